Context: an optimization exercise on an open-source flow, tuned for small area and a short achievable clock period. The choices shown serve that exercise and are no tape-out recipe. At most, simulation tests tie the RTL to the original design; equivalence was not proved. Runs are listed by start time; runs that overlapped did not see each other's results, and the first one shown may already differ from the original design. The series may have gaps, and a smaller design here may also do less where the tests do not look. For runs 2, 3, 6, 9 to 12, 16, 18, 19, 21, 22 and 27 to 30, only the layout was checked, not whether the RTL still works.

### design/flow/design.v
module fifo 
#(
parameter DATA_WIDTH = 8,						 
parameter ADDR_WIDTH = 6						 
)(
input                          rst_n,			 
input                          clk,				 
input                          push,			 
input                          pop,				 
input      [DATA_WIDTH -1 : 0] data_in,			 
output reg [DATA_WIDTH -1 : 0] data_out,		 
output reg                     empty,
output reg                     full,
output reg [DATA_WIDTH -1 : 0] fifo_counter		 
);
reg [ADDR_WIDTH -1 : 0] tail; 					 
reg [ADDR_WIDTH -1 : 0] head; 					 
reg [DATA_WIDTH -1 : 0] buf_mem[63:0]; 			 
always@(fifo_counter) 
begin
	empty = (fifo_counter == 0 );  				 
	full  = (fifo_counter == 64); 				 
end
always@(posedge clk or posedge rst_n) 
begin
	if (rst_n) 										 
		fifo_counter <= 0; 							 
	else if ((!full && push) && (!empty && pop))	 
		fifo_counter <= fifo_counter;				 
	else if (!full && push) 						 
		fifo_counter <= fifo_counter + 1;			 
	else if (!empty && pop) 						 
		fifo_counter <= fifo_counter - 1;			 
	else
		fifo_counter <= fifo_counter; 				 
end
always@(posedge clk or posedge rst_n) 				 
begin
	if (rst_n)										 
		data_out <= 0; 								 
	else begin
		if (pop && !empty) 							 
			data_out <= buf_mem[tail]; 				
		else
			data_out <= data_out; 					 
	end
end
always@(posedge clk) 
begin
	if (push && !full) 								 
		buf_mem[head] <= data_in; 
	else
		buf_mem[head] <= buf_mem[head]; 
end
always@(posedge clk or posedge rst_n)
begin
	if(rst_n)										 
		begin
			head <= 0; 								 
			tail <= 0; 
		end
	else
		begin
			if(!full && push) 						 
				head <= head + 1; 					 
			else
				head <= head;						 
			if(!empty && pop) 						 
				tail <= tail + 1; 					 
			else
				tail <= tail;						 
		end
end
endmodule
### design/flow/run.sh
#!/bin/bash
# synth_recipe.tcl (not shown) runs the flow's synth.tcl, then flattens the netlist and writes it again
# the make line also repeats each setting of config.mk as NAME=value (left out here)
make -C /OpenROAD-flow-scripts/flow DESIGN_CONFIG=/design/flow/config.mk WORK_HOME=/design/flow/orfs CLKGATE_MAP_FILE= SYNTH_SCRIPT=/design/flow/synth_recipe.tcl finish
### design/flow/config.mk
export PLATFORM = sky130hd
export DESIGN_NAME = fifo
export DESIGN_NICKNAME = fifo
export VERILOG_FILES = /design/flow/design.v
export SDC_FILE = /design/flow/constraint.sdc
export NUM_CORES = 4
export LEC_CHECK = 0
export CAP_MARGIN = 20
export CORE_MARGIN = 2
export CORE_UTILIZATION = 40
export SLEW_MARGIN = 20
### design/flow/constraint.sdc
create_clock -name core_clock -period 2.8 [get_ports {clk}]
set_input_delay 0.5600 -clock core_clock [delete_from_list [all_inputs] [get_ports {clk}]]
set_output_delay 0.5600 -clock core_clock [all_outputs]
set_load 0.01 [all_outputs]
==> impl_results.md, run 1 <==
- Pin count of the biggest net entering global routing: 65
- Die area: between 50000 and 60000 um^2
- Crit path from: tail[0]
- Layout Skew: 0.02210 ns
- Largest stage delay, worst path: between 0.6 and 0.7 ns
- Core area: 53710 um^2
- Grt ovf: 0
- CTS tree: done
- Wirelength, routed: ~47 mm
- Setup violations, final: 0
- Synth warn: 1
- Main synth FF type: edfxtp_1
- Clock root buffer: clkbuf_16
- Final ANT Viol Nets: 0
- Initial antenna violation count: 0
- CP Launch Type: flop
- Cell family with most CP delay: multiplexers
- Slew @ Worst Pin: 0.8106 ns
- Min Clock Period, post-route: 2.617 ns
- Yosys top cell area share: 71.00%
- Worst relative slew slack: a little under half
- Status: no timing/DRC/antenna violations
- Clk slew on worst S/H paths: 0.06 ns
- Mapped cell area: 21650 um^2
- CTS Hold Bufs: 0
- CTS sink count: 540
- Share of layout cells above drive strength 1: 24.94%
- Vias per Instance: 5.348
- Final hold violations: 0
- Slowest CP cell: dfrtp_4
- # fillers: 4431
- ANT cells: 0
- RSZ-0062 raised after global routing: false
- Synth area leader: edfxtp_1
- Synthesized Nets: 1152
- Initial DRC Count: 852
- Post-synth EDFFs: roughly 500
- Global-route wire length before repair: 70.55 mm
- Async S/R FF share, synth: under 10%
- Vert. Die Dim: 236.7 um
- Max Slew Vio Count: 0
- Final hold slack: approximately 0.42 ns
- Max-cap violations: 0
- Die X-Extent: 236.7 um
- WP buf/inv: 2
- Residual DRC: 0
- Post-Synthesis Cells: 1131
- Vias: 10820
- Unique masters post-synth: 51
- Crit path setup slack, layout: about 0.18 ns
- Synth top area cells: edfxtp_1 (71%), mux4_2 (8.4%), mux2i_1 (4.1%), dfrtp_1 (3.2%), mux4_1 (1.8%)
- Pre-CTS setup slack: -0.1124 ns
- Cell breakdown of the critical path: buf_4 > mux4_2 > mux2i_1 > a21oi_1 > a21oi_1 > buf_4 > o31ai_2
- Critical path arrival: 3.07 ns
- Commonest non-fill, non-tap cell in the layout: edfxtp_1
- Final period util: 93.47%
- Clk latency of the worst-skew pair: 0.61 ns
- Most frequent cells in the layout: edfxtp_1 (512), buf_4 (116), nor2_1 (99)
- Rows: 85
- Fmax: 382.1 MHz
- Port Buffers: 29
- First-pass DRT Iterations: 5
- Sequential-to-total area share from yosys stat: between 70% and 80%
- Fin nets: 1306
- Total CTS buffers: 54
- Max FO, Critical Path: 14
- GP Congestion: 0.8054
- Setup_tns: 0 ns
- Crit Path Class: flop to flop
- Final Core Density: 47.07%
- Crit. End Element: flop
- Flop and latch count out of synthesis: 540
- WP data required: ~3.3 ns
- CTS H-tree depth: 2
- Total GRT Usage: 16.98%
- Clock Path Buffers: 3
- Initial core utilization: 40.32%
- DP HPWL: a little under 30 mm
- Wire per inst: 23.17 um
- Area Growth Syn to Fin: 16.76%
- Io pins: 30
- Number of global-route vias before repair: 11180
- Avg Cell Area, Syn: about 19 um^2
- Hold crit path type: input pin to async pin
- FF-to-FF Start: tail[0]
path summary, 6_finish.rpt:
path / end / slack, ns / cells after the start
setup / recovery: data_out[3] / 0.18 / 7
hold / removal: fifo_counter[6] / 0.42 / 2
setup reg to reg: data_out[3] / 0.18 / 7
hold reg to reg: data_out[5] / 0.49 / 2
max in group asynchronous: head[2] / 1.70 / 3
min in group core_clock: buf_mem[48][4] / 0.49 / 2
synth_stat cells, types with 7 or more instances:
library cell,number
mux2i_1,89
o22ai_1,9
mux4_2,81
nor2b_1,13
o21ai_1,9
nand3_1,8
nor2_1,99
nand2_1,32
buf_1,8
inv_1,10
nor3_1,11
edfxtp_1,512
mux4_1,15
a22oi_1,24
dfrtp_1,28
o41ai_1,9
ha_1,8
o31ai_2,8
a21oi_1,36
clkbuf_1,12
buf_6,7
buf_2,21
xnor2_1,10
o221ai_1,8
cells by family (layout without fill, tap and decap cells):
kind of cell    Yosys count  count (layout)  synth area share, %
simple gates            185             185                3.843
mux                     186             186                14.41
xor+xnor                 15              15               0.6067
compound gates          122             122                4.016
buf+inv                  74             270                2.329
flops                   540             540                74.24
fa+ha+maj                 9               9               0.5547
metrics by stage:
stage | cell area [um^2] | cells
after CTS | 25270 | 2023
after detailed placement | 23520 | 1924
final | 25280 | 2023
after global placement | 23520 | 1924
after global routing | 25280 | 2023
after floorplan | 21650 | 1131
timing repair:
action,4_1_cts,5_1_grt
gates resized for setup,1,3
setup buffers,1,0
pin swaps,1,1
endpoints found under the setup margin,2,2
sequential cells by signal (all words and copies together) (netlist names):
name	cells
data_out	8
tail	6
fifo_counter	8
buf_mem	512
head	6
layer usage:
layer | GRT usage (%) | up-vias | share of wire [%]
li1 | - | 4869 | -
met1 | 23.75 | 5612 | 45
met2 | 27.11 | 252 | 47
met3 | 3.078 | 85 | 4.8
met4 | 5.485 | 0 | 2.9
met5 | 0 | - | 0
area by class of cell:
class / count / area [um^2] / area share (%)
sequential: 540 / 16090 / 63.62
multi-input combinational: 517 / 5082 / 20.10
timing repair buffer: 162 / 1463 / 5.785
clock buffer: 68 / 1435 / 5.677
tap: 696 / 870.8 / 3.445
clock inverter: 30 / 307.8 / 1.217
inverter: 10 / 37.54 / 0.1485
Power of run 1 is not shown: the default activity estimate is doubtful for this run.
==> inputs of run 2 (changes only) <==
==> design/flow/design.v (replaced) <==
module fifo
#(
parameter DATA_WIDTH = 8,
parameter ADDR_WIDTH = 6
)(
input                          rst_n,
input                          clk,
input                          push,
input                          pop,
input      [DATA_WIDTH -1 : 0] data_in,
output reg [DATA_WIDTH -1 : 0] data_out,
output reg                     empty,
output                         full,
output     [DATA_WIDTH -1 : 0] fifo_counter
);
reg [ADDR_WIDTH -1 : 0] tail;
reg [ADDR_WIDTH -1 : 0] head;
reg [ADDR_WIDTH : 0]    cnt;
reg [DATA_WIDTH -1 : 0] buf_mem[63:0];
assign full         = cnt[ADDR_WIDTH];
assign fifo_counter = {1'b0, cnt};
wire do_push = push & ~cnt[ADDR_WIDTH];
wire do_pop  = pop & ~empty;
always @(posedge clk or posedge rst_n)
	if (rst_n) begin
		cnt   <= 0;
		empty <= 1'b1;
	end else begin
		if (do_push & ~do_pop)
			cnt <= cnt + 1'b1;
		else if (do_pop & ~do_push)
			cnt <= cnt - 1'b1;
		empty <= (empty & ~push) | ((cnt == 1) & pop & ~push);
	end
always @(posedge clk or posedge rst_n)
	if (rst_n)
		data_out <= 0;
	else if (do_pop)
		data_out <= buf_mem[tail];
always @(posedge clk)
	if (do_push)
		buf_mem[head] <= data_in;
always @(posedge clk or posedge rst_n)
	if (rst_n) begin
		head <= 0;
		tail <= 0;
	end else begin
		if (do_push) head <= head + 1'b1;
		if (do_pop)  tail <= tail + 1'b1;
	end
endmodule
==> run 2 against run 1 <==
Compared with the run above: sequential cell count unchanged; synthesized cell count down 2.7%; via count up 1.1%; critical path depth down 1; sequential share of layout area up 0.62 points; routed wire length up 8.3%; core utilization up 0.58 points; clock-buffer cell count up 10; critical endpoint is now data_out[0].
==> impl_results.md, run 2 <==
- Largest register FFs: approximately 510
- Min Clock Period, post-route: 2.558 ns
- Avg Cell Area, Syn: 19.34 um^2
- Layout Skew: 0.01573 ns
- Share of layout cells above drive strength 1: 27.23%
- Final ANT Viol Nets: 0
- Wirelength, routed: ~50 mm
- WP data required: 3.29 ns
- Synth cell count leaders: edfxtp_1 (512), mux4_2 (96), nor2_1 (85)
- Flop and latch count out of synthesis: 540
- Critical path arrival: 3.05 ns
- Area Growth Syn to Fin: 17.64%
- Fmax: 390.9 MHz
- Global-route wire length before repair: 75.20 mm
- Count leader, synth: edfxtp_1
- Vias per Instance: between 5 and 6
- Max-cap violations: 0
- RSZ-0062 raised after global routing: false
- Residual DRC: 0
- Unique masters post-synth: a little over 50
- Initial core utilization: 40.51%
- Max Slew Vio Count: 0
- Max FO, Critical Path: 27
- Synth warn: 1
- Main synth FF type: edfxtp_1
- Pin count of the biggest net entering global routing: 65
- Fin area: 25040 um^2
- Clk slew on worst S/H paths: 0.06 ns
- Wire per inst: 25.52 um
- Final hold violations: 0
- Post-CTS Setup Inserts: 0
- Clk latency of the worst-skew pair: 0.60 ns
- Clock Path Buffers: 3
- Crit Path Class: flop to flop
- Mapped cell area: 21290 um^2
- Rows: 84
- Crit path setup slack, layout: 0.2418 ns
- Hold crit path type: input pin to async pin
- Synthesized Nets: roughly 1100
- Post-cts sizing count: 0
- Setup violations, final: 0
- Io pins: 30
- Crit. End Element: flop
- Fin nets: roughly 1300
- CTS tree: done
- Die area: 55080 um^2
- Total GRT Usage: 18.40%
- First-pass DRT Iterations: 5
- # fillers: 4384
- Most flops, register: buf_mem
- Most frequent cells in the layout: edfxtp_1 (512), buf_4 (123), mux4_2 (96)
- CTS Hold Bufs: 0
- Total CTS buffers: 55
- Worst relative slew slack: 47.76%
- Initial antenna violation count: 0
- Synth top area cells: edfxtp_1 (72%), mux4_2 (10%), dfrtp_1 (3.2%), mux2i_1 (2.7%), mux2_2 (1.7%)
- Vias: 10940
- Largest registers: buf_mem: 512 flops, data_out: 8 flops, cnt: 7 flops
- Vert. Die Dim: 234.7 um
- GP Congestion: between 0.8 and 0.9
- Dpl cell area: 23220 um^2
- Status: no timing/DRC/antenna violations
- Yosys top cell area share: slightly above 70%
- Commonest non-fill, non-tap cell in the layout: edfxtp_1
- CP Launch Type: flop
- Core area: around 53000 um^2
- CTS sink count: 540
- Post-Synthesis Cells: 1101
- Sequential-to-total area share from yosys stat: 75.52%
- Initial DRC Count: 1087
- Non-Filler Instances: 1988
- Synth area leader: edfxtp_1
- Final period util: 91.37%
- Die X-Extent: roughly 230 um
- Port Buffers: 28
- ANT cells: 0
- Pre-CTS setup slack: roughly 0.010 ns
- Post-synth EDFFs: 512
- Slew @ Worst Pin: approximately 0.78 ns
- Clock root buffer: clkbuf_16
- Placed cell count: approximately 1900
- DP HPWL: 32.80 mm
- CTS H-tree depth: 2
- Number of global-route vias before repair: roughly 11000
- Grt ovf: 0
- Async S/R FF share, synth: approximately 5.2%
[run 2: cell count changes in the layout (fill, tap and decap cells not counted), moves of 14 or more]
cell      delta
mux2i_1     -32
mux4_2      +15
a22oi_1     -16
mux4_1      -15
nor2_1      -14
a221oi_1    +16
nand2_1     +19
mux2_2      +32
[run 2: worst paths after layout]
kind	start	endpoint	slack, ns	cells past startpoint
worst min-delay path	rst_n	cnt[1]	0.34	3
worst min register to register	head[2]	head[2]	0.51	1
worst max-delay path	tail[1]	data_out[0]	0.24	6
max in group asynchronous	rst_n	tail[0]	2.13	3
min in group core_clock	data_in[5]	buf_mem[17][5]	0.38	1
worst max register to register	tail[1]	data_out[0]	0.24	6
[run 2: through the flow]
stage | hold slack [ns] | TNS, ns | util [%]
finish | 0.3448 | 0 | 47.65
global route | 0.3713 | 0 | 47.65
CTS | 0.3334 | 0 | 47.65
detailed placement | 0.4894 | 0 | 44.20
global placement | 0.4908 | -0.1404 | 44.20
floorplan | 0.4599 | 0 | -
[run 2: layer usage]
layer | GRT usage (%) | wire length (um) | vias up
met5 | 0 | 0 | -
met4 | 5.773 | 1329 | 0
met3 | 4.088 | 3719 | 90
met2 | 28.06 | 23260 | 365
met1 | 26.46 | 22430 | 5709
li1 | - | - | 4771
[run 2: cell families after synthesis]
group / Yosys count / share of synthesized area (%)
DFF: 540 / 75.52
muxes: 186 / 14.58
and+or+nand+nor: 182 / 3.838
AOI/OAI and AO/OA: 101 / 3.385
buffers and inverters: 68 / 1.605
xor gates and xnor gates: 17 / 0.6994
adders and majority gates: 6 / 0.3526
other: 1 / 0.01762
[run 2: area by class of cell]
type,count,area (um^2),area share (%)
inverter,6,22.52,0.08993
timing repair buffer,162,1384,5.526
sequential,540,16090,64.24
clock inverter,21,272.8,1.089
multi-input combinational,493,4870,19.45
tap,688,860.8,3.437
clock buffer,78,1545,6.170
[run 2: critical path: stages (launching register included)]
cell	delay [ns]
dfrtp_4	0.77
buf_4	0.42
buf_4	0.29
mux2i_1	0.32
o2111ai_1	0.14
a211o_1	0.31
a22o_1	0.18
Power of run 2 is not shown: the default activity estimate is doubtful for this run.
==> inputs of run 3 (changes only) <==
--- a/design/flow/config.mk
+++ b/design/flow/config.mk
@@ -9,3 +9,5 @@
 export CORE_MARGIN = 2
-export CORE_UTILIZATION = 40
+export CORE_UTILIZATION = 65
+export CTS_BUF_LIST = sky130_fd_sc_hd__clkbuf_4 sky130_fd_sc_hd__clkbuf_8
+export PLACE_DENSITY = 0.75
 export SLEW_MARGIN = 20
==> run 3 against run 2 <==
Compared with the run above: via count grew 2.6%; cell count shrank 11%; synthesized cell count is the same; register-to-register slack gained 0.09 ns; hold slack lost 0.0023 ns; clock skew grew 0.0082 ns; sequential cell count is the same; setup slack gained 0.087 ns; critical path type unchanged; highest routed layer unchanged.
==> impl_results.md, run 3 <==
- Status: no timing/DRC/antenna violations
- Core area: ~32000 um^2
- Unique masters post-synth: 51
- Initial antenna violation count: 0
- Port Buffers: 28
- Synth warn: 1
- Main synth FF type: edfxtp_1
- Hold crit path type: input pin to async pin
- Cell family with most CP delay: flip-flops
- Commonest non-fill, non-tap cell in the layout: edfxtp_1
- CTS H-tree depth: 3
- Yosys top cell area share: 72.22%
- Post-Synthesis Cells: 1101
- Final hold violations: 0
- DP HPWL: 29.48 mm
- CTS sink count: 540
- Most flops, register: buf_mem
- Number of global-route vias before repair: 11440
- Largest register FFs: 512
- R2R Setup Slk: ~0.33 ns
- CTS Hold Bufs: 0
- FF-to-FF Start: tail[1]
- Total GRT Usage: 28.78%
- CP Launch Type: flop
- Synth top area cells: edfxtp_1 (72%), mux4_2 (10%), dfrtp_1 (3.2%), mux2i_1 (2.7%), mux2_2 (1.7%)
- Clock root buffer: clkbuf_8
- Grt ovf: 0
- Final ANT Viol Nets: 0
- First-pass DRT Iterations: 5
- ANT cells: 0
- Largest stage delay, worst path: 0.79 ns
- Layout Skew: 0.02393 ns
- CP endpoint: data_out[1]
- Post-Synth Simple-Gate Area: 3.838%
- Max Slew Vio Count: 0
- Most frequent cells in the layout: edfxtp_1 (512), buf_4 (107), mux4_2 (96)
- Fin nets: 1288
- Cell breakdown of the critical path: buf_4 > mux4_2 > o21ai_0 > a32o_1 > o2bb2ai_1
- RSZ-0062 raised after global routing: false
- Post-CTS Setup Inserts: 0
- Crit path from: tail[1]
- Slew @ Worst Pin: about 0.78 ns
- Vias: 11220
- Synth cell count leaders: edfxtp_1 (512), mux4_2 (96), nor2_1 (85)
- Synthesized Nets: 1119
- Die X-Extent: 185.0 um
- Post-synth EDFFs: 512
- Post-cts sizing count: 0
- Final period util: 88.24%
- Critical path arrival: 2.96 ns
- Synth Area in Adders: 0.3527%
- Die area: between 30000 and 40000 um^2
- Max FO, Critical Path: 30
- Post-synthesis compound-gate area fraction: 3.385%
- Async S/R FF share, synth: under 10%
- Initial core utilization: approximately two thirds
- WP data required: 3.28 ns
- Min Clock Period, post-route: 2.471 ns
- Total CTS buffers: 81
- Flop and latch count out of synthesis: 540
- Worst r2r path cells: 5
- Vert. Die Dim: 185.0 um
- Post-Synth XOR/XNOR Area: less than 1%
- Largest family of logic cells by synthesized area: multiplexers
- Worst r2r dst: data_out[1]
- Clock Path Buffers: 3
- Crit Path Class: flop to flop
- Cell depth of the worst setup path: 5
- Sequential-to-total area share from yosys stat: 75.52%
- Worst relative slew slack: 47.87%
- Fmax: 404.7 MHz
- WP buf/inv: 1
- Max-cap violations: 0
- Rows: 66
- GP Congestion: approximately 0.9
- Io pins: 30
- Largest registers: buf_mem: 512 flops, data_out: 8 flops, cnt: 7 flops
- Global-route wire length before repair: approximately 70 mm
- Clk latency of the worst-skew pair: between 0.6 and 0.7 ns
- Area Growth Syn to Fin: 14.92%
- Final hold slack: 0.3426 ns
- Residual DRC: 0
- Clk slew on worst S/H paths: 0.06 ns
- Setup violations, final: 0
- Pin count of the biggest net entering global routing: 65
- Share of layout cells above drive strength 1: between 20% and 30%
- CTS tree: done
- Count leader, synth: edfxtp_1
- Setup_tns: 0 ns
- Vias per Instance: 6.316
- Mapped cell area: 21290 um^2
- Slowest CP cell: dfrtp_4
- Crit. End Element: flop
- Synth area leader: edfxtp_1
- Wirelength, routed: 47.02 mm
- Wire per inst: ~26 um
- Initial DRC Count: between 1500 and 2000
- Fin area: 24460 um^2
- Multiplexer share of the synthesized area: about 15%
- Avg Cell Area, Syn: between 15 and 20 um^2
- Dpl cell area: 22840 um^2
-- run 3: cell families after synthesis --
group,Yosys count
adder cells (fa/ha/maj),6
multiplexers,186
AND/OR/NAND/NOR,182
buffers and inverters,68
XOR/XNOR,17
other,1
AO/OA/AOI/OAI,101
flip-flops,540
-- run 3: per-stage QoR --
stage | cells | util, % | setup slack (ns)
after floorplan | 1101 | - | 0.2322
after global placement | 1629 | 70.55 | 0.2062
after detailed placement | 1629 | 70.55 | 0.1763
after CTS | 1776 | 75.58 | 0.3574
after global routing | 1776 | 75.58 | 0.2512
final | 1776 | 75.58 | 0.3292
-- run 3: worst reg2reg max path: cells and delay by family, from the launching register on --
kind,cells,cell delay [ns]
buffers and inverters,1,0.35
flip-flops,1,0.79
multiplexers,1,0.53
AO/OA/AOI/OAI,3,0.69
-- run 3: layer usage --
| layer | wire, um | track usage [%] | part of all wire [%] | vias to the layer above |
|---|---|---|---|---|
| li1 | - | - | - | 4813 |
| met1 | 18610 | 40.49 | 40 | 5675 |
| met2 | 22570 | 44.93 | 48 | 628 |
| met3 | 4314 | 6.842 | 9.2 | 101 |
| met4 | 1527 | 10.57 | 3.2 | 0 |
| met5 | 0 | 0 | 0 | - |
-- run 3: how the worst min path moves through the flow --
stage,cells past startpoint,end,slack [ns]
after CTS,2,cnt[4],0.32
final,2,head[0],0.34
after floorplan,1,head[2],0.46
after global placement,1,tail[5],0.48
after global routing,2,cnt[0],0.37
after detailed placement,1,head[2],0.50
-- run 3: layout make-up --
type / count / area (um^2)
clock inverters: 37 / 264.0
multi-input cells: 493 / 4870
well taps: 442 / 553.0
fillers: 1851 / 7906
inverters: 6 / 22.52
clock buffers: 110 / 1364
flip-flops and latches: 540 / 16090
repair buffers: 148 / 1304
Power of run 3 is not shown: the default activity estimate is doubtful for this run.
==> inputs of run 4 (changes only) <==
==> design/flow/design.v (replaced) <==
module fifo
#(
parameter DATA_WIDTH = 8,
parameter ADDR_WIDTH = 6
)(
input                          rst_n,
input                          clk,
input                          push,
input                          pop,
input      [DATA_WIDTH -1 : 0] data_in,
output reg [DATA_WIDTH -1 : 0] data_out,
output reg                     empty,
output                         full,
output     [DATA_WIDTH -1 : 0] fifo_counter
);
reg [ADDR_WIDTH : 0]    cnt;
reg [7:0]               sel_lo;		 
reg [7:0]               sel_hi;		 
reg [DATA_WIDTH -1 : 0] buf_mem[63:0];
assign full         = cnt[ADDR_WIDTH];
assign fifo_counter = {1'b0, cnt};
wire do_push = push & ~cnt[ADDR_WIDTH];
wire do_pop  = pop & ~empty;
wire inc     = do_push & ~do_pop;
wire dec     = do_pop & ~do_push;
always @(posedge clk or posedge rst_n)
	if (rst_n) begin
		cnt    <= 0;
		empty  <= 1'b1;
		sel_lo <= 8'd1;
		sel_hi <= 8'd1;
	end else begin
		if (inc) begin
			cnt    <= cnt + 1'b1;
			sel_lo <= {sel_lo[6:0], sel_lo[7]};
			if (sel_lo[7]) sel_hi <= {sel_hi[6:0], sel_hi[7]};
		end else if (dec) begin
			cnt    <= cnt - 1'b1;
			sel_lo <= {sel_lo[0], sel_lo[7:1]};
			if (sel_lo[0]) sel_hi <= {sel_hi[0], sel_hi[7:1]};
		end
		empty <= (empty & ~push) | ((cnt == 1) & pop & ~push);
	end
reg [DATA_WIDTH -1 : 0] grp[7:0];
reg [DATA_WIDTH -1 : 0] rd;
integer a, b;
always @* begin
	for (a = 0; a < 8; a = a + 1) begin
		grp[a] = 0;
		for (b = 0; b < 8; b = b + 1)
			grp[a] = grp[a] | ({DATA_WIDTH{sel_lo[b]}} & buf_mem[(8*a + b + 63) % 64]);
	end
	rd = 0;
	for (a = 0; a < 8; a = a + 1)
		rd = rd | ({DATA_WIDTH{sel_hi[a]}} & grp[a]);
end
always @(posedge clk or posedge rst_n)
	if (rst_n)
		data_out <= 0;
	else if (do_pop)
		data_out <= rd;
integer i;
always @(posedge clk)
	if (do_push) begin
		buf_mem[0] <= data_in;
		for (i = 1; i < 64; i = i + 1)
			buf_mem[i] <= buf_mem[i-1];
	end
endmodule
--- a/design/flow/config.mk
+++ b/design/flow/config.mk
@@ -11,3 +11,6 @@
 export CTS_BUF_LIST = sky130_fd_sc_hd__clkbuf_4 sky130_fd_sc_hd__clkbuf_8
+export CTS_CLUSTER_DIAMETER = 60
+export CTS_CLUSTER_SIZE = 15
 export PLACE_DENSITY = 0.75
+export SETUP_SLACK_MARGIN = 1.2
 export SLEW_MARGIN = 20
==> run 4 against run 3 <==
Compared with the run above: hold slack gained 0.046 ns; synthesized area shrank 6.4%; sequential share of layout area grew 2.1 points; non-clock buffer count grew 19; setup slack gained 0.52 ns; clock-buffer cell count shrank 38; core utilization grew 2.9 points; global-route usage grew 1.0 points; via count grew 3.8%; fmax grew 27%; highest routed layer unchanged; synthesized cell count shrank 2.5%.
==> impl_results.md, run 4 <==
- Post-Synthesis Cells: 1073
- Pin count of the biggest net entering global routing: 95
- Fin area: 23890 um^2
- Pre-CTS setup slack: ~0.39 ns
- WP data required: 3.31 ns
- Layout Skew: 0.03516 ns
- Unique masters post-synth: 32
- Slew @ Worst Pin: 1.074 ns
- Largest family of logic cells by synthesized area: compound AO/OA/AOI/OAI gates
- Share of layout cells above drive strength 1: around 28%
- Min Clock Period, post-route: 1.947 ns
- Clock root buffer: clkbuf_8
- Io pins: 30
- Synth area leader: edfxtp_1
- Multiplexer share of the synthesized area: 0.9040%
- CTS tree: done
- Most flops, register: buf_mem
- Post-synthesis compound-gate area fraction: 13.12%
- Main synth FF type: edfxtp_1
- Die X-Extent: 179.1 um
- Mapped cell area: 19930 um^2
- Number of global-route vias before repair: 11380
- Final period util: a little over two thirds
- Flop and latch count out of synthesis: 544
- Global-route wire length before repair: 69.77 mm
- Initial DRC Count: 1533
- Commonest non-fill, non-tap cell in the layout: edfxtp_1
- # fillers: roughly 1500
- Total CTS buffers: 43
- Initial core utilization: ~65%
- ANT cells: 0
- Clk latency of the worst-skew pair: 0.61 ns
- Final hold violations: 0
- Post-Synth XOR/XNOR Area: 0.3076%
- Largest register FFs: ~510
- Synth warn: 3
- CTS H-tree depth: 2
- Status: no timing/DRC/antenna violations
- Fin nets: 1229
- Area Growth Syn to Fin: 19.88%
- Core area: 30430 um^2
- First-pass DRT Iterations: 5
- Max-cap violations: 0
- Slowest CP cell: dfstp_2
- Critical path arrival: 2.46 ns
- Setup_tns: 0 ns
- Crit Path Class: flop to flop
- Async S/R FF share, synth: 5.882%
- Synth Area in Adders: 0.2511%
- Port Buffers: 28
- Fmax: 513.6 MHz
- Cell mode on critical path: a41oi_2
- Yosys top cell area share: 77.14%
- CP Launch Type: flop
- Sequential-to-total area share from yosys stat: 81.18%
- Worst relative slew slack: 28.40%
- Most frequent cells in the layout: edfxtp_1 (512), a22oi_1 (224), buf_4 (59)
- Post-synth EDFFs: 512
- Count leader, synth: edfxtp_1
- Rows: 64
- Final ANT Viol Nets: 0
- Grt ovf: 0
- Largest stage delay, worst path: 0.72 ns
- Wirelength, routed: 48.90 mm
- Cell breakdown of the critical path: buf_8 > a22oi_1 > a41oi_2 > a2111oi_4 > a41oi_2
- Post-Synth Simple-Gate Area: 1.952%
- Vias per Instance: 7.083
- RSZ-0062 raised after global routing: true
- Crit. End Element: flop
- Synthesized Nets: 1089
- Initial antenna violation count: 0
- Synth top area cells: edfxtp_1 (77%), a22oi_1 (9.9%), dfrtp_1 (3.6%), a41oi_1 (1.8%), buf_2 (1.3%)
- Clock Path Buffers: 3
- Setup violations, final: 0
- Total GRT Usage: 29.79%
- Crit path setup slack, layout: around 0.85 ns
- Vert. Die Dim: 179.1 um
- Vias: approximately 12000
- Hold crit path type: input pin to async pin
- GP Congestion: 0.7737
- Synth cell count leaders: edfxtp_1 (512), a22oi_1 (263), buf_2 (52)
- Max Slew Vio Count: 0
- Avg Cell Area, Syn: 18.57 um^2
- Max FO, Critical Path: 29
- Wire per inst: 29.76 um
- DP HPWL: 23.35 mm
- Residual DRC: 0
- CTS sink count: 544
- Die area: 32080 um^2
- Clk slew on worst S/H paths: ~0.10 ns
- Dpl cell area: 20880 um^2
[run 4: cell types whose count changed after synthesis, moves of 9 or more]
cell	change
a41oi_1	+40
buf_2	+32
clkbuf_1	-12
nand4_1	+31
nor2_1	-63
nand2_1	-39
mux2_2	-33
mux4_2	-96
a22oi_1	+255
mux2i_1	-39
o22ai_1	-9
a221oi_1	-16
buf_1	-9
[run 4: critical path: cells and delay by family (launching register included)]
family	cells	cell delay (ns)
AO/OA/AOI/OAI	4	0.85
flip-flops	1	0.72
buffers and inverters	1	0.30
[run 4: metal layers]
metal / GRT usage (%) / up-vias / part of all wire, %
met5: 0 / - / 0
li1: - / 4803 / -
met4: 11.09 / 0 / 3.5
met3: 6.425 / 125 / 9.8
met2: 46.20 / 808 / 48
met1: 42.44 / 5902 / 39
[run 4: repair_timing]
item,CTS,global route
setup endpoints to repair,284,338
hold buffers,0,0
cloned,13,11
pin swaps,36,26
setup buffers,54,14
resized for setup,187,75
[run 4: metrics by stage]
step / util, % / cells / hold WS, ns
global route: 78.52 / 1643 / 0.4168
CTS: 76.29 / 1618 / 0.3837
global placement: 68.62 / 1472 / 0.4278
finish: 78.52 / 1643 / 0.3887
detailed placement: 68.62 / 1472 / 0.4338
floorplan: - / 1073 / 0.4272
[run 4: cells by family (layout without fill, tap and decap cells)]
group / count (synthesis) / count (layout)
xor gates and xnor gates: 7 / 7
adders and majority gates: 4 / 4
other: 1 / 1
buffers and inverters: 81 / 255
DFF: 544 / 544
muxes: 18 / 18
AOI/OAI and AO/OA: 342 / 342
and+or+nand+nor: 76 / 76
[run 4: worst paths after layout]
check                               from            end  slack [ns]  cells after the start
min reg2reg                buf_mem[3][4]  buf_mem[4][4]        0.45                      0
min in group core_clock              pop          empty        0.44                      5
min                                rst_n    data_out[6]        0.39                      3
max reg2reg                    sel_lo[0]    data_out[3]        0.85                      5
max                            sel_lo[0]    data_out[3]        0.85                      5
max in group asynchronous          rst_n      sel_lo[3]        2.01                      3
[run 4: layout make-up]
type                            count  area, um^2  area share (%)
Tap cell                          396       495.5           2.074
Inverter                            9       37.54          0.1571
Sequential cell                   544       16210           67.84
Multi-Input combinational cell    448        3902           16.33
Timing Repair Buffer              167        2355           9.855
Clock buffer                       72       815.8           3.414
Clock inverter                      7       78.83          0.3299
Power of run 4 is not shown: the default activity estimate is doubtful for this run.
==> inputs of run 5 (changes only) <==
--- a/design/flow/config.mk
+++ b/design/flow/config.mk
@@ -14,3 +14,3 @@
 export PLACE_DENSITY = 0.75
-export SETUP_SLACK_MARGIN = 1.2
+export SETUP_SLACK_MARGIN = 0.9
 export SLEW_MARGIN = 20
==> run 5 against run 4 <==
Compared with the run above: still clean; global-route usage down 2.3 points; via count shrank 4.8%; core utilization fell by 3.8 points; routed wire length is 9.9% lower; register-to-register slack gained 0.03 ns; sequential share of layout area rose by 3.5 points; die area stayed put; fmax rose by 1.7%; synthesized area stayed put; final area fell by 4.9%; synthesized cell count is the same; clock skew down 0.0023 ns; critical endpoint unchanged; largest cell class unchanged.
==> impl_results.md, run 5 <==
- Status: no timing/DRC/antenna violations
- CP Launch Type: flop
- Clock root buffer: clkbuf_8
- Global-route wire length before repair: ~65 mm
- Io pins: 30
- Max FO, Critical Path: 8
- Avg Cell Area, Syn: 18.57 um^2
- R2R Setup Slk: just under 0.9 ns
- Mapped cell area: 19930 um^2
- Unique masters post-synth: 32
- Placed cell count: between 1000 and 1500
- Yosys top cell area share: 77.14%
- Max Slew Vio Count: 0
- Fin nets: about 1200
- Share of layout cells above drive strength 1: a little over a fifth
- Final period util: 68.40%
- Final hold slack: 0.4141 ns
- GP Congestion: 0.7737
- Fin area: between 20000 and 25000 um^2
- Area Growth Syn to Fin: 14.02%
- Pin count of the biggest net entering global routing: 95
- Residual DRC: 0
- Most flops, register: buf_mem
- Register area: 16210 um^2
- Min Clock Period, post-route: 1.915 ns
- Vert. Die Dim: 179.1 um
- First-pass DRT Iterations: 5
- Wire per inst: 27.63 um
- Crit Path Class: flop to flop
- Largest register FFs: slightly above 500
- Total CTS buffers: between 40 and 50
- Sequential-to-total area share from yosys stat: 81.18%
- Rows: 64
- CTS sink count: approximately 540
- Count leader, synth: edfxtp_1
- Footprint of the multi-input gates: ~3700 um^2
- Clock Path Buffers: 3
- Non-Filler Instances: 1595
- Synth area leader: edfxtp_1
- Initial DRC Count: 1497
- Worst r2r dst: data_out[3]
- Synth top area cells: edfxtp_1 (77%), a22oi_1 (9.9%), dfrtp_1 (3.6%), a41oi_1 (1.8%), buf_2 (1.3%)
- Synthesized Nets: 1089
- Initial core utilization: 65.50%
- Worst r2r path cells: 4
- Post-synth EDFFs: 512
- Initial antenna violation count: 0
- Critical path arrival: 2.35 ns
- Slew @ Worst Pin: between 1 and 1.5 ns
- Vias: around 11000
- Wirelength, routed: 44.06 mm
- Die X-Extent: 179.1 um
- Port Buffers: 28
- CTS tree: done
- Total GRT Usage: 27.53%
- Core area: 30430 um^2
- Synth warn: 3
- Final ANT Viol Nets: 0
- Dpl cell area: approximately 21000 um^2
- Most frequent cells in the layout: edfxtp_1 (512), a22oi_1 (231), buf_4 (46)
- Main synth FF type: edfxtp_1
- Flop and latch count out of synthesis: 544
- Vias per Instance: about 6.9
- Clk slew on worst S/H paths: approximately 0.10 ns
- WP data required: 3.24 ns
- Crit. End Element: flop
- Fmax: 522.1 MHz
- Layout Skew: 0.03281 ns
- Die area: 32080 um^2
- Max-cap violations: 0
- Hold crit path type: input pin to async pin
- # fillers: ~1700
- RSZ-0062 raised after global routing: true
- Clk latency of the worst-skew pair: 0.59 ns
- Post-Synthesis Cells: between 1000 and 1500
- Synth cell count leaders: edfxtp_1 (512), a22oi_1 (263), buf_2 (52)
- Number of global-route vias before repair: 10840
- Commonest non-fill, non-tap cell in the layout: edfxtp_1
- Async S/R FF share, synth: 5.882%
- Grt ovf: 0
- FF-to-FF Start: sel_hi[4]
- DP HPWL: approximately 23 mm
- ANT cells: 0
- Final hold violations: 0
- Worst relative slew slack: 29.06%
- CTS H-tree depth: 2
- Setup violations, final: 0
## run 5: cell count changes in the layout (fill, tap and decap cells not counted), sizes merged, moves of 3 or more
cell           change
dlygate4sd2       +12
buf               -55
clkdlybuf4s15      +3
bufbuf             -4
clkbuf             -5
## run 5: worst max path at each step
stage	start	to	slack, ns
after floorplan	push	sel_hi[0]	-6.93
after global placement	push	buf_mem[54][3]	0.42
after detailed placement	pop	sel_hi[2]	0.39
after CTS	cnt[0]	fifo_counter[0]	0.74
after global routing	sel_lo[2]	data_out[1]	0.81
final	sel_hi[4]	data_out[3]	0.88
## run 5: cells by family after synthesis
logic type	count (synthesis)	share of synthesized area, %
buffers and inverters	81	2.266
DFF	544	81.18
adders and majority gates	4	0.2511
muxes	18	0.9040
xor gates and xnor gates	7	0.3076
and+or+nand+nor	76	1.952
AOI/OAI and AO/OA	342	13.12
other	1	0.01882
## run 5: repair_timing
action	in CTS	in global routing
setup endpoints to repair	25	41
hold buffers	0	0
cloned	1	3
resized for setup	65	53
pin swaps	15	24
setup buffers	29	11
## run 5: routing by layer
metal  share of wire [%]  GRT usage (%)
met3                 8.5          4.962
met5                   0              0
met1                  41          40.59
met4                 2.5          8.434
met2                  48          42.87
## run 5: stage by stage
step                utilization (%)  TNS (ns)  setup WS (ns)
floorplan                         -  -3154.40         -6.934
finish                        74.68         0         0.8848
global placement              68.62         0         0.4190
global route                  74.68         0         0.8140
detailed placement            68.62         0         0.3878
CTS                           73.22         0         0.7359
## run 5: cell type report
type	count	share of cell area, %
flip-flops and latches	544	71.32
multi-input cells	448	16.30
repair buffers	119	6.117
clock buffers	72	3.590
well taps	396	2.180
clock inverters	7	0.3469
inverters	9	0.1487
## run 5: worst max-delay path, cell delays in order, from the launching register on
cell	delay (ns)
dfrtp_1	0.42
inv_1	0.59
a41oi_2	0.14
a2111oi_4	0.46
a41oi_1	0.16
Power of run 5 is not shown: the default activity estimate is doubtful for this run.
==> inputs of run 6 (changes only) <==
--- a/design/flow/design.v
+++ b/design/flow/design.v
@@ -17,3 +17,2 @@
 reg [7:0]               sel_lo;		 
-reg [7:0]               sel_hi;		 
 reg [DATA_WIDTH -1 : 0] buf_mem[63:0];
@@ -21,6 +20,13 @@
 assign fifo_counter = {1'b0, cnt};
-wire do_push = push & ~cnt[ADDR_WIDTH];
-wire do_pop  = pop & ~empty;
-wire inc     = do_push & ~do_pop;
-wire dec     = do_pop & ~do_push;
+wire [ADDR_WIDTH : 0] cnt_inc = cnt + 1'b1;
+wire [ADDR_WIDTH : 0] cnt_dec = cnt - 1'b1;
+wire [7:0] lo_inc = {sel_lo[6:0], sel_lo[7]};
+wire [7:0] lo_dec = {sel_lo[0], sel_lo[7:1]};
+wire [ADDR_WIDTH : 0] cnt_10 = full  ? cnt : cnt_inc;
+wire [ADDR_WIDTH : 0] cnt_01 = empty ? cnt : cnt_dec;
+wire [ADDR_WIDTH : 0] cnt_11 = empty ? cnt_inc : (full ? cnt_dec : cnt);
+wire [7:0] lo_10 = full  ? sel_lo : lo_inc;
+wire [7:0] lo_01 = empty ? sel_lo : lo_dec;
+wire [7:0] lo_11 = empty ? lo_inc : (full ? lo_dec : sel_lo);
+wire one = (cnt == 1);
 always @(posedge clk or posedge rst_n)
@@ -30,15 +36,8 @@
 		sel_lo <= 8'd1;
-		sel_hi <= 8'd1;
 	end else begin
-		if (inc) begin
-			cnt    <= cnt + 1'b1;
-			sel_lo <= {sel_lo[6:0], sel_lo[7]};
-			if (sel_lo[7]) sel_hi <= {sel_hi[6:0], sel_hi[7]};
-		end else if (dec) begin
-			cnt    <= cnt - 1'b1;
-			sel_lo <= {sel_lo[0], sel_lo[7:1]};
-			if (sel_lo[0]) sel_hi <= {sel_hi[0], sel_hi[7:1]};
-		end
-		empty <= (empty & ~push) | ((cnt == 1) & pop & ~push);
+		cnt    <= push ? (pop ? cnt_11 : cnt_10) : (pop ? cnt_01 : cnt);
+		sel_lo <= push ? (pop ? lo_11 : lo_10) : (pop ? lo_01 : sel_lo);
+		empty  <= ~push & (empty | (pop & one));
 	end
+wire [7:0] sel_hi = 8'd1 << cnt[5:3];
 reg [DATA_WIDTH -1 : 0] grp[7:0];
@@ -59,4 +58,5 @@
 		data_out <= 0;
-	else if (do_pop)
+	else if (pop & ~empty)
 		data_out <= rd;
+wire do_push = push & ~full;
 integer i;
==> run 6 against run 5 <==
Compared with the run above: final area up 1.2%; clock-buffer cell count up 4; via count up 5.2%; first-iteration DRC count up 20%; sequential cell count down 8; non-clock buffer count up 43; synthesized cell count up 0.19%; routed wire length up 6.8%; critical path depth up 2; fmax down 6.2%; highest routed layer is now met5.
==> impl_results.md, run 6 <==
- Synth warn: 3
- GP Congestion: 0.8013
- Area Growth Syn to Fin: 16.33%
- Flop and latch count out of synthesis: 536
- Async S/R FF share, synth: about 4.5%
- Worst r2r dst: data_out[5]
- Initial DRC Count: 1789
- Fin nets: 1228
- CP Launch Type: flop
- Initial core utilization: 66.34%
- Layout Skew: 0.03651 ns
- Io pins: 30
- Main synth FF type: edfxtp_1
- Synthesized Nets: 1092
- Clock Path Buffers: 3
- Critical path arrival: 2.49 ns
- Final period util: approximately 73%
- Total CTS buffers: 42
- Global-route wire length before repair: 67.74 mm
- Count leader, synth: edfxtp_1
- Post-synthesis compound-gate area fraction: 13.55%
- CP endpoint: data_out[5]
- Wirelength, routed: ~47 mm
- RSZ-0062 raised after global routing: true
- Commonest non-fill, non-tap cell in the layout: edfxtp_1
- Largest family of logic cells by synthesized area: compound AO/OA/AOI/OAI gates
- Post-synth EDFFs: 512
- Clk latency of the worst-skew pair: 0.60 ns
- Die X-Extent: 178.4 um
- Setup violations, final: 0
- CTS tree: done
- Residual DRC: 0
- Synth top area cells: edfxtp_1 (78%), a22oi_1 (9.0%), dfrtp_1 (2.8%), buf_2 (1.1%), a41oi_1 (1.1%)
- Final hold slack: 0.3452 ns
- Mapped cell area: 19770 um^2
- Wire per inst: ~29 um
- Clock root buffer: clkbuf_8
- Unique masters post-synth: between 50 and 60
- Share of layout cells above drive strength 1: 23.13%
- Slew @ Worst Pin: 0.5403 ns
- R2R Setup Slk: 0.76 ns
- Most flops, register: buf_mem
- Max FO, Critical Path: 10
- Synth Area in Adders: 0.3165%
- Vias: about 12000
- Largest stage delay, worst path: approximately 0.60 ns
- Min Clock Period, post-route: 2.042 ns
- Post-Synthesis Cells: 1075
- WP buf/inv: 1
- Crit path from: sel_lo[2]
- Vias per Instance: slightly above 7
- Largest register FFs: 512
- Multiplexer share of the synthesized area: 0.5064%
- Final hold violations: 0
- Synth area leader: edfxtp_1
- Initial antenna violation count: 1
- Final ANT Viol Nets: 0
- Pin count of the biggest net entering global routing: 88
- Die area: 31820 um^2
- Worst relative slew slack: 63.74%
- Clk slew on worst S/H paths: 0.11 ns
- WP data required: 3.25 ns
- Port Buffers: 28
- Core area: 29800 um^2
- Cell breakdown of the critical path: buf_12 > a22o_1 > a221oi_1 > a311oi_1 > o31ai_2 > a31oi_1
- Hold crit path type: input pin to async pin
- Crit. End Element: flop
- Sequential-to-total area share from yosys stat: 80.83%
- Largest registers: buf_mem: 512 flops, data_out: 8 flops, sel_lo: 8 flops
- Post-Synth Simple-Gate Area: 2.494%
- Avg Cell Area, Syn: between 15 and 20 um^2
- Crit Path Class: flop to flop
- CTS Hold Bufs: 0
- Cell family with most CP delay: compound AO/OA/AOI/OAI gates
- Synth cell count leaders: edfxtp_1 (512), a22oi_1 (236), buf_2 (43)
- # fillers: 1591
- Post-Synth XOR/XNOR Area: less than 1%
- Max-cap violations: 0
- ANT cells: 0
- CTS H-tree depth: 2
- First-pass DRT Iterations: 6
- Most frequent cells in the layout: edfxtp_1 (512), a22oi_1 (211), buf_4 (80)
- CTS sink count: 536
- Status: no timing/DRC/antenna violations
- Vert. Die Dim: 178.4 um
- Max Slew Vio Count: 0
- Rows: between 60 and 70
- Worst r2r path cells: 6
- Yosys top cell area share: 77.78%
- DP HPWL: 24.46 mm
- FF-to-FF Start: sel_lo[2]
- Footprint of the multi-input gates: 3670 um^2
- Cell depth of the worst setup path: 6
- Number of global-route vias before repair: 11270
- Register area: 16020 um^2
- Grt ovf: 0
- Final Core Density: 77.18%
- Total GRT Usage: 28.91%
- Fmax: 489.6 MHz
- Slowest CP cell: dfrtp_4
## run 6: kinds of logic (layout without fill, tap and decap cells)
kind of cell,count (synthesis),count (layout)
xor gates and xnor gates,4,4
AOI/OAI and AO/OA,355,356
buffers and inverters,79,248
DFF,536,536
muxes,10,10
adders and majority gates,5,5
other,1,1
and+or+nand+nor,85,85
## run 6: how the worst min path moves through the flow
| stage | start | end | slack, ns | cells past startpoint |
|---|---|---|---|---|
| global route | rst_n | sel_lo[2] | 0.39 | 3 |
| CTS | rst_n | sel_lo[4] | 0.34 | 3 |
| finish | rst_n | sel_lo[4] | 0.35 | 3 |
| detailed placement | buf_mem[39][2] | buf_mem[40][2] | 0.43 | 0 |
| floorplan | buf_mem[23][0] | buf_mem[24][0] | 0.43 | 0 |
| global placement | buf_mem[13][6] | buf_mem[14][6] | 0.43 | 0 |
## run 6: final cells by class
| type | count | share of cell area, % |
|---|---|---|
| flip-flops and latches | 536 | 69.65 |
| multi-input cells | 461 | 15.96 |
| repair buffers | 162 | 8.308 |
| clock buffers | 76 | 3.705 |
| well taps | 390 | 2.122 |
| inverters | 8 | 0.1469 |
| clock inverters | 2 | 0.1088 |
## run 6: worst register-to-register path: stages (launching register included)
cell	delay, ns
dfrtp_4	0.60
buf_12	0.19
a22o_1	0.24
a221oi_1	0.31
a311oi_1	0.19
o31ai_2	0.24
a31oi_1	0.12
## run 6: timing repair
| item | in CTS | in global routing |
|---|---|---|
| setup endpoints to repair | 26 | 367 |
| buffers inserted | 46 | 20 |
| gates cloned | 2 | 10 |
| resized for setup | 74 | 74 |
| pin swaps | 16 | 25 |
## run 6: stage by stage
stage,cells,area [um^2],setup TNS (ns),worst slack [ns]
after detailed placement,1479,20810,0,0.3628
after CTS,1605,22290,0,0.7138
final,1635,23000,0,0.7577
after global routing,1635,23000,0,0.7215
after global placement,1479,20810,0,0.4040
after floorplan,1075,19780,-1249.33,-2.839
## run 6: layer usage
metal  global-route usage, %  vias up  wire (um)
li1                        -     4823          -
met1                   44.09     5918      18920
met2                   41.84      799      21570
met3                   7.396      112       5366
met4                   8.943        2       1201
met5                       0        -         13
Power of run 6 is not shown: the default activity estimate is doubtful for this run.
==> inputs of run 7 (changes only) <==
--- a/design/flow/design.v
+++ b/design/flow/design.v
@@ -17,2 +17,3 @@
 reg [7:0]               sel_lo;		 
+reg [7:0]               sel_hi;		 
 reg [DATA_WIDTH -1 : 0] buf_mem[63:0];
@@ -20,13 +21,6 @@
 assign fifo_counter = {1'b0, cnt};
-wire [ADDR_WIDTH : 0] cnt_inc = cnt + 1'b1;
-wire [ADDR_WIDTH : 0] cnt_dec = cnt - 1'b1;
-wire [7:0] lo_inc = {sel_lo[6:0], sel_lo[7]};
-wire [7:0] lo_dec = {sel_lo[0], sel_lo[7:1]};
-wire [ADDR_WIDTH : 0] cnt_10 = full  ? cnt : cnt_inc;
-wire [ADDR_WIDTH : 0] cnt_01 = empty ? cnt : cnt_dec;
-wire [ADDR_WIDTH : 0] cnt_11 = empty ? cnt_inc : (full ? cnt_dec : cnt);
-wire [7:0] lo_10 = full  ? sel_lo : lo_inc;
-wire [7:0] lo_01 = empty ? sel_lo : lo_dec;
-wire [7:0] lo_11 = empty ? lo_inc : (full ? lo_dec : sel_lo);
-wire one = (cnt == 1);
+wire do_push = push & ~cnt[ADDR_WIDTH];
+wire do_pop  = pop & ~empty;
+wire inc     = do_push & ~do_pop;
+wire dec     = do_pop & ~do_push;
 always @(posedge clk or posedge rst_n)
@@ -36,8 +30,15 @@
 		sel_lo <= 8'd1;
+		sel_hi <= 8'd1;
 	end else begin
-		cnt    <= push ? (pop ? cnt_11 : cnt_10) : (pop ? cnt_01 : cnt);
-		sel_lo <= push ? (pop ? lo_11 : lo_10) : (pop ? lo_01 : sel_lo);
-		empty  <= ~push & (empty | (pop & one));
+		if (inc) begin
+			cnt    <= cnt + 1'b1;
+			sel_lo <= {sel_lo[6:0], sel_lo[7]};
+			if (sel_lo[7]) sel_hi <= {sel_hi[6:0], sel_hi[7]};
+		end else if (dec) begin
+			cnt    <= cnt - 1'b1;
+			sel_lo <= {sel_lo[0], sel_lo[7:1]};
+			if (sel_lo[0]) sel_hi <= {sel_hi[0], sel_hi[7:1]};
+		end
+		empty <= (empty & ~push) | ((cnt == 1) & pop & ~push);
 	end
-wire [7:0] sel_hi = 8'd1 << cnt[5:3];
 reg [DATA_WIDTH -1 : 0] grp[7:0];
@@ -58,5 +59,4 @@
 		data_out <= 0;
-	else if (pop & ~empty)
+	else if (do_pop)
 		data_out <= rd;
-wire do_push = push & ~full;
 integer i;
==> design/flow/flow/run.sh (new file) <==
#!/bin/bash
# Standard ORFS layout, but let the resizer swap cells across footprints so
# the port buffers (which start as delay cells) can be resized to fast ones.
set -euo pipefail
bash standard.sh MATCH_CELL_FOOTPRINT=0 finish > standard.log 2>&1
==> design/flow/standard.sh (new file) <==
#!/bin/bash
# synth_recipe.tcl (not shown) runs the flow's synth.tcl, then flattens the netlist and writes it again
# the make line also repeats each setting of config.mk as NAME=value (left out here)
make -C /OpenROAD-flow-scripts/flow DESIGN_CONFIG=/design/flow/config.mk WORK_HOME=/design/flow/orfs CLKGATE_MAP_FILE= SYNTH_SCRIPT=/design/flow/synth_recipe.tcl "${@:-finish}"
removed: design/flow/run.sh
==> run 7 against run 6 <==
Compared with the run above: sequential cell count increased by 8; final area shrank 1.5%; register-to-register slack gained 0.05 ns; via count shrank 6.5%; setup slack improved by 0.045 ns; clock-buffer cell count down 3; hold slack improved by 0.046 ns; non-clock buffer count fell by 55; synthesized area grew 0.82%; first-iteration DRC count is 11% lower; still clean; highest routed layer is now met4.
==> impl_results.md, run 7 <==
- Status: no timing/DRC/antenna violations
- Die area: 32080 um^2
- Largest register FFs: approximately 500
- GP Congestion: 0.7869
- CTS tree: done
- Clk latency of the worst-skew pair: just under 0.6 ns
- Core area: 30430 um^2
- Fin area: 22660 um^2
- Unique masters post-synth: 32
- CP Launch Type: flop
- Cell breakdown of the critical path: buf_4 > a22oi_2 > a41oi_2 > a2111oi_2 > a41oi_1
- Avg Cell Area, Syn: between 15 and 20 um^2
- Grt ovf: 0
- Dpl cell area: 20850 um^2
- Max Slew Vio Count: 0
- Most frequent cells in the layout: edfxtp_1 (512), a22oi_1 (232), clkbuf_8 (43)
- WP data required: about 3.2 ns
- Post-synthesis compound-gate area fraction: roughly an eighth
- Pre-CTS setup slack: roughly 0.35 ns
- ANT cells: 0
- Post-Synth XOR/XNOR Area: less than 1%
- Post-synth EDFFs: 512
- Largest stage delay, worst path: 0.58 ns
- Residual DRC: 0
- DR WL met2: 19.68 mm
- Crit path setup slack, layout: 0.8030 ns
- Yosys top cell area share: 77.14%
- Wirelength, routed: 42.52 mm
- Clock Path Buffers: 3
- DR top layer: met4
- Wire length on met3: 3.909 mm
- CTS sink count: 544
- Met1 WL: 17.75 mm
- Port Buffers: 28
- Min Clock Period, post-route: between 1.5 and 2 ns
- R2R Setup Slk: between 0.8 and 0.9 ns
- Wire per inst: 26.91 um
- DP HPWL: 22.62 mm
- Count leader, synth: edfxtp_1
- Synth warn: 3
- Post-Synthesis Cells: around 1100
- First-pass DRT Iterations: 5
- Io pins: 30
- Fin nets: roughly 1200
- Synth area leader: edfxtp_1
- Pin count of the biggest net entering global routing: 99
- Setup violations, final: 0
- Synth Area in Adders: less than 1%
- Slew @ Worst Pin: 1.158 ns
- Sequential-to-total area share from yosys stat: 81.18%
- CTS H-tree depth: 2
- Layout Skew: 0.02288 ns
- Final period util: a little under three quarters
- Synthesized Nets: 1089
- Number of global-route vias before repair: approximately 11000
- Vias per Instance: a little under 7
- Final hold violations: 0
- Main synth FF type: edfxtp_1
- RSZ-0062 raised after global routing: true
- Largest family of logic cells by synthesized area: compound AO/OA/AOI/OAI gates
- Hold crit path type: input pin to async pin
- Clock root buffer: clkbuf_8
- Flop and latch count out of synthesis: 544
- Final ANT Viol Nets: 0
- Max-cap violations: 0
- Initial DRC Count: 1600
- Fmax: 500.8 MHz
- # fillers: 1718
- Final Core Density: 74.45%
- Post-Synth Simple-Gate Area: 1.952%
- Rows: 64
- Total GRT Usage: 26.86%
- Critical path arrival: 2.44 ns
- Initial antenna violation count: 0
- Most flops, register: buf_mem
- Area Growth Syn to Fin: 13.67%
- Global-route wire length before repair: roughly 64 mm
- Synth cell count leaders: edfxtp_1 (512), a22oi_1 (263), buf_2 (52)
- Initial core utilization: between 60% and 70%
- Clk slew on worst S/H paths: around 0.10 ns
- Synth top area cells: edfxtp_1 (77%), a22oi_1 (9.9%), dfrtp_1 (3.6%), a41oi_1 (1.8%), buf_2 (1.3%)
- Total CTS buffers: 42
- Worst r2r path cells: 5
- Vias: about 11000
- Die X-Extent: 179.1 um
- Share of layout cells above drive strength 1: slightly above 20%
- Crit Path Class: flop to flop
- Commonest non-fill, non-tap cell in the layout: edfxtp_1
- Final hold slack: 0.3915 ns
- Slowest CP cell: dfrtp_4
- Mapped cell area: 19930 um^2
- Crit. End Element: flop
- Worst r2r dst: data_out[3]
- Worst relative slew slack: a little under a quarter
- Vert. Die Dim: 179.1 um
- Max FO, Critical Path: 14
- Async S/R FF share, synth: under 10%
- FF-to-FF Start: sel_lo[5]
- Multiplexer share of the synthesized area: less than 1%
## run 7: cell types whose count changed after synthesis, sizes merged, moves of 5 or more
cell	delta
a22oi	+26
o21ai	-11
buf	+6
dfrtp	+7
a41oi	+16
a22o	-11
a31oi	-11
nor2	+10
a21oi	+9
mux2i	+8
nand3b	-5
clkbuf	-5
a221oi	-14
## run 7: routing by layer
metal  vias to the layer above  track usage, %
met5                         -               0
met4                         0           9.543
met3                        82           5.577
met2                       645           39.20
met1                      5512           41.06
li1                       4661               -
## run 7: kinds of logic (layout without fill, tap and decap cells)
kind of cell             after synthesis  in the layout
AND/OR/NAND/NOR                       76             76
flip-flops                           544            544
AO/OA/AOI/OAI                        342            342
other                                  1              1
multiplexers                          18             18
adder cells (fa/ha/maj)                4              4
buffers and inverters                 81            192
XOR/XNOR                               7              7
## run 7: worst max-delay path: cells and delay by family, from the launching register on
kind                   cells  cell delay (ns)
AOI/OAI and AO/OA          4             1.02
DFF                        1             0.58
buffers and inverters      1             0.25
## run 7: how the worst max path moves through the flow
stage               slack [ns]              to      start
detailed placement        0.35  buf_mem[19][0]       push
floorplan                -6.96       sel_hi[1]       push
finish                    0.80     data_out[3]  sel_lo[5]
global placement          0.39          cnt[6]       push
global route              0.81     data_out[3]  sel_lo[3]
CTS                       0.84     data_out[6]  sel_lo[7]
## run 7: cell type report
cell class / count / area, um^2 / share of cell area, %
timing repair buffer: 107 / 1325 / 5.849
clock inverter: 3 / 45.04 / 0.1988
tap: 396 / 495.5 / 2.187
clock buffer: 73 / 817.0 / 3.606
multi-input combinational: 448 / 3725 / 16.44
sequential: 544 / 16210 / 71.54
inverter: 9 / 41.29 / 0.1822
## run 7: through the flow
step,std cells,TNS [ns]
CTS,1574,0
global placement,1467,0
detailed placement,1467,0
global route,1580,0
floorplan,1073,-3154.86
finish,1580,0
## run 7: repair_timing
item | 4_1_cts | 5_1_grt
resized for setup | 62 | 45
setup buffers | 28 | 5
hold buffers | 0 | 0
setup endpoints to repair | 25 | 121
cloned | 3 | 1
pin swaps | 22 | 22
Power of run 7 is not shown: the default activity estimate is doubtful for this run.
==> inputs of run 8 (changes only) <==
==> design/flow/flow/run.sh (replaced) <==
#!/bin/bash
# Standard ORFS layout with fast port buffers (buf_4) instead of the
# default choice.
set -euo pipefail
bash standard.sh "BUFFER_PORTS_ARGS=-buffer_cell sky130_fd_sc_hd__buf_4" finish > standard.log 2>&1
--- a/design/flow/config.mk
+++ b/design/flow/config.mk
@@ -14,3 +14,3 @@
 export PLACE_DENSITY = 0.75
-export SETUP_SLACK_MARGIN = 0.9
+export SETUP_SLACK_MARGIN = 1.1
 export SLEW_MARGIN = 20
==> run 8 against run 7 <==
Compared with the run above: fmax grew 4.8%; sequential cell count is the same; sequential share of layout area is 0.88 points lower; clock skew is 0.0014 ns lower; die area unchanged; still clean; hold slack worse by 0.28 ns; clock-buffer cell count up 1.
==> impl_results.md, run 8 <==
- Status: no timing/DRC/antenna violations
- Post-synth EDFFs: around 500
- Share of layout cells above drive strength 1: 25.46%
- Port Buffers: 28
- Grt ovf: 0
- Unique masters post-synth: 32
- Count leader, synth: edfxtp_1
- Total GRT Usage: 28.62%
- Synth warn: 3
- Crit Path Class: flop to flop
- R2R Setup Slk: 0.89 ns
- Critical path arrival: 2.34 ns
- Area Growth Syn to Fin: 15.05%
- Main synth FF type: edfxtp_1
- Residual DRC: 0
- Max Slew Vio Count: 0
- Fmax: ~520 MHz
- Clk latency of the worst-skew pair: 0.59 ns
- Total CTS buffers: 43
- Met2 Track Usage GR: 44.33%
- Initial core utilization: about 65%
- Io pins: 30
- Final ANT Viol Nets: 0
- Most frequent cells in the layout: edfxtp_1 (512), a22oi_1 (212), a22oi_2 (52)
- Layout Skew: ~0.021 ns
- Clock root buffer: clkbuf_8
- RSZ-0062 raised after global routing: true
- Yosys top cell area share: 77.14%
- Pin count of the biggest net entering global routing: 75
- CTS Hold Bufs: 0
- Synth cell count leaders: edfxtp_1 (512), a22oi_1 (263), buf_2 (52)
- Met1 usage: 42.05%
- CTS tree: done
- CP Launch Type: flop
- Fin nets: 1172
- Core area: ~30000 um^2
- Synthesized Nets: 1089
- Die area: roughly 32000 um^2
- Crit. End Element: flop
- Clock Path Buffers: 3
- Most flops, register: buf_mem
- Placed cell count: 1460
- DP HPWL: 22.76 mm
- Max FO, Critical Path: 24
- Min Clock Period, post-route: 1.906 ns
- Hold crit path type: input pin to async pin
- WP data required: 3.23 ns
- Global-route wire length before repair: 67.09 mm
- First-pass DRT Iterations: 5
- Mapped cell area: roughly 20000 um^2
- Non-Filler Instances: 1586
- Vias: 11150
- ANT cells: 0
- Synth top area cells: edfxtp_1 (77%), a22oi_1 (9.9%), dfrtp_1 (3.6%), a41oi_1 (1.8%), buf_2 (1.3%)
- Initial antenna violation count: 0
- Largest register FFs: a little over 500
- CTS sink count: about 540
- Post-Synthesis Cells: 1073
- Die X-Extent: 179.1 um
- Clk slew on worst S/H paths: 0.10 ns
- Vias per Instance: roughly 7
- Synth area leader: edfxtp_1
- Initial DRC Count: approximately 1600
- Sequential-to-total area share from yosys stat: about four fifths
- Worst relative slew slack: 20.45%
- Number of global-route vias before repair: 10850
- Final hold violations: 0
- Max-cap violations: 0
- Avg Cell Area, Syn: 18.57 um^2
- Rows: between 60 and 70
- Flop and latch count out of synthesis: 544
- Vert. Die Dim: roughly 180 um
- Commonest non-fill, non-tap cell in the layout: edfxtp_1
- Final period util: 68.08%
- Setup violations, final: 0
- GRT Max-Usage Layer: met2
- Wire per inst: 28.72 um
- Slew @ Worst Pin: approximately 1.2 ns
- GP Congestion: approximately 0.8
- GR Util met3: 4.750%
- Wirelength, routed: between 40 and 50 mm
- CTS H-tree depth: 2
- Async S/R FF share, synth: under 10%
==> run 8: cell count changes in the layout (fill, tap and decap cells not counted), sizes merged <==
cell / previous run / this run
buf: 74 / 103
bufbuf: 0 / 4
dlymetal6s2s: 16 / 0
bufinv: 1 / 0
inv: 7 / 9
clkdlybuf4s50: 11 / 0
clkinv: 0 / 1
clkbuf: 79 / 77
==> run 8: cell families after synthesis <==
family	count (synthesis)	share of synthesized area (%)
AOI/OAI and AO/OA	342	13.12
xor gates and xnor gates	7	0.3076
adders and majority gates	4	0.2511
buffers and inverters	81	2.266
DFF	544	81.18
muxes	18	0.9040
other	1	0.01882
and+or+nand+nor	76	1.952
==> run 8: path summary, 6_finish.rpt <==
path / start / to / cells past startpoint
worst max-delay path: sel_lo[7] / data_out[7] / 5
worst min-delay path: rst_n / data_out[0] / 3
worst max register to register: sel_lo[7] / data_out[7] / 5
worst min register to register: buf_mem[8][7] / buf_mem[9][7] / 0
max in group asynchronous: rst_n / sel_lo[3] / 3
min in group core_clock: push / empty / 2
==> run 8: worst max-delay path: stages, from the launching register on <==
cell and delay, ns:
dfrtp_4 0.54, buf_8 0.19, a22oi_1 0.22, nand4_1 0.20
a2111oi_4 0.42, a41oi_2 0.17
==> run 8: metal layers <==
| layer | up-vias | share of wire [%] |
|---|---|---|
| li1 | 4676 | - |
| met1 | 5655 | 40 |
| met2 | 708 | 48 |
| met3 | 107 | 9.7 |
| met4 | 0 | 3.1 |
| met5 | - | 0 |
==> run 8: layout make-up <==
type / instances / area, um^2
Clock buffer: 74 / 837.1
Clock inverter: 5 / 46.29
Fill cell: 1652 / 7498
Inverter: 9 / 33.78
Multi-Input combinational cell: 448 / 3849
Sequential cell: 544 / 16200
Tap cell: 396 / 495.5
Timing Repair Buffer: 110 / 1466
==> run 8: stage by stage <==
stage                     util (%)  hold WS, ns  TNS (ns)  cell area, um^2  setup WS (ns)
after CTS                    74.12      0.08067         0            22550         0.9713
after global placement       67.93       0.4283         0            20670         0.5911
after detailed placement     67.93       0.4336         0            20670         0.5434
after floorplan                  -       0.4272  -3154.40            19970         -6.934
after global routing         75.36       0.1006         0            22930         0.8677
final                        75.36       0.1080         0            22930         0.8937
==> run 8: timing repair <==
action | in CTS | in global routing
resized for setup | 90 | 58
endpoints found under the setup margin | 455 | 192
cloned | 7 | 3
pin swaps | 37 | 30
setup buffers | 32 | 5
hold endpoints to repair | 0 | 0
Power of run 8 is not shown: the default activity estimate is doubtful for this run.
==> inputs of run 9 (changes only) <==
--- a/design/flow/design.v
+++ b/design/flow/design.v
@@ -21,6 +21,18 @@
 assign fifo_counter = {1'b0, cnt};
-wire do_push = push & ~cnt[ADDR_WIDTH];
-wire do_pop  = pop & ~empty;
-wire inc     = do_push & ~do_pop;
-wire dec     = do_pop & ~do_push;
+wire [ADDR_WIDTH : 0] cnt_inc = cnt + 1'b1;
+wire [ADDR_WIDTH : 0] cnt_dec = cnt - 1'b1;
+wire [7:0] lo_inc = {sel_lo[6:0], sel_lo[7]};
+wire [7:0] lo_dec = {sel_lo[0], sel_lo[7:1]};
+wire [7:0] hi_inc = sel_lo[7] ? {sel_hi[6:0], sel_hi[7]} : sel_hi;
+wire [7:0] hi_dec = sel_lo[0] ? {sel_hi[0], sel_hi[7:1]} : sel_hi;
+wire [ADDR_WIDTH : 0] cnt_10 = full  ? cnt : cnt_inc;
+wire [ADDR_WIDTH : 0] cnt_01 = empty ? cnt : cnt_dec;
+wire [ADDR_WIDTH : 0] cnt_11 = empty ? cnt_inc : (full ? cnt_dec : cnt);
+wire [7:0] lo_10 = full  ? sel_lo : lo_inc;
+wire [7:0] lo_01 = empty ? sel_lo : lo_dec;
+wire [7:0] lo_11 = empty ? lo_inc : (full ? lo_dec : sel_lo);
+wire [7:0] hi_10 = full  ? sel_hi : hi_inc;
+wire [7:0] hi_01 = empty ? sel_hi : hi_dec;
+wire [7:0] hi_11 = empty ? hi_inc : (full ? hi_dec : sel_hi);
+wire one = (cnt == 1);
 always @(posedge clk or posedge rst_n)
@@ -32,13 +44,9 @@
 	end else begin
-		if (inc) begin
-			cnt    <= cnt + 1'b1;
-			sel_lo <= {sel_lo[6:0], sel_lo[7]};
-			if (sel_lo[7]) sel_hi <= {sel_hi[6:0], sel_hi[7]};
-		end else if (dec) begin
-			cnt    <= cnt - 1'b1;
-			sel_lo <= {sel_lo[0], sel_lo[7:1]};
-			if (sel_lo[0]) sel_hi <= {sel_hi[0], sel_hi[7:1]};
-		end
-		empty <= (empty & ~push) | ((cnt == 1) & pop & ~push);
+		cnt    <= push ? (pop ? cnt_11 : cnt_10) : (pop ? cnt_01 : cnt);
+		sel_lo <= push ? (pop ? lo_11 : lo_10) : (pop ? lo_01 : sel_lo);
+		sel_hi <= push ? (pop ? hi_11 : hi_10) : (pop ? hi_01 : sel_hi);
+		empty  <= ~push & (empty | (pop & one));
 	end
+wire do_push = push & ~full;
+wire do_pop  = pop & ~empty;
 reg [DATA_WIDTH -1 : 0] grp[7:0];
--- a/design/flow/config.mk
+++ b/design/flow/config.mk
@@ -14,3 +14,3 @@
 export PLACE_DENSITY = 0.75
-export SETUP_SLACK_MARGIN = 1.1
+export SETUP_SLACK_MARGIN = 0.9
 export SLEW_MARGIN = 20
==> run 9 against run 8 <==
Compared with the run above: sequential cell count stayed put; register-to-register slack gained 0.02 ns; sequential share of layout area is 3.2 points higher; hold slack better by 0.025 ns; core utilization shrank 3.4 points; setup slack gained 0.022 ns; via count rose by 0.35%; still clean; critical endpoint is now data_out[3]; clock-buffer cell count unchanged.
==> impl_results.md, run 9 <==
- Status: no timing/DRC/antenna violations
- Slew @ Worst Pin: 0.8119 ns
- Clock root buffer: clkbuf_8
- Count leader, synth: edfxtp_1
- Total GRT Usage: 26.24%
- Initial DRC Count: 1833
- Die X-Extent: 179.9 um
- Number of global-route vias before repair: ~11000
- Die area: 32370 um^2
- GP Congestion: slightly above 0.8
- Share of layout cells above drive strength 1: 16.60%
- Sequential-to-total area share from yosys stat: between 80% and 90%
- Met2 Track Usage GR: a little under two fifths
- Final ANT Viol Nets: 0
- Initial core utilization: 65.93%
- Wire per inst: 27.63 um
- Final Core Density: 71.96%
- RSZ-0062 raised after global routing: false
- ANT cells: 0
- Main synth FF type: edfxtp_1
- CTS Hold Bufs: 0
- Crit. End Element: flop
- First-pass DRT Iterations: 6
- DP HPWL: 23.11 mm
- Worst relative slew slack: a little under half
- Worst r2r path cells: 4
- R2R Setup Slk: 0.92 ns
- WP data required: 3.30 ns
- Grt ovf: 0
- FF-to-FF Start: sel_hi[4]
- Synth cell count leaders: edfxtp_1 (512), a22oi_1 (256), a41oi_1 (65)
- Global-route wire length before repair: about 65 mm
- GR Util met3: 5.045%
- Max Slew Vio Count: 0
- Met1 usage: 41.48%
- CP Launch Type: flop
- Avg Cell Area, Syn: 18.51 um^2
- Layout Skew: 0.01305 ns
- CTS sink count: 544
- Residual DRC: 0
- Synth warn: 3
- Clk slew on worst S/H paths: around 0.1 ns
- Dpl cell area: roughly 21000 um^2
- Synthesized Nets: about 1100
- Vias per Instance: around 7
- Most frequent cells in the layout: edfxtp_1 (512), a22oi_1 (255), a41oi_1 (64)
- Initial antenna violation count: 0
- Mapped cell area: 20120 um^2
- Min Clock Period, post-route: 1.885 ns
- Fin nets: roughly 1200
- Unique masters post-synth: 42
- Flop and latch count out of synthesis: 544
- Post-synth EDFFs: 512
- Setup violations, final: 0
- Fin area: between 20000 and 25000 um^2
- Most flops, register: buf_mem
- Crit Path Class: flop to flop
- Io pins: 30
- Post-Synthesis Cells: about 1100
- Worst r2r dst: data_out[3]
- Largest register FFs: 512
- CTS tree: done
- Hold crit path type: input pin to async pin
- Area Growth Syn to Fin: 9.143%
- Total CTS buffers: 42
- Commonest non-fill, non-tap cell in the layout: edfxtp_1
- Yosys top cell area share: 76.43%
- Clock Path Buffers: 3
- GRT Max-Usage Layer: met1
- Clk latency of the worst-skew pair: between 0.5 and 0.6 ns
- Synth top area cells: edfxtp_1 (76%), a22oi_1 (9.6%), dfrtp_1 (3.6%), a41oi_1 (2.8%), buf_2 (0.97%)
- Wirelength, routed: 43.41 mm
- Fmax: 530.6 MHz
- Final period util: 67.31%
- Rows: 64
- Final hold slack: approximately 0.13 ns
- Max FO, Critical Path: 9
- Synth area leader: edfxtp_1
- Vert. Die Dim: 179.9 um
- Port Buffers: 28
- CTS H-tree depth: 2
- Max-cap violations: 0
- Critical path arrival: 2.38 ns
- Async S/R FF share, synth: 5.882%
- # fillers: 1810
- Core area: between 30000 and 40000 um^2
- Pin count of the biggest net entering global routing: between 100 and 150
- Vias: 11190
- Final hold violations: 0
==> run 9: cell types whose count changed in the layout (fill, tap and decap cells not counted), sizes merged, moves of 6 or more <==
cell	delta
mux2i	-10
a22oi	-8
buf	-25
a2111oi	-8
nand4	-34
o22ai	+9
nor4	+16
a41oi	+25
a21oi	-6
a31oi	+9
a2bb2oi	+8
==> run 9: cells by family (layout without fill, tap and decap cells) <==
logic type | after synthesis | count (layout) | synth area share, %
other | 1 | 1 | 0.01864
XOR/XNOR | 5 | 5 | 0.2177
AO/OA/AOI/OAI | 378 | 378 | 14.37
multiplexers | 8 | 8 | 0.3981
buffers and inverters | 82 | 170 | 2.594
AND/OR/NAND/NOR | 64 | 64 | 1.655
flip-flops | 544 | 544 | 80.43
adder cells (fa/ha/maj) | 5 | 5 | 0.3110
==> run 9: layout make-up <==
| type | instances | area (um^2) | share of cell area, % |
|---|---|---|---|
| Sequential cell | 544 | 16210 | 73.81 |
| Multi-Input combinational cell | 461 | 3510 | 15.99 |
| Clock buffer | 74 | 837.1 | 3.813 |
| Timing Repair Buffer | 80 | 799.5 | 3.642 |
| Tap cell | 396 | 495.5 | 2.257 |
| Inverter | 14 | 68.82 | 0.3134 |
| Clock inverter | 2 | 38.79 | 0.1767 |
==> run 9: per-layer routing <==
layer	vias to the layer above	part of all wire, %
met3	103	10
met4	0	2.9
met5	-	0
met2	726	45
met1	5648	42
li1	4708	-
==> run 9: per-stage QoR <==
| stage | setup TNS, ns | instances | worst slack, ns |
|---|---|---|---|
| after floorplan | -3018.94 | 1087 | -6.132 |
| after global placement | 0 | 1473 | 0.7297 |
| after detailed placement | 0 | 1473 | 0.7065 |
| after CTS | 0 | 1556 | 0.8996 |
| after global routing | 0 | 1571 | 0.8639 |
| final | 0 | 1571 | 0.9154 |
==> run 9: worst max-delay path by stage <==
stage	startpoint	end	slack (ns)	cells after the start
final	sel_hi[4]	data_out[3]	0.92	4
after global routing	sel_lo[2]	data_out[6]	0.86	5
after CTS	sel_lo[4]	data_out[6]	0.90	5
after detailed placement	push	buf_mem[39][4]	0.71	4
after global placement	pop	cnt[3]	0.73	5
after floorplan	push	cnt[5]	-6.13	4
==> run 9: worst max-delay path, stage by stage, from the launching register on <==
cell and delay [ns]:
dfrtp_1 0.43, clkinv_1 0.56, a41oi_1 0.52, nor4_2 0.11, a31oi_1 0.17
==> run 9: repair_timing <==
item	in CTS	in global routing
resized for setup	16	14
pin swaps	0	3
endpoints found under the setup margin	18	18
setup buffers	7	15
Power of run 9 is not shown: the default activity estimate is doubtful for this run.
==> inputs of run 10 (changes only) <==
--- a/design/flow/config.mk
+++ b/design/flow/config.mk
@@ -15,2 +15,2 @@
 export SETUP_SLACK_MARGIN = 0.9
-export SLEW_MARGIN = 20
+export SLEW_MARGIN = 70
==> run 10 against run 9 <==
Compared with the run above: via count grew 0.33%; clock-buffer cell count grew 2; global-route usage is 0.46 points higher; critical endpoint is now data_out[0]; non-clock buffer count increased by 8; hold slack improved by 0.019 ns; routed wire length rose by 1.1%; sequential cell count stayed put; register-to-register slack about the same.
==> impl_results.md, run 10 <==
- Wire per inst: 27.77 um
- Synth cell count leaders: edfxtp_1 (512), a22oi_1 (256), a41oi_1 (65)
- Initial DRC Count: 1698
- Synth top area cells: edfxtp_1 (76%), a22oi_1 (9.6%), dfrtp_1 (3.6%), a41oi_1 (2.8%), buf_2 (0.97%)
- Layout Skew: between 0.02 and 0.03 ns
- Max-cap violations: 0
- Sequential-to-total area share from yosys stat: 80.43%
- ANT cells: 0
- CTS tree: done
- Global-route wire length before repair: 66.36 mm
- Async S/R FF share, synth: 5.882%
- Clock root buffer: clkbuf_8
- Core area: between 30000 and 40000 um^2
- Number of global-route vias before repair: 11050
- Clk slew on worst S/H paths: 0.10 ns
- Total CTS buffers: between 40 and 50
- Fmax: 532.7 MHz
- Commonest non-fill, non-tap cell in the layout: edfxtp_1
- Main synth FF type: edfxtp_1
- Post-Synth Simple-Gate Area: under 10%
- Final period util: 67.04%
- Total GRT Usage: 26.71%
- Max Slew Vio Count: 0
- CTS H-tree depth: 2
- Cell breakdown of the critical path: buf_4 > a22oi_1 > a41oi_1 > nor4_2 > a31oi_1
- Clk latency of the worst-skew pair: 0.59 ns
- Unique masters post-synth: 42
- Grt ovf: 0
- WP data required: roughly 3.3 ns
- Most flops, register: buf_mem
- Clock Path Buffers: 3
- Status: no timing/DRC/antenna violations
- Pin count of the biggest net entering global routing: 75
- Vert. Die Dim: 179.9 um
- GP Congestion: slightly above 0.8
- # fillers: between 1500 and 2000
- Largest stage delay, worst path: 0.56 ns
- Initial antenna violation count: 0
- Residual DRC: 0
- RSZ-0062 raised after global routing: true
- DP HPWL: 23.46 mm
- Die area: 32370 um^2
- Initial core utilization: around 66%
- Post-synthesis compound-gate area fraction: 14.37%
- Post-Synthesis Cells: 1087
- Slowest CP cell: dfrtp_4
- Pre-CTS setup slack: between 0.5 and 0.6 ns
- Wirelength, routed: 43.90 mm
- Vias per Instance: 7.098
- Crit. End Element: flop
- Mapped cell area: 20120 um^2
- Port Buffers: 28
- CP Launch Type: flop
- Cell family with most CP delay: compound AO/OA/AOI/OAI gates
- Fin nets: ~1200
- Fin area: 22180 um^2
- Crit path setup slack, layout: 0.9228 ns
- Die X-Extent: 179.9 um
- Post-synth EDFFs: about 510
- Count leader, synth: edfxtp_1
- Area Growth Syn to Fin: 10.27%
- Critical path arrival: 2.33 ns
- Final hold violations: 0
- Vias: 11220
- Rows: between 60 and 70
- Final ANT Viol Nets: 0
- Synth warn: 3
- Largest register FFs: 512
- Avg Cell Area, Syn: ~19 um^2
- Synthesized Nets: between 1000 and 1500
- Post-Synth XOR/XNOR Area: 0.2177%
- First-pass DRT Iterations: 5
- Setup violations, final: 0
- Most frequent cells in the layout: edfxtp_1 (512), a22oi_1 (254), a41oi_1 (64)
- Max FO, Critical Path: 20
- Largest family of logic cells by synthesized area: compound AO/OA/AOI/OAI gates
- Yosys top cell area share: 76.43%
- WP buf/inv: 1
- Synth area leader: edfxtp_1
- Hold crit path type: input pin to flop
- CTS sink count: roughly 540
- Share of layout cells above drive strength 1: 17.13%
- Flop and latch count out of synthesis: roughly 540
- Min Clock Period, post-route: 1.877 ns
- Synth Area in Adders: less than 1%
- Multiplexer share of the synthesized area: 0.3981%
- Io pins: 30
- Final Core Density: 72.70%
- Crit Path Class: flop to flop
- Dpl cell area: between 20000 and 25000 um^2
[run 10: cell families after synthesis]
logic type               count (synthesis)
AO/OA/AOI/OAI                          378
multiplexers                             8
XOR/XNOR                                 5
flip-flops                             544
buffers and inverters                   82
adder cells (fa/ha/maj)                  5
AND/OR/NAND/NOR                         64
other                                    1
[run 10: per-stage QoR]
stage          hold slack (ns)   TNS, ns  std cells
2_1_floorplan           0.4268  -3018.94       1087
3_3_place_gp            0.4287         0       1473
3_5_place_dp            0.4345         0       1477
4_1_cts                 0.1294         0       1567
5_1_grt                 0.1247         0       1581
6_report                0.1521         0       1581
[run 10: layout make-up]
type                    count  area [um^2]  share of cell area (%)
multi-input cells         461         3500                   15.78
clock buffers              76        852.1                   3.841
well taps                 396        495.5                   2.234
inverters                  14        62.56                  0.2820
clock inverters             2        15.01                 0.06769
flip-flops and latches    544        16200                   73.05
repair buffers             88         1052                   4.744
[run 10: timing repair]
action / in CTS / in global routing
endpoints found under the setup margin: 104 / 80
endpoints found under the hold margin: 15 / 0
buffers inserted: 8 / 12
cloned: 3 / 1
pin swaps: 0 / 1
hold buffers: 1 / 0
gates resized for setup: 5 / 11
[run 10: routing by layer]
metal	wire [um]	GRT usage (%)	vias to the layer above	share of wire [%]
li1	-	-	4733	-
met1	18240	41.18	5722	42
met2	19970	39.00	678	45
met3	4703	6.524	89	11
met4	994	7.220	0	2.3
met5	0	0	-	0
[run 10: path summary, 6_finish.rpt]
path	start	endpoint	slack [ns]	depth (start not counted)
setup / recovery	sel_lo[6]	data_out[0]	0.92	5
hold / removal	data_in[2]	buf_mem[0][2]	0.15	1
setup reg to reg	sel_lo[6]	data_out[0]	0.92	5
hold reg to reg	buf_mem[6][5]	buf_mem[7][5]	0.45	0
max in group asynchronous	rst_n	sel_hi[0]	1.79	4
min in group asynchronous	rst_n	sel_lo[3]	0.48	3
Power of run 10 is not shown: the default activity estimate is doubtful for this run.
==> inputs of run 11 (changes only) <==
--- a/design/flow/design.v
+++ b/design/flow/design.v
@@ -16,4 +16,4 @@
 reg [ADDR_WIDTH : 0]    cnt;
-reg [7:0]               sel_lo;		 
-reg [7:0]               sel_hi;		 
+reg [15:0]              sel_lo;		 
+reg [3:0]               sel_hi;		 
 reg [DATA_WIDTH -1 : 0] buf_mem[63:0];
@@ -23,6 +23,6 @@
 wire [ADDR_WIDTH : 0] cnt_dec = cnt - 1'b1;
-wire [7:0] lo_inc = {sel_lo[6:0], sel_lo[7]};
-wire [7:0] lo_dec = {sel_lo[0], sel_lo[7:1]};
-wire [7:0] hi_inc = sel_lo[7] ? {sel_hi[6:0], sel_hi[7]} : sel_hi;
-wire [7:0] hi_dec = sel_lo[0] ? {sel_hi[0], sel_hi[7:1]} : sel_hi;
+wire [15:0] lo_inc = {sel_lo[14:0], sel_lo[15]};
+wire [15:0] lo_dec = {sel_lo[0], sel_lo[15:1]};
+wire [3:0]  hi_inc = sel_lo[15] ? {sel_hi[2:0], sel_hi[3]} : sel_hi;
+wire [3:0]  hi_dec = sel_lo[0]  ? {sel_hi[0], sel_hi[3:1]} : sel_hi;
 wire [ADDR_WIDTH : 0] cnt_10 = full  ? cnt : cnt_inc;
@@ -30,8 +30,8 @@
 wire [ADDR_WIDTH : 0] cnt_11 = empty ? cnt_inc : (full ? cnt_dec : cnt);
-wire [7:0] lo_10 = full  ? sel_lo : lo_inc;
-wire [7:0] lo_01 = empty ? sel_lo : lo_dec;
-wire [7:0] lo_11 = empty ? lo_inc : (full ? lo_dec : sel_lo);
-wire [7:0] hi_10 = full  ? sel_hi : hi_inc;
-wire [7:0] hi_01 = empty ? sel_hi : hi_dec;
-wire [7:0] hi_11 = empty ? hi_inc : (full ? hi_dec : sel_hi);
+wire [15:0] lo_10 = full  ? sel_lo : lo_inc;
+wire [15:0] lo_01 = empty ? sel_lo : lo_dec;
+wire [15:0] lo_11 = empty ? lo_inc : (full ? lo_dec : sel_lo);
+wire [3:0]  hi_10 = full  ? sel_hi : hi_inc;
+wire [3:0]  hi_01 = empty ? sel_hi : hi_dec;
+wire [3:0]  hi_11 = empty ? hi_inc : (full ? hi_dec : sel_hi);
 wire one = (cnt == 1);
@@ -41,4 +41,4 @@
 		empty  <= 1'b1;
-		sel_lo <= 8'd1;
-		sel_hi <= 8'd1;
+		sel_lo <= 16'd1;
+		sel_hi <= 4'd1;
 	end else begin
@@ -51,3 +51,3 @@
 wire do_pop  = pop & ~empty;
-reg [DATA_WIDTH -1 : 0] grp[7:0];
+reg [DATA_WIDTH -1 : 0] grp[3:0];
 reg [DATA_WIDTH -1 : 0] rd;
@@ -55,9 +55,9 @@
 always @* begin
-	for (a = 0; a < 8; a = a + 1) begin
+	for (a = 0; a < 4; a = a + 1) begin
 		grp[a] = 0;
-		for (b = 0; b < 8; b = b + 1)
-			grp[a] = grp[a] | ({DATA_WIDTH{sel_lo[b]}} & buf_mem[(8*a + b + 63) % 64]);
+		for (b = 0; b < 16; b = b + 1)
+			grp[a] = grp[a] | ({DATA_WIDTH{sel_lo[b]}} & buf_mem[(16*a + b + 63) % 64]);
 	end
 	rd = 0;
-	for (a = 0; a < 8; a = a + 1)
+	for (a = 0; a < 4; a = a + 1)
 		rd = rd | ({DATA_WIDTH{sel_hi[a]}} & grp[a]);
==> design/flow/flow/run.sh (replaced) <==
#!/bin/bash
# Standard ORFS layout with fast port buffers (buf_4) instead of the
# default choice, and a clock tree without dummy loads.
set -euo pipefail
bash standard.sh "BUFFER_PORTS_ARGS=-buffer_cell sky130_fd_sc_hd__buf_4" \
  "CTS_ARGS=-sink_clustering_enable -repair_clock_nets -sink_clustering_size 15 -sink_clustering_max_diameter 60 -buf_list {sky130_fd_sc_hd__clkbuf_4 sky130_fd_sc_hd__clkbuf_8} -dont_use_dummy_load" \
  finish > standard.log 2>&1
--- a/design/flow/config.mk
+++ b/design/flow/config.mk
@@ -15,2 +15,2 @@
 export SETUP_SLACK_MARGIN = 0.9
-export SLEW_MARGIN = 70
+export SLEW_MARGIN = 20
==> run 11 against run 10 <==
Compared with the run above: highest routed layer unchanged; setup slack got worse by 0.078 ns; via count increased by 3.2%; critical endpoint is now data_out[2]; final area increased by 0.80%.
==> impl_results.md, run 11 <==
- Status: no timing/DRC/antenna violations
- Cell depth of the worst setup path: 6
- Main synth FF type: edfxtp_1
- Max Slew Vio Count: 0
- First-pass DRT Iterations: 5
- Yosys top cell area share: between 70 and 80%
- Hold crit path type: input pin to flop
- Initial DRC Count: 1634
- Port Buffers: 28
- Clock Path Buffers: 3
- Most flops, register: buf_mem
- Wire per inst: 32.98 um
- Min Clock Period, post-route: 1.955 ns
- Flop and latch count out of synthesis: between 500 and 600
- Fin nets: about 1200
- Cell breakdown of the critical path: buf_12 > a22o_1 > a221oi_1 > nand4_1 > a22oi_2 > a31oi_1
- Max-cap violations: 0
- Largest registers: buf_mem: 512 flops, sel_lo: 16 flops, data_out: 8 flops
- Core area: 30510 um^2
- Crit. End Element: flop
- Clock root buffer: clkbuf_8
- DP HPWL: 22.59 mm
- Sequential-to-total area share from yosys stat: approximately 81%
- Async S/R FF share, synth: 6.569%
- Final hold violations: 0
- Slew @ Worst Pin: between 1 and 1.5 ns
- Clk slew on worst S/H paths: 0.10 ns
- WP data required: 3.26 ns
- Layout Skew: roughly 0.04 ns
- Min-Delay Startpoint: data_in[7]
- GP Congestion: around 0.8
- R2R Setup Slk: 0.85 ns
- Total CTS buffers: 42
- FF-to-FF Start: sel_lo[1]
- GR Util met3: around 8.5%
- Share of layout cells above drive strength 1: 18.12%
- CTS H-tree depth: 2
- Avg Cell Area, Syn: 18.85 um^2
- Worst r2r path cells: 6
- Largest register FFs: 512
- Initial antenna violation count: 1
- Mapped cell area: slightly above 20000 um^2
- Worst r2r dst: data_out[2]
- Vert. Die Dim: between 150 and 200 um
- Unique masters post-synth: 45
- Setup_tns: 0 ns
- Final period util: 69.82%
- Fin area: around 22000 um^2
- Commonest non-fill, non-tap cell in the layout: edfxtp_1
- CP Launch Type: flop
- Synth top area cells: edfxtp_1 (76%), a221oi_1 (5.6%), a22o_1 (5.6%), dfrtp_1 (4.1%), nand4_1 (0.99%)
- Largest stage delay, worst path: between 0.5 and 0.6 ns
- Dpl cell area: 20660 um^2
- Io pins: 30
- Worst relative slew slack: 30.62%
- Count leader, synth: edfxtp_1
- Slowest CP cell: dfrtp_4
- Wirelength, routed: 50.59 mm
- Final Core Density: 73.28%
- Synth area leader: edfxtp_1
- CTS sink count: approximately 550
- Critical path arrival: 2.41 ns
- Post-synth EDFFs: 512
- Worst Hold End: buf_mem[0][7]
- Die area: 32400 um^2
- Vias: 11590
- Area Growth Syn to Fin: 11.04%
- Number of global-route vias before repair: 11180
- Synth warn: 3
- Total GRT Usage: 30.05%
- Global-route wire length before repair: slightly above 70 mm
- Initial core utilization: 65.99%
- WP buf/inv: 1
- Post-Synthesis Cells: 1068
- Clk latency of the worst-skew pair: 0.59 ns
- Final ANT Viol Nets: 0
- Synthesized Nets: 1085
- Met1 usage: 43.96%
- CTS tree: done
- Rows: 64
- Met2 Track Usage GR: a little over two fifths
- Residual DRC: 0
- Crit Path Class: flop to flop
- Synth cell count leaders: edfxtp_1 (512), a221oi_1 (129), a22o_1 (128)
- Hold path cells: 1
- Grt ovf: 0
- Max FO, Critical Path: 5
- GRT Max-Usage Layer: met1
- Fmax: 511.5 MHz
- Setup violations, final: 0
- Cell family with most CP delay: compound AO/OA/AOI/OAI gates
- Most frequent cells in the layout: edfxtp_1 (512), a22o_1 (128), a221oi_1 (112)
- RSZ-0062 raised after global routing: true
- Die X-Extent: between 150 and 200 um
- Pin count of the biggest net entering global routing: 192
- Vias per Instance: between 7 and 8
-- run 11: changes by cell type in the layout (fill, tap and decap cells not counted), moves of 10 or more --
cell	change
a41oi_1	-63
nand4_1	+32
buf_12	+17
a221oi_2	+17
clkbuf_4	-31
a22oi_1	-242
a221oi_1	+111
o21ai_0	+14
a22o_1	+128
buf_4	+10
-- run 11: timing repair --
item,CTS,global route
pin swaps,0,6
setup endpoints to repair,12,189
hold buffers,1,0
gates resized for setup,16,30
buffers inserted,35,27
endpoints found under the hold margin,3,0
gates cloned,0,0
-- run 11: kinds of logic after synthesis --
kind of cell | count (synthesis) | synth area share [%]
flip-flops | 548 | 80.85
AO/OA/AOI/OAI | 319 | 13.25
buffers and inverters | 85 | 2.057
AND/OR/NAND/NOR | 84 | 2.225
multiplexers | 21 | 1.069
adder cells (fa/ha/maj) | 5 | 0.3107
XOR/XNOR | 5 | 0.2175
other | 1 | 0.01862
-- run 11: final cells by class --
class	instances	area, um^2
diodes	1	2.502
clock buffers	42	578.1
fillers	1705	8152
inverters	4	15.01
multi-input cells	435	3593
flip-flops and latches	548	16340
well taps	396	495.5
repair buffers	108	1331
-- run 11: stage by stage --
step | instances | worst slack, ns | hold slack (ns)
CTS | 1506 | 0.8612 | 0.1236
global route | 1533 | 0.8540 | 0.1273
global placement | 1428 | 0.7315 | 0.4282
finish | 1534 | 0.8450 | 0.1529
floorplan | 1068 | -6.883 | 0.4267
detailed placement | 1428 | 0.6520 | 0.4344
-- run 11: worst max-delay path by stage --
stage	start	end	slack, ns
after floorplan	push	sel_lo[12]	-6.88
after global placement	sel_lo[0]	data_out[7]	0.73
after detailed placement	sel_lo[0]	data_out[3]	0.65
after CTS	sel_lo[9]	data_out[3]	0.86
after global routing	sel_lo[4]	data_out[4]	0.85
final	sel_lo[1]	data_out[2]	0.85
-- run 11: routing by layer --
metal / share of wire, % / wire, um
met2: 44 / 22280
met4: 4.6 / 2341
met1: 36 / 18410
met5: 0 / 0
met3: 15 / 7559
Power of run 11 is not shown: the default activity estimate is doubtful for this run.
==> inputs of run 12 (changes only) <==
--- a/design/flow/design.v
+++ b/design/flow/design.v
@@ -16,4 +16,4 @@
 reg [ADDR_WIDTH : 0]    cnt;
-reg [15:0]              sel_lo;		 
-reg [3:0]               sel_hi;		 
+reg [7:0]               sel_lo;		 
+reg [7:0]               sel_hi;		 
 reg [DATA_WIDTH -1 : 0] buf_mem[63:0];
@@ -23,6 +23,6 @@
 wire [ADDR_WIDTH : 0] cnt_dec = cnt - 1'b1;
-wire [15:0] lo_inc = {sel_lo[14:0], sel_lo[15]};
-wire [15:0] lo_dec = {sel_lo[0], sel_lo[15:1]};
-wire [3:0]  hi_inc = sel_lo[15] ? {sel_hi[2:0], sel_hi[3]} : sel_hi;
-wire [3:0]  hi_dec = sel_lo[0]  ? {sel_hi[0], sel_hi[3:1]} : sel_hi;
+wire [7:0] lo_inc = {sel_lo[6:0], sel_lo[7]};
+wire [7:0] lo_dec = {sel_lo[0], sel_lo[7:1]};
+wire [7:0] hi_inc = sel_lo[7] ? {sel_hi[6:0], sel_hi[7]} : sel_hi;
+wire [7:0] hi_dec = sel_lo[0] ? {sel_hi[0], sel_hi[7:1]} : sel_hi;
 wire [ADDR_WIDTH : 0] cnt_10 = full  ? cnt : cnt_inc;
@@ -30,8 +30,8 @@
 wire [ADDR_WIDTH : 0] cnt_11 = empty ? cnt_inc : (full ? cnt_dec : cnt);
-wire [15:0] lo_10 = full  ? sel_lo : lo_inc;
-wire [15:0] lo_01 = empty ? sel_lo : lo_dec;
-wire [15:0] lo_11 = empty ? lo_inc : (full ? lo_dec : sel_lo);
-wire [3:0]  hi_10 = full  ? sel_hi : hi_inc;
-wire [3:0]  hi_01 = empty ? sel_hi : hi_dec;
-wire [3:0]  hi_11 = empty ? hi_inc : (full ? hi_dec : sel_hi);
+wire [7:0] lo_10 = full  ? sel_lo : lo_inc;
+wire [7:0] lo_01 = empty ? sel_lo : lo_dec;
+wire [7:0] lo_11 = empty ? lo_inc : (full ? lo_dec : sel_lo);
+wire [7:0] hi_10 = full  ? sel_hi : hi_inc;
+wire [7:0] hi_01 = empty ? sel_hi : hi_dec;
+wire [7:0] hi_11 = empty ? hi_inc : (full ? hi_dec : sel_hi);
 wire one = (cnt == 1);
@@ -41,4 +41,4 @@
 		empty  <= 1'b1;
-		sel_lo <= 16'd1;
-		sel_hi <= 4'd1;
+		sel_lo <= 8'd1;
+		sel_hi <= 8'd1;
 	end else begin
@@ -51,3 +51,3 @@
 wire do_pop  = pop & ~empty;
-reg [DATA_WIDTH -1 : 0] grp[3:0];
+reg [DATA_WIDTH -1 : 0] grp[7:0];
 reg [DATA_WIDTH -1 : 0] rd;
@@ -55,9 +55,9 @@
 always @* begin
-	for (a = 0; a < 4; a = a + 1) begin
+	for (a = 0; a < 8; a = a + 1) begin
 		grp[a] = 0;
-		for (b = 0; b < 16; b = b + 1)
-			grp[a] = grp[a] | ({DATA_WIDTH{sel_lo[b]}} & buf_mem[(16*a + b + 63) % 64]);
+		for (b = 0; b < 8; b = b + 1)
+			grp[a] = grp[a] | ({DATA_WIDTH{sel_lo[b]}} & buf_mem[(8*a + b + 63) % 64]);
 	end
 	rd = 0;
-	for (a = 0; a < 4; a = a + 1)
+	for (a = 0; a < 8; a = a + 1)
 		rd = rd | ({DATA_WIDTH{sel_hi[a]}} & grp[a]);
--- a/design/flow/config.mk
+++ b/design/flow/config.mk
@@ -7,2 +7,3 @@
 export LEC_CHECK = 0
+export ABC_AREA = 1
 export CAP_MARGIN = 20
==> run 12 against run 11 <==
Compared with the run above: final area up 4.2%; global-route usage shrank 3.0 points; still clean; register-to-register slack gained 0.12 ns; via count is 16% higher; hold slack lost 0.067 ns; non-clock buffer count down 24; critical path depth is 4 lower; cell count up 54%; first-iteration DRC count fell by 8.4%; synthesized cell count is 76% higher.
==> impl_results.md, run 12 <==
- R2R Setup Slk: 0.97 ns
- Final ANT Viol Nets: 0
- Flop and latch count out of synthesis: approximately 540
- Fmax: 540.2 MHz
- Initial DRC Count: 1496
- Most frequent cells in the layout: nand2_1 (934), edfxtp_1 (512), nor2_1 (151)
- Worst r2r dst: data_out[6]
- Total CTS buffers: 42
- Post-synth EDFFs: around 510
- Vias per Instance: 5.685
- Share of layout cells above drive strength 1: 7.936%
- Pre-CTS setup slack: roughly 0.66 ns
- Yosys top cell area share: slightly above 70%
- Number of global-route vias before repair: between 10000 and 15000
- Clk slew on worst S/H paths: 0.10 ns
- Unique masters post-synth: 31
- Port Buffers: 28
- Most flops, register: buf_mem
- FF-to-FF Start: sel_lo[0]
- Post-Synthesis Cells: 1879
- Crit path setup slack, layout: approximately 0.95 ns
- Synthesized Nets: 1896
- Vias: 13470
- Crit Path Class: flop to primary output
- Synth area leader: edfxtp_1
- CTS tree: done
- Worst relative slew slack: around 43%
- Non-Filler Instances: about 2400
- Worst r2r path cells: 11
- # fillers: about 2200
- Residual DRC: 0
- Clock root buffer: clkbuf_8
- Final Core Density: 71.40%
- Pin count of the biggest net entering global routing: 95
- Mapped cell area: around 22000 um^2
- Initial antenna violation count: 0
- CP Launch Type: flop
- Initial core utilization: roughly two thirds
- Hold crit path type: input pin to async pin
- Count leader, synth: nand2_1
- RSZ-0062 raised after global routing: true
- Avg Cell Area, Syn: 11.49 um^2
- Max-cap violations: 0
- Dpl cell area: 22470 um^2
- Wire per inst: between 15 and 20 um
- Async S/R FF share, synth: roughly 6%
- Final period util: 66.11%
- Main synth FF type: edfxtp_1
- Largest register FFs: 512
- Fin area: ~23000 um^2
- Wirelength, routed: 45.55 mm
- Core area: 32620 um^2
- WP data required: 2.24 ns
- Clk latency of the worst-skew pair: 0.60 ns
- First-pass DRT Iterations: 5
- Layout Skew: 0.05660 ns
- GP Congestion: slightly below 0.8
- Setup violations, final: 0
- Global-route wire length before repair: 70.56 mm
- Commonest non-fill, non-tap cell in the layout: nand2_1
- CTS Hold Bufs: 0
- Clock Path Buffers: 3
- Crit. End Element: primary output
- Sequential-to-total area share from yosys stat: 74.97%
- Max FO, Critical Path: 4
- Vert. Die Dim: 186.2 um
- CTS H-tree depth: 2
- Max Slew Vio Count: 0
- Area Growth Syn to Fin: 7.913%
- ANT cells: 0
- Final hold violations: 0
- Synth top area cells: edfxtp_1 (71%), nand2_1 (16%), dfrtp_1 (3.4%), nor2_1 (2.7%), buf_2 (1.1%)
- Die area: approximately 35000 um^2
- DP HPWL: between 20 and 30 mm
- Io pins: 30
- Fin nets: around 1900
- Status: no timing/DRC/antenna violations
- Synth cell count leaders: nand2_1 (934), edfxtp_1 (512), nor2_1 (154)
- Synth warn: 3
- Die X-Extent: 186.2 um
- Grt ovf: 0
- CTS sink count: 544
- Rows: 66
- Critical path arrival: 1.29 ns
- Min Clock Period, post-route: approximately 1.9 ns
- Total GRT Usage: between 20% and 30%
- Slew @ Worst Pin: 0.8547 ns
- Placed cell count: 2310
run 12: cell type report:
class / instances / area [um^2] / area share (%)
Sequential cell: 544 / 16210 / 69.59
Tap cell: 442 / 553.0 / 2.375
Inverter: 41 / 160.2 / 0.6877
Clock buffer: 42 / 578.1 / 2.482
Timing Repair Buffer: 84 / 894.6 / 3.841
Multi-Input combinational cell: 1217 / 4896 / 21.02
run 12: cell families after synthesis:
| kind of cell | Yosys count | synth area share, % |
|---|---|---|
| buffers and inverters | 119 | 2.522 |
| adders and majority gates | 5 | 0.2899 |
| other | 1 | 0.01738 |
| and+or+nand+nor | 1125 | 19.86 |
| DFF | 544 | 74.97 |
| AOI/OAI and AO/OA | 80 | 2.145 |
| xor gates and xnor gates | 5 | 0.2029 |
run 12: per-layer routing:
metal	up-vias	part of all wire, %	track usage (%)
li1	6287	-	-
met1	6522	42	40.54
met2	568	47	41.83
met3	97	8.3	4.128
met4	0	2.8	8.126
met5	-	0	0
run 12: worst max path at each step:
stage,from,end,slack [ns],cells past startpoint
2_1_floorplan,push,buf_mem[0][0],-5.85,2
6_report,cnt[0],fifo_counter[0],0.95,2
3_3_place_gp,push,cnt[2],0.71,7
5_1_grt,sel_lo[0],data_out[6],0.86,11
4_1_cts,cnt[0],cnt[6],0.88,6
3_5_place_dp,pop,cnt[2],0.66,7
run 12: worst max-delay path: stages (launching register included):
cell and delay, ns:
dfrtp_2 0.45, buf_4 0.15, buf_4 0.14
run 12: stage by stage:
step	setup TNS, ns	hold WS [ns]
final	0	0.08580
after global routing	0	0.09004
after CTS	0	0.07896
after detailed placement	0	0.4323
after global placement	0	0.4284
after floorplan	-2996.60	0.4262
run 12: timing repair:
item	in CTS	in global routing
endpoints found under the setup margin	26	28
setup buffers	1	16
gates resized for setup	7	10
gates cloned	1	0
pin swaps	1	0
Power of run 12 is not shown: the default activity estimate is doubtful for this run.
==> inputs of run 13 (changes only) <==
--- a/design/flow/design.v
+++ b/design/flow/design.v
@@ -21,18 +21,6 @@
 assign fifo_counter = {1'b0, cnt};
-wire [ADDR_WIDTH : 0] cnt_inc = cnt + 1'b1;
-wire [ADDR_WIDTH : 0] cnt_dec = cnt - 1'b1;
-wire [7:0] lo_inc = {sel_lo[6:0], sel_lo[7]};
-wire [7:0] lo_dec = {sel_lo[0], sel_lo[7:1]};
-wire [7:0] hi_inc = sel_lo[7] ? {sel_hi[6:0], sel_hi[7]} : sel_hi;
-wire [7:0] hi_dec = sel_lo[0] ? {sel_hi[0], sel_hi[7:1]} : sel_hi;
-wire [ADDR_WIDTH : 0] cnt_10 = full  ? cnt : cnt_inc;
-wire [ADDR_WIDTH : 0] cnt_01 = empty ? cnt : cnt_dec;
-wire [ADDR_WIDTH : 0] cnt_11 = empty ? cnt_inc : (full ? cnt_dec : cnt);
-wire [7:0] lo_10 = full  ? sel_lo : lo_inc;
-wire [7:0] lo_01 = empty ? sel_lo : lo_dec;
-wire [7:0] lo_11 = empty ? lo_inc : (full ? lo_dec : sel_lo);
-wire [7:0] hi_10 = full  ? sel_hi : hi_inc;
-wire [7:0] hi_01 = empty ? sel_hi : hi_dec;
-wire [7:0] hi_11 = empty ? hi_inc : (full ? hi_dec : sel_hi);
-wire one = (cnt == 1);
+wire do_push = push & ~cnt[ADDR_WIDTH];
+wire do_pop  = pop & ~empty;
+wire inc     = do_push & ~do_pop;
+wire dec     = do_pop & ~do_push;
 always @(posedge clk or posedge rst_n)
@@ -44,9 +32,13 @@
 	end else begin
-		cnt    <= push ? (pop ? cnt_11 : cnt_10) : (pop ? cnt_01 : cnt);
-		sel_lo <= push ? (pop ? lo_11 : lo_10) : (pop ? lo_01 : sel_lo);
-		sel_hi <= push ? (pop ? hi_11 : hi_10) : (pop ? hi_01 : sel_hi);
-		empty  <= ~push & (empty | (pop & one));
+		if (inc) begin
+			cnt    <= cnt + 1'b1;
+			sel_lo <= {sel_lo[6:0], sel_lo[7]};
+			if (sel_lo[7]) sel_hi <= {sel_hi[6:0], sel_hi[7]};
+		end else if (dec) begin
+			cnt    <= cnt - 1'b1;
+			sel_lo <= {sel_lo[0], sel_lo[7:1]};
+			if (sel_lo[0]) sel_hi <= {sel_hi[0], sel_hi[7:1]};
+		end
+		empty <= (empty & ~push) | ((cnt == 1) & pop & ~push);
 	end
-wire do_push = push & ~full;
-wire do_pop  = pop & ~empty;
 reg [DATA_WIDTH -1 : 0] grp[7:0];
--- a/design/flow/config.mk
+++ b/design/flow/config.mk
@@ -7,3 +7,2 @@
 export LEC_CHECK = 0
-export ABC_AREA = 1
 export CAP_MARGIN = 20
==> run 13 against run 12 <==
Compared with the run above: still clean on timing, DRC and antenna; die area shrank 7.5%; fmax shrank 2.7%; routed wire length shrank 5.8%; critical path depth grew 3; non-clock buffer count shrank 5; critical path type is now flop to flop; largest cell class unchanged.
==> impl_results.md, run 13 <==
- Status: no timing/DRC/antenna violations
- Io pins: 30
- Vias per Instance: 7.150
- Clk latency of the worst-skew pair: 0.58 ns
- Final period util: 67.94%
- Async S/R FF share, synth: 5.882%
- Die X-Extent: 179.1 um
- Crit Path Class: flop to flop
- # fillers: 1849
- CTS sink count: 544
- Most frequent cells in the layout: edfxtp_1 (512), a22oi_1 (259), buf_4 (51)
- Rows: 64
- Synth warn: 3
- Max Slew Vio Count: 0
- Setup violations, final: 0
- Slew @ Worst Pin: 1.102 ns
- Area Growth Syn to Fin: 8.576%
- Wire per inst: 28.24 um
- Max-cap violations: 0
- Total GRT Usage: 27.15%
- CP Launch Type: flop
- Synth area leader: edfxtp_1
- Final hold violations: 0
- GRT Max-Usage Layer: met2
- Met2 Track Usage GR: 41.46%
- WP data required: ~3.2 ns
- Wirelength, routed: 42.90 mm
- Synthesized Nets: 1089
- Final hold slack: 0.1155 ns
- Mapped cell area: 19930 um^2
- FF-to-FF Start: sel_lo[5]
- Sequential-to-total area share from yosys stat: between 80% and 90%
- Grt ovf: 0
- Main synth FF type: edfxtp_1
- Commonest non-fill, non-tap cell in the layout: edfxtp_1
- Total CTS buffers: 43
- Yosys top cell area share: ~77%
- DP HPWL: 22.76 mm
- Register area: 16200 um^2
- First-pass DRT Iterations: 5
- Largest register FFs: 512
- Most flops, register: buf_mem
- Die area: 32080 um^2
- Clock root buffer: clkbuf_8
- Non-Filler Instances: 1519
- Clk slew on worst S/H paths: 0.10 ns
- Final ANT Viol Nets: 0
- Avg Cell Area, Syn: 18.57 um^2
- Post-synth EDFFs: 512
- Pin count of the biggest net entering global routing: 80
- Fmax: 525.7 MHz
- Synth top area cells: edfxtp_1 (77%), a22oi_1 (9.9%), dfrtp_1 (3.6%), a41oi_1 (1.8%), buf_2 (1.3%)
- Min Clock Period, post-route: 1.902 ns
- Worst relative slew slack: a little over a quarter
- Worst r2r dst: data_out[7]
- Max FO, Critical Path: 14
- Share of layout cells above drive strength 1: 13.62%
- Count leader, synth: edfxtp_1
- Initial DRC Count: between 1500 and 2000
- Initial core utilization: about two thirds
- R2R Setup Slk: 0.90 ns
- Setup_tns: 0 ns
- Hold crit path type: input pin to async pin
- Global-route wire length before repair: 63.95 mm
- Residual DRC: 0
- Met1 usage: between 40% and 50%
- RSZ-0062 raised after global routing: true
- Unique masters post-synth: 32
- Port Buffers: 28
- Placed cell count: 1460
- Layout Skew: roughly 0.054 ns
- Core area: 30430 um^2
- CTS H-tree depth: 2
- Vert. Die Dim: 179.1 um
- Fin nets: 1141
- Synth cell count leaders: edfxtp_1 (512), a22oi_1 (263), buf_2 (52)
- Post-Synthesis Cells: 1073
- Clock Path Buffers: 3
- Number of global-route vias before repair: 10440
- Critical path arrival: around 2.3 ns
- Crit path from: sel_lo[5]
- Worst r2r path cells: 5
- Crit. End Element: flop
- ANT cells: 0
- GP Congestion: 0.7799
- CTS tree: done
- GR Util met3: roughly 5.3%
- Footprint of the multi-input gates: 3386 um^2
- Vias: 10860
- CP endpoint: data_out[7]
- Flop and latch count out of synthesis: 544
- CTS Hold Bufs: 0
- Initial antenna violation count: 0
## run 13: cell count changes in the layout (fill, tap and decap cells not counted), sizes merged, moves of 6 or more
cell     delta
o211ai     -16
buf         -6
nand3      -27
a22oi     +264
mux2i      +18
nand4      +31
inv        -31
nand2     -923
o21ai      -33
a2111oi     +8
a41oi      +40
nor2      -131
## run 13: cells by family (layout without fill, tap and decap cells)
kind of cell / count (synthesis) / count (layout) / synth area share, %
other: 1 / 1 / 0.01882
xor gates and xnor gates: 7 / 7 / 0.3076
adders and majority gates: 4 / 4 / 0.2511
buffers and inverters: 81 / 131 / 2.266
DFF: 544 / 544 / 81.18
muxes: 18 / 18 / 0.9040
AOI/OAI and AO/OA: 342 / 342 / 13.12
and+or+nand+nor: 76 / 76 / 1.952
## run 13: what timing repair did
action                                  4_1_cts  5_1_grt
resized for setup                             8       17
pin swaps                                     1        8
setup buffers                                 8        6
cloned                                        2        0
endpoints found under the setup margin      375      142
endpoints found under the hold margin         0        0
## run 13: stage by stage
stage	area (um^2)	setup slack [ns]	utilization, %
floorplan	19970	-6.934	-
global placement	20670	0.5911	67.93
detailed placement	20670	0.5434	67.93
CTS	21470	0.7591	70.57
global route	21640	0.8583	71.11
finish	21640	0.8977	71.11
## run 13: worst min path at each step
stage / endpoint / slack (ns) / depth (start not counted)
3_5_place_dp: buf_mem[16][7] / 0.43 / 0
6_report: data_out[5] / 0.12 / 3
3_3_place_gp: buf_mem[41][0] / 0.43 / 0
5_1_grt: empty / 0.12 / 2
2_1_floorplan: buf_mem[10][0] / 0.43 / 0
4_1_cts: data_out[5] / 0.1 / 3
## run 13: area by class of cell
cell class                      count  area share (%)
Sequential cell                   544           74.85
Multi-Input combinational cell    448           15.65
Clock buffer                       43           2.735
Inverter                            9          0.1561
Tap cell                          396           2.290
Timing Repair Buffer               79           4.319
## run 13: worst max-delay path: stages, from the launching register on
cell	delay, ns
dfrtp_4	0.57
buf_4	0.23
a22oi_1	0.20
nand4_1	0.18
a2111oi_4	0.39
a41oi_1	0.17
## run 13: per-layer routing
layer | part of all wire, % | vias to the layer above | wire length (um)
met3 | 9.5 | 106 | 4068
met1 | 41 | 5530 | 17380
met4 | 2.9 | 0 | 1260
met2 | 47 | 649 | 20190
li1 | - | 4576 | -
met5 | 0 | - | 0
Power of run 13 is not shown: the default activity estimate is doubtful for this run.
==> inputs of run 14 (changes only) <==
--- a/design/flow/config.mk
+++ b/design/flow/config.mk
@@ -9,3 +9,3 @@
 export CORE_MARGIN = 2
-export CORE_UTILIZATION = 65
+export CORE_UTILIZATION = 75
 export CTS_BUF_LIST = sky130_fd_sc_hd__clkbuf_4 sky130_fd_sc_hd__clkbuf_8
@@ -13,3 +13,3 @@
 export CTS_CLUSTER_SIZE = 15
-export PLACE_DENSITY = 0.75
+export PLACE_DENSITY = 0.85
 export SETUP_SLACK_MARGIN = 0.9
==> run 14 against run 13 <==
Compared with the run above: critical path depth is 3 higher; register-to-register slack lost 0.17 ns; via count increased by 4.9%; fmax fell by 8.0%; synthesized area unchanged; sequential cell count unchanged; die area is 13% lower; global-route usage grew 4.1 points.
==> impl_results.md, run 14 <==
- CP Launch Type: flop
- First-pass DRT Iterations: 6
- Initial DRC Count: 2037
- Initial antenna violation count: 1
- Post-Synth XOR/XNOR Area: 0.3076%
- Clock Path Buffers: 3
- CP endpoint: cnt[6]
- Count leader, synth: edfxtp_1
- Initial core utilization: 76.48%
- Post-Synth Simple-Gate Area: 1.952%
- Commonest non-fill, non-tap cell in the layout: edfxtp_1
- Vert. Die Dim: 167.0 um
- Vias per Instance: 7.774
- Worst r2r path cells: 8
- Residual DRC: 0
- Synth Area in Adders: 0.2511%
- Max FO, Critical Path: 15
- Largest register FFs: 512
- Slowest CP cell: dfstp_2
- Clk slew on worst S/H paths: 0.10 ns
- Post-synth EDFFs: 512
- CTS H-tree depth: 2
- Final period util: between 70% and 80%
- Setup_tns: 0 ns
- Clock root buffer: clkbuf_8
- Synth cell count leaders: edfxtp_1 (512), a22oi_1 (263), buf_2 (52)
- Crit path from: empty
- Global-route wire length before repair: approximately 65 mm
- Max-cap violations: 0
- Fmax: 483.4 MHz
- Critical path arrival: 2.54 ns
- CTS sink count: ~540
- Final hold violations: 0
- Setup violations, final: 0
- Worst relative slew slack: between 20% and 30%
- Post-Synthesis Cells: 1073
- Most frequent cells in the layout: edfxtp_1 (512), a22oi_1 (239), buf_4 (57)
- CTS Hold Bufs: 0
- Wire per inst: 31.50 um
- Layout Skew: 0.03946 ns
- Vias: 11390
- Main synth FF type: edfxtp_1
- Rows: 59
- Final ANT Viol Nets: 0
- Clk latency of the worst-skew pair: 0.59 ns
- Port Buffers: 28
- Pre-CTS setup slack: 0.6014 ns
- Mapped cell area: 19930 um^2
- Share of layout cells above drive strength 1: 17.09%
- RSZ-0062 raised after global routing: true
- Avg Cell Area, Syn: 18.57 um^2
- Cell family with most CP delay: flip-flops
- FF-to-FF Start: empty
- Synthesized Nets: 1089
- Cell depth of the worst setup path: 8
- DP HPWL: 24.19 mm
- Crit. End Element: flop
- Crit Path Class: flop to flop
- Final hold slack: 0.06918 ns
- Final Core Density: 83.63%
- Synth warn: 3
- Flop and latch count out of synthesis: 544
- CTS tree: done
- Grt ovf: 0
- Fin nets: 1147
- Sequential-to-total area share from yosys stat: 81.18%
- Post-synthesis compound-gate area fraction: approximately an eighth
- Total CTS buffers: 42
- Io pins: 30
- Yosys top cell area share: between 70 and 80%
- WP data required: 3.28 ns
- Min Clock Period, post-route: between 2 and 2.5 ns
- Most flops, register: buf_mem
- Core area: 26060 um^2
- Pin count of the biggest net entering global routing: 154
- Area Growth Syn to Fin: 9.342%
- Slew @ Worst Pin: between 1 and 1.5 ns
- GP Congestion: 0.7917
- Status: no timing/DRC/antenna violations
- Wirelength, routed: 46.15 mm
- WP buf/inv: 2
- Largest stage delay, worst path: 0.57 ns
- R2R Setup Slk: 0.73 ns
- Die X-Extent: roughly 170 um
- Cell breakdown of the critical path: nor2b_2 > inv_1 > ha_2 > buf_6 > nand4_1 > o2bb2ai_1 > nand2_1 > xnor2_1
- Die area: 27890 um^2
- Synth area leader: edfxtp_1
- Multiplexer share of the synthesized area: 0.9040%
- Async S/R FF share, synth: 5.882%
- Synth top area cells: edfxtp_1 (77%), a22oi_1 (9.9%), dfrtp_1 (3.6%), a41oi_1 (1.8%), buf_2 (1.3%)
- Worst r2r dst: cnt[6]
- Hold crit path type: input pin to async pin
- Unique masters post-synth: 32
- Largest family of logic cells by synthesized area: compound AO/OA/AOI/OAI gates
- Max Slew Vio Count: 0
- Total GRT Usage: 31.20%
- Crit path setup slack, layout: 0.7313 ns
- Number of global-route vias before repair: 10990
==> run 14: changes by cell type in the layout (fill, tap and decap cells not counted), sizes merged <==
cell	previous run	this run
buf	78	83
clkbuf	43	45
diode	0	1
bufbuf	1	0
==> run 14: how the worst min path moves through the flow <==
stage,cells after the start,startpoint,slack (ns),to
after floorplan,0,buf_mem[9][0],0.43,buf_mem[10][0]
after global placement,0,buf_mem[27][1],0.43,buf_mem[28][1]
after detailed placement,0,buf_mem[26][7],0.43,buf_mem[27][7]
after CTS,2,rst_n,0.05,data_out[0]
after global routing,2,rst_n,0.07,data_out[3]
final,2,rst_n,0.07,data_out[0]
==> run 14: stage by stage <==
| step | area (um^2) | cells |
|---|---|---|
| after floorplan | 19970 | 1073 |
| after detailed placement | 20580 | 1394 |
| after global placement | 20580 | 1394 |
| after global routing | 21790 | 1464 |
| after CTS | 21400 | 1455 |
| final | 21790 | 1465 |
==> run 14: routing by layer <==
metal / share of wire, % / track usage [%] / vias to the layer above
met5: 0 / 0 / -
met3: 14 / 6.868 / 159
met1: 35 / 47.17 / 5510
met2: 47 / 46.68 / 1133
met4: 4.1 / 10.72 / 0
li1: - / - / 4587
==> run 14: final cells by class <==
type                    count  area (um^2)
clock buffers              42        578.1
diodes                      1        2.502
fillers                  1029         4267
well taps                 335        419.2
flip-flops and latches    544        16210
multi-input cells         448         3600
inverters                   9        33.78
repair buffers             86        950.9
==> run 14: cell families (layout without fill, tap and decap cells) <==
| kind of cell | count (synthesis) | after routing |
|---|---|---|
| DFF | 544 | 544 |
| AOI/OAI and AO/OA | 342 | 342 |
| buffers and inverters | 81 | 137 |
| and+or+nand+nor | 76 | 76 |
| muxes | 18 | 18 |
| xor gates and xnor gates | 7 | 7 |
| adders and majority gates | 4 | 4 |
| other | 1 | 2 |
==> run 14: what timing repair did <==
item / CTS / global route
endpoints found under the hold margin: 0 / 0
pin swaps: 5 / 17
resized for setup: 15 / 45
gates cloned: 0 / 2
buffers inserted: 19 / 7
endpoints found under the setup margin: 8 / 217
==> run 14: worst reg2reg max path, cell delays in order (launching register included) <==
cell and delay, ns:
dfstp_2 0.57, nor2b_2 0.06, inv_1 0.06, ha_2 0.25, buf_6 0.21, nand4_1 0.21, o2bb2ai_1 0.34, nand2_1 0.11
xnor2_1 0.14
Power of run 14 is not shown: the default activity estimate is doubtful for this run.
==> inputs of run 15 (changes only) <==
==> design/flow/flow/run.sh (replaced) <==
#!/bin/bash
# Standard ORFS layout with fast port buffers (buf_4) instead of the
# default choice, and a clock tree without dummy loads.
set -euo pipefail
bash standard.sh "BUFFER_PORTS_ARGS=-buffer_cell sky130_fd_sc_hd__buf_4" \
  "CTS_ARGS=-sink_clustering_enable -repair_clock_nets -sink_clustering_size 22 -sink_clustering_max_diameter 80 -buf_list {sky130_fd_sc_hd__clkbuf_8 sky130_fd_sc_hd__clkbuf_16} -dont_use_dummy_load" \
  finish > standard.log 2>&1
--- a/design/flow/config.mk
+++ b/design/flow/config.mk
@@ -9,3 +9,3 @@
 export CORE_MARGIN = 2
-export CORE_UTILIZATION = 75
+export CORE_UTILIZATION = 65
 export CTS_BUF_LIST = sky130_fd_sc_hd__clkbuf_4 sky130_fd_sc_hd__clkbuf_8
@@ -13,3 +13,3 @@
 export CTS_CLUSTER_SIZE = 15
-export PLACE_DENSITY = 0.85
+export PLACE_DENSITY = 0.75
 export SETUP_SLACK_MARGIN = 0.9
==> run 15 against run 14 <==
Compared with the run above: still clean; sequential cell count unchanged; die area rose by 15%; synthesized area unchanged; first-iteration DRC count shrank 28%.
==> impl_results.md, run 15 <==
- Die area: 32080 um^2
- Post-synth EDFFs: 512
- DP HPWL: 22.76 mm
- Initial core utilization: roughly two thirds
- Pin count of the biggest net entering global routing: 99
- Largest stage delay, worst path: approximately 0.47 ns
- Core area: 30430 um^2
- Synth area leader: edfxtp_1
- Initial DRC Count: about 1500
- Commonest non-fill, non-tap cell in the layout: edfxtp_1
- Layout Skew: 0.02521 ns
- Max FO, Critical Path: 22
- Fin nets: 1133
- Critical path arrival: 2.34 ns
- RSZ-0062 raised after global routing: true
- Synth top area cells: edfxtp_1 (77%), a22oi_1 (9.9%), dfrtp_1 (3.6%), a41oi_1 (1.8%), buf_2 (1.3%)
- Slew @ Worst Pin: around 1.1 ns
- # fillers: 1810
- Final period util: 67.92%
- CTS sink count: 544
- Main synth FF type: edfxtp_1
- CP Launch Type: flop
- Final ANT Viol Nets: 0
- Count leader, synth: edfxtp_1
- CTS tree: done
- Max-cap violations: 0
- Yosys top cell area share: 77.14%
- Wire per inst: 28.60 um
- Worst r2r path cells: 5
- Setup violations, final: 0
- Share of layout cells above drive strength 1: approximately 16%
- Min Clock Period, post-route: 1.902 ns
- Fmax: 525.8 MHz
- Worst relative slew slack: between 20% and 30%
- Grt ovf: 0
- Post-Synthesis Cells: about 1100
- Residual DRC: 0
- Async S/R FF share, synth: 5.882%
- Rows: 64
- Number of global-route vias before repair: 10320
- Worst r2r dst: data_out[7]
- Io pins: 30
- Most frequent cells in the layout: edfxtp_1 (512), a22oi_1 (242), buf_4 (57)
- Cell mode on critical path: a41oi_2
- Final hold violations: 0
- Vias: 10710
- Synthesized Nets: 1089
- Clk slew on worst S/H paths: 0.09 ns
- Crit Path Class: flop to flop
- Vias per Instance: 7.085
- Port Buffers: 28
- Status: no timing/DRC/antenna violations
- Slowest CP cell: dfrtp_2
- Sequential-to-total area share from yosys stat: approximately 81%
- Total GRT Usage: 26.92%
- Initial antenna violation count: 0
- FF-to-FF Start: sel_lo[2]
- Flop and latch count out of synthesis: 544
- Area Growth Syn to Fin: 10.36%
- Avg Cell Area, Syn: 18.57 um^2
- Most flops, register: buf_mem
- Clk latency of the worst-skew pair: 0.58 ns
- GP Congestion: 0.7799
- Total CTS buffers: 28
- Hold crit path type: input pin to async pin
- Max Slew Vio Count: 0
- Synth warn: 3
- First-pass DRT Iterations: 5
- Mapped cell area: 19930 um^2
- Die X-Extent: 179.1 um
- Wirelength, routed: 43.21 mm
- Final Core Density: slightly above 70%
- Unique masters post-synth: 32
- Clock root buffer: clkbuf_16
- CTS H-tree depth: 1
- Cell breakdown of the critical path: buf_4 > a22oi_1 > a41oi_2 > a2111oi_4 > a41oi_2
- WP data required: about 3.2 ns
- Vert. Die Dim: ~180 um
- Crit. End Element: flop
- Synth cell count leaders: edfxtp_1 (512), a22oi_1 (263), buf_2 (52)
- Largest register FFs: roughly 500
- R2R Setup Slk: 0.90 ns
- Global-route wire length before repair: 63.63 mm
- Clock Path Buffers: 3
- ANT cells: 0
## run 15: stage by stage
stage	hold slack (ns)	TNS (ns)	setup slack (ns)	cells	instance area [um^2]
floorplan	0.4272	-3154.40	-6.934	1073	19970
global placement	0.4283	0	0.5911	1460	20670
detailed placement	0.4336	0	0.5434	1460	20670
CTS	0.09453	0	0.8877	1501	21610
global route	0.1059	0	0.8445	1511	21990
finish	0.1108	0	0.8982	1511	21990
## run 15: critical path: cells and delay by family, from the launching register on
| family | cells | cell delay, ns |
|---|---|---|
| buffers and inverters | 1 | 0.27 |
| DFF | 1 | 0.47 |
| AOI/OAI and AO/OA | 4 | 1.00 |
## run 15: what timing repair did
item / CTS / global route
setup buffers: 12 / 8
endpoints found under the hold margin: 0 / 0
endpoints found under the setup margin: 393 / 297
resized for setup: 12 / 45
pin swaps: 2 / 18
gates cloned: 1 / 2
hold buffers: 0 / 0
## run 15: area by class of cell
class,instances,area [um^2],area share (%)
repair buffers,86,982.2,4.466
inverters,9,33.78,0.1536
clock buffers,28,700.7,3.186
well taps,396,495.5,2.253
multi-input cells,448,3583,16.29
flip-flops and latches,544,16200,73.65
## run 15: cell families (layout without fill, tap and decap cells)
logic type	count (synthesis)	after routing	share of synthesized area [%]
AOI/OAI and AO/OA	342	342	13.12
xor gates and xnor gates	7	7	0.3076
muxes	18	18	0.9040
buffers and inverters	81	123	2.266
adders and majority gates	4	4	0.2511
other	1	1	0.01882
and+or+nand+nor	76	76	1.952
DFF	544	544	81.18
## run 15: per-layer routing
| metal | up-vias | part of all wire (%) | GRT usage [%] |
|---|---|---|---|
| li1 | 4559 | - | - |
| met1 | 5469 | 40 | 40.18 |
| met2 | 588 | 48 | 41.88 |
| met3 | 89 | 9.1 | 4.686 |
| met4 | 0 | 3.1 | 7.594 |
| met5 | - | 0 | 0 |
## run 15: how the worst max path moves through the flow
| stage | start | end | cells past startpoint |
|---|---|---|---|
| 2_1_floorplan | push | sel_hi[0] | 6 |
| 3_5_place_dp | sel_lo[5] | data_out[7] | 5 |
| 6_report | sel_lo[2] | data_out[7] | 5 |
| 3_3_place_gp | push | buf_mem[40][1] | 4 |
| 5_1_grt | sel_lo[3] | data_out[4] | 7 |
| 4_1_cts | sel_lo[5] | data_out[7] | 5 |
Power of run 15 is not shown: the default activity estimate is doubtful for this run.
==> inputs of run 16 (changes only) <==
--- a/design/flow/design.v
+++ b/design/flow/design.v
@@ -17,3 +17,2 @@
 reg [7:0]               sel_lo;		 
-reg [7:0]               sel_hi;		 
 reg [DATA_WIDTH -1 : 0] buf_mem[63:0];
@@ -21,6 +20,13 @@
 assign fifo_counter = {1'b0, cnt};
-wire do_push = push & ~cnt[ADDR_WIDTH];
-wire do_pop  = pop & ~empty;
-wire inc     = do_push & ~do_pop;
-wire dec     = do_pop & ~do_push;
+wire [ADDR_WIDTH : 0] cnt_inc = cnt + 1'b1;
+wire [ADDR_WIDTH : 0] cnt_dec = cnt - 1'b1;
+wire [7:0] lo_inc = {sel_lo[6:0], sel_lo[7]};
+wire [7:0] lo_dec = {sel_lo[0], sel_lo[7:1]};
+wire [ADDR_WIDTH : 0] cnt_10 = full  ? cnt : cnt_inc;
+wire [ADDR_WIDTH : 0] cnt_01 = empty ? cnt : cnt_dec;
+wire [ADDR_WIDTH : 0] cnt_11 = empty ? cnt_inc : (full ? cnt_dec : cnt);
+wire [7:0] lo_10 = full  ? sel_lo : lo_inc;
+wire [7:0] lo_01 = empty ? sel_lo : lo_dec;
+wire [7:0] lo_11 = empty ? lo_inc : (full ? lo_dec : sel_lo);
+wire one = (cnt == 1);
 always @(posedge clk or posedge rst_n)
@@ -30,15 +36,8 @@
 		sel_lo <= 8'd1;
-		sel_hi <= 8'd1;
 	end else begin
-		if (inc) begin
-			cnt    <= cnt + 1'b1;
-			sel_lo <= {sel_lo[6:0], sel_lo[7]};
-			if (sel_lo[7]) sel_hi <= {sel_hi[6:0], sel_hi[7]};
-		end else if (dec) begin
-			cnt    <= cnt - 1'b1;
-			sel_lo <= {sel_lo[0], sel_lo[7:1]};
-			if (sel_lo[0]) sel_hi <= {sel_hi[0], sel_hi[7:1]};
-		end
-		empty <= (empty & ~push) | ((cnt == 1) & pop & ~push);
+		cnt    <= push ? (pop ? cnt_11 : cnt_10) : (pop ? cnt_01 : cnt);
+		sel_lo <= push ? (pop ? lo_11 : lo_10) : (pop ? lo_01 : sel_lo);
+		empty  <= ~push & (empty | (pop & one));
 	end
+wire [7:0] sel_hi = 8'd1 << cnt[5:3];
 reg [DATA_WIDTH -1 : 0] grp[7:0];
@@ -59,4 +58,5 @@
 		data_out <= 0;
-	else if (do_pop)
+	else if (pop & ~empty)
 		data_out <= rd;
+wire do_push = push & ~full;
 integer i;
==> design/flow/flow/run.sh (replaced) <==
#!/bin/bash
# Standard ORFS layout with fast port buffers (buf_4) instead of the
# default choice, and a clock tree without dummy loads.
set -euo pipefail
bash standard.sh "BUFFER_PORTS_ARGS=-buffer_cell sky130_fd_sc_hd__buf_4" \
  "CTS_ARGS=-sink_clustering_enable -repair_clock_nets -sink_clustering_size 15 -sink_clustering_max_diameter 60 -buf_list {sky130_fd_sc_hd__clkbuf_4 sky130_fd_sc_hd__clkbuf_8} -dont_use_dummy_load" \
  finish > standard.log 2>&1
==> run 16 against run 15 <==
Compared with the run above: cell count up 4.7%; routed wire length up 9.4%; synthesized cell count up 0.19%; die area down 0.80%; final area up 2.0%; non-clock buffer count up 60; highest routed layer unchanged.
==> impl_results.md, run 16 <==
- Synthesized Nets: approximately 1100
- CTS tree: done
- Synth area leader: edfxtp_1
- Pre-CTS setup slack: 0.4733 ns
- Yosys top cell area share: about 80%
- Clk latency of the worst-skew pair: 0.60 ns
- Wire per inst: between 20 and 30 um
- Die X-Extent: 178.4 um
- GP Congestion: 0.8324
- Grt ovf: 0
- Vias: approximately 12000
- Fin area: 22450 um^2
- Vert. Die Dim: 178.4 um
- Pin count of the biggest net entering global routing: 117
- Area Growth Syn to Fin: 13.55%
- Wirelength, routed: ~47 mm
- Cell mode on critical path: buf_6
- Most frequent cells in the layout: edfxtp_1 (512), a22oi_1 (197), buf_4 (98)
- Global-route wire length before repair: ~67 mm
- Initial DRC Count: 1946
- WP data required: between 2 and 2.5 ns
- Io pins: 30
- Initial antenna violation count: 1
- Clock Path Buffers: 3
- Final ANT Viol Nets: 0
- Total CTS buffers: 41
- Final Core Density: 75.33%
- # fillers: 1659
- Fmax: 512.9 MHz
- Final period util: a little under 70%
- Die area: between 30000 and 40000 um^2
- Worst relative slew slack: 43.60%
- Synth cell count leaders: edfxtp_1 (512), a22oi_1 (236), buf_2 (43)
- Port Buffers: 28
- Clock root buffer: clkbuf_8
- Initial core utilization: 66.34%
- Post-synth EDFFs: 512
- DP HPWL: around 25 mm
- Max Slew Vio Count: 0
- Rows: 63
- Avg Cell Area, Syn: around 18 um^2
- CP Launch Type: flop
- Crit path setup slack, layout: ~0.85 ns
- Commonest non-fill, non-tap cell in the layout: edfxtp_1
- Slowest CP cell: dfrtp_2
- Fin nets: 1210
- Vias per Instance: 7.272
- Min Clock Period, post-route: 1.950 ns
- Most flops, register: buf_mem
- Count leader, synth: edfxtp_1
- Clk slew on worst S/H paths: about 0.09 ns
- Layout Skew: 0.04198 ns
- Largest register FFs: a little over 500
- Slew @ Worst Pin: 0.8451 ns
- Unique masters post-synth: 55
- Largest registers: buf_mem: 512 flops, data_out: 8 flops, sel_lo: 8 flops
- Number of global-route vias before repair: 10850
- Register area: approximately 16000 um^2
- Flop and latch count out of synthesis: around 540
- CTS sink count: around 540
- Cell breakdown of the critical path: buf_6 > buf_6 > buf_6
- Hold crit path type: input pin to flop
- Async S/R FF share, synth: 4.478%
- RSZ-0062 raised after global routing: true
- Footprint of the multi-input gates: 3782 um^2
- Sequential-to-total area share from yosys stat: around four fifths
- Post-Synthesis Cells: ~1100
- Core area: approximately 30000 um^2
- Synth warn: 3
- Residual DRC: 0
- Share of layout cells above drive strength 1: 23.17%
- Main synth FF type: edfxtp_1
- Final hold violations: 0
- Setup violations, final: 0
- Status: no timing/DRC/antenna violations
- Total GRT Usage: 28.72%
- Synth top area cells: edfxtp_1 (78%), a22oi_1 (9.0%), dfrtp_1 (2.8%), buf_2 (1.1%), a41oi_1 (1.1%)
- CTS H-tree depth: 2
- Mapped cell area: 19770 um^2
- Max FO, Critical Path: 4
- Dpl cell area: 20660 um^2
- Max-cap violations: 0
- Crit. End Element: primary output
- Critical path arrival: about 1.4 ns
- Crit Path Class: flop to primary output
- First-pass DRT Iterations: 7
- Largest stage delay, worst path: 0.45 ns
[run 16: critical path: cells and delay by family (launching register included)]
family,cells,cell delay (ns)
buffers and inverters,3,0.35
DFF,1,0.45
[run 16: area by class of cell]
class,instances,share of cell area [%]
clock buffer,41,2.514
sequential,536,71.33
inverter,8,0.1505
timing repair buffer,146,6.968
multi-input combinational,460,16.85
antenna,1,0.01115
tap,390,2.174
[run 16: path summary, 6_finish.rpt]
check	start	to	slack (ns)	cells past startpoint
max	cnt[0]	fifo_counter[0]	0.85	3
min	data_in[2]	buf_mem[0][2]	0.14	1
max reg2reg	sel_lo[1]	data_out[7]	0.85	6
min reg2reg	buf_mem[11][3]	buf_mem[12][3]	0.45	0
max in group asynchronous	rst_n	data_out[1]	1.93	3
min in group asynchronous	rst_n	cnt[0]	0.15	2
[run 16: logic make-up after synthesis]
logic type                 share of synthesized area [%]
AOI/OAI and AO/OA                                  13.55
xor gates and xnor gates                          0.1773
adders and majority gates                         0.3165
buffers and inverters                              2.114
DFF                                                80.83
muxes                                             0.5064
other                                            0.01897
and+or+nand+nor                                    2.494
[run 16: routing by layer]
| metal | share of wire (%) | track usage (%) | up-vias |
|---|---|---|---|
| met1 | 39 | 43.66 | 5750 |
| met3 | 12 | 7.182 | 126 |
| met2 | 46 | 41.09 | 883 |
| met5 | 0 | 0 | - |
| met4 | 3.4 | 10.70 | 0 |
| li1 | - | - | 4746 |
[run 16: stage by stage]
| step | cells | hold slack, ns | TNS [ns] |
|---|---|---|---|
| after global routing | 1581 | 0.1232 | 0 |
| final | 1582 | 0.1427 | 0 |
| after CTS | 1561 | 0.1167 | 0 |
| after floorplan | 1075 | 0.4267 | -1249.33 |
| after global placement | 1476 | 0.4286 | 0 |
| after detailed placement | 1476 | 0.4344 | 0 |
[run 16: timing repair]
item	CTS	global route
resized for setup	48	75
setup buffers	43	14
hold buffers	0	0
cloned	1	6
pin swaps	18	42
setup endpoints to repair	118	243
Power of run 16 is not shown: the default activity estimate is doubtful for this run.
==> inputs of run 17 (changes only) <==
--- a/design/flow/design.v
+++ b/design/flow/design.v
@@ -17,2 +17,3 @@
 reg [7:0]               sel_lo;		 
+reg [7:0]               sel_hi;		 
 reg [DATA_WIDTH -1 : 0] buf_mem[63:0];
@@ -20,13 +21,6 @@
 assign fifo_counter = {1'b0, cnt};
-wire [ADDR_WIDTH : 0] cnt_inc = cnt + 1'b1;
-wire [ADDR_WIDTH : 0] cnt_dec = cnt - 1'b1;
-wire [7:0] lo_inc = {sel_lo[6:0], sel_lo[7]};
-wire [7:0] lo_dec = {sel_lo[0], sel_lo[7:1]};
-wire [ADDR_WIDTH : 0] cnt_10 = full  ? cnt : cnt_inc;
-wire [ADDR_WIDTH : 0] cnt_01 = empty ? cnt : cnt_dec;
-wire [ADDR_WIDTH : 0] cnt_11 = empty ? cnt_inc : (full ? cnt_dec : cnt);
-wire [7:0] lo_10 = full  ? sel_lo : lo_inc;
-wire [7:0] lo_01 = empty ? sel_lo : lo_dec;
-wire [7:0] lo_11 = empty ? lo_inc : (full ? lo_dec : sel_lo);
-wire one = (cnt == 1);
+wire do_push = push & ~cnt[ADDR_WIDTH];
+wire do_pop  = pop & ~empty;
+wire inc     = do_push & ~do_pop;
+wire dec     = do_pop & ~do_push;
 always @(posedge clk or posedge rst_n)
@@ -36,8 +30,15 @@
 		sel_lo <= 8'd1;
+		sel_hi <= 8'd1;
 	end else begin
-		cnt    <= push ? (pop ? cnt_11 : cnt_10) : (pop ? cnt_01 : cnt);
-		sel_lo <= push ? (pop ? lo_11 : lo_10) : (pop ? lo_01 : sel_lo);
-		empty  <= ~push & (empty | (pop & one));
+		if (inc) begin
+			cnt    <= cnt + 1'b1;
+			sel_lo <= {sel_lo[6:0], sel_lo[7]};
+			if (sel_lo[7]) sel_hi <= {sel_hi[6:0], sel_hi[7]};
+		end else if (dec) begin
+			cnt    <= cnt - 1'b1;
+			sel_lo <= {sel_lo[0], sel_lo[7:1]};
+			if (sel_lo[0]) sel_hi <= {sel_hi[0], sel_hi[7:1]};
+		end
+		empty <= (empty & ~push) | ((cnt == 1) & pop & ~push);
 	end
-wire [7:0] sel_hi = 8'd1 << cnt[5:3];
 reg [DATA_WIDTH -1 : 0] grp[7:0];
@@ -58,5 +59,4 @@
 		data_out <= 0;
-	else if (pop & ~empty)
+	else if (do_pop)
 		data_out <= rd;
-wire do_push = push & ~full;
 integer i;
--- a/design/flow/config.mk
+++ b/design/flow/config.mk
@@ -9,3 +9,3 @@
 export CORE_MARGIN = 2
-export CORE_UTILIZATION = 65
+export CORE_UTILIZATION = 55
 export CTS_BUF_LIST = sky130_fd_sc_hd__clkbuf_4 sky130_fd_sc_hd__clkbuf_8
@@ -13,3 +13,3 @@
 export CTS_CLUSTER_SIZE = 15
-export PLACE_DENSITY = 0.75
+export PLACE_DENSITY = 0.7
 export SETUP_SLACK_MARGIN = 0.9
==> run 17 against run 16 <==
Compared with the run above: core utilization down 13 points; sequential cell count up 8; cell count up 0.95%; setup slack worse by 0.0058 ns; sequential share of layout area up 2.1 points.
==> impl_results.md, run 17 <==
- CTS tree: done
- Core area: between 30000 and 40000 um^2
- Synthesized Nets: 1089
- Min Clock Period, post-route: 1.955 ns
- Main synth FF type: edfxtp_1
- Crit Path Class: flop to flop
- Crit path setup slack, layout: 0.8446 ns
- Die X-Extent: between 150 and 200 um
- Yosys top cell area share: a little under 80%
- Share of layout cells above drive strength 1: 16.81%
- Final hold violations: 0
- RSZ-0062 raised after global routing: true
- Rows: 69
- Residual DRC: 0
- Count leader, synth: edfxtp_1
- Final period util: 69.84%
- Commonest non-fill, non-tap cell in the layout: edfxtp_1
- First-pass DRT Iterations: 5
- Clock root buffer: clkbuf_8
- Pin count of the biggest net entering global routing: about 180
- Fmax: 511.4 MHz
- Layout Skew: ~0.033 ns
- DP HPWL: 22.07 mm
- Total GRT Usage: 22.26%
- Vert. Die Dim: 194.4 um
- Async S/R FF share, synth: 5.882%
- Clk slew on worst S/H paths: around 0.1 ns
- Max-cap violations: 0
- Synth warn: 3
- Io pins: 30
- Most frequent cells in the layout: edfxtp_1 (512), a22oi_1 (241), buf_4 (57)
- Sequential-to-total area share from yosys stat: roughly four fifths
- Synth cell count leaders: edfxtp_1 (512), a22oi_1 (263), buf_2 (52)
- Status: no timing/DRC/antenna violations
- Vias: 10750
- Critical path arrival: 2.40 ns
- Fin nets: roughly 1200
- Wirelength, routed: 43.49 mm
- Hold crit path type: input pin to async pin
- Post-synth EDFFs: between 500 and 600
- Initial antenna violation count: 0
- Area Growth Syn to Fin: 10.74%
- Port Buffers: 28
- Crit. End Element: flop
- Unique masters post-synth: 32
- Largest register FFs: 512
- Max FO, Critical Path: 18
- CTS sink count: 544
- Post-Synthesis Cells: 1073
- Max Slew Vio Count: 0
- ANT cells: 0
- Total CTS buffers: 42
- Avg Cell Area, Syn: ~19 um^2
- Worst relative slew slack: about 30%
- Pre-CTS setup slack: 0.5839 ns
- Vias per Instance: 6.730
- Clk latency of the worst-skew pair: 0.59 ns
- Wire per inst: 27.23 um
- Flop and latch count out of synthesis: 544
- Clock Path Buffers: 3
- Synth top area cells: edfxtp_1 (77%), a22oi_1 (9.9%), dfrtp_1 (3.6%), a41oi_1 (1.8%), buf_2 (1.3%)
- Final ANT Viol Nets: 0
- Synth area leader: edfxtp_1
- Setup violations, final: 0
- Die area: 37780 um^2
- Number of global-route vias before repair: 10540
- CTS H-tree depth: 2
- WP data required: 3.25 ns
- GP Congestion: ~0.79
- Grt ovf: 0
- Most flops, register: buf_mem
- Slew @ Worst Pin: 1.057 ns
- Mapped cell area: 19930 um^2
- Initial DRC Count: 1531
- Initial core utilization: 55.90%
- Global-route wire length before repair: 64.20 mm
- CP Launch Type: flop
==> run 17: logic make-up after synthesis <==
family	Yosys count	share of synthesized area, %
adders and majority gates	4	0.2511
DFF	544	81.18
and+or+nand+nor	76	1.952
buffers and inverters	81	2.266
other	1	0.01882
muxes	18	0.9040
xor gates and xnor gates	7	0.3076
AOI/OAI and AO/OA	342	13.12
==> run 17: stage by stage <==
stage | instance area, um^2 | hold WS [ns] | utilization [%] | setup TNS (ns) | cells
after floorplan | 19970 | 0.4272 | - | -3154.40 | 1073
after global placement | 20750 | 0.4283 | 58.19 | 0 | 1521
after detailed placement | 20750 | 0.4334 | 58.19 | 0 | 1521
after CTS | 21570 | 0.1075 | 60.50 | 0 | 1581
after global routing | 22070 | 0.1317 | 61.90 | 0 | 1597
final | 22070 | 0.1152 | 61.90 | 0 | 1597
==> run 17: routing by layer <==
metal / GRT usage [%] / wire length [um]
met2: 34.19 / 20680
met4: 7.379 / 1111
met1: 33.53 / 18400
met3: 3.002 / 3303
met5: 0 / 0
==> run 17: worst paths after layout <==
check                      slack (ns)  cells after the start      startpoint        endpoint
hold / removal                   0.12                      3           rst_n          cnt[5]
min in group core_clock          0.13                      2            push           empty
setup reg to reg                 0.84                      6       sel_lo[3]     data_out[0]
hold reg to reg                  0.44                      0  buf_mem[59][0]  buf_mem[60][0]
max in group asynchronous        2.26                      3           rst_n       sel_lo[4]
setup / recovery                 0.84                      6       sel_lo[3]     data_out[0]
==> run 17: what timing repair did <==
action | CTS | global route
setup buffers | 16 | 10
hold buffers | 0 | 0
pin swaps | 3 | 19
setup endpoints to repair | 160 | 353
gates cloned | 2 | 6
gates resized for setup | 10 | 50
==> run 17: worst max-delay path, stage by stage (launching register included) <==
cell	delay, ns
dfrtp_4	0.51
buf_6	0.17
buf_16	0.18
a22oi_1	0.20
a41oi_1	0.21
a2111oi_4	0.39
a41oi_1	0.15
==> run 17: layout make-up <==
type,instances,area [um^2]
Sequential cell,544,16200
Fill cell,2409,13580
Multi-Input combinational cell,448,3566
Timing Repair Buffer,93,1114
Clock buffer,42,578.1
Tap cell,461,576.8
Inverter,9,33.78
Power of run 17 is not shown: the default activity estimate is doubtful for this run.
==> inputs of run 18 (changes only) <==
--- a/design/flow/design.v
+++ b/design/flow/design.v
@@ -18,2 +18,4 @@
 reg [7:0]               sel_hi;		 
+reg [7:0]               sel_lo_n;	 
+reg                     not_full;	 
 reg [DATA_WIDTH -1 : 0] buf_mem[63:0];
@@ -21,6 +23,24 @@
 assign fifo_counter = {1'b0, cnt};
-wire do_push = push & ~cnt[ADDR_WIDTH];
-wire do_pop  = pop & ~empty;
-wire inc     = do_push & ~do_pop;
-wire dec     = do_pop & ~do_push;
+wire [ADDR_WIDTH : 0] cnt_inc = cnt + 1'b1;
+wire [ADDR_WIDTH : 0] cnt_dec = cnt - 1'b1;
+wire [7:0] lo_inc = {sel_lo[6:0], sel_lo[7]};
+wire [7:0] lo_dec = {sel_lo[0], sel_lo[7:1]};
+wire [7:0] ln_inc = {sel_lo_n[6:0], sel_lo_n[7]};
+wire [7:0] ln_dec = {sel_lo_n[0], sel_lo_n[7:1]};
+wire [7:0] hi_inc = sel_lo[7] ? {sel_hi[6:0], sel_hi[7]} : sel_hi;
+wire [7:0] hi_dec = sel_lo[0] ? {sel_hi[0], sel_hi[7:1]} : sel_hi;
+wire [ADDR_WIDTH : 0] cnt_10 = full  ? cnt : cnt_inc;
+wire [ADDR_WIDTH : 0] cnt_01 = empty ? cnt : cnt_dec;
+wire [ADDR_WIDTH : 0] cnt_11 = empty ? cnt_inc : (full ? cnt_dec : cnt);
+wire [7:0] lo_10 = full  ? sel_lo : lo_inc;
+wire [7:0] lo_01 = empty ? sel_lo : lo_dec;
+wire [7:0] lo_11 = empty ? lo_inc : (full ? lo_dec : sel_lo);
+wire [7:0] ln_10 = full  ? sel_lo_n : ln_inc;
+wire [7:0] ln_01 = empty ? sel_lo_n : ln_dec;
+wire [7:0] ln_11 = empty ? ln_inc : (full ? ln_dec : sel_lo_n);
+wire [7:0] hi_10 = full  ? sel_hi : hi_inc;
+wire [7:0] hi_01 = empty ? sel_hi : hi_dec;
+wire [7:0] hi_11 = empty ? hi_inc : (full ? hi_dec : sel_hi);
+wire one = (cnt == 1);
+wire s63 = (cnt == 63);
 always @(posedge clk or posedge rst_n)
@@ -31,14 +51,14 @@
 		sel_hi <= 8'd1;
+		sel_lo_n <= 8'hfe;
+		not_full <= 1'b1;
 	end else begin
-		if (inc) begin
-			cnt    <= cnt + 1'b1;
-			sel_lo <= {sel_lo[6:0], sel_lo[7]};
-			if (sel_lo[7]) sel_hi <= {sel_hi[6:0], sel_hi[7]};
-		end else if (dec) begin
-			cnt    <= cnt - 1'b1;
-			sel_lo <= {sel_lo[0], sel_lo[7:1]};
-			if (sel_lo[0]) sel_hi <= {sel_hi[0], sel_hi[7:1]};
-		end
-		empty <= (empty & ~push) | ((cnt == 1) & pop & ~push);
+		cnt    <= push ? (pop ? cnt_11 : cnt_10) : (pop ? cnt_01 : cnt);
+		sel_lo <= push ? (pop ? lo_11 : lo_10) : (pop ? lo_01 : sel_lo);
+		sel_hi <= push ? (pop ? hi_11 : hi_10) : (pop ? hi_01 : sel_hi);
+		sel_lo_n <= push ? (pop ? ln_11 : ln_10) : (pop ? ln_01 : sel_lo_n);
+		empty  <= ~push & (empty | (pop & one));
+		not_full <= ~((full & ~pop) | (s63 & push & ~pop));
 	end
+wire do_push = push & not_full;
+wire do_pop  = pop & ~empty;
 reg [DATA_WIDTH -1 : 0] grp[7:0];
@@ -50,3 +70,3 @@
 		for (b = 0; b < 8; b = b + 1)
-			grp[a] = grp[a] | ({DATA_WIDTH{sel_lo[b]}} & buf_mem[(8*a + b + 63) % 64]);
+			grp[a] = grp[a] | ({{(DATA_WIDTH/2){~sel_lo_n[b]}}, {(DATA_WIDTH/2){sel_lo[b]}}} & buf_mem[(8*a + b + 63) % 64]);
 	end
--- a/design/flow/config.mk
+++ b/design/flow/config.mk
@@ -9,3 +9,3 @@
 export CORE_MARGIN = 2
-export CORE_UTILIZATION = 55
+export CORE_UTILIZATION = 65
 export CTS_BUF_LIST = sky130_fd_sc_hd__clkbuf_4 sky130_fd_sc_hd__clkbuf_8
@@ -13,4 +13,4 @@
 export CTS_CLUSTER_SIZE = 15
-export PLACE_DENSITY = 0.7
-export SETUP_SLACK_MARGIN = 0.9
+export PLACE_DENSITY = 0.75
+export SETUP_SLACK_MARGIN = 1.0
 export SLEW_MARGIN = 20
==> run 18 against run 17 <==
Compared with the run above: largest cell class unchanged; via count increased by 14%; setup slack improved by 0.018 ns; first-iteration DRC count decreased by 2.4%.
==> impl_results.md, run 18 <==
- Wirelength, routed: between 40 and 50 mm
- Synth warn: 3
- Slew @ Worst Pin: 1.039 ns
- Clock Path Buffers: 3
- Clock root buffer: clkbuf_8
- ANT cells: 0
- Port Buffers: 28
- Final period util: 69.20%
- Post-Synthesis Cells: ~1400
- CP Launch Type: flop
- Area Growth Syn to Fin: 10.35%
- Clk slew on worst S/H paths: 0.10 ns
- Grt ovf: 0
- Avg Cell Area, Syn: 15.39 um^2
- R2R Setup Slk: 0.86 ns
- Vert. Die Dim: 185.9 um
- Share of layout cells above drive strength 1: 17.49%
- Largest register FFs: 512
- Total GRT Usage: 26.26%
- Max Slew Vio Count: 0
- Final hold slack: 0.02779 ns
- Flop and latch count out of synthesis: ~550
- Hold crit path type: input pin to async pin
- CTS H-tree depth: 2
- Unique masters post-synth: 48
- Vias: roughly 12000
- Io pins: 30
- Clk latency of the worst-skew pair: 0.59 ns
- Rows: 66
- Slowest CP cell: dfstp_4
- Setup violations, final: 0
- Die X-Extent: around 190 um
- Synth area leader: edfxtp_1
- Post-synth EDFFs: roughly 510
- Core area: 32540 um^2
- CTS Hold Bufs: 0
- Final hold violations: 0
- CTS tree: done
- Number of global-route vias before repair: 11990
- GP Congestion: 0.8285
- Synth top area cells: edfxtp_1 (71%), a22oi_1 (5.0%), inv_1 (4.5%), o22ai_1 (4.0%), dfrtp_1 (3.5%)
- WP data required: between 3 and 4 ns
- DP HPWL: 24.24 mm
- Worst relative slew slack: 30.73%
- Die area: 34570 um^2
- Min Clock Period, post-route: 1.938 ns
- Fmax: 516.1 MHz
- Sequential-to-total area share from yosys stat: between 70% and 80%
- CTS sink count: ~550
- Initial core utilization: approximately two thirds
- Cell breakdown of the critical path: buf_4 > o22ai_1 > o41ai_2 > nand4_1 > o31a_1
- Vias per Instance: about 6.4
- Mapped cell area: 21520 um^2
- Max FO, Critical Path: 11
- WP buf/inv: 1
- Yosys top cell area share: 71.46%
- Global-route wire length before repair: 68.50 mm
- Layout Skew: about 0.058 ns
- Pin count of the biggest net entering global routing: 90
- Crit Path Class: flop to flop
- Main synth FF type: edfxtp_1
- Most frequent cells in the layout: edfxtp_1 (512), inv_1 (259), a22oi_1 (135), o22ai_1 (135), buf_4 (73)
- Wire per inst: 23.55 um
- Largest stage delay, worst path: 0.68 ns
- Async S/R FF share, synth: 7.414%
- Count leader, synth: edfxtp_1
- Initial DRC Count: 1494
- Max-cap violations: 0
- Final ANT Viol Nets: 0
- Status: no timing/DRC/antenna violations
- Synth cell count leaders: edfxtp_1 (512), inv_1 (260), a22oi_1 (144)
- RSZ-0062 raised after global routing: true
- Most flops, register: buf_mem
- Residual DRC: 0
- Critical path arrival: 2.37 ns
- Commonest non-fill, non-tap cell in the layout: edfxtp_1
- First-pass DRT Iterations: 5
- Initial antenna violation count: 0
- Synthesized Nets: 1415
- Crit. End Element: flop
- Total CTS buffers: 43
- Fin nets: ~1500
- Cell family with most CP delay: compound AO/OA/AOI/OAI gates
[run 18: cell types whose count changed after synthesis, moves of 14 or more]
cell / before / now
buf_4: 2 / 19
o22ai_1: 0 / 137
o21ai_2: 0 / 14
nor2_1: 22 / 8
o41ai_1: 0 / 32
inv_1: 9 / 260
a22oi_1: 263 / 144
a41oi_1: 40 / 5
[run 18: cell type report]
type / instances / area (um^2)
multi-input combinational: 498 / 3851
inverter: 260 / 975.9
clock buffer: 43 / 591.8
fill: 2004 / 8793
timing repair buffer: 115 / 1310
sequential: 553 / 16460
tap: 442 / 553.0
[run 18: metrics by stage]
step                util (%)  instance area [um^2]  setup TNS [ns]  setup WS (ns)  std cells
detailed placement     68.19                 22190               0         0.5207       1818
CTS                    71.82                 23370               0         0.9169       1892
floorplan                  -                 21530         -948.61         -1.853       1398
global placement       68.19                 22190               0         0.5808       1818
global route           72.97                 23740               0         0.8138       1911
finish                 72.97                 23740               0         0.8625       1911
[run 18: layer usage]
layer / vias up / share of wire [%] / GRT usage (%)
met2: 704 / 45 / 38.75
li1: 5404 / - / -
met3: 102 / 11 / 3.894
met4: 0 / 2.7 / 7.024
met1: 6059 / 42 / 41.61
met5: - / 0 / 0
[run 18: logic make-up (layout without fill, tap and decap cells)]
group	after synthesis	count (layout)	share of synthesized area (%)
XOR/XNOR	4	4	0.1629
AO/OA/AOI/OAI	368	368	12.34
buffers and inverters	348	418	7.240
multiplexers	25	25	1.210
adder cells (fa/ha/maj)	5	5	0.2908
AND/OR/NAND/NOR	94	95	2.448
flip-flops	553	553	76.29
other	1	1	0.01743
[run 18: worst reg2reg max path, cell delays in order (launching register included)]
cell and delay, ns:
dfstp_4 0.68, buf_4 0.22, o22ai_1 0.11, o41ai_2 0.35, nand4_1 0.17, o31a_1 0.30
[run 18: worst paths after layout]
kind,from,end,cells after the start
worst max-delay path,sel_lo_n[6],data_out[7],5
worst min-delay path,rst_n,data_out[2],2
worst max register to register,sel_lo_n[6],data_out[7],5
worst min register to register,buf_mem[31][1],buf_mem[32][1],0
max in group asynchronous,rst_n,sel_lo_n[1],3
min in group core_clock,data_in[3],buf_mem[0][3],1
[run 18: timing repair]
| action | in CTS | in global routing |
|---|---|---|
| endpoints found under the hold margin | 0 | 0 |
| setup buffers | 28 | 16 |
| endpoints found under the setup margin | 33 | 16 |
| pin swaps | 17 | 13 |
| cloned | 3 | 3 |
| resized for setup | 48 | 35 |
Power of run 18 is not shown: the default activity estimate is doubtful for this run.
==> inputs of run 19 (changes only) <==
--- a/design/flow/config.mk
+++ b/design/flow/config.mk
@@ -14,3 +14,3 @@
 export PLACE_DENSITY = 0.75
-export SETUP_SLACK_MARGIN = 1.0
+export SETUP_SLACK_MARGIN = 0.9
 export SLEW_MARGIN = 20
==> run 19 against run 18 <==
Compared with the run above: still clean on timing, DRC and antenna; synthesized area unchanged; synthesized cell count unchanged; sequential cell count unchanged; clock skew increased by 0.00088 ns; fmax decreased by 0.43%; die area unchanged; critical path type unchanged; critical endpoint unchanged; largest cell class unchanged.
==> impl_results.md, run 19 <==
- Total GRT Usage: 25.65%
- Core area: 32540 um^2
- RSZ-0062 raised after global routing: true
- Initial core utilization: between 60% and 70%
- Post-synth EDFFs: roughly 510
- Min Clock Period, post-route: 1.946 ns
- Clock Path Buffers: 3
- Final Core Density: 72.00%
- Synth warn: 3
- Global-route wire length before repair: 67.10 mm
- Post-Synthesis Cells: 1398
- CTS Hold Bufs: 0
- Clock root buffer: clkbuf_8
- Vert. Die Dim: 185.9 um
- Worst relative slew slack: ~30%
- Io pins: 30
- Layout Skew: 0.05934 ns
- GP Congestion: 0.8285
- Crit path setup slack, layout: 0.8542 ns
- Grt ovf: 0
- Crit Path Class: flop to flop
- Clk latency of the worst-skew pair: 0.59 ns
- Share of layout cells above drive strength 1: 15.08%
- Vias: 12120
- Main synth FF type: edfxtp_1
- Residual DRC: 0
- Initial antenna violation count: 0
- Wire per inst: 23.26 um
- Fin nets: between 1000 and 1500
- Sequential-to-total area share from yosys stat: 76.29%
- Synthesized Nets: approximately 1400
- Most flops, register: buf_mem
- Total CTS buffers: 43
- Number of global-route vias before repair: 11840
- Setup violations, final: 0
- Synth cell count leaders: edfxtp_1 (512), inv_1 (260), a22oi_1 (144)
- Count leader, synth: edfxtp_1
- Max Slew Vio Count: 0
- Yosys top cell area share: 71.46%
- Non-Filler Instances: approximately 1900
- Unique masters post-synth: 48
- Largest register FFs: between 500 and 600
- Synth top area cells: edfxtp_1 (71%), a22oi_1 (5.0%), inv_1 (4.5%), o22ai_1 (4.0%), dfrtp_1 (3.5%)
- Pre-CTS setup slack: 0.5207 ns
- Dpl cell area: 22190 um^2
- Status: no timing/DRC/antenna violations
- Max-cap violations: 0
- CTS sink count: ~550
- Max FO, Critical Path: 6
- Crit. End Element: flop
- Initial DRC Count: around 1400
- Area Growth Syn to Fin: 8.880%
- Vias per Instance: roughly 6.4
- Final period util: a little over two thirds
- ANT cells: 0
- Avg Cell Area, Syn: between 15 and 20 um^2
- Wirelength, routed: 43.91 mm
- Commonest non-fill, non-tap cell in the layout: edfxtp_1
- Port Buffers: 28
- DP HPWL: around 24 mm
- Clk slew on worst S/H paths: 0.10 ns
- Rows: 66
- Fmax: 513.9 MHz
- WP data required: 3.23 ns
- Most frequent cells in the layout: edfxtp_1 (512), inv_1 (259), a22oi_1 (144)
- First-pass DRT Iterations: 5
- Die X-Extent: 185.9 um
- Pin count of the biggest net entering global routing: 90
- Hold crit path type: input pin to async pin
- Placed cell count: 1818
- Mapped cell area: 21520 um^2
- Die area: 34570 um^2
- Final hold violations: 0
- Final ANT Viol Nets: 0
- Critical path arrival: 2.38 ns
- Flop and latch count out of synthesis: 553
- Async S/R FF share, synth: 7.414%
- Synth area leader: edfxtp_1
- CP Launch Type: flop
- Fin area: 23430 um^2
- CTS tree: done
- CTS H-tree depth: 2
- Slew @ Worst Pin: 1.048 ns
run 19: cell families (layout without fill, tap and decap cells):
group | Yosys count | count (layout) | share of synthesized area, %
flip-flops | 553 | 553 | 76.29
AO/OA/AOI/OAI | 368 | 368 | 12.34
XOR/XNOR | 4 | 4 | 0.1629
AND/OR/NAND/NOR | 94 | 95 | 2.448
multiplexers | 25 | 25 | 1.210
buffers and inverters | 348 | 395 | 7.240
adder cells (fa/ha/maj) | 5 | 5 | 0.2908
other | 1 | 1 | 0.01743
run 19: layout make-up:
type | count | area, um^2
Sequential cell | 553 | 16450
Fill cell | 2063 | 9110
Multi-Input combinational cell | 498 | 3795
Timing Repair Buffer | 92 | 1057
Inverter | 260 | 975.9
Clock buffer | 43 | 591.8
Tap cell | 442 | 553.0
run 19: what timing repair did:
action | CTS | global route
gates resized for setup | 27 | 26
setup endpoints to repair | 22 | 19
pin swaps | 2 | 10
setup buffers | 12 | 10
cloned | 2 | 3
run 19: metal layers:
metal	share of wire, %	track usage (%)	vias up	wire (um)
met5	0	0	-	0
met4	2.7	7.055	0	1191
met3	9.3	4.167	92	4068
met2	45	37.59	589	19680
met1	43	40.53	6084	18980
li1	-	-	5350	-
run 19: worst max-delay path: stages, from the launching register on:
cell	delay (ns)
dfstp_4	0.73
buf_12	0.16
o22ai_1	0.11
o41ai_2	0.37
nand4_1	0.17
o31a_1	0.30
run 19: worst paths after layout:
kind,from,slack [ns],end,depth (start not counted)
min reg2reg,buf_mem[24][1],0.40,buf_mem[25][1],0
max,sel_lo_n[2],0.85,data_out[7],5
max in group asynchronous,rst_n,2.12,sel_lo_n[1],3
min,rst_n,0.03,data_out[3],2
max reg2reg,sel_lo_n[2],0.85,data_out[7],5
min in group core_clock,data_in[3],0.14,buf_mem[0][3],1
run 19: metrics by stage:
stage,hold slack [ns],TNS (ns)
final,0.02649,0
after global routing,0.04145,0
after CTS,0.01997,0
after detailed placement,0.4318,0
after floorplan,0.4264,-948.61
after global placement,0.4290,0
Power of run 19 is not shown: the default activity estimate is doubtful for this run.
==> inputs of run 20 (changes only) <==
==> design/flow/design.v (replaced) <==
module fifo
#(
parameter DATA_WIDTH = 8,
parameter ADDR_WIDTH = 6
)(
input                          rst_n,
input                          clk,
input                          push,
input                          pop,
input      [DATA_WIDTH -1 : 0] data_in,
output reg [DATA_WIDTH -1 : 0] data_out,
output reg                     empty,
output                         full,
output     [DATA_WIDTH -1 : 0] fifo_counter
);
reg [ADDR_WIDTH : 0]    cnt;
reg [7:0]               sel_lo;		 
reg [7:0]               sel_hi;		 
reg [DATA_WIDTH -1 : 0] buf_mem[63:0];
assign full         = cnt[ADDR_WIDTH];
assign fifo_counter = {1'b0, cnt};
wire do_push = push & ~cnt[ADDR_WIDTH];
wire do_pop  = pop & ~empty;
wire inc     = do_push & ~do_pop;
wire dec     = do_pop & ~do_push;
always @(posedge clk or posedge rst_n)
	if (rst_n) begin
		cnt    <= 0;
		empty  <= 1'b1;
		sel_lo <= 8'd1;
		sel_hi <= 8'd1;
	end else begin
		if (inc) begin
			cnt    <= cnt + 1'b1;
			sel_lo <= {sel_lo[6:0], sel_lo[7]};
			if (sel_lo[7]) sel_hi <= {sel_hi[6:0], sel_hi[7]};
		end else if (dec) begin
			cnt    <= cnt - 1'b1;
			sel_lo <= {sel_lo[0], sel_lo[7:1]};
			if (sel_lo[0]) sel_hi <= {sel_hi[0], sel_hi[7:1]};
		end
		empty <= (empty & ~push) | ((cnt == 1) & pop & ~push);
	end
reg [DATA_WIDTH -1 : 0] grp[7:0];
reg [DATA_WIDTH -1 : 0] rd;
integer a, b;
always @* begin
	for (a = 0; a < 8; a = a + 1) begin
		grp[a] = 0;
		for (b = 0; b < 8; b = b + 1)
			grp[a] = grp[a] | ({DATA_WIDTH{sel_lo[b]}} & buf_mem[(8*a + b + 63) % 64]);
	end
	rd = 0;
	for (a = 0; a < 8; a = a + 1)
		rd = rd | ({DATA_WIDTH{sel_hi[a]}} & grp[a]);
end
always @(posedge clk or posedge rst_n)
	if (rst_n)
		data_out <= 0;
	else if (do_pop)
		data_out <= rd;
integer i;
always @(posedge clk)
	if (do_push) begin
		buf_mem[0] <= data_in;
		for (i = 1; i < 64; i = i + 1)
			buf_mem[i] <= buf_mem[i-1];
	end
endmodule
--- a/design/flow/config.mk
+++ b/design/flow/config.mk
@@ -13,2 +13,3 @@
 export CTS_CLUSTER_SIZE = 15
+export GPL_TIMING_DRIVEN = 0
 export PLACE_DENSITY = 0.75
==> run 20 against run 19 <==
Compared with the run above: fmax decreased by 6.2%; synthesized area is 7.4% lower; clock-buffer cell count decreased by 1; critical path depth up 5; routed wire length up 24%; non-clock buffer count is 105 higher; cell count decreased by 13%; global-route usage grew 7.9 points; sequential share of layout area is 2.2 points lower; clock skew is 0.0043 ns lower; die area down 7.2%; critical path type unchanged.
==> impl_results.md, run 20 <==
- Status: no timing/DRC/antenna violations
- Async S/R FF share, synth: 5.882%
- Synth warn: 3
- Initial DRC Count: 2090
- Count leader, synth: edfxtp_1
- Initial core utilization: 65.50%
- Fin area: 23790 um^2
- Slew @ Worst Pin: 0.9849 ns
- Vias per Instance: 7.446
- Setup violations, final: 0
- Final ANT Viol Nets: 0
- Min Clock Period, post-route: 2.073 ns
- Flop and latch count out of synthesis: 544
- Die area: 32080 um^2
- Hold crit path type: input pin to flop
- Clock root buffer: clkbuf_8
- Fin nets: 1258
- CTS H-tree depth: 2
- Vias: 12180
- Clk slew on worst S/H paths: about 0.090 ns
- Dpl cell area: roughly 21000 um^2
- CTS tree: done
- Most flops, register: buf_mem
- Area Growth Syn to Fin: 19.37%
- Clock Path Buffers: 3
- Core area: 30430 um^2
- Final period util: roughly three quarters
- Max Slew Vio Count: 0
- Total GRT Usage: roughly a third
- Setup_tns: 0 ns
- Post-Synthesis Cells: 1073
- Largest register FFs: ~510
- GP Congestion: between 0.8 and 0.9
- Wire per inst: ~33 um
- Port Buffers: 28
- DP HPWL: 30.97 mm
- Sequential-to-total area share from yosys stat: 81.18%
- Final Core Density: 78.19%
- Pin count of the biggest net entering global routing: 33
- Layout Skew: around 0.055 ns
- WP data required: between 3 and 4 ns
- Commonest non-fill, non-tap cell in the layout: edfxtp_1
- Critical path arrival: 2.38 ns
- Total CTS buffers: 42
- Avg Cell Area, Syn: 18.57 um^2
- Mapped cell area: 19930 um^2
- Crit. End Element: flop
- Final hold violations: 0
- Grt ovf: 0
- Initial antenna violation count: 0
- ANT cells: 0
- Residual DRC: 0
- Yosys top cell area share: 77.14%
- RSZ-0062 raised after global routing: true
- Share of layout cells above drive strength 1: roughly a quarter
- Max-cap violations: 0
- # fillers: 1544
- Crit Path Class: flop to flop
- First-pass DRT Iterations: 6
- Wirelength, routed: 54.38 mm
- Synth area leader: edfxtp_1
- Clk latency of the worst-skew pair: a little under 0.6 ns
- Global-route wire length before repair: 76.09 mm
- Synthesized Nets: 1089
- Fmax: 482.3 MHz
- Unique masters post-synth: 32
- Die X-Extent: 179.1 um
- Most frequent cells in the layout: edfxtp_1 (512), a22oi_1 (242), buf_4 (83)
- Post-synth EDFFs: 512
- Main synth FF type: edfxtp_1
- Vert. Die Dim: 179.1 um
- Io pins: 30
- Synth cell count leaders: edfxtp_1 (512), a22oi_1 (263), buf_2 (52)
- Worst relative slew slack: 34.34%
- CTS sink count: 544
- CP Launch Type: flop
- Number of global-route vias before repair: roughly 12000
- Rows: 64
- Max FO, Critical Path: 6
- Synth top area cells: edfxtp_1 (77%), a22oi_1 (9.9%), dfrtp_1 (3.6%), a41oi_1 (1.8%), buf_2 (1.3%)
-- run 20: cell count changes after synthesis, moves of 14 or more --
cell / delta
o22ai_1: -137
nor2_1: +14
o21ai_2: -14
a22oi_1: +119
inv_1: -251
a41oi_1: +35
o41ai_1: -32
buf_4: -17
-- run 20: per-layer routing --
| layer | wire (um) | vias to the layer above | track usage [%] |
|---|---|---|---|
| li1 | - | 4824 | - |
| met1 | 20130 | 6163 | 48.32 |
| met2 | 25100 | 1030 | 50.38 |
| met3 | 6773 | 162 | 7.676 |
| met4 | 2341 | 2 | 13.91 |
| met5 | 40 | - | 0 |
-- run 20: final cells by class --
cell class                      count  area [um^2]  area share [%]
Sequential cell                   544        16180           68.01
Clock buffer                       42        578.1           2.430
Timing Repair Buffer              125         2102           8.835
Buffer                             72        645.6           2.714
Inverter                            9        38.79          0.1630
Multi-Input combinational cell    448         3750           15.76
Tap cell                          396        495.5           2.083
-- run 20: path summary, 6_finish.rpt --
check                                 endpoint      startpoint  depth (start not counted)  slack (ns)
worst max register to register  buf_mem[13][2]          cnt[6]                         10        0.73
worst min-delay path                     empty            push                          2        0.09
min in group asynchronous               cnt[3]           rst_n                          2        0.10
worst max-delay path            buf_mem[13][2]          cnt[6]                         10        0.73
max in group asynchronous               cnt[6]           rst_n                          2        2.11
worst min register to register  buf_mem[38][5]  buf_mem[37][5]                          0        0.42
-- run 20: kinds of logic after synthesis --
logic type	share of synthesized area, %
DFF	81.18
AOI/OAI and AO/OA	13.12
buffers and inverters	2.266
and+or+nand+nor	1.952
muxes	0.9040
xor gates and xnor gates	0.3076
adders and majority gates	0.2511
other	0.01882
-- run 20: through the flow --
stage | instances | hold WS (ns) | setup WS, ns
after floorplan | 1073 | 0.4272 | -6.934
after detailed placement | 1518 | 0.4343 | -0.4158
after CTS | 1614 | 0.08920 | 0.7782
after global placement | 1497 | 0.4298 | -9.683
final | 1636 | 0.08963 | 0.7265
after global routing | 1636 | 0.09281 | 0.7040
-- run 20: critical path, stage by stage (launching register included) --
cell and delay [ns]:
dfrtp_2 0.44, nor2b_4 0.16, buf_4 0.13, buf_6 0.09, buf_12 0.10, buf_16 0.10
buf_16 0.11, buf_16 0.11, buf_16 0.12, buf_16 0.14, bufbuf_16 0.27
-- run 20: what timing repair did --
item,CTS,global route
endpoints found under the setup margin,409,185
buffers inserted,35,12
gates resized for setup,70,146
hold buffers,0,0
pin swaps,8,21
cloned,19,10
Power of run 20 is not shown: the default activity estimate is doubtful for this run.
==> inputs of run 21 (changes only) <==
--- a/design/flow/design.v
+++ b/design/flow/design.v
@@ -18,2 +18,4 @@
 reg [7:0]               sel_hi;		 
+reg [7:0]               sel_lo2;	 
+reg                     not_full;	 
 reg [DATA_WIDTH -1 : 0] buf_mem[63:0];
@@ -21,6 +23,24 @@
 assign fifo_counter = {1'b0, cnt};
-wire do_push = push & ~cnt[ADDR_WIDTH];
-wire do_pop  = pop & ~empty;
-wire inc     = do_push & ~do_pop;
-wire dec     = do_pop & ~do_push;
+wire [ADDR_WIDTH : 0] cnt_inc = cnt + 1'b1;
+wire [ADDR_WIDTH : 0] cnt_dec = cnt - 1'b1;
+wire [7:0] lo_inc = {sel_lo[6:0], sel_lo[7]};
+wire [7:0] lo_dec = {sel_lo[0], sel_lo[7:1]};
+wire [7:0] l2_inc = {sel_lo2[6:0], sel_lo2[7]};
+wire [7:0] l2_dec = {sel_lo2[0], sel_lo2[7:1]};
+wire [7:0] hi_inc = sel_lo[7] ? {sel_hi[6:0], sel_hi[7]} : sel_hi;
+wire [7:0] hi_dec = sel_lo[0] ? {sel_hi[0], sel_hi[7:1]} : sel_hi;
+wire [ADDR_WIDTH : 0] cnt_10 = full  ? cnt : cnt_inc;
+wire [ADDR_WIDTH : 0] cnt_01 = empty ? cnt : cnt_dec;
+wire [ADDR_WIDTH : 0] cnt_11 = empty ? cnt_inc : (full ? cnt_dec : cnt);
+wire [7:0] lo_10 = full  ? sel_lo : lo_inc;
+wire [7:0] lo_01 = empty ? sel_lo : lo_dec;
+wire [7:0] lo_11 = empty ? lo_inc : (full ? lo_dec : sel_lo);
+wire [7:0] l2_10 = full  ? sel_lo2 : l2_inc;
+wire [7:0] l2_01 = empty ? sel_lo2 : l2_dec;
+wire [7:0] l2_11 = empty ? l2_inc : (full ? l2_dec : sel_lo2);
+wire [7:0] hi_10 = full  ? sel_hi : hi_inc;
+wire [7:0] hi_01 = empty ? sel_hi : hi_dec;
+wire [7:0] hi_11 = empty ? hi_inc : (full ? hi_dec : sel_hi);
+wire one = (cnt == 1);
+wire s63 = (cnt == 63);
 always @(posedge clk or posedge rst_n)
@@ -31,14 +51,14 @@
 		sel_hi <= 8'd1;
+		sel_lo2 <= 8'd1;
+		not_full <= 1'b1;
 	end else begin
-		if (inc) begin
-			cnt    <= cnt + 1'b1;
-			sel_lo <= {sel_lo[6:0], sel_lo[7]};
-			if (sel_lo[7]) sel_hi <= {sel_hi[6:0], sel_hi[7]};
-		end else if (dec) begin
-			cnt    <= cnt - 1'b1;
-			sel_lo <= {sel_lo[0], sel_lo[7:1]};
-			if (sel_lo[0]) sel_hi <= {sel_hi[0], sel_hi[7:1]};
-		end
-		empty <= (empty & ~push) | ((cnt == 1) & pop & ~push);
+		cnt    <= push ? (pop ? cnt_11 : cnt_10) : (pop ? cnt_01 : cnt);
+		sel_lo <= push ? (pop ? lo_11 : lo_10) : (pop ? lo_01 : sel_lo);
+		sel_hi <= push ? (pop ? hi_11 : hi_10) : (pop ? hi_01 : sel_hi);
+		sel_lo2 <= push ? (pop ? l2_11 : l2_10) : (pop ? l2_01 : sel_lo2);
+		empty  <= ~push & (empty | (pop & one));
+		not_full <= ~((full & ~pop) | (s63 & push & ~pop));
 	end
+wire do_push = push & not_full;
+wire do_pop  = pop & ~empty;
 reg [DATA_WIDTH -1 : 0] grp[7:0];
@@ -50,3 +70,3 @@
 		for (b = 0; b < 8; b = b + 1)
-			grp[a] = grp[a] | ({DATA_WIDTH{sel_lo[b]}} & buf_mem[(8*a + b + 63) % 64]);
+			grp[a] = grp[a] | ({{(DATA_WIDTH/2){sel_lo2[b]}}, {(DATA_WIDTH/2){sel_lo[b]}}} & buf_mem[(8*a + b + 63) % 64]);
 	end
==> design/flow/flow/run.sh (replaced) <==
#!/bin/bash
# Standard ORFS layout with fast port buffers (buf_4) instead of the
# default choice, and a clock tree without dummy loads.
set -euo pipefail
bash standard.sh "BUFFER_PORTS_ARGS=-buffer_cell sky130_fd_sc_hd__buf_4" \
  "CTS_ARGS=-sink_clustering_enable -repair_clock_nets -sink_clustering_size 20 -sink_clustering_max_diameter 50 -buf_list {sky130_fd_sc_hd__clkbuf_4 sky130_fd_sc_hd__clkbuf_8} -dont_use_dummy_load" \
  finish > standard.log 2>&1
--- a/design/flow/config.mk
+++ b/design/flow/config.mk
@@ -13,3 +13,2 @@
 export CTS_CLUSTER_SIZE = 15
-export GPL_TIMING_DRIVEN = 0
 export PLACE_DENSITY = 0.75
==> run 21 against run 20 <==
Compared with the run above: global-route usage shrank 7.6 points; hold slack better by 0.058 ns; clock-buffer cell count fell by 1; highest routed layer is now met4.
==> impl_results.md, run 21 <==
- Status: no timing/DRC/antenna violations
- Post-Synthesis Cells: 1145
- Non-Filler Instances: between 1500 and 2000
- Vias per Instance: 7.111
- Residual DRC: 0
- Synth top area cells: edfxtp_1 (75%), a22oi_1 (9.7%), dfrtp_1 (4.4%), a41oi_1 (1.8%), buf_2 (1.2%)
- Final hold violations: 0
- RSZ-0062 raised after global routing: true
- First-pass DRT Iterations: 5
- Initial antenna violation count: 0
- Total GRT Usage: 25.95%
- Crit path from: sel_lo[1]
- Vert. Die Dim: 181.3 um
- Unique masters post-synth: 49
- Grt ovf: 0
- Hold crit path type: input pin to flop
- Crit. End Element: flop
- CP Launch Type: flop
- Core area: about 30000 um^2
- Worst r2r dst: data_out[0]
- Slew @ Worst Pin: between 0.8 and 0.9 ns
- Wire per inst: 26.83 um
- Count leader, synth: edfxtp_1
- Io pins: 30
- Worst relative slew slack: around two fifths
- R2R Setup Slk: 0.91 ns
- Final ANT Viol Nets: 0
- CTS tree: done
- Wirelength, routed: 43.39 mm
- Synthesized Nets: 1162
- Clk slew on worst S/H paths: about 0.11 ns
- Critical path arrival: 2.32 ns
- Share of layout cells above drive strength 1: 18.43%
- Max-cap violations: 0
- Synth area leader: edfxtp_1
- Initial DRC Count: about 1800
- Final period util: 67.46%
- Area Growth Syn to Fin: 10.78%
- Rows: between 60 and 70
- Most flops, register: buf_mem
- Flop and latch count out of synthesis: about 550
- Port Buffers: 28
- Die X-Extent: 181.3 um
- Hold path cells: 1
- Max FO, Critical Path: 8
- Avg Cell Area, Syn: 17.85 um^2
- Dpl cell area: 21300 um^2
- # fillers: around 1800
- Fin nets: 1240
- Min Clock Period, post-route: 1.889 ns
- Synth warn: 3
- Yosys top cell area share: approximately three quarters
- Min-Delay Startpoint: data_in[4]
- Crit Path Class: flop to flop
- Global-route wire length before repair: about 65 mm
- Die area: about 33000 um^2
- FF-to-FF Start: sel_lo[1]
- Post-synth EDFFs: 512
- CTS H-tree depth: 2
- Placed cell count: 1534
- Commonest non-fill, non-tap cell in the layout: edfxtp_1
- Layout Skew: 0.04976 ns
- Clock Path Buffers: 3
- Setup violations, final: 0
- Initial core utilization: 66.46%
- Clock root buffer: clkbuf_8
- GP Congestion: 0.8018
- Vias: 11500
- Max Slew Vio Count: 0
- Number of global-route vias before repair: 11180
- Total CTS buffers: between 40 and 50
- CTS sink count: ~550
- Clk latency of the worst-skew pair: 0.58 ns
- Worst r2r path cells: 5
- ANT cells: 0
- Sequential-to-total area share from yosys stat: 80.29%
- CTS Hold Bufs: 0
- Synth cell count leaders: edfxtp_1 (512), a22oi_1 (264), buf_2 (51)
- Main synth FF type: edfxtp_1
- Fmax: between 500 and 600 MHz
- Worst Hold End: buf_mem[0][4]
- Most frequent cells in the layout: edfxtp_1 (512), a22oi_1 (255), buf_4 (85)
- Async S/R FF share, synth: roughly 7.4%
- Fin area: 22640 um^2
- Pin count of the biggest net entering global routing: 108
- DP HPWL: 24.17 mm
- Largest register FFs: roughly 510
- WP data required: 3.23 ns
- Mapped cell area: 20430 um^2
run 21: changes by cell type after synthesis, sizes merged, moves of 3 or more:
cell / delta
clkinv: +4
o22ai: +9
a221oi: +4
buf: -7
clkbuf: +17
o21ai: +12
or2: +3
dfrtp: +7
nor2: -6
a2bb2oi: +8
nand2: +12
run 21: worst max-delay path: stages, from the launching register on:
cell and delay (ns):
dfrtp_4 0.52, buf_4 0.20, a22oi_1 0.19, nand4_1 0.21
a2111oi_4 0.46, a41oi_1 0.17
run 21: routing by layer:
| layer | share of wire, % | up-vias | wire length (um) | GRT usage [%] |
|---|---|---|---|---|
| li1 | - | 4906 | - | - |
| met1 | 41 | 5755 | 17930 | 40.54 |
| met2 | 46 | 761 | 19860 | 38.22 |
| met3 | 11 | 76 | 4822 | 5.442 |
| met4 | 1.8 | 0 | 779 | 6.537 |
| met5 | 0 | - | 0 | 0 |
run 21: worst max path at each step:
stage               slack [ns]  depth (start not counted)       endpoint
detailed placement        0.15                          5    data_out[2]
global route              0.86                          5    data_out[0]
CTS                       0.90                          4    data_out[5]
global placement          0.19                          4    data_out[2]
floorplan                -1.86                          2  buf_mem[0][0]
finish                    0.91                          5    data_out[0]
run 21: cell type report:
class / instances / area [um^2] / share of cell area (%)
inverter: 12 / 57.56 / 0.2542
timing repair buffer: 117 / 1209 / 5.339
sequential: 553 / 16460 / 72.70
clock buffer: 41 / 564.3 / 2.493
tap: 396 / 495.5 / 2.189
multi-input combinational: 498 / 3854 / 17.02
run 21: repair_timing:
action	4_1_cts	5_1_grt
pin swaps	4	12
endpoints found under the setup margin	25	22
cloned	0	1
resized for setup	46	34
setup buffers	20	21
run 21: kinds of logic (layout without fill, tap and decap cells):
logic type	count (synthesis)	after routing	share of synthesized area (%)
simple gates	91	91	2.345
other cells	1	1	0.01835
mux	17	17	0.8388
fa+ha+maj	5	5	0.3061
buf+inv	94	170	2.131
xor+xnor	5	5	0.2143
compound gates	379	379	13.86
flops	553	553	80.29
run 21: through the flow:
stage	worst slack [ns]	util, %	hold slack, ns	setup TNS, ns
6_report	0.9111	73.62	0.1478	0
5_1_grt	0.8562	73.62	0.1228	0
4_1_cts	0.9015	72.23	0.1236	0
3_5_place_dp	0.1465	69.26	0.4334	0
3_3_place_gp	0.1896	69.26	0.4294	0
2_1_floorplan	-1.858	-	0.4268	-951.45
Power of run 21 is not shown: the default activity estimate is doubtful for this run.
==> inputs of run 22 (changes only) <==
--- a/design/flow/design.v
+++ b/design/flow/design.v
@@ -18,3 +18,2 @@
 reg [7:0]               sel_hi;		 
-reg [7:0]               sel_lo2;	 
 reg                     not_full;	 
@@ -27,4 +26,2 @@
 wire [7:0] lo_dec = {sel_lo[0], sel_lo[7:1]};
-wire [7:0] l2_inc = {sel_lo2[6:0], sel_lo2[7]};
-wire [7:0] l2_dec = {sel_lo2[0], sel_lo2[7:1]};
 wire [7:0] hi_inc = sel_lo[7] ? {sel_hi[6:0], sel_hi[7]} : sel_hi;
@@ -37,5 +34,2 @@
 wire [7:0] lo_11 = empty ? lo_inc : (full ? lo_dec : sel_lo);
-wire [7:0] l2_10 = full  ? sel_lo2 : l2_inc;
-wire [7:0] l2_01 = empty ? sel_lo2 : l2_dec;
-wire [7:0] l2_11 = empty ? l2_inc : (full ? l2_dec : sel_lo2);
 wire [7:0] hi_10 = full  ? sel_hi : hi_inc;
@@ -51,3 +45,2 @@
 		sel_hi <= 8'd1;
-		sel_lo2 <= 8'd1;
 		not_full <= 1'b1;
@@ -57,3 +50,2 @@
 		sel_hi <= push ? (pop ? hi_11 : hi_10) : (pop ? hi_01 : sel_hi);
-		sel_lo2 <= push ? (pop ? l2_11 : l2_10) : (pop ? l2_01 : sel_lo2);
 		empty  <= ~push & (empty | (pop & one));
@@ -70,3 +62,3 @@
 		for (b = 0; b < 8; b = b + 1)
-			grp[a] = grp[a] | ({{(DATA_WIDTH/2){sel_lo2[b]}}, {(DATA_WIDTH/2){sel_lo[b]}}} & buf_mem[(8*a + b + 63) % 64]);
+			grp[a] = grp[a] | ({DATA_WIDTH{sel_lo[b]}} & buf_mem[(8*a + b + 63) % 64]);
 	end
==> run 22 against run 21 <==
Compared with the run above: still clean; core utilization decreased by 0.93 points; sequential cell count decreased by 8; critical path depth unchanged; register-to-register slack about the same; final area decreased by 2.0%; routed wire length increased by 0.82%; die area decreased by 1.9%; via count decreased by 3.5%; synthesized area decreased by 1.9%; setup slack got worse by 0.0031 ns; first-iteration DRC count decreased by 2.7%; clock-buffer cell count decreased by 1; critical path type unchanged; largest cell class unchanged.
==> impl_results.md, run 22 <==
- Port Buffers: 28
- RSZ-0062 raised after global routing: true
- Synth warn: 3
- Fin area: around 22000 um^2
- Clock Path Buffers: 3
- Hold crit path type: input pin to async pin
- Commonest non-fill, non-tap cell in the layout: edfxtp_1
- Wire per inst: between 20 and 30 um
- Clk slew on worst S/H paths: around 0.12 ns
- Clock root buffer: clkbuf_8
- Grt ovf: 0
- Synthesized Nets: 1120
- Setup violations, final: 0
- CP Launch Type: flop
- Clk latency of the worst-skew pair: 0.60 ns
- Largest register FFs: 512
- Mapped cell area: 20050 um^2
- Max FO, Critical Path: 19
- Avg Cell Area, Syn: 18.18 um^2
- Most flops, register: buf_mem
- Fin nets: 1191
- Fmax: roughly 530 MHz
- Final Core Density: 72.69%
- Pin count of the biggest net entering global routing: slightly below 80
- Residual DRC: 0
- Synth top area cells: edfxtp_1 (77%), a22oi_1 (9.9%), dfrtp_1 (3.6%), a41oi_1 (1.8%), buf_2 (1.1%)
- Core area: 30510 um^2
- CTS H-tree depth: 2
- Synth area leader: edfxtp_1
- Global-route wire length before repair: 66.45 mm
- Min Clock Period, post-route: 1.892 ns
- Status: no timing/DRC/antenna violations
- ANT cells: 0
- Initial DRC Count: between 1500 and 2000
- Yosys top cell area share: 76.69%
- Worst relative slew slack: a little over a fifth
- Critical path arrival: 2.33 ns
- Area Growth Syn to Fin: 10.62%
- Wirelength, routed: 43.75 mm
- Unique masters post-synth: 48
- Dpl cell area: 20910 um^2
- First-pass DRT Iterations: 5
- Total GRT Usage: 27.05%
- GP Congestion: 0.8029
- Main synth FF type: edfxtp_1
- Slew @ Worst Pin: ~1.2 ns
- Final hold violations: 0
- Vias: 11090
- Layout Skew: 0.08141 ns
- Post-synth EDFFs: 512
- Final period util: between 60% and 70%
- Die X-Extent: 179.6 um
- Max Slew Vio Count: 0
- WP data required: 3.23 ns
- Max-cap violations: 0
- Crit Path Class: flop to flop
- Initial antenna violation count: 0
- Final ANT Viol Nets: 0
- Number of global-route vias before repair: 10870
- Vias per Instance: 7.075
- Post-Synthesis Cells: 1103
- CTS tree: done
- Vert. Die Dim: 179.6 um
- Most frequent cells in the layout: edfxtp_1 (512), a22oi_1 (246), buf_4 (69)
- Total CTS buffers: 40
- CTS Hold Bufs: 0
- Count leader, synth: edfxtp_1
- Flop and latch count out of synthesis: about 550
- Share of layout cells above drive strength 1: between 10% and 20%
- DP HPWL: roughly 25 mm
- Die area: 32260 um^2
- CTS sink count: about 550
- Sequential-to-total area share from yosys stat: 80.83%
- Synth cell count leaders: edfxtp_1 (512), a22oi_1 (264), buf_2 (43)
- Rows: 64
- Final hold slack: 0.02684 ns
- Async S/R FF share, synth: 6.055%
- Io pins: 30
- Crit. End Element: flop
- Initial core utilization: around two thirds
==> run 22: changes by cell type in the layout (fill, tap and decap cells not counted), moves of 7 or more <==
cell     delta
a22oi_1     -9
a22oi_2     +9
buf_4      -16
mux2i_1     -7
nand2_1     -9
o21ai_0    -10
==> run 22: area by class of cell <==
type	count	area, um^2
Timing Repair Buffer	103	1075
Tap cell	396	495.5
Sequential cell	545	16240
Inverter	11	46.29
Clock buffer	40	550.5
Fill cell	1796	8332
Multi-Input combinational cell	473	3772
==> run 22: critical path, stage by stage (launching register included) <==
cell and delay, ns:
dfrtp_4 0.60, buf_8 0.20, a22oi_1 0.22, nand4_1 0.18
a2111oi_4 0.39, a41oi_2 0.16
==> run 22: worst paths after layout <==
path | start | end | slack [ns] | cells after the start
max in group asynchronous | rst_n | sel_lo[6] | 2.42 | 3
min in group core_clock | data_in[0] | buf_mem[0][0] | 0.15 | 1
setup reg to reg | sel_lo[3] | data_out[7] | 0.91 | 5
hold reg to reg | buf_mem[57][4] | buf_mem[58][4] | 0.41 | 0
setup / recovery | sel_lo[3] | data_out[7] | 0.91 | 5
hold / removal | rst_n | data_out[1] | 0.03 | 3
==> run 22: metal layers <==
| metal | vias to the layer above | wire, um | global-route usage, % |
|---|---|---|---|
| li1 | 4750 | - | - |
| met1 | 5646 | 18160 | 41.84 |
| met3 | 88 | 4297 | 5.551 |
| met4 | 0 | 1200 | 7.935 |
| met5 | - | 0 | 0 |
| met2 | 610 | 20090 | 39.89 |
==> run 22: logic make-up after synthesis <==
logic type	share of synthesized area, %
buffers and inverters	1.941
and+or+nand+nor	2.228
xor gates and xnor gates	0.2184
AOI/OAI and AO/OA	13.94
adders and majority gates	0.3121
muxes	0.5055
DFF	80.83
other	0.01871
==> run 22: repair_timing <==
action | CTS | global route
endpoints found under the setup margin | 11 | 19
setup buffers | 19 | 12
pin swaps | 2 | 15
gates resized for setup | 25 | 53
==> run 22: through the flow <==
step / TNS, ns / std cells / worst slack, ns
after CTS: 0 / 1556 / 0.8469
after floorplan: -1017.48 / 1103 / -1.987
final: 0 / 1568 / 0.9080
after global placement: 0 / 1497 / 0.6360
after global routing: 0 / 1568 / 0.8277
after detailed placement: 0 / 1497 / 0.6003
Power of run 22 is not shown: the default activity estimate is doubtful for this run.
==> inputs of run 23 (changes only) <==
==> design/flow/design.v (replaced) <==
module fifo
#(
parameter DATA_WIDTH = 8,
parameter ADDR_WIDTH = 6
)(
input                          rst_n,
input                          clk,
input                          push,
input                          pop,
input      [DATA_WIDTH -1 : 0] data_in,
output reg [DATA_WIDTH -1 : 0] data_out,
output reg                     empty,
output                         full,
output     [DATA_WIDTH -1 : 0] fifo_counter
);
reg [ADDR_WIDTH : 0]    cnt;
reg [7:0]               sel_lo;		 
reg [7:0]               sel_hi;		 
reg [DATA_WIDTH -1 : 0] buf_mem[63:0];
assign full         = cnt[ADDR_WIDTH];
assign fifo_counter = {1'b0, cnt};
wire do_push = push & ~cnt[ADDR_WIDTH];
wire do_pop  = pop & ~empty;
wire inc     = do_push & ~do_pop;
wire dec     = do_pop & ~do_push;
always @(posedge clk or posedge rst_n)
	if (rst_n) begin
		cnt    <= 0;
		empty  <= 1'b1;
		sel_lo <= 8'd1;
		sel_hi <= 8'd1;
	end else begin
		if (inc) begin
			cnt    <= cnt + 1'b1;
			sel_lo <= {sel_lo[6:0], sel_lo[7]};
			if (sel_lo[7]) sel_hi <= {sel_hi[6:0], sel_hi[7]};
		end else if (dec) begin
			cnt    <= cnt - 1'b1;
			sel_lo <= {sel_lo[0], sel_lo[7:1]};
			if (sel_lo[0]) sel_hi <= {sel_hi[0], sel_hi[7:1]};
		end
		empty <= (empty & ~push) | ((cnt == 1) & pop & ~push);
	end
reg [DATA_WIDTH -1 : 0] grp[7:0];
reg [DATA_WIDTH -1 : 0] rd;
integer a, b;
always @* begin
	for (a = 0; a < 8; a = a + 1) begin
		grp[a] = 0;
		for (b = 0; b < 8; b = b + 1)
			grp[a] = grp[a] | ({DATA_WIDTH{sel_lo[b]}} & buf_mem[(8*a + b + 63) % 64]);
	end
	rd = 0;
	for (a = 0; a < 8; a = a + 1)
		rd = rd | ({DATA_WIDTH{sel_hi[a]}} & grp[a]);
end
always @(posedge clk or posedge rst_n)
	if (rst_n)
		data_out <= 0;
	else if (do_pop)
		data_out <= rd;
integer i;
always @(posedge clk)
	if (do_push) begin
		buf_mem[0] <= data_in;
		for (i = 1; i < 64; i = i + 1)
			buf_mem[i] <= buf_mem[i-1];
	end
endmodule
==> run 23 against run 22 <==
Compared with the run above: still clean; non-clock buffer count fell by 28; register-to-register slack barely moved; hold slack improved by 0.072 ns; routed wire length shrank 3.5%; final area decreased by 3.1%; fmax increased by 0.72%; die area decreased by 0.57%; first-iteration DRC count fell by 21%; critical endpoint unchanged.
==> impl_results.md, run 23 <==
- Cell breakdown of the critical path: buf_4 > a22oi_1 > nand4_1 > a2111oi_4 > a41oi_1
- RSZ-0062 raised after global routing: true
- Pin count of the biggest net entering global routing: 99
- Setup_tns: 0 ns
- Cell family with most CP delay: compound AO/OA/AOI/OAI gates
- Yosys top cell area share: a little under 80%
- Vert. Die Dim: 179.1 um
- Min Clock Period, post-route: 1.879 ns
- Synth top area cells: edfxtp_1 (77%), a22oi_1 (9.9%), dfrtp_1 (3.6%), a41oi_1 (1.8%), buf_2 (1.3%)
- Residual DRC: 0
- Hold crit path type: input pin to async pin
- Final ANT Viol Nets: 0
- Post-Synth XOR/XNOR Area: less than 1%
- Largest family of logic cells by synthesized area: compound AO/OA/AOI/OAI gates
- CP Launch Type: flop
- Max-cap violations: 0
- Post-synthesis compound-gate area fraction: 13.12%
- Share of layout cells above drive strength 1: 12.90%
- Clk latency of the worst-skew pair: 0.58 ns
- Flop and latch count out of synthesis: 544
- DP HPWL: 22.76 mm
- CTS sink count: 544
- Core area: 30430 um^2
- Status: no timing/DRC/antenna violations
- Rows: 64
- Total CTS buffers: 40
- Initial core utilization: 65.50%
- Post-Synthesis Cells: 1073
- Wire per inst: 27.93 um
- Total GRT Usage: 26.86%
- Port Buffers: 28
- First-pass DRT Iterations: 5
- Layout Skew: 0.04962 ns
- Area Growth Syn to Fin: 7.816%
- Initial antenna violation count: 0
- Slew @ Worst Pin: 0.9728 ns
- Crit. End Element: flop
- Unique masters post-synth: 32
- GP Congestion: 0.7799
- Post-synth EDFFs: 512
- CTS Hold Bufs: 0
- Final Core Density: between 70% and 80%
- Critical path arrival: between 2 and 2.5 ns
- Crit Path Class: flop to flop
- Clock root buffer: clkbuf_8
- Post-Synth Simple-Gate Area: 1.952%
- Synth warn: 3
- Vias per Instance: 7.077
- Commonest non-fill, non-tap cell in the layout: edfxtp_1
- Sequential-to-total area share from yosys stat: 81.18%
- Vias: roughly 11000
- Number of global-route vias before repair: 10310
- Count leader, synth: edfxtp_1
- Grt ovf: 0
- Clk slew on worst S/H paths: 0.12 ns
- Async S/R FF share, synth: 5.882%
- Avg Cell Area, Syn: roughly 19 um^2
- Max FO, Critical Path: 14
- WP data required: 3.23 ns
- Die area: ~32000 um^2
- Max Slew Vio Count: 0
- Clock Path Buffers: 3
- Slowest CP cell: dfrtp_4
- Fmax: 532.3 MHz
- Wirelength, routed: 42.23 mm
- Initial DRC Count: 1357
- Most frequent cells in the layout: edfxtp_1 (512), a22oi_1 (261), buf_4 (50)
- Synth area leader: edfxtp_1
- Final hold violations: 0
- ANT cells: 0
- Global-route wire length before repair: 63.26 mm
- Largest stage delay, worst path: approximately 0.57 ns
- Die X-Extent: 179.1 um
- CTS tree: done
- Io pins: 30
- Largest register FFs: 512
- Setup violations, final: 0
- Final period util: roughly 67%
- Multiplexer share of the synthesized area: less than 1%
- Synthesized Nets: between 1000 and 1500
- Main synth FF type: edfxtp_1
- Synth Area in Adders: 0.2511%
- Most flops, register: buf_mem
- Mapped cell area: about 20000 um^2
- CTS H-tree depth: 2
- Fin nets: 1134
- Worst relative slew slack: 35.15%
- WP buf/inv: 1
- Synth cell count leaders: edfxtp_1 (512), a22oi_1 (263), buf_2 (52)
==> run 23: cell types whose count changed after synthesis, moves of 4 or more <==
| cell | previous run | this run |
|---|---|---|
| a2bb2oi_1 | 8 | 0 |
| mux2i_1 | 9 | 18 |
| a2111oi_0 | 8 | 0 |
| clkinv_1 | 4 | 0 |
| o22ai_1 | 9 | 0 |
| a2111oi_2 | 0 | 8 |
| buf_1 | 10 | 0 |
| buf_2 | 43 | 52 |
| buf_6 | 0 | 10 |
| clkbuf_1 | 16 | 8 |
==> run 23: metal layers <==
| layer | track usage, % | wire length, um | vias up | part of all wire (%) |
|---|---|---|---|---|
| li1 | - | - | 4561 | - |
| met1 | 39.49 | 17240 | 5439 | 41 |
| met2 | 41.35 | 19930 | 602 | 47 |
| met3 | 5.916 | 3886 | 98 | 9.2 |
| met4 | 7.897 | 1168 | 0 | 2.8 |
| met5 | 0 | 0 | - | 0 |
==> run 23: kinds of logic (layout without fill, tap and decap cells) <==
kind of cell,Yosys count,after routing
AO/OA/AOI/OAI,342,342
XOR/XNOR,7,7
adder cells (fa/ha/maj),4,4
buffers and inverters,81,124
flip-flops,544,544
multiplexers,18,18
other,1,1
AND/OR/NAND/NOR,76,76
==> run 23: path summary, 6_finish.rpt <==
check,depth (start not counted),start,endpoint,slack [ns]
max,5,sel_lo[5],data_out[7],0.92
min,3,rst_n,data_out[1],0.1
max reg2reg,5,sel_lo[5],data_out[7],0.92
min reg2reg,0,buf_mem[54][6],buf_mem[55][6],0.40
max in group asynchronous,3,rst_n,sel_lo[7],2.26
min in group core_clock,2,push,empty,0.15
==> run 23: final cells by class <==
cell class                 count  area (um^2)
clock buffer                  40        550.5
fill                        1855         8941
multi-input combinational    448         3356
timing repair buffer          75        853.3
sequential                   544        16200
tap                          396        495.5
inverter                       9        33.78
==> run 23: through the flow <==
stage | worst slack (ns) | hold WS, ns | instances | area [um^2]
4_1_cts | 0.8075 | 0.08781 | 1510 | 21420
2_1_floorplan | -6.934 | 0.4272 | 1073 | 19970
6_report | 0.9214 | 0.09841 | 1512 | 21490
3_5_place_dp | 0.5434 | 0.4336 | 1460 | 20670
5_1_grt | 0.8611 | 0.1200 | 1512 | 21490
3_3_place_gp | 0.5911 | 0.4283 | 1460 | 20670
==> run 23: what timing repair did <==
action / 4_1_cts / 5_1_grt
hold endpoints to repair: 0 / 0
setup endpoints to repair: 300 / 98
setup buffers: 9 / 2
gates resized for setup: 7 / 11
gates cloned: 1 / 0
pin swaps: 2 / 6
==> run 23: worst reg2reg max path, stage by stage (launching register included) <==
cell and delay (ns):
dfrtp_4 0.57, buf_4 0.23, a22oi_1 0.21, nand4_1 0.18, a2111oi_4 0.39, a41oi_1 0.17
Power of run 23 is not shown: the default activity estimate is doubtful for this run.
==> inputs of run 24 (changes only) <==
--- a/design/flow/config.mk
+++ b/design/flow/config.mk
@@ -7,2 +7,3 @@
 export LEC_CHECK = 0
+export ABC_CLOCK_PERIOD_IN_PS = 1500
 export CAP_MARGIN = 20
==> run 24 against run 23 <==
Compared with the run above: die area did not move; synthesized cell count unchanged; core utilization did not move; non-clock buffer count did not move.
==> impl_results.md, run 24 <==
- Unique masters post-synth: 32
- First-pass DRT Iterations: 5
- CP endpoint: data_out[7]
- Final ANT Viol Nets: 0
- Number of global-route vias before repair: 10310
- RSZ-0062 raised after global routing: true
- Max FO, Critical Path: 14
- Min Clock Period, post-route: 1.879 ns
- Initial DRC Count: 1357
- Clock root buffer: clkbuf_8
- Mapped cell area: 19930 um^2
- CP Launch Type: flop
- Most frequent cells in the layout: edfxtp_1 (512), a22oi_1 (261), buf_4 (50)
- Initial core utilization: between 60 and 70%
- Slew @ Worst Pin: a little under 1 ns
- Placed cell count: 1460
- R2R Setup Slk: 0.92 ns
- Synth top area cells: edfxtp_1 (77%), a22oi_1 (9.9%), dfrtp_1 (3.6%), a41oi_1 (1.8%), buf_2 (1.3%)
- Critical path arrival: roughly 2.3 ns
- Non-Filler Instances: 1512
- Max-cap violations: 0
- Main synth FF type: edfxtp_1
- Status: no timing/DRC/antenna violations
- Die X-Extent: 179.1 um
- Fin nets: ~1100
- Synthesized Nets: 1089
- Async S/R FF share, synth: 5.882%
- Max Slew Vio Count: 0
- Avg Cell Area, Syn: 18.57 um^2
- Flop and latch count out of synthesis: approximately 540
- Residual DRC: 0
- Final hold violations: 0
- Count leader, synth: edfxtp_1
- Commonest non-fill, non-tap cell in the layout: edfxtp_1
- GP Congestion: 0.7799
- Vias per Instance: slightly above 7
- Total CTS buffers: 40
- ANT cells: 0
- Worst r2r dst: data_out[7]
- Clk slew on worst S/H paths: 0.12 ns
- Worst relative slew slack: 35.15%
- Crit Path Class: flop to flop
- Fmax: 532.3 MHz
- Post-synth EDFFs: slightly above 500
- Dpl cell area: 20670 um^2
- Crit. End Element: flop
- Post-Synthesis Cells: 1073
- Wirelength, routed: 42.23 mm
- Io pins: 30
- Vias: 10700
- Yosys top cell area share: 77.14%
- Layout Skew: around 0.050 ns
- CTS tree: done
- Global-route wire length before repair: between 60 and 70 mm
- WP data required: around 3.2 ns
- Footprint of the multi-input gates: 3356 um^2
- Share of layout cells above drive strength 1: 12.90%
- Most flops, register: buf_mem
- # fillers: 1855
- Final period util: 67.09%
- Rows: 64
- Pin count of the biggest net entering global routing: 99
- Synth area leader: edfxtp_1
- Setup violations, final: 0
- DP HPWL: 22.76 mm
- Grt ovf: 0
- Port Buffers: 28
- Largest register FFs: 512
- Synth warn: 3
- Final hold slack: 0.09841 ns
- Initial antenna violation count: 0
- CTS H-tree depth: 2
- Die area: ~32000 um^2
- Hold crit path type: input pin to async pin
- Clk latency of the worst-skew pair: 0.58 ns
- Clock Path Buffers: 3
- Sequential-to-total area share from yosys stat: 81.18%
- Total GRT Usage: 26.86%
- Vert. Die Dim: 179.1 um
- Synth cell count leaders: edfxtp_1 (512), a22oi_1 (263), buf_2 (52)
- FF-to-FF Start: sel_lo[5]
- Fin area: ~21000 um^2
- Wire per inst: around 28 um
- Register area: ~16000 um^2
- Setup_tns: 0 ns
- Crit path from: sel_lo[5]
- Area Growth Syn to Fin: 7.816%
- CTS sink count: 544
- Core area: 30430 um^2
- Worst r2r path cells: 5
[run 24: cell counts in the layout (fill, tap and decap cells not counted)]
Identical to the previous run, type by type.
[run 24: worst min path at each step]
| stage | from | slack [ns] | cells past startpoint | to |
|---|---|---|---|---|
| final | rst_n | 0.1 | 3 | data_out[1] |
| after global routing | rst_n | 0.12 | 3 | data_out[1] |
| after CTS | rst_n | 0.09 | 3 | data_out[1] |
| after detailed placement | buf_mem[15][7] | 0.43 | 0 | buf_mem[16][7] |
| after global placement | buf_mem[40][0] | 0.43 | 0 | buf_mem[41][0] |
| after floorplan | buf_mem[9][0] | 0.43 | 0 | buf_mem[10][0] |
[run 24: per-stage QoR]
stage          utilization, %  setup WS, ns
6_report                70.62        0.9214
5_1_grt                 70.62        0.8611
4_1_cts                 70.38        0.8075
3_5_place_dp            67.93        0.5434
3_3_place_gp            67.93        0.5911
2_1_floorplan               -        -6.934
[run 24: logic make-up (layout without fill, tap and decap cells)]
group / after synthesis / count (layout) / share of synthesized area, %
DFF: 544 / 544 / 81.18
AOI/OAI and AO/OA: 342 / 342 / 13.12
and+or+nand+nor: 76 / 76 / 1.952
other: 1 / 1 / 0.01882
buffers and inverters: 81 / 124 / 2.266
xor gates and xnor gates: 7 / 7 / 0.3076
adders and majority gates: 4 / 4 / 0.2511
muxes: 18 / 18 / 0.9040
[run 24: per-layer routing]
metal / share of wire (%) / vias up / global-route usage [%]
li1: - / 4561 / -
met2: 47 / 602 / 41.35
met3: 9.2 / 98 / 5.916
met5: 0 / - / 0
met1: 41 / 5439 / 39.49
met4: 2.8 / 0 / 7.897
[run 24: final cells by class]
cell class	count	share of cell area [%]
repair buffers	75	3.971
flip-flops and latches	544	75.39
inverters	9	0.1572
multi-input cells	448	15.62
well taps	396	2.306
clock buffers	40	2.562
[run 24: repair_timing]
item / CTS / global route
pin swaps: 2 / 6
gates cloned: 1 / 0
buffers inserted: 9 / 2
hold buffers: 0 / 0
resized for setup: 7 / 11
setup endpoints to repair: 300 / 98
[run 24: critical path: stages, from the launching register on]
cell       delay [ns]
dfrtp_4          0.57
buf_4            0.23
a22oi_1          0.20
nand4_1          0.18
a2111oi_4        0.39
a41oi_1          0.17
Power of run 24 is not shown: the default activity estimate is doubtful for this run.
==> inputs of run 25 (changes only) <==
--- a/design/flow/config.mk
+++ b/design/flow/config.mk
@@ -7,3 +7,3 @@
 export LEC_CHECK = 0
-export ABC_CLOCK_PERIOD_IN_PS = 1500
+export ABC_CLOCK_PERIOD_IN_PS = 3500
 export CAP_MARGIN = 20
==> run 25 against run 24 <==
Compared with the run above: fmax unchanged; die area unchanged; hold slack unchanged; via count unchanged; sequential share of layout area unchanged.
==> impl_results.md, run 25 <==
- Status: no timing/DRC/antenna violations
- CTS H-tree depth: 2
- Global-route wire length before repair: 63.26 mm
- GP Congestion: 0.7799
- Synth top area cells: edfxtp_1 (77%), a22oi_1 (9.9%), dfrtp_1 (3.6%), a41oi_1 (1.8%), buf_2 (1.3%)
- Initial DRC Count: 1357
- Slew @ Worst Pin: 0.9728 ns
- DP HPWL: around 23 mm
- Number of global-route vias before repair: around 10000
- Clock Path Buffers: 3
- Wirelength, routed: about 42 mm
- Max FO, Critical Path: 14
- CTS sink count: 544
- Clk slew on worst S/H paths: 0.12 ns
- Grt ovf: 0
- Fmax: 532.3 MHz
- Most flops, register: buf_mem
- Core area: between 30000 and 40000 um^2
- R2R Setup Slk: 0.92 ns
- Worst r2r path cells: 5
- Final hold violations: 0
- Setup violations, final: 0
- Post-synth EDFFs: 512
- Synth area leader: edfxtp_1
- Async S/R FF share, synth: 5.882%
- Hold crit path type: input pin to async pin
- Area Growth Syn to Fin: 7.816%
- Clock root buffer: clkbuf_8
- Total CTS buffers: 40
- Synth warn: 3
- Worst relative slew slack: between 30% and 40%
- Die area: 32080 um^2
- Sequential-to-total area share from yosys stat: around 80%
- Largest family of logic cells by synthesized area: compound AO/OA/AOI/OAI gates
- Crit. End Element: flop
- Dpl cell area: a little over 20000 um^2
- Vias: about 11000
- First-pass DRT Iterations: 5
- Post-Synth Simple-Gate Area: 1.952%
- Final ANT Viol Nets: 0
- Total GRT Usage: 26.86%
- Share of layout cells above drive strength 1: 12.90%
- CP Launch Type: flop
- Critical path arrival: 2.31 ns
- Max-cap violations: 0
- Mapped cell area: roughly 20000 um^2
- Post-Synthesis Cells: 1073
- Residual DRC: 0
- Crit Path Class: flop to flop
- Pin count of the biggest net entering global routing: 99
- Vias per Instance: 7.077
- Most frequent cells in the layout: edfxtp_1 (512), a22oi_1 (261), buf_4 (50)
- Rows: 64
- Port Buffers: 28
- Min Clock Period, post-route: between 1.5 and 2 ns
- Post-synthesis compound-gate area fraction: 13.12%
- Synth cell count leaders: edfxtp_1 (512), a22oi_1 (263), buf_2 (52)
- Largest register FFs: a little over 500
- Wire per inst: between 20 and 30 um
- Final period util: 67.09%
- Die X-Extent: 179.1 um
- Setup_tns: 0 ns
- Synth Area in Adders: 0.2511%
- CTS Hold Bufs: 0
- Vert. Die Dim: 179.1 um
- Initial antenna violation count: 0
- Io pins: 30
- Count leader, synth: edfxtp_1
- Unique masters post-synth: 32
- Multiplexer share of the synthesized area: 0.9040%
- Clk latency of the worst-skew pair: 0.58 ns
- ANT cells: 0
- Main synth FF type: edfxtp_1
- Synthesized Nets: 1089
- CTS tree: done
- Layout Skew: 0.04962 ns
- Yosys top cell area share: 77.14%
- Post-Synth XOR/XNOR Area: 0.3076%
- WP data required: 3.23 ns
- Final Core Density: 70.62%
- Fin nets: 1134
- RSZ-0062 raised after global routing: true
- Max Slew Vio Count: 0
- Fin area: 21490 um^2
- Initial core utilization: approximately two thirds
- Avg Cell Area, Syn: roughly 19 um^2
- Commonest non-fill, non-tap cell in the layout: edfxtp_1
- Flop and latch count out of synthesis: approximately 540
- # fillers: 1855
## run 25: cell counts after synthesis
Identical to the previous run, type by type.
## run 25: cells by family after synthesis
logic type,after synthesis
AO/OA/AOI/OAI,342
buffers and inverters,81
multiplexers,18
adder cells (fa/ha/maj),4
XOR/XNOR,7
other,1
flip-flops,544
AND/OR/NAND/NOR,76
## run 25: layout make-up
class                      instances  area, um^2  area share [%]
timing repair buffer              75       853.3           3.971
tap                              396       495.5           2.306
inverter                           9       33.78          0.1572
multi-input combinational        448        3356           15.62
clock buffer                      40       550.5           2.562
sequential                       544       16200           75.39
## run 25: path summary, 6_finish.rpt
path | from | end
worst max-delay path | sel_lo[5] | data_out[7]
worst max register to register | sel_lo[5] | data_out[7]
max in group asynchronous | rst_n | sel_lo[7]
worst min register to register | buf_mem[54][6] | buf_mem[55][6]
min in group core_clock | push | empty
worst min-delay path | rst_n | data_out[1]
## run 25: worst max-delay path, stage by stage (launching register included)
cell,delay (ns)
dfrtp_4,0.57
buf_4,0.23
a22oi_1,0.20
nand4_1,0.18
a2111oi_4,0.39
a41oi_1,0.17
## run 25: repair_timing
item,in CTS,in global routing
setup buffers,9,2
endpoints found under the setup margin,300,98
gates cloned,1,0
resized for setup,7,11
pin swaps,2,6
endpoints found under the hold margin,0,0
## run 25: routing by layer
| metal | wire length [um] | track usage (%) |
|---|---|---|
| met5 | 0 | 0 |
| met3 | 3886 | 5.916 |
| met4 | 1168 | 7.897 |
| met1 | 17240 | 39.49 |
| met2 | 19930 | 41.35 |
## run 25: per-stage QoR
| step | worst slack [ns] | hold WS [ns] | cells |
|---|---|---|---|
| 3_5_place_dp | 0.5434 | 0.4336 | 1460 |
| 3_3_place_gp | 0.5911 | 0.4283 | 1460 |
| 2_1_floorplan | -6.934 | 0.4272 | 1073 |
| 5_1_grt | 0.8611 | 0.1200 | 1512 |
| 4_1_cts | 0.8075 | 0.08781 | 1510 |
| 6_report | 0.9214 | 0.09841 | 1512 |
Power of run 25 is not shown: the default activity estimate is doubtful for this run.
==> inputs of run 26 (changes only) <==
--- a/design/flow/config.mk
+++ b/design/flow/config.mk
@@ -7,3 +7,3 @@
 export LEC_CHECK = 0
-export ABC_CLOCK_PERIOD_IN_PS = 3500
+export ABC_CLOCK_PERIOD_IN_PS = 2800
 export CAP_MARGIN = 20
==> run 26 against run 25 <==
Compared with the run above: clock-buffer cell count is the same; final area is the same; fmax is the same; core utilization is the same; via count is the same; sequential cell count is the same; synthesized area is the same; routed wire length is the same; first-iteration DRC count is the same; cell count is the same; global-route usage is the same; synthesized cell count is the same; highest routed layer unchanged.
==> impl_results.md, run 26 <==
- Clock Path Buffers: 3
- RSZ-0062 raised after global routing: true
- Worst r2r dst: data_out[7]
- Slowest CP cell: dfrtp_4
- # fillers: between 1500 and 2000
- Fin nets: 1134
- Most frequent cells in the layout: edfxtp_1 (512), a22oi_1 (261), buf_4 (50)
- Slew @ Worst Pin: 0.9728 ns
- Vias: 10700
- Cell family with most CP delay: compound AO/OA/AOI/OAI gates
- First-pass DRT Iterations: 5
- Final hold violations: 0
- Initial core utilization: 65.50%
- Synth top area cells: edfxtp_1 (77%), a22oi_1 (9.9%), dfrtp_1 (3.6%), a41oi_1 (1.8%), buf_2 (1.3%)
- Async S/R FF share, synth: 5.882%
- Clock root buffer: clkbuf_8
- Total CTS buffers: 40
- CTS Hold Bufs: 0
- Global-route wire length before repair: 63.26 mm
- Rows: 64
- Residual DRC: 0
- Min Clock Period, post-route: 1.879 ns
- Initial antenna violation count: 0
- R2R Setup Slk: approximately 0.92 ns
- Die area: 32080 um^2
- Unique masters post-synth: 32
- Yosys top cell area share: 77.14%
- Post-Synth XOR/XNOR Area: 0.3076%
- WP buf/inv: 1
- Largest stage delay, worst path: 0.57 ns
- Critical path arrival: 2.31 ns
- CTS sink count: 544
- Sequential-to-total area share from yosys stat: 81.18%
- Mapped cell area: 19930 um^2
- CP Launch Type: flop
- Area Growth Syn to Fin: 7.816%
- Wirelength, routed: 42.23 mm
- Io pins: 30
- Synth cell count leaders: edfxtp_1 (512), a22oi_1 (263), buf_2 (52)
- Post-Synthesis Cells: 1073
- FF-to-FF Start: sel_lo[5]
- Clk latency of the worst-skew pair: between 0.5 and 0.6 ns
- WP data required: 3.23 ns
- Crit path from: sel_lo[5]
- CTS H-tree depth: 2
- Count leader, synth: edfxtp_1
- Placed cell count: 1460
- Fmax: about 530 MHz
- Main synth FF type: edfxtp_1
- GP Congestion: 0.7799
- Max FO, Critical Path: 14
- Flop and latch count out of synthesis: 544
- Port Buffers: 28
- Die X-Extent: 179.1 um
- Hold crit path type: input pin to async pin
- DP HPWL: approximately 23 mm
- Final period util: approximately two thirds
- Multiplexer share of the synthesized area: less than 1%
- Vias per Instance: about 7.1
- ANT cells: 0
- Clk slew on worst S/H paths: 0.12 ns
- Number of global-route vias before repair: 10310
- CTS tree: done
- Post-Synth Simple-Gate Area: 1.952%
- Worst r2r path cells: 5
- Register area: 16200 um^2
- Post-synthesis compound-gate area fraction: between 10% and 20%
- Vert. Die Dim: between 150 and 200 um
- Synthesized Nets: 1089
- Share of layout cells above drive strength 1: 12.90%
- Grt ovf: 0
- Crit. End Element: flop
- Final ANT Viol Nets: 0
- Synth warn: 3
- Status: no timing/DRC/antenna violations
- Max-cap violations: 0
- Post-synth EDFFs: 512
- Commonest non-fill, non-tap cell in the layout: edfxtp_1
- Wire per inst: 27.93 um
- Largest family of logic cells by synthesized area: compound AO/OA/AOI/OAI gates
- Worst relative slew slack: between 30% and 40%
- Core area: just over 30000 um^2
- Footprint of the multi-input gates: around 3400 um^2
- Layout Skew: about 0.050 ns
- Non-Filler Instances: 1512
- Initial DRC Count: 1357
- Crit Path Class: flop to flop
- Most flops, register: buf_mem
- Max Slew Vio Count: 0
- Largest register FFs: a little over 500
- Cell breakdown of the critical path: buf_4 > a22oi_1 > nand4_1 > a2111oi_4 > a41oi_1
- Synth Area in Adders: 0.2511%
- Total GRT Usage: 26.86%
- Avg Cell Area, Syn: 18.57 um^2
- Setup violations, final: 0
- Pin count of the biggest net entering global routing: 99
- Synth area leader: edfxtp_1
[run 26: routing by layer]
layer	part of all wire (%)	GRT usage [%]
met1	41	39.49
met2	47	41.35
met3	9.2	5.916
met4	2.8	7.897
met5	0	0
[run 26: through the flow]
step	hold WS (ns)	utilization [%]	TNS (ns)	setup WS (ns)	cell area (um^2)
floorplan	0.4272	-	-3154.40	-6.934	19970
global placement	0.4283	67.93	0	0.5911	20670
detailed placement	0.4336	67.93	0	0.5434	20670
CTS	0.08781	70.38	0	0.8075	21420
global route	0.1200	70.62	0	0.8611	21490
finish	0.09841	70.62	0	0.9214	21490
[run 26: cell type report]
| cell class | count | share of cell area, % |
|---|---|---|
| clock buffer | 40 | 2.562 |
| inverter | 9 | 0.1572 |
| tap | 396 | 2.306 |
| timing repair buffer | 75 | 3.971 |
| sequential | 544 | 75.39 |
| multi-input combinational | 448 | 15.62 |
[run 26: kinds of logic (layout without fill, tap and decap cells)]
| logic type | Yosys count | in the layout |
|---|---|---|
| flip-flops | 544 | 544 |
| AO/OA/AOI/OAI | 342 | 342 |
| buffers and inverters | 81 | 124 |
| AND/OR/NAND/NOR | 76 | 76 |
| multiplexers | 18 | 18 |
| XOR/XNOR | 7 | 7 |
| adder cells (fa/ha/maj) | 4 | 4 |
| other | 1 | 1 |
[run 26: timing repair]
action | CTS | global route
pin swaps | 2 | 6
gates resized for setup | 7 | 11
hold endpoints to repair | 0 | 0
gates cloned | 1 | 0
setup buffers | 9 | 2
setup endpoints to repair | 300 | 98
[run 26: worst min-delay path, stage by stage]
cell,delay [ns]
buf_4,0.10
inv_1,0.04
buf_4,0.43
[run 26: worst max-delay path by stage]
stage,endpoint,slack (ns),depth (start not counted)
2_1_floorplan,sel_hi[0],-6.93,6
6_report,data_out[7],0.92,5
3_5_place_dp,data_out[7],0.54,5
5_1_grt,data_out[7],0.86,5
3_3_place_gp,buf_mem[40][1],0.59,4
4_1_cts,data_out[7],0.81,5
Power of run 26 is not shown: the default activity estimate is doubtful for this run.
==> inputs of run 27 (changes only) <==
--- a/design/flow/design.v
+++ b/design/flow/design.v
@@ -25,20 +25,15 @@
 wire dec     = do_pop & ~do_push;
+wire [ADDR_WIDTH : 0] cnt_nxt = inc ? cnt + 1'b1 : dec ? cnt - 1'b1 : cnt;
 always @(posedge clk or posedge rst_n)
 	if (rst_n) begin
-		cnt    <= 0;
-		empty  <= 1'b1;
-		sel_lo <= 8'd1;
-		sel_hi <= 8'd1;
+		cnt   <= 0;
+		empty <= 1'b1;
 	end else begin
-		if (inc) begin
-			cnt    <= cnt + 1'b1;
-			sel_lo <= {sel_lo[6:0], sel_lo[7]};
-			if (sel_lo[7]) sel_hi <= {sel_hi[6:0], sel_hi[7]};
-		end else if (dec) begin
-			cnt    <= cnt - 1'b1;
-			sel_lo <= {sel_lo[0], sel_lo[7:1]};
-			if (sel_lo[0]) sel_hi <= {sel_hi[0], sel_hi[7:1]};
-		end
+		cnt   <= cnt_nxt;
 		empty <= (empty & ~push) | ((cnt == 1) & pop & ~push);
 	end
+always @(posedge clk) begin
+	sel_lo <= 8'd1 << cnt_nxt[2:0];
+	sel_hi <= 8'd1 << cnt_nxt[5:3];
+end
 reg [DATA_WIDTH -1 : 0] grp[7:0];
--- a/design/flow/config.mk
+++ b/design/flow/config.mk
@@ -7,3 +7,2 @@
 export LEC_CHECK = 0
-export ABC_CLOCK_PERIOD_IN_PS = 2800
 export CAP_MARGIN = 20
==> run 27 against run 26 <==
Compared with the run above: sequential cell count stayed put; routed wire length shrank 1.1%; fmax down 13%; core utilization rose by 2.2 points; first-iteration DRC count rose by 12%; die area decreased by 1.9%; global-route usage down 0.28 points; clock skew grew 0.018 ns; synthesized cell count down 2.3%; largest cell class unchanged.
==> impl_results.md, run 27 <==
- Rows: 63
- Worst relative slew slack: 35.79%
- Pin count of the biggest net entering global routing: roughly 170
- Initial DRC Count: 1525
- Max Slew Vio Count: 0
- Async S/R FF share, synth: 2.941%
- Largest register FFs: 512
- Flop and latch count out of synthesis: 544
- Clock root buffer: clkbuf_8
- Max-cap violations: 0
- CP Launch Type: flop
- Final period util: 76.81%
- Clock Path Buffers: 3
- Fin nets: 1135
- Synthesized Nets: 1065
- Area Growth Syn to Fin: 10.48%
- Largest stage delay, worst path: 0.37 ns
- Initial core utilization: 65.94%
- Main synth FF type: edfxtp_1
- Post-synth EDFFs: 512
- Setup violations, final: 0
- Die area: 31470 um^2
- Vert. Die Dim: 177.4 um
- Cell mode on critical path: buf_6
- Clk latency of the worst-skew pair: 0.61 ns
- Die X-Extent: roughly 180 um
- Avg Cell Area, Syn: 18.65 um^2
- Most flops, register: buf_mem
- Initial antenna violation count: 0
- Slowest CP cell: dfrtp_1
- Crit. End Element: flop
- Crit Path Class: flop to flop
- Critical path arrival: 2.63 ns
- Commonest non-fill, non-tap cell in the layout: edfxtp_1
- ANT cells: 0
- Most frequent cells in the layout: edfxtp_1 (512), a22oi_1 (262), buf_4 (75)
- CTS sink count: roughly 540
- CTS tree: done
- Mapped cell area: 19540 um^2
- Total CTS buffers: 38
- Vias: between 10000 and 15000
- Share of layout cells above drive strength 1: 17.11%
- Slew @ Worst Pin: 0.9618 ns
- Sequential-to-total area share from yosys stat: 82.36%
- Final hold violations: 0
- Vias per Instance: 7.062
- Global-route wire length before repair: 62.35 mm
- Number of global-route vias before repair: roughly 10000
- Wirelength, routed: 41.76 mm
- Non-Filler Instances: 1506
- Synth area leader: edfxtp_1
- Layout Skew: about 0.068 ns
- Total GRT Usage: a little over a quarter
- WP data required: about 3.3 ns
- Grt ovf: 0
- Min Clock Period, post-route: 2.151 ns
- First-pass DRT Iterations: 5
- Setup_tns: 0 ns
- CTS Hold Bufs: 0
- Synth warn: 3
- Fmax: 465.0 MHz
- Synth top area cells: edfxtp_1 (79%), a22oi_1 (10%), dfrtp_1 (1.9%), a41oi_1 (1.8%), dfxtp_1 (1.6%)
- Clk slew on worst S/H paths: 0.11 ns
- Synth cell count leaders: edfxtp_1 (512), a22oi_1 (264), a41oi_1 (40)
- # fillers: 1773
- Unique masters post-synth: between 40 and 50
- Residual DRC: 0
- Placed cell count: 1439
- Count leader, synth: edfxtp_1
- Port Buffers: 28
- GP Congestion: 0.8237
- Max FO, Critical Path: 3
- Io pins: 30
- Final ANT Viol Nets: 0
- DP HPWL: 23.07 mm
- Hold crit path type: input pin to flop
- Yosys top cell area share: 78.67%
- Wire per inst: roughly 28 um
- Status: no timing/DRC/antenna violations
- Cell breakdown of the critical path: nand2b_4 > clkinvlp_4 > ha_4 > buf_6 > nand3b_1 > o32ai_4 > xnor2_2 > buf_4 > buf_6 > a211oi_2
- CTS H-tree depth: 2
- Core area: 29640 um^2
- RSZ-0062 raised after global routing: true
- Post-Synthesis Cells: 1048
-- run 27: cell types whose count changed after synthesis, moves of 8 or more --
cell       previous run  this run
a2111oi_0             0         8
o21ai_0               9         0
buf_6                10         0
mux2i_1              18         0
a2111oi_2             8         0
dfxtp_1               0        16
buf_2                52        20
a21oi_1              18        10
clkbuf_1              8        19
buf_1                 0        22
dfrtp_1              29        15
-- run 27: final timing paths --
| check | depth (start not counted) | from | endpoint | slack (ns) |
|---|---|---|---|---|
| hold / removal | 1 | data_in[3] | buf_mem[0][3] | 0.14 |
| hold reg to reg | 0 | buf_mem[22][4] | buf_mem[23][4] | 0.42 |
| min in group asynchronous | 2 | rst_n | data_out[4] | 0.16 |
| max in group asynchronous | 2 | rst_n | cnt[3] | 1.95 |
| setup reg to reg | 10 | cnt[6] | sel_hi[2] | 0.65 |
| setup / recovery | 10 | cnt[6] | sel_hi[2] | 0.65 |
-- run 27: metal layers --
layer | global-route usage, % | share of wire (%)
met1 | 40.88 | 42
met2 | 40.07 | 47
met3 | 3.942 | 8.1
met4 | 8.743 | 3.0
met5 | 0 | 0
-- run 27: area by class of cell --
cell class / count / area [um^2] / area share, %
Sequential cell: 544 / 16130 / 74.69
Tap cell: 390 / 488.0 / 2.260
Clock buffer: 38 / 523.0 / 2.422
Inverter: 13 / 58.81 / 0.2724
Timing Repair Buffer: 95 / 969.7 / 4.491
Multi-Input combinational cell: 426 / 3426 / 15.87
-- run 27: stage by stage --
step                hold WS [ns]  area, um^2  util [%]  setup slack, ns
floorplan                 0.4268       19630         -           -7.179
global placement          0.4282       20490     69.14           0.3762
detailed placement        0.4335       20490     69.14           0.2734
CTS                       0.1208       21340     71.99           0.7437
global route              0.1162       21590     72.85           0.5419
finish                    0.1393       21590     72.85           0.6494
-- run 27: what timing repair did --
action	4_1_cts	5_1_grt
cloned	1	1
setup buffers	16	11
resized for setup	38	21
pin swaps	10	10
endpoints found under the setup margin	360	169
-- run 27: worst max-delay path, delay by kind of cell, from the launching register on --
family | cells | cell delay, ns
AO/OA/AOI/OAI | 2 | 0.54
XOR/XNOR | 1 | 0.15
AND/OR/NAND/NOR | 2 | 0.36
adder cells (fa/ha/maj) | 1 | 0.17
buffers and inverters | 4 | 0.49
flip-flops | 1 | 0.37
-- run 27: cell families (layout without fill, tap and decap cells) --
| group | after synthesis | count (layout) | synth area share (%) |
|---|---|---|---|
| other | 1 | 1 | 0.01919 |
| and+or+nand+nor | 80 | 80 | 2.292 |
| buffers and inverters | 78 | 146 | 1.722 |
| AOI/OAI and AO/OA | 336 | 336 | 13.11 |
| xor gates and xnor gates | 4 | 4 | 0.1792 |
| adders and majority gates | 5 | 5 | 0.3201 |
| DFF | 544 | 544 | 82.36 |
Power of run 27 is not shown: the default activity estimate is doubtful for this run.
==> inputs of run 28 (changes only) <==
--- a/design/flow/design.v
+++ b/design/flow/design.v
@@ -25,3 +25,2 @@
 wire dec     = do_pop & ~do_push;
-wire [ADDR_WIDTH : 0] cnt_nxt = inc ? cnt + 1'b1 : dec ? cnt - 1'b1 : cnt;
 always @(posedge clk or posedge rst_n)
@@ -31,8 +30,23 @@
 	end else begin
-		cnt   <= cnt_nxt;
+		if (inc)
+			cnt <= cnt + 1'b1;
+		else if (dec)
+			cnt <= cnt - 1'b1;
 		empty <= (empty & ~push) | ((cnt == 1) & pop & ~push);
 	end
+wire [7:0] lo_cur = 8'd1 << cnt[2:0];
+wire [7:0] hi_cur = 8'd1 << cnt[5:3];
+wire [7:0] lo_inc = {lo_cur[6:0], lo_cur[7]};
+wire [7:0] lo_dec = {lo_cur[0], lo_cur[7:1]};
+wire [7:0] hi_inc = lo_cur[7] ? {hi_cur[6:0], hi_cur[7]} : hi_cur;
+wire [7:0] hi_dec = lo_cur[0] ? {hi_cur[0], hi_cur[7:1]} : hi_cur;
+wire [7:0] lo_10 = full  ? lo_cur : lo_inc;
+wire [7:0] lo_01 = empty ? lo_cur : lo_dec;
+wire [7:0] lo_11 = empty ? lo_inc : (full ? lo_dec : lo_cur);
+wire [7:0] hi_10 = full  ? hi_cur : hi_inc;
+wire [7:0] hi_01 = empty ? hi_cur : hi_dec;
+wire [7:0] hi_11 = empty ? hi_inc : (full ? hi_dec : hi_cur);
 always @(posedge clk) begin
-	sel_lo <= 8'd1 << cnt_nxt[2:0];
-	sel_hi <= 8'd1 << cnt_nxt[5:3];
+	sel_lo <= push ? (pop ? lo_11 : lo_10) : (pop ? lo_01 : lo_cur);
+	sel_hi <= push ? (pop ? hi_11 : hi_10) : (pop ? hi_01 : hi_cur);
 end
==> run 28 against run 27 <==
Compared with the run above: first-iteration DRC count down 0.13%; core utilization down 2.0 points; final area up 0.67%; non-clock buffer count down 29; critical path type unchanged; highest routed layer unchanged.
==> impl_results.md, run 28 <==
- Clock Path Buffers: 3
- Initial DRC Count: 1523
- Clock root buffer: clkbuf_8
- Largest family of logic cells by synthesized area: compound AO/OA/AOI/OAI gates
- First-pass DRT Iterations: 5
- Yosys top cell area share: 75.73%
- Cell breakdown of the critical path: nand2b_4 > clkinvlp_4 > buf_12 > buf_16
- Post-Synth Simple-Gate Area: around 3.8%
- Post-Synthesis Cells: 1168
- Wire per inst: 26.48 um
- Unique masters post-synth: 55
- Io pins: 30
- Share of layout cells above drive strength 1: between 10% and 20%
- Most flops, register: buf_mem
- Clk latency of the worst-skew pair: 0.61 ns
- Total CTS buffers: 41
- Initial core utilization: 66.20%
- Post-Synth XOR/XNOR Area: 0.3451%
- Slowest CP cell: buf_16
- Min Clock Period, post-route: 1.932 ns
- Most frequent cells in the layout: edfxtp_1 (512), a22oi_1 (289), nand4_1 (66)
- Fmax: 517.6 MHz
- DP HPWL: 22.59 mm
- Placed cell count: 1532
- Global-route wire length before repair: 64.18 mm
- Synth cell count leaders: edfxtp_1 (512), a22oi_1 (289), nand4_1 (66)
- Synthesized Nets: 1188
- Critical path arrival: 2.12 ns
- Flop and latch count out of synthesis: 544
- Non-Filler Instances: 1585
- Grt ovf: 0
- Vias per Instance: 7.062
- Max-cap violations: 0
- Initial antenna violation count: 0
- Wirelength, routed: 41.97 mm
- Clk slew on worst S/H paths: 0.12 ns
- Final hold violations: 0
- Slew @ Worst Pin: 0.9071 ns
- WP buf/inv: 3
- Largest stage delay, worst path: approximately 0.44 ns
- Area Growth Syn to Fin: 7.069%
- Crit Path Class: flop to flop
- Layout Skew: between 0.07 and 0.08 ns
- Count leader, synth: edfxtp_1
- Worst relative slew slack: 39.44%
- Final ANT Viol Nets: 0
- WP data required: 2.99 ns
- Mapped cell area: 20300 um^2
- Crit. End Element: flop
- Post-synthesis compound-gate area fraction: 13.40%
- Number of global-route vias before repair: 11160
- Async S/R FF share, synth: 2.941%
- Synth warn: 3
- Post-synth EDFFs: 512
- Multiplexer share of the synthesized area: 0.3944%
- Sequential-to-total area share from yosys stat: between 70% and 80%
- Avg Cell Area, Syn: roughly 17 um^2
- Max Slew Vio Count: 0
- Hold crit path type: input pin to async pin
- Vert. Die Dim: 180.7 um
- Final hold slack: around 0.0055 ns
- Max FO, Critical Path: 114
- Die X-Extent: roughly 180 um
- Final period util: 69.01%
- Pin count of the biggest net entering global routing: ~120
- RSZ-0062 raised after global routing: true
- Synth top area cells: edfxtp_1 (76%), a22oi_1 (11%), nand4_1 (2.0%), dfrtp_1 (1.8%), dfxtp_1 (1.6%)
- Port Buffers: 28
- Setup violations, final: 0
- Synth Area in Adders: less than 1%
- Fin nets: around 1200
- Synth area leader: edfxtp_1
- CTS tree: done
- CTS Hold Bufs: 0
- Largest register FFs: a little over 500
- CP Launch Type: flop
- Rows: 64
- Commonest non-fill, non-tap cell in the layout: edfxtp_1
- Status: no timing/DRC/antenna violations
- Core area: 30670 um^2
- Residual DRC: 0
- ANT cells: 0
- Vias: 11190
- Cell family with most CP delay: buffers and inverters
- CTS H-tree depth: 2
- CTS sink count: 544
- Total GRT Usage: approximately a quarter
- Die area: ~33000 um^2
- GP Congestion: 0.7607
- Main synth FF type: edfxtp_1
-- run 28: layer usage --
metal | part of all wire (%) | routed length [um] | track usage, %
met1 | 41 | 17390 | 38.22
met5 | 0 | 0 | 0
met2 | 46 | 19420 | 38.05
met3 | 9.0 | 3769 | 4.959
met4 | 3.3 | 1381 | 9.677
-- run 28: kinds of logic (layout without fill, tap and decap cells) --
group                    after synthesis  in the layout
AO/OA/AOI/OAI                        368            368
XOR/XNOR                               8              8
adder cells (fa/ha/maj)                8              8
buffers and inverters                 95            116
flip-flops                           544            544
multiplexers                           8              8
other                                  1              1
AND/OR/NAND/NOR                      136            136
-- run 28: path summary, 6_finish.rpt --
kind | from | end | cells past startpoint | slack (ns)
max | cnt[6] | buf_mem[28][5] | 4 | 0.87
min | rst_n | data_out[1] | 2 | 0.006
max reg2reg | cnt[6] | buf_mem[28][5] | 4 | 0.87
min reg2reg | buf_mem[54][4] | buf_mem[55][4] | 0 | 0.41
max in group asynchronous | rst_n | empty | 3 | 2.05
min in group core_clock | data_in[0] | buf_mem[0][0] | 1 | 0.15
-- run 28: area by class of cell --
| type | count | area (um^2) |
|---|---|---|
| repair buffers | 66 | 676.9 |
| fillers | 1892 | 8932 |
| multi-input cells | 529 | 3841 |
| flip-flops and latches | 544 | 16120 |
| well taps | 396 | 495.5 |
| clock buffers | 41 | 564.3 |
| inverters | 9 | 37.54 |
-- run 28: timing repair --
item | CTS | global route
buffers inserted | 3 | 9
endpoints found under the setup margin | 52 | 345
resized for setup | 11 | 17
pin swaps | 0 | 4
-- run 28: stage by stage --
step	TNS, ns	instance area (um^2)	setup WS (ns)	utilization (%)
final	0	21740	0.8679	70.88
after global routing	0	21740	0.7800	70.88
after detailed placement	0	20970	0.3528	68.38
after global placement	0	20970	0.4177	68.38
after CTS	0	21590	0.8698	70.39
after floorplan	-3162.66	20350	-7.144	-
Power of run 28 is not shown: the default activity estimate is doubtful for this run.
==> inputs of run 29 (changes only) <==
--- a/design/flow/config.mk
+++ b/design/flow/config.mk
@@ -14,3 +14,3 @@
 export PLACE_DENSITY = 0.75
-export SETUP_SLACK_MARGIN = 0.9
+export SETUP_SLACK_MARGIN = 1.1
 export SLEW_MARGIN = 20
==> run 29 against run 28 <==
Compared with the run above: largest cell class unchanged; critical path type unchanged; still clean; core utilization grew 2.8 points; synthesized cell count is the same; cell count grew 3.0%; critical endpoint is now sel_hi[5]; highest routed layer unchanged.
==> impl_results.md, run 29 <==
- Status: no timing/DRC/antenna violations
- Synth Area in Adders: 0.4930%
- Global-route wire length before repair: ~67 mm
- Clock Path Buffers: 3
- Hold crit path type: input pin to flop
- Vert. Die Dim: 180.7 um
- First-pass DRT Iterations: 5
- Max FO, Critical Path: 7
- Main synth FF type: edfxtp_1
- Total GRT Usage: 26.72%
- Layout Skew: 0.09663 ns
- CTS Hold Bufs: 0
- Port Buffers: 28
- Synth warn: 3
- CTS tree: done
- CTS H-tree depth: 2
- Number of global-route vias before repair: 11330
- Total CTS buffers: 40
- Post-synthesis compound-gate area fraction: 13.40%
- DP HPWL: 22.71 mm
- Synth top area cells: edfxtp_1 (76%), a22oi_1 (11%), nand4_1 (2.0%), dfrtp_1 (1.8%), dfxtp_1 (1.6%)
- Multiplexer share of the synthesized area: 0.3944%
- Area Growth Syn to Fin: 11.32%
- Synth cell count leaders: edfxtp_1 (512), a22oi_1 (289), nand4_1 (66)
- Rows: 64
- CTS sink count: 544
- Final ANT Viol Nets: 0
- Crit Path Class: flop to flop
- Post-synth EDFFs: around 510
- CP Launch Type: flop
- Sequential-to-total area share from yosys stat: around four fifths
- Synthesized Nets: 1188
- Post-Synth XOR/XNOR Area: 0.3451%
- Slew @ Worst Pin: 0.9693 ns
- Io pins: 30
- Final Core Density: 73.69%
- Worst relative slew slack: 35.31%
- Wirelength, routed: 44.51 mm
- Most flops, register: buf_mem
- Commonest non-fill, non-tap cell in the layout: edfxtp_1
- ANT cells: 0
- Core area: 30670 um^2
- Critical path arrival: 2.36 ns
- Async S/R FF share, synth: under 10%
- Synth area leader: edfxtp_1
- Post-Synthesis Cells: 1168
- Setup violations, final: 0
- Final period util: roughly 68%
- Largest family of logic cells by synthesized area: compound AO/OA/AOI/OAI gates
- Register area: 16120 um^2
- Die X-Extent: 180.7 um
- WP data required: 3.25 ns
- Clk latency of the worst-skew pair: 0.61 ns
- Clk slew on worst S/H paths: 0.11 ns
- Yosys top cell area share: 75.73%
- Initial antenna violation count: 0
- Max Slew Vio Count: 0
- Mapped cell area: 20300 um^2
- Residual DRC: 0
- Clock root buffer: clkbuf_8
- Fmax: 525.4 MHz
- Avg Cell Area, Syn: approximately 17 um^2
- Footprint of the multi-input gates: 4118 um^2
- Fin nets: 1258
- Initial DRC Count: roughly 1600
- Min Clock Period, post-route: 1.903 ns
- Unique masters post-synth: between 50 and 60
- Cell family with most CP delay: simple AND/OR/NAND/NOR gates
- Flop and latch count out of synthesis: 544
- Max-cap violations: 0
- RSZ-0062 raised after global routing: true
- Final hold violations: 0
- GP Congestion: 0.7949
- Cell breakdown of the critical path: buf_6 > and4bb_2 > o21ai_1 > a31oi_1 > or3_4 > a21boi_2
- Largest stage delay, worst path: between 0.5 and 0.6 ns
- Die area: 32660 um^2
- Post-Synth Simple-Gate Area: 3.840%
- WP buf/inv: 1
- R2R Setup Slk: approximately 0.9 ns
- Crit. End Element: flop
- # fillers: 1795
- Share of layout cells above drive strength 1: between 10% and 20%
- Count leader, synth: edfxtp_1
- Most frequent cells in the layout: edfxtp_1 (512), a22oi_1 (264), buf_4 (67)
- Wire per inst: about 27 um
- Initial core utilization: 66.20%
- Grt ovf: 0
- Slowest CP cell: dfstp_2
- Vias per Instance: 7.051
- Vias: 11510
- Largest register FFs: ~500
- Pin count of the biggest net entering global routing: 74
[run 29: cell count changes in the layout (fill, tap and decap cells not counted), sizes merged]
cell / delta
buf: +46
bufbuf: +2
clkbuf: -1
[run 29: timing repair]
| item | CTS | global route |
|---|---|---|
| gates resized for setup | 70 | 58 |
| cloned | 4 | 0 |
| pin swaps | 8 | 29 |
| setup endpoints to repair | 517 | 42 |
| buffers inserted | 35 | 21 |
[run 29: cells by family (layout without fill, tap and decap cells)]
logic type / Yosys count / in the layout
mux: 8 / 8
other cells: 1 / 1
fa+ha+maj: 8 / 8
compound gates: 368 / 368
buf+inv: 95 / 163
flops: 544 / 544
xor+xnor: 8 / 8
simple gates: 136 / 136
[run 29: metal layers]
layer | up-vias | track usage [%] | routed length [um]
met5 | - | 0 | 0
met4 | 0 | 7.935 | 1104
met3 | 87 | 4.838 | 4169
met2 | 609 | 40.61 | 21060
met1 | 5847 | 40.45 | 18170
li1 | 4965 | - | -
[run 29: through the flow]
stage | instance area [um^2] | hold WS, ns | setup slack (ns) | setup TNS (ns) | cells
2_1_floorplan | 20350 | 0.4268 | -7.144 | -3162.66 | 1168
3_5_place_dp | 20960 | 0.4337 | 0.3962 | 0 | 1532
3_3_place_gp | 20960 | 0.4288 | 0.4610 | 0 | 1532
5_1_grt | 22600 | 0.1269 | 0.7454 | 0 | 1632
6_report | 22600 | 0.1433 | 0.8966 | 0 | 1632
4_1_cts | 22200 | 0.1287 | 0.9899 | 0 | 1611
[run 29: worst register-to-register path: cells and delay by family, from the launching register on]
kind | cells | cell delay, ns
AO/OA/AOI/OAI | 3 | 0.42
buffers and inverters | 1 | 0.15
flip-flops | 1 | 0.59
AND/OR/NAND/NOR | 2 | 0.68
[run 29: final cells by class]
| type | instances | area share [%] |
|---|---|---|
| Multi-Input combinational cell | 529 | 18.22 |
| Clock buffer | 40 | 2.436 |
| Timing Repair Buffer | 114 | 5.630 |
| Inverter | 9 | 0.1772 |
| Sequential cell | 544 | 71.34 |
| Tap cell | 396 | 2.192 |
[run 29: worst paths after layout]
check                                from        endpoint  cells after the start
hold reg to reg            buf_mem[41][0]  buf_mem[42][0]                      0
setup reg to reg                    empty       sel_hi[5]                      6
min in group asynchronous           rst_n     data_out[1]                      2
hold / removal                 data_in[6]   buf_mem[0][6]                      1
setup / recovery                    empty       sel_hi[5]                      6
max in group asynchronous           rst_n          cnt[4]                      2
Power of run 29 is not shown: the default activity estimate is doubtful for this run.
==> inputs of run 30 (changes only) <==
--- a/design/flow/design.v
+++ b/design/flow/design.v
@@ -24,2 +24,3 @@
 wire inc     = do_push & ~do_pop;
+wire [7:0] lo_cur = 8'd1 << cnt[2:0];
 wire dec     = do_pop & ~do_push;
@@ -29,15 +30,15 @@
 		empty <= 1'b1;
+		sel_hi <= 8'd1;
 	end else begin
-		if (inc)
+		if (inc) begin
 			cnt <= cnt + 1'b1;
-		else if (dec)
+			if (lo_cur[7]) sel_hi <= {sel_hi[6:0], sel_hi[7]};
+		end else if (dec) begin
 			cnt <= cnt - 1'b1;
+			if (lo_cur[0]) sel_hi <= {sel_hi[0], sel_hi[7:1]};
+		end
 		empty <= (empty & ~push) | ((cnt == 1) & pop & ~push);
 	end
-wire [7:0] lo_cur = 8'd1 << cnt[2:0];
-wire [7:0] hi_cur = 8'd1 << cnt[5:3];
 wire [7:0] lo_inc = {lo_cur[6:0], lo_cur[7]};
 wire [7:0] lo_dec = {lo_cur[0], lo_cur[7:1]};
-wire [7:0] hi_inc = lo_cur[7] ? {hi_cur[6:0], hi_cur[7]} : hi_cur;
-wire [7:0] hi_dec = lo_cur[0] ? {hi_cur[0], hi_cur[7:1]} : hi_cur;
 wire [7:0] lo_10 = full  ? lo_cur : lo_inc;
@@ -45,8 +46,4 @@
 wire [7:0] lo_11 = empty ? lo_inc : (full ? lo_dec : lo_cur);
-wire [7:0] hi_10 = full  ? hi_cur : hi_inc;
-wire [7:0] hi_01 = empty ? hi_cur : hi_dec;
-wire [7:0] hi_11 = empty ? hi_inc : (full ? hi_dec : hi_cur);
 always @(posedge clk) begin
 	sel_lo <= push ? (pop ? lo_11 : lo_10) : (pop ? lo_01 : lo_cur);
-	sel_hi <= push ? (pop ? hi_11 : hi_10) : (pop ? hi_01 : hi_cur);
 end
--- a/design/flow/config.mk
+++ b/design/flow/config.mk
@@ -14,3 +14,3 @@
 export PLACE_DENSITY = 0.75
-export SETUP_SLACK_MARGIN = 1.1
+export SETUP_SLACK_MARGIN = 0.9
 export SLEW_MARGIN = 20
==> run 30 against run 29 <==
Compared with the run above: via count decreased by 2.4%; cell count decreased by 3.7%; core utilization down 2.3 points; sequential share of layout area increased by 2.7 points; non-clock buffer count decreased by 31; final area is 3.4% lower; die area shrank 0.60%; clock skew is 0.032 ns lower; critical path depth increased by 2; synthesized area down 0.61%.
==> impl_results.md, run 30 <==
- Status: no timing/DRC/antenna violations
- Wirelength, routed: between 40 and 50 mm
- Sequential-to-total area share from yosys stat: 79.98%
- Most frequent cells in the layout: edfxtp_1 (512), a22oi_1 (262), buf_4 (54)
- GP Congestion: between 0.8 and 0.9
- CTS sink count: 544
- Unique masters post-synth: 45
- Fin nets: ~1200
- CP Launch Type: flop
- Vias: approximately 11000
- Rows: 64
- Total CTS buffers: 41
- Vert. Die Dim: 180.2 um
- Avg Cell Area, Syn: ~18 um^2
- Yosys top cell area share: between 70% and 80%
- RSZ-0062 raised after global routing: true
- Main synth FF type: edfxtp_1
- Worst relative slew slack: 26.60%
- Mapped cell area: 20180 um^2
- Wire per inst: 28.04 um
- Initial DRC Count: 1445
- Min Clock Period, post-route: 1.911 ns
- Cell breakdown of the critical path: and2b_1 > inv_2 > ha_2 > buf_6 > nand4_1 > o2bb2a_2 > nor2_2 > xnor2_1
- Total GRT Usage: 26.27%
- Largest stage delay, worst path: 0.57 ns
- Async S/R FF share, synth: 4.412%
- Count leader, synth: edfxtp_1
- Clock Path Buffers: 3
- WP data required: 3.25 ns
- Post-synth EDFFs: 512
- Fmax: 523.3 MHz
- Crit Path Class: flop to flop
- Crit path setup slack, layout: slightly below 0.9 ns
- Pin count of the biggest net entering global routing: 116
- Largest register FFs: 512
- Synth warn: 3
- Die area: approximately 32000 um^2
- Clk latency of the worst-skew pair: about 0.6 ns
- Initial antenna violation count: 0
- Port Buffers: 28
- Final period util: between 60% and 70%
- Flop and latch count out of synthesis: 544
- Synth top area cells: edfxtp_1 (76%), a22oi_1 (9.7%), dfrtp_1 (2.7%), a41oi_1 (2.0%), buf_2 (1.1%)
- Number of global-route vias before repair: 11160
- Synth area leader: edfxtp_1
- Max Slew Vio Count: 0
- Vias per Instance: 7.142
- Layout Skew: 0.06484 ns
- Residual DRC: 0
- Post-Synthesis Cells: 1128
- Commonest non-fill, non-tap cell in the layout: edfxtp_1
- Final hold violations: 0
- CTS tree: done
- Synth cell count leaders: edfxtp_1 (512), a22oi_1 (262), a41oi_1 (46), buf_2 (46), a21oi_1 (33)
- Synthesized Nets: 1148
- Final ANT Viol Nets: 0
- Initial core utilization: between 60% and 70%
- Core area: between 30000 and 40000 um^2
- Clock root buffer: clkbuf_8
- Most flops, register: buf_mem
- Clk slew on worst S/H paths: 0.12 ns
- First-pass DRT Iterations: 5
- Max-cap violations: 0
- DP HPWL: between 20 and 25 mm
- Max FO, Critical Path: 8
- Global-route wire length before repair: ~65 mm
- Grt ovf: 0
- Area Growth Syn to Fin: 8.247%
- Die X-Extent: 180.2 um
- Slowest CP cell: dfstp_2
- Setup violations, final: 0
- Hold crit path type: input pin to async pin
- ANT cells: 0
- Io pins: 30
- Pre-CTS setup slack: 0.4934 ns
- Crit. End Element: flop
- Slew @ Worst Pin: 1.101 ns
- CTS H-tree depth: 2
- Critical path arrival: 2.36 ns
- Share of layout cells above drive strength 1: 13.86%
[run 30: changes by cell type after synthesis, moves of 7 or more]
| cell | before | now |
|---|---|---|
| dfrtp_1 | 15 | 22 |
| nand4_1 | 66 | 29 |
| dfxtp_1 | 16 | 8 |
| a41oi_1 | 10 | 46 |
| a21o_1 | 8 | 0 |
| a22oi_1 | 289 | 262 |
| nor2_1 | 18 | 30 |
| buf_2 | 60 | 46 |
| a21oi_1 | 14 | 33 |
[run 30: path summary, 6_finish.rpt]
path / from / endpoint / slack (ns) / depth (start not counted)
max: empty / cnt[6] / 0.89 / 8
min: rst_n / data_out[6] / 0.08 / 3
min reg2reg: buf_mem[26][6] / buf_mem[27][6] / 0.42 / 0
max in group asynchronous: rst_n / cnt[6] / 2.31 / 3
max reg2reg: empty / cnt[6] / 0.89 / 8
min in group core_clock: data_in[0] / buf_mem[0][0] / 0.14 / 1
[run 30: area by class of cell]
| cell class | instances | area [um^2] |
|---|---|---|
| sequential | 544 | 16170 |
| fill | 1885 | 8747 |
| multi-input combinational | 497 | 3628 |
| timing repair buffer | 83 | 937.1 |
| clock buffer | 41 | 564.3 |
| tap | 396 | 495.5 |
| inverter | 11 | 48.80 |
[run 30: logic make-up after synthesis]
logic type | Yosys count | synth area share [%]
flops | 544 | 79.98
compound gates | 380 | 14.29
simple gates | 94 | 2.356
buf+inv | 87 | 2.201
fa+ha+maj | 8 | 0.4961
mux | 8 | 0.3969
xor+xnor | 6 | 0.2604
other cells | 1 | 0.01858
[run 30: repair_timing]
| action | in CTS | in global routing |
|---|---|---|
| endpoints found under the setup margin | 372 | 335 |
| resized for setup | 12 | 15 |
| buffers inserted | 8 | 13 |
| endpoints found under the hold margin | 0 | 0 |
| hold buffers | 0 | 0 |
| cloned | 0 | 3 |
| pin swaps | 3 | 3 |
[run 30: per-layer routing]
metal  track usage, %  vias up  wire length (um)
met5                0        -                 0
met2            39.18      702             20480
li1                 -     4785                 -
met4            9.484        0              1594
met1            38.53     5638             17050
met3            6.487      102              4958
[run 30: per-stage QoR]
step	utilization [%]	instances	TNS, ns	hold slack, ns	cell area (um^2)
CTS	70.52	1556	0	0.06116	21570
global placement	68.27	1507	0	0.4285	20880
detailed placement	68.27	1507	0	0.4343	20880
finish	71.40	1572	0	0.08240	21840
global route	71.40	1572	0	0.1110	21840
floorplan	-	1128	-3233.26	0.4268	20240
[run 30: critical path: cells and delay by family (launching register included)]
| family | cells | cell delay, ns |
|---|---|---|
| flip-flops | 1 | 0.57 |
| AND/OR/NAND/NOR | 3 | 0.46 |
| AO/OA/AOI/OAI | 1 | 0.28 |
| buffers and inverters | 2 | 0.20 |
| adder cells (fa/ha/maj) | 1 | 0.20 |
| XOR/XNOR | 1 | 0.12 |
Power of run 30 is not shown: the default activity estimate is doubtful for this run.

separate check: timing with driven ports:
The results above use ideal ports. As a check the final layouts listed here were re-extracted and re-timed, cells and wires unchanged.
Step 1: set_driving_cell puts a clkbuf_16 on clk and a buf_2 on each other input, an assumption about the parent block.
Step 2 adds t to the input delays and takes it off the output delays; t is the mean of the earliest and latest rising clock arrival at the registers after step 1. Input paths then give back, and output paths get back, about the clock's delay inside the block.
Slacks: ideal / step 1 / step 2; pairs: ideal / step 1.
run | t (ns) | setup WS [ns] | hold slack, ns | worst register clock-pin slew, ns
run 1 | 0.649 | 0.183 / 0.183 / -0.157 | 0.424 / 0.393 / 0.489 | 0.06 / 0.06
run 2 | 0.645 | 0.242 / 0.242 / -0.041 | 0.345 / 0.315 / 0.505 | 0.06 / 0.06
run 3 | 0.646 | 0.329 / 0.329 / 0.112 | 0.343 / 0.321 / 0.518 | 0.07 / 0.07
run 4 | 0.637 | 0.853 / 0.853 / 0.356 | 0.389 / 0.359 / 0.448 | 0.10 / 0.10
run 5 | 0.625 | 0.885 / 0.885 / 0.388 | 0.414 / 0.393 / 0.446 | 0.10 / 0.10
run 6 | 0.637 | 0.758 / 0.758 / 0.403 | 0.345 / 0.317 / 0.435 | 0.11 / 0.11
run 7 | 0.617 | 0.803 / 0.803 / 0.372 | 0.391 / 0.366 / 0.450 | 0.11 / 0.11
run 8 | 0.623 | 0.894 / 0.894 / 0.816 | 0.108 / 0.085 / 0.448 | 0.10 / 0.10
run 9 | 0.620 | 0.915 / 0.908 / 0.656 | 0.133 / 0.114 / 0.452 | 0.10 / 0.10
run 10 | 0.622 | 0.923 / 0.898 / 0.611 | 0.152 / 0.133 / 0.448 | 0.10 / 0.10
run 11 | 0.619 | 0.845 / 0.845 / 0.653 | 0.153 / 0.129 / 0.439 | 0.11 / 0.11
run 12 | 0.621 | 0.949 / 0.898 / 0.691 | 0.086 / 0.060 / 0.411 | 0.10 / 0.10
run 13 | 0.601 | 0.898 / 0.898 / 0.738 | 0.115 / 0.089 / 0.393 | 0.10 / 0.10
run 14 | 0.622 | 0.731 / 0.731 / 0.509 | 0.069 / 0.043 / 0.415 | 0.10 / 0.10
run 15 | 0.619 | 0.898 / 0.898 / 0.744 | 0.111 / 0.079 / 0.436 | 0.09 / 0.09
run 16 | 0.626 | 0.850 / 0.800 / 0.815 | 0.143 / 0.119 / 0.449 | 0.11 / 0.11
run 17 | 0.617 | 0.845 / 0.845 / 0.714 | 0.115 / 0.100 / 0.436 | 0.10 / 0.10
run 18 | 0.612 | 0.862 / 0.862 / 0.821 | 0.028 / 0.000 / 0.396 | 0.10 / 0.10
run 19 | 0.612 | 0.854 / 0.854 / 0.836 | 0.026 / -0.001 / 0.401 | 0.10 / 0.10
run 20 | 0.619 | 0.727 / 0.683 / 0.386 | 0.090 / 0.070 / 0.425 | 0.11 / 0.11
run 21 | 0.607 | 0.911 / 0.875 / 0.711 | 0.148 / 0.133 / 0.406 | 0.12 / 0.12
run 22 | 0.611 | 0.908 / 0.908 / 0.713 | 0.027 / -0.002 / 0.408 | 0.12 / 0.12
run 23 | 0.606 | 0.921 / 0.921 / 0.712 | 0.098 / 0.073 / 0.402 | 0.12 / 0.12
run 24 | 0.606 | 0.921 / 0.921 / 0.712 | 0.098 / 0.073 / 0.402 | 0.12 / 0.12
run 25 | 0.606 | 0.921 / 0.921 / 0.712 | 0.098 / 0.073 / 0.402 | 0.12 / 0.12
run 26 | 0.606 | 0.921 / 0.921 / 0.712 | 0.098 / 0.073 / 0.402 | 0.12 / 0.12
run 27 | 0.622 | 0.649 / 0.649 / 0.359 | 0.139 / 0.118 / 0.415 | 0.12 / 0.12
run 28 | 0.616 | 0.868 / 0.868 / 0.411 | 0.006 / -0.024 / 0.412 | 0.12 / 0.12
run 29 | 0.618 | 0.897 / 0.897 / 0.454 | 0.143 / 0.118 / 0.412 | 0.12 / 0.12
run 30 | 0.615 | 0.889 / 0.889 / 0.541 | 0.082 / 0.056 / 0.417 | 0.12 / 0.12
With both steps, setup timing fails in run 1 and run 2, where it was met with ideal ports.
